Background: an optimization exercise with open tools, aiming at small area. Do not read the settings as production practice.
The RTL was checked by simulation tests, not by an equivalence proof against the original design.
Runs are listed by start time; runs that overlapped did not see each other's results, and the first one shown may already differ from the original design.
The series may have gaps, and a smaller design here may also do less where the tests do not look.

## config.mk

```make
export PLATFORM = sky130hd
export DESIGN_NAME = SoC_Algorithm
export DESIGN_NICKNAME = SoC_Algorithm
export VERILOG_FILES = /design/flow/design.v
export SDC_FILE = /design/flow/constraint.sdc
export NUM_CORES = 4
export LEC_CHECK = 0
export CAP_MARGIN = 20
export CORE_MARGIN = 2
export CORE_UTILIZATION = 40
export SLEW_MARGIN = 20
```

## constraint.sdc

```tcl
create_clock -name core_clock -period 36.0 [get_ports {clk}]
set_input_delay 7.2000 -clock core_clock [delete_from_list [all_inputs] [get_ports {clk}]]
set_output_delay 7.2000 -clock core_clock [all_outputs]
set_load 0.01 [all_outputs]
```

## design.v

```verilog
module SoC_Algorithm (
    input clk,               
    input rst_n,           
    input [15:0] voltage,	
    input signed [15:0] current, 
    output reg [7:0] soc   
);
parameter SOC_SCALE    = 14000;      
parameter CLK_DIV 	= 50;             
parameter V_MAX        =  65535 ;	 
parameter V_MIN        =  0		;	 
parameter C_NOM       =  2000;	 
parameter ESR         =  1000;	 
parameter I_THRESH    =  5		; 
reg [15:0] clk_cnt;              
reg [15:0] v_comp;                
reg signed [31:0] q_accum;        
reg [7:0] soc_voltage;            
reg use_v_soc;                    
wire ms_tick;
reg signed [31:0] v_ocv;          
always @(posedge clk or negedge rst_n) begin
    if (!rst_n)begin
	clk_cnt <= 16'b0;
    end else if(clk_cnt == CLK_DIV -1)begin
	clk_cnt <= 16'b0;
    end else begin
	clk_cnt <= clk_cnt + 1;
    end
end
assign ms_tick = (clk_cnt == CLK_DIV-1);
always @(*) begin
    if (current > I_THRESH)begin        
        v_ocv = $signed({16'b0, voltage}) - ((current * ESR)/1000);
    end else if (current < -I_THRESH)begin  
        v_ocv = $signed({16'b0, voltage}) + (((-current) * ESR)/1000);
    end else begin                             
        v_ocv = $signed({16'b0, voltage});
    end
end
always @(posedge clk or negedge rst_n) begin
    if (!rst_n)begin 
	v_comp <= 16'b0;
    end else if (ms_tick) begin
        if (v_ocv < 0)begin
            v_comp <= 16'd0;
        end else if (v_ocv > 65535)begin
            v_comp <= 16'hFFFF;
        end else begin
            v_comp <= v_ocv[15:0];
        end
    end else begin
	v_comp <= v_comp;							 
     end
end
always @(posedge clk or negedge rst_n) begin
    if (!rst_n)begin
	soc_voltage <= 8'b0;
    end else if (ms_tick) begin
        if (v_comp >= V_MAX)begin 
		soc_voltage <= 100;
        end else if (v_comp <= V_MIN)begin 
		soc_voltage <= 0;
        end else begin
		soc_voltage <= ((v_comp - V_MIN) * 100) / (V_MAX - V_MIN);
	end
    end else begin
	soc_voltage <= soc_voltage;
    end
end
always @(posedge clk or negedge rst_n) begin
    if (!rst_n) begin
        q_accum <= 0;
        use_v_soc <= 1;
    end else if (ms_tick) begin
        if (current > -I_THRESH && current < I_THRESH) begin
            q_accum <= soc_voltage * SOC_SCALE;
            use_v_soc <= 1;
        end else begin
            q_accum <= q_accum + (current*100);
            use_v_soc <= 0;
        end
    end else begin
	use_v_soc <= use_v_soc;
    end
end
always @(posedge clk or negedge rst_n) begin
    if (!rst_n)begin
		soc <= 0;
    end else if (ms_tick) begin
        if (use_v_soc) begin
            soc <= soc_voltage;   
        end else begin
            if (q_accum >= 100 * SOC_SCALE)begin
				soc <= 100;
            end else if (q_accum <= 0)begin 
				soc <= 0;
            end else begin
				soc <= q_accum / SOC_SCALE;
	    end
        end
    end else begin
	 soc <= soc;
    end
end
endmodule
```

## run.sh

```bash
#!/bin/bash
# synth_recipe.tcl (not shown) runs the flow's synth.tcl, then flattens the netlist and writes it again
# the make line also repeats each setting of config.mk as NAME=value (left out here)
make -C /OpenROAD-flow-scripts/flow DESIGN_CONFIG=/design/flow/config.mk WORK_HOME=/design/flow/orfs CLKGATE_MAP_FILE= SYNTH_SCRIPT=/design/flow/synth_recipe.tcl finish
```

==> implementation parameters, run 1 <==
Parameter                              Value

Synthesis
  Area of the mapped netlist    ~42000 µm²
  Library cell with the highest instance count after synthesis    sky130_fd_sc_hd__nand2_1
  Top_reg_cell synth    sky130_fd_sc_hd__dfrtp_1
  Sequential cell area fraction in the yosys report    between 4 and 5%
  Count of unique library cells instantiated by Yosys    138
  Number of synthesized register bits    79
  Most area-consuming cells after synthesis    sky130_fd_sc_hd__ha_1 11%, sky130_fd_sc_hd__fa_1 8.8%, sky130_fd_sc_hd__xnor2_1 8.2%
  Library cell occupying the most area in the post-synthesis netlist    sky130_fd_sc_hd__ha_1
  Number of nets in the synthesized netlist    around 6300
  Mapped Cells    5715
  Synthesized area per cell    ~7.3 µm²
  Fraction of synthesized cell area taken by the top area cell type    11.0%
  Post-synth top cells    493 x sky130_fd_sc_hd__nand2_1, 476 x sky130_fd_sc_hd__inv_1, 460 x sky130_fd_sc_hd__nor2_1
  Share of synthesized registers carrying an async set or reset    100%
  Number of enable flip-flop cells after synthesis    0
  Number of warnings reported in the yosys synthesis log    1

STA
  Count of endpoints failing hold in the final timing report    0
  Worst slew margin relative to its limit    approximately 29%
  Final setup violation count    0
  Max Freq    between 0.02 and 0.03 GHz
  Number of slew-limit violations in the final report    0
  Clock Skews    ~0.017 ns
  Shortest period the worst path allows    34.63 ns
  Worst slew pin tran    about 1.0 ns
  Least setup slack across all paths after layout    between 1 and 1.5 ns
  Period utilisation layout    a little over nine tenths

Critical path
  Largest stage delay, worst path    around 0.57 ns
  CP startpoint kind    primary input
  Maximum fanout along the worst path    16
  Arrival time at the worst endpoint    between 30 and 40 ns
  Cell with the largest stage delay on the worst path    sky130_fd_sc_hd__or4b_1
  Crit path kind    primary input to register
  Crit end category    register
  Most numerous cell on the critical path    sky130_fd_sc_hd__a21o_1
  Worst Path Required    ~36 ns

Cells and area
  Total non-filler cell area in the finished layout    44600 µm²
  Layout area overhead    7.05%
  Share of the core filled with cells in the final layout    43.1%
  Final-layout fill cell count    10676
  Final Non-Filler Cells    7073
  Number of nets in the layout    around 6300
  Layout cells sized above 1    roughly 7.3%

Clock network
  Clock sink count    79
  Number of H-tree levels    3
  Clock latency at the later pin of the worst-skew pair    around 0.38 ns
  CTS tree    yes
  Clock transition time at the flip-flop clock pins of the worst setup and hold paths    ~0.08 ns
  CTS Hold Buffers Added    0
  Clock root buffer master    sky130_fd_sc_hd__clkbuf_16
  Number of CTS-inserted buffers    9
  Buffers from clock root to sink, at most    2

Floorplanning
  Top-level I/O count    42
  Initial core utilization    about two fifths
  Core area    103000 µm²
  Horizontal die dimension    about 330 µm
  Area enclosed by the die boundary    107000 µm²
  Std cell rows    about 120
  Die Ht    327 µm

Place
  Placed insts    between 7000 and 8000
  Final GP Congestion    0.939
  Port Buffers    41
  Standard cell area after detailed placement    ~44000 µm²
  HPWL Detailed    between 100000 and 150000 µm
  Worst slack, placed    slightly above 0.09 ns

Route
  Violation count after the first detailed-routing iteration    between 3000 and 4000
  Post-DR wirelength/cell    between 15 and 20 µm
  Number of detailed-routing iterations run before antenna repair    6
  Detailed-route vias per instance    roughly 6
  ANT nets after route    0
  Total DRC errors in the routed layout    0
  Drt total wl    between 100000 and 150000 µm
  Vias post-DR    approximately 42000

GRT
  Antenna violations before repair    5
  First-pass GRT wire length    around 210000 µm
  Vias in the first global route    slightly below 40000
  Total congestion overflow    0
  Largest net degree at the start of global routing    between 60 and 70
  Combined global-route utilization of all metal layers    around 22%

Worst hold path
  Worst min-delay path class    register to register

Run status
  Result of the run  no timing/DRC/antenna violations

Job
  Max-cap violation count    0
## area by class of cell
| type | instances | area [µm²] | share of cell area [%] |
|---|---|---|---|
| sequential | 79 | 1980 | 4.44 |
| clock inverter | 7 | 75.1 | 0.168 |
| inverter | 477 | 1790 | 4.03 |
| timing repair buffer | 145 | 1190 | 2.68 |
| antenna | 1 | 2.50 | 0.00561 |
| clock buffer | 9 | 225 | 0.505 |
| multi-input combinational | 4975 | 37600 | 84.3 |
| tap | 1380 | 1730 | 3.87 |
## logic make-up after synthesis
group | synth area share, %
flops | 4.75
fa+ha+maj | 20.4
compound gates | 31.9
simple gates | 22.0
xor+xnor | 11.5
buf+inv | 6.21
mux | 3.22
## worst max-delay path, delay by kind of cell
kind	cells	cell delay (ns)
AND/OR/NAND/NOR	20	5.63
adder cells (fa/ha/maj)	8	3.10
AO/OA/AOI/OAI	54	13.45
XOR/XNOR	7	1.38
buffers and inverters	11	1.86
multiplexers	6	2.20
## cells in the final DEF (no fill, tap or decap), types with 25 or more instances in the layout
master                            Yosys  final
sky130_fd_sc_hd__o31ai_1             58     56
sky130_fd_sc_hd__o21ai_1             45     45
sky130_fd_sc_hd__nand2_1            493    493
sky130_fd_sc_hd__fa_1               184    184
sky130_fd_sc_hd__nor3_1             166    161
sky130_fd_sc_hd__o211a_1             27     27
sky130_fd_sc_hd__o21a_1              57     56
sky130_fd_sc_hd__a21oi_1            338    333
sky130_fd_sc_hd__clkdlybuf4s50_1      0     39
sky130_fd_sc_hd__o2111ai_1           25     25
sky130_fd_sc_hd__or2_2               45     46
sky130_fd_sc_hd__a211oi_1           101     98
sky130_fd_sc_hd__ha_1               366    366
sky130_fd_sc_hd__xnor2_1            389    371
sky130_fd_sc_hd__a22oi_1             42     42
sky130_fd_sc_hd__or3_1               68     68
sky130_fd_sc_hd__o21ai_0            335    334
sky130_fd_sc_hd__nor2b_1             38     38
sky130_fd_sc_hd__and2_1              68     67
sky130_fd_sc_hd__xor2_1             147    146
sky130_fd_sc_hd__o22ai_1             41     41
sky130_fd_sc_hd__a31oi_1             96     91
sky130_fd_sc_hd__nand3_1            156    156
sky130_fd_sc_hd__a21o_1             102    102
sky130_fd_sc_hd__mux2_2              34     35
sky130_fd_sc_hd__and3_1              58     58
sky130_fd_sc_hd__inv_1              476    472
sky130_fd_sc_hd__o211ai_1            92     92
sky130_fd_sc_hd__a211o_1             38     38
sky130_fd_sc_hd__o21bai_1            41     41
sky130_fd_sc_hd__mux2i_1             79     74
sky130_fd_sc_hd__nor4_1              58     56
sky130_fd_sc_hd__buf_4                8    104
sky130_fd_sc_hd__nand2b_1            54     54
sky130_fd_sc_hd__nand4_1             59     59
sky130_fd_sc_hd__dfrtp_1             78     78
sky130_fd_sc_hd__nor2_1             460    456
## worst paths after layout
| kind | start | endpoint | slack (ns) | cells after the start |
|---|---|---|---|---|
| min in group asynchronous | rst_n | q_accum[19] | 6.81 | 1 |
| min | soc[4] | soc[4] | 0.49 | 2 |
| max in group asynchronous | rst_n | clk_cnt[13] | 28.16 | 2 |
| max reg2reg | q_accum[12] | soc[0] | 12.42 | 64 |
| min reg2reg | soc[4] | soc[4] | 0.49 | 2 |
| max | current[3] | v_comp[0] | 1.37 | 106 |
## registers in the layout, indices dropped and copies added, names as in the netlist
register / flops
q_accum: 30
clk_cnt: 16
v_comp: 16
soc: 8
soc_voltage: 8
use_v_soc: 1
## per-stage QoR
step                setup TNS [ns]  hold WS (ns)
floorplan                        0         0.469
global placement                 0         0.484
detailed placement               0         0.478
CTS                              0         0.494
global route               -0.0169         0.510
finish                           0         0.485
## metal layers
| layer | vias up | track usage, % | wire length, µm |
|---|---|---|---|
| met1 | 20115 | 31.7 | 59200 |
| met3 | 105 | 1.58 | 5150 |
| met2 | 994 | 37.8 | 57900 |
| li1 | 21072 | - | - |
| met4 | 8 | 3.77 | 1720 |
| met5 | - | 0 | 55 |
## what timing repair did
| item | in CTS | in global routing |
|---|---|---|
| endpoints found under the setup margin | 0 | 16 |
| buffers inserted | 0 | 8 |
| resized for setup | 0 | 79 |
Power of run 1 is not shown: default switching activity piles up to over one toggle a cycle in this logic, so the estimate is an artifact.
==> run 2: changes to the inputs <==
==> design.v (replaced) <==
module SoC_Algorithm (
    input clk,
    input rst_n,
    input [15:0] voltage,
    input signed [15:0] current,
    output [7:0] soc
);
function [32:0] radd;
    input [31:0] a;
    input [31:0] b;
    input ci;
    integer k;
    reg c;
    begin
        c = ci;
        for (k = 0; k < 32; k = k + 1) begin
            radd[k] = a[k] ^ b[k] ^ c;
            c = (a[k] & b[k]) | (c & (a[k] ^ b[k]));
        end
        radd[32] = c;
    end
endfunction
reg [5:0] clk_cnt;
reg [6:0] soc_vpend;      
reg [6:0] soc_voltage;
reg [29:0] q4;            
reg [15:0] cur_r;         
reg use_v_soc;
reg [6:0] soc_r;
reg [16:0] dv;            
wire ms_tick  = clk_cnt[5] & clk_cnt[4] & clk_cnt[0];                                             
wire add_last = ~clk_cnt[5] & clk_cnt[4] & clk_cnt[3] & ~clk_cnt[2] & ~clk_cnt[1] & ~clk_cnt[0];  
wire dv_load  = clk_cnt[5] & ~clk_cnt[4] & clk_cnt[3] & ~clk_cnt[2] & ~clk_cnt[1] & clk_cnt[0];   
always @(posedge clk or negedge rst_n) begin
    if (!rst_n) clk_cnt <= 6'd0;
    else if (ms_tick) clk_cnt <= 6'd0;
    else clk_cnt <= clk_cnt + 6'd1;
end
wire comp = (current > 16'sd5) || (current < -16'sd5);
wire rest = (current > -16'sd5) && (current < 16'sd5);
wire [15:0] cg = current & {16{comp}};
wire [32:0] xsum = radd({16'd0, voltage}, {16'd0, ~cg}, 1'b1);
wire [15:0] xs = xsum[15:0];
wire x_neg = ~cg[15] & ~xsum[16];    
wire x_ovf = cg[15] & xsum[16];      
wire [32:0] x3 = radd({16'd0, xs}, {15'd0, xs, 1'b0}, 1'b0);
wire [32:0] p = radd({16'd0, xs}, {x3[28:0], 3'd0}, 1'b0);
wire [6:0] q0 = p[20:14];
wire [32:0] lo = radd({25'd0, p[4:0], 2'b00}, {25'd0, q0}, 1'b1);
wire corr = lo[7] & (&p[13:5]);
wire [32:0] q0c = radd({25'd0, q0}, 32'd0, corr);
wire [6:0] f_x = x_neg ? 7'd0 : x_ovf ? 7'd100 : q0c[6:0];
wire [32:0] sv3 = radd({25'd0, soc_voltage}, {24'd0, soc_voltage, 1'b0}, 1'b0);
wire [32:0] sv35 = radd({20'd0, soc_voltage, 5'd0}, {23'd0, sv3[8:0]}, 1'b0);
wire [13:0] sv140 = {sv35[11:0], 2'b00};
wire [32:0] qs = radd({2'b0, q4}, {{16{cur_r[15]}}, cur_r}, 1'b0);
always @(posedge clk or negedge rst_n) begin
    if (!rst_n) begin
        q4 <= 30'd0;
        cur_r <= 16'd0;
    end else begin
        q4 <= (ms_tick & rest) ? 30'd0 : qs[29:0];
        if (ms_tick) cur_r <= rest ? {2'b0, sv140} : current;
        else if (add_last) cur_r <= 16'd0;
    end
end
wire [32:0] dd = radd({21'd0, dv[16:6]}, {21'd0, 11'd1173}, 1'b0);    
wire dge = dd[11];
always @(posedge clk) begin
    if (dv_load) dv <= q4[18:2];
    else dv <= {dge ? dd[9:0] : dv[15:6], dv[5:0], dge};
end
wire q_big = ~q4[29] & ((|q4[28:19]) | (q4[18:0] >= 19'd350000));
wire [6:0] q_soc = q4[29] ? 7'd0 : q_big ? 7'd100 : dv[6:0];
always @(posedge clk or negedge rst_n) begin
    if (!rst_n) begin
        soc_vpend <= 7'd0;
        soc_voltage <= 7'd0;
        use_v_soc <= 1'b1;
        soc_r <= 7'd0;
    end else if (ms_tick) begin
        soc_vpend <= f_x;
        soc_voltage <= soc_vpend;
        use_v_soc <= rest;
        soc_r <= use_v_soc ? soc_voltage : q_soc;
    end
end
assign soc = {1'b0, soc_r};
endmodule
==> implementation parameters, run 2 <==
Parameter                              Value

Run status
  Result of the run  no timing/DRC/antenna violations

Clock network
  Clock transition time at the flip-flop clock pins of the worst setup and hold paths    0.07 ns (about the same)
  Post-CTS Setup Repair Bufs    0 (unchanged)
  Number of CTS-inserted buffers    9 (unchanged)
  Number of H-tree levels    3 (unchanged)
  CTS Hold Buffers Added    0 (unchanged)
  Buffers from clock root to sink, at most    2 (unchanged)
  Clock latency at the later pin of the worst-skew pair    0.35 ns (-0.03 ns)
  Resized cells post-CTS    0 (unchanged)
  Clock sink count    91 (+15%)
  CTS tree    yes
  Clock root buffer master    sky130_fd_sc_hd__clkbuf_16

Critical path
  Largest stage delay, worst path    0.90 ns (+0.33 ns)
  Arrival time at the worst endpoint    19.62 ns (-15.24 ns)
  R2r startpoint    cur_r[0]
  Worst Path Required    36.21 ns (-0.03 ns)
  CP startpoint kind    primary input
  Crit end category    register
  Maximum fanout along the worst path    23 (+7)
  Register-to-register path setup slack    25.29 ns (+12.87 ns)
  Worst R2R Path Depth    32 (-50%)
  Count of buffer and inverter cells on the critical path    8 (-3)
  Crit path max-delay family    adder cells
  Worst reg2reg path endpoint    q4[28]
  Cell with the largest stage delay on the worst path    sky130_fd_sc_hd__or4_1
  Most numerous cell on the critical path    sky130_fd_sc_hd__fa_1
  Crit path kind    primary input to register

GRT
  Antenna violations before repair    0 (-5)
  Largest net degree at the start of global routing    75 (+23%)
  First-pass GRT wire length    25000 µm (-88%)
  Combined global-route utilization of all metal layers    17.9% (-4.5 points)
  Total congestion overflow    0 (unchanged)
  Vias in the first global route    4831 (-88%)

Cells and area
  Share of the core filled with cells in the final layout    46.6% (+3.5 points)
  Register containing the most flip-flops in the final layout    q4
  Layout area overhead    13.2%
  Combined area of the multi-input logic cells    3850 µm² (-90%)
  Leading cell types in the layout, fill and taps excluded    107 x sky130_fd_sc_hd__inv_1, 78 x sky130_fd_sc_hd__fa_1, 73 x sky130_fd_sc_hd__dfrtp_1, 43 x sky130_fd_sc_hd__nand2_1, 39 x sky130_fd_sc_hd__clkdlybuf4s50_1
  Sequential Area    2190 µm² (+11%)
  Regs by FF count    q4 (30), dv (17), cur_r (16)
  Max FFs per register    30 (unchanged)
  Number of nets in the layout    797 (-87%)
  Final-layout fill cell count    1551 (-85%)
  Antenna diode instance count    0 (-1)
  Leading cell type in the layout, fill and taps excluded    sky130_fd_sc_hd__inv_1
  Layout cells sized above 1    7.31% (+0.015 points)

Floorplanning
  Core area    16000 µm² (-85%)
  Horizontal die dimension    132 µm (-60%)
  Std cell rows    46 (-61%)
  Top-level I/O count    42 (unchanged)
  Area enclosed by the die boundary    17500 µm² (-84%)
  Die Ht    132 µm (-60%)
  Initial core utilization    41.1% (+0.86 points)

Route
  Post-DR wirelength/cell    16.3 µm (-7.2%)
  Detailed-route vias per instance    5.18 (-13%)
  Number of detailed-routing iterations run before antenna repair    4 (-2)
  Vias post-DR    4520 (-89%)
  Drt total wl    14200 µm (-89%)
  ANT nets after route    0 (unchanged)
  Violation count after the first detailed-routing iteration    207 (-94%)
  Total DRC errors in the routed layout    0 (unchanged)

STA
  Number of slew-limit violations in the final report    0 (unchanged)
  Sum of negative setup slack    0 ns (unchanged)
  Final setup violation count    0 (unchanged)
  Count of endpoints failing hold in the final timing report    0 (unchanged)
  Shortest period the worst path allows    19.41 ns (-15.22 ns)
  Worst slew pin tran    0.963 ns (-0.0821 ns)
  Max Freq    0.0515 GHz (+78%)
  RSZ-0062 raised after global routing    no
  Clock Skews    0.00796 ns (-0.00925 ns)
  Worst slew margin relative to its limit    35.8% (+6.6 points)
  Period utilisation layout    53.9% (-42 points)

Synthesis
  Area of the mapped netlist    6580 µm² (-84%)
  Library cell with the highest instance count after synthesis    sky130_fd_sc_hd__inv_1
  Fraction of synthesized cell area taken by the top area cell type    27.8% (+17 points)
  Number of synthesized register bits    91 (+15%)
  Most area-consuming cells after synthesis    sky130_fd_sc_hd__dfrtp_1 28%, sky130_fd_sc_hd__fa_1 24%, sky130_fd_sc_hd__ha_1 6.3%
  Number of enable flip-flop cells after synthesis    0 (unchanged)
  Top_reg_cell synth    sky130_fd_sc_hd__dfrtp_1
  Number of nets in the synthesized netlist    774 (-88%)
  Mapped Cells    629 (-89%)
  Post-synth top cells    107 x sky130_fd_sc_hd__inv_1, 78 x sky130_fd_sc_hd__fa_1, 73 x sky130_fd_sc_hd__dfrtp_1
  Count of unique library cells instantiated by Yosys    54 (-61%)
  Synthesized area per cell    10.5 µm² (+44%)
  Sequential cell area fraction in the yosys report    33.3% (+29 points)
  Share of synthesized registers carrying an async set or reset    81.3% (-19 points)
  Library cell occupying the most area in the post-synthesis netlist    sky130_fd_sc_hd__dfrtp_1
  Number of warnings reported in the yosys synthesis log    1 (unchanged)

Place
  HPWL Detailed    11000 µm (-89%)
  Port Buffers    40 (-2.4%)
  Final GP Congestion    0.894 (-4.8%)

Worst hold path
  Worst Hold Endpoint    dv[12]
  Launch instance of the worst min-delay path    q4[14]
  Count of cells along the worst hold path    2 (unchanged)
  Worst min-delay path class    register to register

Job
  Max-cap violation count    0 (unchanged)
run 2: cell count changes after synthesis, moves of 164 or more:
| cell | change |
|---|---|
| sky130_fd_sc_hd__a21oi_1 | -306 |
| sky130_fd_sc_hd__xnor2_1 | -384 |
| sky130_fd_sc_hd__nor2_1 | -450 |
| sky130_fd_sc_hd__nor3_1 | -164 |
| sky130_fd_sc_hd__ha_1 | -333 |
| sky130_fd_sc_hd__o21ai_0 | -302 |
| sky130_fd_sc_hd__nand2_1 | -450 |
| sky130_fd_sc_hd__inv_1 | -369 |
run 2: worst max-delay path by stage:
stage	cells past startpoint	end	slack (ns)	start
after floorplan	47	soc_vpend[6]	18.08	current[4]
after global placement	45	soc_vpend[6]	16.52	current[15]
after detailed placement	45	soc_vpend[6]	16.14	current[15]
after CTS	45	soc_vpend[6]	16.58	current[15]
after global routing	45	soc_vpend[6]	15.87	current[15]
final	45	soc_vpend[6]	16.59	current[15]
run 2: metrics by stage:
stage / setup slack (ns) / cell area (µm²) / std cells / hold slack [ns]
2_1_floorplan: 18.08 / 6580 / 629 / 0.439
3_3_place_gp: 16.52 / 7150 / 857 / 0.455
3_5_place_dp: 16.14 / 7150 / 857 / 0.469
4_1_cts: 16.58 / 7450 / 873 / 0.487
5_1_grt: 15.87 / 7450 / 873 / 0.512
6_report: 16.59 / 7450 / 873 / 0.490
run 2: area by class of cell:
cell class,instances,share of cell area (%)
inverters,108,5.44
multi-input cells,398,51.7
clock inverters,5,0.537
flip-flops and latches,91,29.4
repair buffers,44,5.74
well taps,216,3.63
clock buffers,11,3.54
run 2: logic make-up after synthesis:
logic type               count (synthesis)  share of synthesized area (%)
flip-flops                              91                           33.3
buffers and inverters                  140                           8.29
other                                    1                         0.0570
adder cells (fa/ha/maj)                111                           30.0
XOR/XNOR                                 7                          0.931
AO/OA/AOI/OAI                          151                           16.1
AND/OR/NAND/NOR                        115                           9.18
multiplexers                            13                           2.11
run 2: worst register-to-register path: cells and delay by family, from the launching register on:
family,cells,cell delay [ns]
DFF,1,0.36
AOI/OAI and AO/OA,1,0.13
adders and majority gates,29,9.97
buffers and inverters,2,0.12
run 2: layer usage:
metal	track usage [%]	part of all wire, %	vias up
li1	-	-	2155
met1	26.2	48	2302
met2	27.8	48	47
met3	2.88	2.1	16
met4	4.72	1.5	0
met5	0	0	-
Power of run 2 is not shown: the default activity estimate is doubtful for this run.
==> run 3: changes to the inputs <==
==> flow/run.sh (new file) <==
#!/bin/bash
set -euo pipefail
export BUFFER_PORTS_ARGS="-buffer_cell sky130_fd_sc_hd__buf_1"
bash standard.sh > flow_standard.log 2>&1
==> standard.sh (new file) <==
#!/bin/bash
# synth_recipe.tcl (not shown) runs the flow's synth.tcl, then flattens the netlist and writes it again
# the make line also repeats each setting of config.mk as NAME=value (left out here)
make -C /OpenROAD-flow-scripts/flow DESIGN_CONFIG=/design/flow/config.mk WORK_HOME=/design/flow/orfs CLKGATE_MAP_FILE= SYNTH_SCRIPT=/design/flow/synth_recipe.tcl "${@:-finish}"
--- a/config.mk
+++ b/config.mk
@@ -9,3 +9,5 @@
 export CORE_MARGIN = 2
 export CORE_UTILIZATION = 40
+export CTS_CLUSTER_DIAMETER = 200
+export CTS_CLUSTER_SIZE = 50
 export SLEW_MARGIN = 20
removed: run.sh
==> implementation parameters, run 3 <==
Parameter                              Value

STA
  Worst slew margin relative to its limit    35.8% (about the same)
  Worst slew pin tran    0.963 ns (-0.000126 ns)
  Number of slew-limit violations in the final report    0 (unchanged)
  Shortest period the worst path allows    19.21 ns (-0.197 ns)
  Max Freq    0.0521 GHz (+1.0%)
  RSZ-0062 raised after global routing    no
  Sum of negative setup slack    0 ns (unchanged)
  Period utilisation layout    53.4% (-0.55 points)
  Clock Skews    0.0102 ns (+0.00228 ns)
  Count of endpoints failing hold in the final timing report    0 (unchanged)
  Final setup violation count    0 (unchanged)

Route
  Post-DR wirelength/cell    16.3 µm (+0.42%)
  Violation count after the first detailed-routing iteration    262 (+27%)
  Number of detailed-routing iterations run before antenna repair    4 (unchanged)
  ANT nets after route    0 (unchanged)
  DR top layer    met4
  Met3 wire length    518 µm (+76%)
  Wire length the detailed router placed on met1    6550 µm (-4.7%)
  Detailed-route vias per instance    5.17 (about the same)
  Drt total wl    14300 µm (+0.42%)
  Total DRC errors in the routed layout    0 (unchanged)
  Routed wire length on met2    6950 µm (+1.8%)
  Vias post-DR    4516 (-0.088%)

Cells and area
  Antenna diode instance count    0 (unchanged)
  Layout cells sized above 1    7.31% (unchanged)
  Number of nets in the layout    797 (unchanged)
  Leading cell types in the layout, fill and taps excluded    107 x sky130_fd_sc_hd__inv_1, 78 x sky130_fd_sc_hd__fa_1, 73 x sky130_fd_sc_hd__dfrtp_1, 43 x sky130_fd_sc_hd__nand2_1, 39 x sky130_fd_sc_hd__buf_1
  Layout area overhead    9.20%
  Leading cell type in the layout, fill and taps excluded    sky130_fd_sc_hd__inv_1
  Max FFs per register    30 (unchanged)
  Final-layout fill cell count    1557 (+0.39%)
  Regs by FF count    q4 (30), dv (17), cur_r (16)
  Share of the core filled with cells in the final layout    44.9% (-1.7 points)
  Register containing the most flip-flops in the final layout    q4

Synthesis
  Synth Area in Compound Gates    16.1% (unchanged)
  Largest family of logic cells by synthesized area    adder cells
  Library cell with the highest instance count after synthesis    sky130_fd_sc_hd__inv_1
  Most area-consuming cells after synthesis    sky130_fd_sc_hd__dfrtp_1 28%, sky130_fd_sc_hd__fa_1 24%, sky130_fd_sc_hd__ha_1 6.3%
  Library cell occupying the most area in the post-synthesis netlist    sky130_fd_sc_hd__dfrtp_1
  Synthesized area per cell    10.5 µm² (unchanged)
  Area of the mapped netlist    6580 µm² (unchanged)
  Number of warnings reported in the yosys synthesis log    1 (unchanged)
  Number of enable flip-flop cells after synthesis    0 (unchanged)
  XOR/XNOR share of the synthesized area    0.931% (unchanged)
  Simple logic cell fraction of the synthesized area    9.18% (unchanged)
  Post-synth top cells    107 x sky130_fd_sc_hd__inv_1, 78 x sky130_fd_sc_hd__fa_1, 73 x sky130_fd_sc_hd__dfrtp_1
  Mux share of post-synthesis cell area    2.11% (unchanged)
  Number of synthesized register bits    91 (unchanged)
  Post-synthesis share of cell area spent on full adders, half adders and majority gates    30.0% (unchanged)
  Count of unique library cells instantiated by Yosys    54 (unchanged)
  Share of synthesized registers carrying an async set or reset    81.3% (unchanged)
  Top_reg_cell synth    sky130_fd_sc_hd__dfrtp_1
  Sequential cell area fraction in the yosys report    33.3% (unchanged)
  Number of nets in the synthesized netlist    774 (unchanged)
  Fraction of synthesized cell area taken by the top area cell type    27.8% (unchanged)
  Mapped Cells    629 (unchanged)

Critical path
  Arrival time at the worst endpoint    19.41 ns (-0.21 ns)
  Most numerous cell on the critical path    sky130_fd_sc_hd__fa_1
  Worst Path Required    36.20 ns (about the same)
  Cell with the largest stage delay on the worst path    sky130_fd_sc_hd__or4_1
  Crit path kind    primary input to register
  Maximum fanout along the worst path    23 (unchanged)
  Count of buffer and inverter cells on the critical path    8 (unchanged)
  Crit path max-delay family    adder cells
  Largest stage delay, worst path    0.90 ns (about the same)
  CP startpoint kind    primary input
  Crit end category    register

GRT
  Total congestion overflow    0 (unchanged)
  Antenna violations before repair    0 (unchanged)
  Largest net degree at the start of global routing    75 (unchanged)
  First-pass GRT wire length    24800 µm (-0.58%)
  Vias in the first global route    4909 (+1.6%)
  Combined global-route utilization of all metal layers    17.6% (-0.26 points)

Clock network
  Post-CTS Setup Repair Bufs    0 (unchanged)
  Clock root buffer master    sky130_fd_sc_hd__clkbuf_16
  Number of CTS-inserted buffers    9 (unchanged)
  Buffers from clock root to sink, at most    2 (unchanged)
  Number of H-tree levels    3 (unchanged)
  Clock transition time at the flip-flop clock pins of the worst setup and hold paths    0.06 ns (about the same)
  Clock latency at the later pin of the worst-skew pair    0.34 ns (about the same)
  Resized cells post-CTS    0 (unchanged)
  Clock sink count    91 (unchanged)
  CTS tree    yes
  CTS Hold Buffers Added    0 (unchanged)

Floorplanning
  Die Ht    132 µm (unchanged)
  Area enclosed by the die boundary    17500 µm² (unchanged)
  Horizontal die dimension    132 µm (unchanged)
  Std cell rows    46 (unchanged)
  Initial core utilization    41.1% (unchanged)
  Top-level I/O count    42 (unchanged)
  Core area    16000 µm² (unchanged)

Place
  Final GP Congestion    0.929 (+3.9%)
  Port Buffers    40 (unchanged)
  HPWL Detailed    11200 µm (+1.9%)

Worst hold path
  Worst min-delay path class    register to register

Job
  Max-cap violation count    0 (unchanged)

Run status
  Result of the run  no timing/DRC/antenna violations
-- run 3: cell counts after synthesis --
Identical to the previous run, type by type.
-- run 3: cell families after synthesis --
group,after synthesis
xor gates and xnor gates,7
muxes,13
buffers and inverters,140
adders and majority gates,111
other,1
DFF,91
and+or+nand+nor,115
AOI/OAI and AO/OA,151
-- run 3: metrics by stage --
| stage | hold WS [ns] | instance area [µm²] | std cells | setup WS, ns |
|---|---|---|---|---|
| 2_1_floorplan | 0.439 | 6580 | 629 | 18.08 |
| 3_3_place_gp | 0.459 | 6900 | 857 | 16.93 |
| 3_5_place_dp | 0.461 | 6900 | 857 | 16.44 |
| 4_1_cts | 0.479 | 7190 | 873 | 16.84 |
| 5_1_grt | 0.494 | 7190 | 873 | 16.05 |
| 6_report | 0.474 | 7190 | 873 | 16.79 |
-- run 3: worst paths after layout --
check / start / end / slack, ns / cells after the start
worst max-delay path: current[15] / soc_vpend[6] / 16.79 / 45
worst min-delay path: soc_vpend[0] / soc_voltage[0] / 0.47 / 2
worst min register to register: soc_vpend[0] / soc_voltage[0] / 0.47 / 2
min in group asynchronous: rst_n / q4[15] / 6.98 / 1
worst max register to register: cur_r[0] / q4[28] / 25.22 / 32
max in group asynchronous: rst_n / soc_voltage[1] / 28.36 / 1
-- run 3: layer usage --
layer	vias to the layer above	GRT usage, %
li1	2158	-
met1	2248	24.6
met2	86	28.8
met3	24	2.92
met4	0	4.72
met5	-	0
-- run 3: layout make-up --
type                            instances  area (µm²)  share of cell area (%)
Tap cell                              216         270                    3.76
Clock buffer                            9         225                    3.13
Sequential cell                        91        2190                    30.5
Multi-Input combinational cell        398        3850                    53.6
Clock inverter                          7        58.8                   0.818
Timing Repair Buffer                   44         184                    2.56
Inverter                              108         405                    5.64
-- run 3: worst min-delay path, stage by stage, from the launching register on --
cell and delay, ns:
sky130_fd_sc_hd__dfrtp_1 0.34, sky130_fd_sc_hd__nand2_1 0.05, sky130_fd_sc_hd__nand2_1 0.05
Power of run 3 is not shown: the default activity estimate is doubtful for this run.
==> run 4: changes to the inputs <==
--- a/config.mk
+++ b/config.mk
@@ -9,5 +9,4 @@
 export CORE_MARGIN = 2
 export CORE_UTILIZATION = 40
-export CTS_CLUSTER_DIAMETER = 200
-export CTS_CLUSTER_SIZE = 50
+export CTS_BUF_LIST = sky130_fd_sc_hd__clkbuf_8
 export SLEW_MARGIN = 20
==> implementation parameters, run 4 <==
Parameter                              Value

Critical path
  Crit path kind    primary input to register
  CP startpoint kind    primary input
  Arrival time at the worst endpoint    19.38 ns (-0.03 ns)
  Maximum fanout along the worst path    23 (unchanged)
  Launch point of the worst path    current[15]
  Register-to-register path setup slack    25.22 ns (about the same)
  Cell with the largest stage delay on the worst path    sky130_fd_sc_hd__or4_1
  Largest stage delay, worst path    0.90 ns (about the same)
  Worst R2R Path Depth    32 (unchanged)
  Crit end category    register
  Worst Path Required    36.23 ns (+0.03 ns)
  Most numerous cell on the critical path    sky130_fd_sc_hd__fa_1
  R2r startpoint    cur_r[0]

Cells and area
  Layout area overhead    7.66%
  Layout cells sized above 1    7.31% (unchanged)
  Register containing the most flip-flops in the final layout    q4
  Number of nets in the layout    797 (unchanged)
  Leading cell types in the layout, fill and taps excluded    107 x sky130_fd_sc_hd__inv_1, 78 x sky130_fd_sc_hd__fa_1, 73 x sky130_fd_sc_hd__dfrtp_1, 43 x sky130_fd_sc_hd__nand2_1, 39 x sky130_fd_sc_hd__buf_1
  Final Non-Filler Cells    873 (unchanged)
  Antenna diode instance count    0 (unchanged)
  Regs by FF count    q4 (30), dv (17), cur_r (16)
  Leading cell type in the layout, fill and taps excluded    sky130_fd_sc_hd__inv_1
  Max FFs per register    30 (unchanged)

Route
  Vias post-DR    4501 (-0.33%)
  ANT nets after route    0 (unchanged)
  Post-DR wirelength/cell    16.3 µm (-0.34%)
  Total DRC errors in the routed layout    0 (unchanged)
  Drt total wl    14200 µm (-0.34%)
  Violation count after the first detailed-routing iteration    223 (-15%)
  Number of detailed-routing iterations run before antenna repair    5 (+1)
  Detailed-route vias per instance    5.16 (-0.33%)

GRT
  Total congestion overflow    0 (unchanged)
  Vias in the first global route    4899 (-0.20%)
  Largest net degree at the start of global routing    75 (unchanged)
  Combined global-route utilization of all metal layers    17.6% (about the same)
  Antenna violations before repair    0 (unchanged)
  First-pass GRT wire length    24800 µm (-0.22%)

Synthesis
  Number of enable flip-flop cells after synthesis    0 (unchanged)
  Library cell with the highest instance count after synthesis    sky130_fd_sc_hd__inv_1
  Top_reg_cell synth    sky130_fd_sc_hd__dfrtp_1
  Area of the mapped netlist    6580 µm² (unchanged)
  Library cell occupying the most area in the post-synthesis netlist    sky130_fd_sc_hd__dfrtp_1
  Synthesized area per cell    10.5 µm² (unchanged)
  Share of synthesized registers carrying an async set or reset    81.3% (unchanged)
  Count of unique library cells instantiated by Yosys    54 (unchanged)
  Post-synth top cells    107 x sky130_fd_sc_hd__inv_1, 78 x sky130_fd_sc_hd__fa_1, 73 x sky130_fd_sc_hd__dfrtp_1
  Number of warnings reported in the yosys synthesis log    1 (unchanged)
  Fraction of synthesized cell area taken by the top area cell type    27.8% (unchanged)
  Mapped Cells    629 (unchanged)
  Number of synthesized register bits    91 (unchanged)
  Number of nets in the synthesized netlist    774 (unchanged)
  Most area-consuming cells after synthesis    sky130_fd_sc_hd__dfrtp_1 28%, sky130_fd_sc_hd__fa_1 24%, sky130_fd_sc_hd__ha_1 6.3%
  Sequential cell area fraction in the yosys report    33.3% (unchanged)

STA
  RSZ-0062 raised after global routing    no
  Shortest period the worst path allows    19.15 ns (-0.0582 ns)
  Sum of negative setup slack    0 ns (unchanged)
  Clock Skews    0.0160 ns (+0.00578 ns)
  Count of endpoints failing hold in the final timing report    0 (unchanged)
  Period utilisation layout    53.2% (-0.16 points)
  Least setup slack across all paths after layout    16.85 ns (+0.0582 ns)
  Max Freq    0.0522 GHz (+0.30%)
  Worst slew margin relative to its limit    36.9% (+1.1 points)
  Number of slew-limit violations in the final report    0 (unchanged)
  Worst slew pin tran    0.946 ns (-0.0167 ns)
  Final setup violation count    0 (unchanged)

Place
  Placed insts    857 (unchanged)
  Final GP Congestion    0.929 (unchanged)
  Port Buffers    40 (unchanged)
  Worst slack, placed    16.44 ns (unchanged)
  HPWL Detailed    11200 µm (unchanged)

Floorplanning
  Die Ht    132 µm (unchanged)
  Top-level I/O count    42 (unchanged)
  Core area    16000 µm² (unchanged)
  Initial core utilization    41.1% (unchanged)
  Horizontal die dimension    132 µm (unchanged)
  Std cell rows    46 (unchanged)
  Area enclosed by the die boundary    17500 µm² (unchanged)

Clock network
  Post-CTS Setup Repair Bufs    0 (unchanged)
  CTS tree    yes
  Clock root buffer master    sky130_fd_sc_hd__clkbuf_8
  Resized cells post-CTS    0 (unchanged)
  Number of H-tree levels    3 (unchanged)
  Clock transition time at the flip-flop clock pins of the worst setup and hold paths    0.08 ns (+0.02 ns)
  CTS Hold Buffers Added    0 (unchanged)
  Clock sink count    91 (unchanged)
  Buffers from clock root to sink, at most    2 (unchanged)
  Number of CTS-inserted buffers    9 (unchanged)
  Clock latency at the later pin of the worst-skew pair    0.37 ns (+0.03 ns)

Run status
  Result of the run  no timing/DRC/antenna violations

Worst hold path
  Launch instance of the worst min-delay path    soc_vpend[0]
  Worst min-delay path class    register to register
  Count of cells along the worst hold path    2 (unchanged)

Job
  Max-cap violation count    0 (unchanged)
## run 4: area by class of cell
cell class	instances	area (µm²)
fill	1575	8910
clock inverter	7	58.8
sequential	91	2190
tap	216	270
timing repair buffer	44	184
inverter	108	405
clock buffer	9	124
multi-input combinational	398	3850
## run 4: final timing paths
path / end
min in group asynchronous: q4[15]
worst max-delay path: soc_vpend[6]
worst min register to register: soc_voltage[0]
max in group asynchronous: soc_voltage[0]
worst min-delay path: soc_voltage[0]
worst max register to register: q4[28]
## run 4: cell families after synthesis
family / synth area share [%]
AOI/OAI and AO/OA: 16.1
buffers and inverters: 8.29
and+or+nand+nor: 9.18
adders and majority gates: 30.0
DFF: 33.3
muxes: 2.11
xor gates and xnor gates: 0.931
other: 0.0570
## run 4: metrics by stage
| step | instance area, µm² | hold slack, ns | util (%) |
|---|---|---|---|
| floorplan | 6580 | 0.439 | - |
| global placement | 6900 | 0.459 | 43.1 |
| detailed placement | 6900 | 0.461 | 43.1 |
| CTS | 7090 | 0.486 | 44.3 |
| global route | 7090 | 0.503 | 44.3 |
| finish | 7090 | 0.480 | 44.3 |
## run 4: critical path: cells and delay by family
kind | cells | cell delay, ns
adders and majority gates | 27 | 8.41
buffers and inverters | 8 | 1.05
xor gates and xnor gates | 1 | 0.13
AOI/OAI and AO/OA | 6 | 1.42
and+or+nand+nor | 3 | 1.17
## run 4: layer usage
metal / GRT usage (%) / part of all wire (%) / vias to the layer above
met3: 3.04 / 3.6 / 20
met1: 24.6 / 46 / 2250
met4: 4.72 / 1.5 / 0
met2: 28.6 / 49 / 78
met5: 0 / 0 / -
li1: - / - / 2153
Power of run 4 is not shown: the default activity estimate is doubtful for this run.
==> run 5: changes to the inputs <==
--- a/design.v
+++ b/design.v
@@ -25,11 +25,13 @@
 reg [6:0] soc_voltage;
 reg [29:0] q4;            
-reg [15:0] cur_r;         
 reg use_v_soc;
 reg [6:0] soc_r;
-reg [16:0] dv;            
+reg ticked;               
+reg [19:0] wk;            
+reg [1:0] scy;            
 wire ms_tick  = clk_cnt[5] & clk_cnt[4] & clk_cnt[0];                                             
-wire add_last = ~clk_cnt[5] & clk_cnt[4] & clk_cnt[3] & ~clk_cnt[2] & ~clk_cnt[1] & ~clk_cnt[0];  
 wire dv_load  = clk_cnt[5] & ~clk_cnt[4] & clk_cnt[3] & ~clk_cnt[2] & ~clk_cnt[1] & clk_cnt[0];   
+wire dv_en    = clk_cnt[5];                                                                       
+wire pass     = ticked & ~clk_cnt[5] & ~(&clk_cnt[4:1]);                                          
 always @(posedge clk or negedge rst_n) begin
     if (!rst_n) clk_cnt <= 6'd0;
@@ -53,24 +55,42 @@
 wire [32:0] sv3 = radd({25'd0, soc_voltage}, {24'd0, soc_voltage, 1'b0}, 1'b0);
 wire [32:0] sv35 = radd({20'd0, soc_voltage, 5'd0}, {23'd0, sv3[8:0]}, 1'b0);
-wire [13:0] sv140 = {sv35[11:0], 2'b00};
-wire [32:0] qs = radd({2'b0, q4}, {{16{cur_r[15]}}, cur_r}, 1'b0);
+wire [15:0] addend = rest ? {sv35[13:0], 2'b00} : current;
+wire qb = q4[0] & ~use_v_soc;            
+wire s1  = wk[15] ^ wk[18] ^ wk[19];
+wire k1  = (wk[15] & wk[18]) | (wk[19] & (wk[15] ^ wk[18]));
+wire sb  = qb ^ s1 ^ scy[0];
+wire k2  = (qb & s1) | (scy[0] & (qb ^ s1));
+wire c0n = k1 ^ k2 ^ scy[1];
+wire c1n = (k1 & k2) | (scy[1] & (k1 ^ k2));
 always @(posedge clk or negedge rst_n) begin
     if (!rst_n) begin
         q4 <= 30'd0;
-        cur_r <= 16'd0;
+        ticked <= 1'b0;
     end else begin
-        q4 <= (ms_tick & rest) ? 30'd0 : qs[29:0];
-        if (ms_tick) cur_r <= rest ? {2'b0, sv140} : current;
-        else if (add_last) cur_r <= 16'd0;
+        if (pass) q4 <= {sb, q4[29:1]};
+        if (ms_tick) ticked <= 1'b1;
     end
 end
-wire [32:0] dd = radd({21'd0, dv[16:6]}, {21'd0, 11'd1173}, 1'b0);    
-wire dge = dd[11];
 always @(posedge clk) begin
-    if (dv_load) dv <= q4[18:2];
-    else dv <= {dge ? dd[9:0] : dv[15:6], dv[5:0], dge};
+    if (ms_tick) scy <= 2'b00;
+    else scy <= {c1n, c0n};
+end
+wire [32:0] dd = radd({21'd0, wk[19:9]}, {21'd0, 11'd1173}, 1'b0);    
+wire dge = dv_en & dd[11];
+integer j;
+always @(posedge clk) begin
+    if (ms_tick) begin
+        wk[19:16] <= 4'd0;
+        for (j = 0; j < 16; j = j + 1) wk[15-j] <= addend[j];
+    end else if (dv_load) begin
+        wk[19:3] <= q4[18:2];
+    end else begin
+        wk[19:10] <= dge ? dd[9:0] : wk[18:9];
+        wk[9:1] <= wk[8:0];
+        wk[0] <= dv_en ? dge : wk[0];
+    end
 end
 wire q_big = ~q4[29] & ((|q4[28:19]) | (q4[18:0] >= 19'd350000));
-wire [6:0] q_soc = q4[29] ? 7'd0 : q_big ? 7'd100 : dv[6:0];
+wire [6:0] q_soc = q4[29] ? 7'd0 : q_big ? 7'd100 : wk[6:0];
 always @(posedge clk or negedge rst_n) begin
     if (!rst_n) begin
==> implementation parameters, run 5 <==
Parameter                              Value

Critical path
  Worst R2R Path Depth    20 (-38%)
  Register-to-register path setup slack    31.31 ns (+6.09 ns)
  Cell with the largest stage delay on the worst path    sky130_fd_sc_hd__fa_1
  R2r startpoint    soc_voltage[0]
  CP startpoint kind    primary input
  Crit path max-delay family    adder cells
  Largest stage delay, worst path    0.61 ns (-0.29 ns)
  Worst reg2reg path endpoint    wk[2]
  Crit end category    register
  Arrival time at the worst endpoint    19.05 ns (-0.33 ns)
  Most numerous cell on the critical path    sky130_fd_sc_hd__fa_1
  Maximum fanout along the worst path    13 (-43%)
  Worst Path Required    36.26 ns (+0.03 ns)
  Crit path kind    primary input to register
  Count of buffer and inverter cells on the critical path    8 (unchanged)

Synthesis
  Sequential cell area fraction in the yosys report    34.6% (+1.3 points)
  Synthesized area per cell    10.3 µm² (-1.7%)
  Mapped Cells    547 (-13%)
  Count of unique library cells instantiated by Yosys    57 (+5.6%)
  Area of the mapped netlist    5630 µm² (-15%)
  Fraction of synthesized cell area taken by the top area cell type    25.8% (-2.0 points)
  Number of warnings reported in the yosys synthesis log    1 (unchanged)
  Top_reg_cell synth    sky130_fd_sc_hd__dfrtp_1
  Number of enable flip-flop cells after synthesis    3 (+3)
  Library cell occupying the most area in the post-synthesis netlist    sky130_fd_sc_hd__dfrtp_1
  Share of synthesized registers carrying an async set or reset    72.8% (-8.5 points)
  Most area-consuming cells after synthesis    sky130_fd_sc_hd__dfrtp_1 26%, sky130_fd_sc_hd__fa_1 19%, sky130_fd_sc_hd__ha_1 7.3%
  Library cell with the highest instance count after synthesis    sky130_fd_sc_hd__inv_1
  Number of synthesized register bits    81 (-11%)
  Number of nets in the synthesized netlist    667 (-14%)
  Post-synth top cells    86 x sky130_fd_sc_hd__inv_1, 58 x sky130_fd_sc_hd__dfrtp_1, 53 x sky130_fd_sc_hd__fa_1

Worst hold path
  Worst Hold Endpoint    soc_r[3]
  Launch instance of the worst min-delay path    wk[3]
  Count of cells along the worst hold path    2 (unchanged)
  Worst min-delay path class    register to register

Route
  Detailed-route vias per instance    5.21 (+1.1%)
  Number of detailed-routing iterations run before antenna repair    5 (unchanged)
  Post-DR wirelength/cell    16.0 µm (-1.9%)
  Total DRC errors in the routed layout    0 (unchanged)
  ANT nets after route    0 (unchanged)
  Drt total wl    12300 µm (-14%)
  Vias post-DR    4004 (-11%)
  Violation count after the first detailed-routing iteration    364 (+63%)

Cells and area
  Max FFs per register    30 (unchanged)
  Leading cell types in the layout, fill and taps excluded    86 x sky130_fd_sc_hd__inv_1, 58 x sky130_fd_sc_hd__dfrtp_1, 53 x sky130_fd_sc_hd__fa_1, 47 x sky130_fd_sc_hd__nand2_1, 39 x sky130_fd_sc_hd__buf_1
  Number of nets in the layout    703 (-12%)
  Layout cells sized above 1    10.4% (+3.1 points)
  Layout area overhead    8.85%
  Final-layout fill cell count    1325 (-16%)
  Antenna diode instance count    0 (unchanged)
  Regs by FF count    q4 (30), wk (20)
  Leading cell type in the layout, fill and taps excluded    sky130_fd_sc_hd__inv_1
  Register containing the most flip-flops in the final layout    q4

Clock network
  Number of CTS-inserted buffers    9 (unchanged)
  Resized cells post-CTS    0 (unchanged)
  CTS Hold Buffers Added    0 (unchanged)
  Clock root buffer master    sky130_fd_sc_hd__clkbuf_8
  CTS tree    yes
  Number of H-tree levels    3 (unchanged)
  Clock sink count    81 (-11%)
  Clock latency at the later pin of the worst-skew pair    0.37 ns (about the same)
  Buffers from clock root to sink, at most    2 (unchanged)
  Clock transition time at the flip-flop clock pins of the worst setup and hold paths    0.09 ns (about the same)
  Post-CTS Setup Repair Bufs    0 (unchanged)

STA
  Sum of negative setup slack    0 ns (unchanged)
  RSZ-0062 raised after global routing    no
  Clock Skews    0.0122 ns (-0.00379 ns)
  Shortest period the worst path allows    18.79 ns (-0.362 ns)
  Number of slew-limit violations in the final report    0 (unchanged)
  Max Freq    0.0532 GHz (+1.9%)
  Period utilisation layout    52.2% (-1.0 points)
  Final setup violation count    0 (unchanged)
  Worst slew pin tran    1.07 ns (+0.120 ns)
  Worst slew margin relative to its limit    28.3% (-8.7 points)
  Count of endpoints failing hold in the final timing report    0 (unchanged)

Place
  Final GP Congestion    0.826 (-11%)
  HPWL Detailed    9530 µm (-15%)
  Port Buffers    40 (unchanged)

Floorplanning
  Area enclosed by the die boundary    15000 µm² (-14%)
  Horizontal die dimension    123 µm (-7.3%)
  Std cell rows    43 (-6.5%)
  Core area    13800 µm² (-14%)
  Top-level I/O count    42 (unchanged)
  Die Ht    123 µm (-7.3%)
  Initial core utilization    40.7% (-0.44 points)

GRT
  First-pass GRT wire length    20700 µm (-16%)
  Largest net degree at the start of global routing    60 (-20%)
  Total congestion overflow    0 (unchanged)
  Vias in the first global route    4097 (-16%)
  Combined global-route utilization of all metal layers    17.8% (+0.22 points)
  Antenna violations before repair    0 (unchanged)

Run status
  Result of the run  no timing/DRC/antenna violations

Job
  Max-cap violation count    0 (unchanged)
[run 5: changes by cell type after synthesis, moves of 9 or more]
cell                       before  now
sky130_fd_sc_hd__and3_1        12    2
sky130_fd_sc_hd__a21boi_0      19    1
sky130_fd_sc_hd__nor2_1        10   23
sky130_fd_sc_hd__dfrtp_1       73   58
sky130_fd_sc_hd__inv_1        107   86
sky130_fd_sc_hd__o211ai_1      12    3
sky130_fd_sc_hd__clkbuf_1      23    9
sky130_fd_sc_hd__mux2_2         7   29
sky130_fd_sc_hd__o221ai_1      12    0
sky130_fd_sc_hd__fa_1          78   53
[run 5: metrics by stage]
stage | worst slack (ns) | instance area, µm² | cells | hold slack (ns) | utilization [%]
detailed placement | 16.89 | 5930 | 752 | 0.463 | 42.9
global route | 16.48 | 6130 | 768 | 0.508 | 44.3
finish | 17.21 | 6130 | 768 | 0.476 | 44.3
global placement | 17.38 | 5930 | 752 | 0.458 | 42.9
CTS | 17.27 | 6130 | 768 | 0.485 | 44.3
floorplan | 18.15 | 5630 | 547 | 0.428 | -
[run 5: metal layers]
layer / global-route usage, % / share of wire (%) / vias to the layer above
met1: 25.5 / 46 / 1994
met2: 28.2 / 47 / 112
li1: - / - / 1889
met3: 2.97 / 6.2 / 9
met5: 0 / 0 / -
met4: 4.74 / 1.0 / 0
[run 5: final cells by class]
cell class	instances	area (µm²)	area share, %
multi-input cells	359	3230	52.8
flip-flops and latches	81	1950	31.8
inverters	86	323	5.27
well taps	180	225	3.68
repair buffers	46	196	3.21
clock buffers	9	124	2.02
clock inverters	7	76.3	1.25
[run 5: how the worst max path moves through the flow]
stage	depth (start not counted)	start	slack, ns	end
3_5_place_dp	48	current[9]	16.89	soc_vpend[6]
5_1_grt	48	current[8]	16.48	soc_vpend[6]
4_1_cts	48	current[9]	17.27	soc_vpend[6]
6_report	48	current[9]	17.21	soc_vpend[6]
3_3_place_gp	48	current[7]	17.38	soc_vpend[6]
2_1_floorplan	47	current[9]	18.15	soc_vpend[6]
[run 5: worst reg2reg max path: cells and delay by family, from the launching register on]
kind,cells,cell delay (ns)
adders and majority gates,12,3.45
DFF,1,0.49
buffers and inverters,7,0.43
AOI/OAI and AO/OA,1,0.07
[run 5: kinds of logic after synthesis]
family                   count (synthesis)  share of synthesized area, %
XOR/XNOR                                 5                         0.778
multiplexers                            43                          8.29
AND/OR/NAND/NOR                        130                          11.5
adder cells (fa/ha/maj)                 86                          26.2
flip-flops                              81                          34.6
other                                    1                        0.0666
buffers and inverters                  107                          7.94
AO/OA/AOI/OAI                           94                          10.6
Power of run 5 is not shown: the default activity estimate is doubtful for this run.
==> run 6: changes to the inputs <==
==> flow/run.sh (replaced) <==
#!/bin/bash
set -euo pipefail
export BUFFER_PORTS_ARGS="-buffer_cell sky130_fd_sc_hd__buf_1"
export CTS_ARGS="-sink_clustering_enable -repair_clock_nets -dont_use_dummy_load -buf_list sky130_fd_sc_hd__clkbuf_8"
bash standard.sh > flow_standard.log 2>&1
==> implementation parameters, run 6 <==
Parameter                              Value

Cells and area
  Max FFs per register    30 (unchanged)
  Register containing the most flip-flops in the final layout    q4
  Antenna diode instance count    0 (unchanged)
  Regs by FF count    q4 (30), wk (20)
  Final Non-Filler Cells    761 (-0.91%)
  Layout cells sized above 1    9.29% (-1.1 points)
  Leading cell types in the layout, fill and taps excluded    86 x sky130_fd_sc_hd__inv_1, 58 x sky130_fd_sc_hd__dfrtp_1, 53 x sky130_fd_sc_hd__fa_1, 47 x sky130_fd_sc_hd__nand2_1, 39 x sky130_fd_sc_hd__buf_1
  Number of nets in the layout    703 (unchanged)
  Leading cell type in the layout, fill and taps excluded    sky130_fd_sc_hd__inv_1
  Layout area overhead    7.49%

STA
  Count of endpoints failing hold in the final timing report    0 (unchanged)
  Worst slew margin relative to its limit    27.2% (-1.1 points)
  Shortest period the worst path allows    18.85 ns (+0.0549 ns)
  Period utilisation layout    52.4% (+0.15 points)
  RSZ-0062 raised after global routing    no
  Worst slew pin tran    1.08 ns (+0.0158 ns)
  Sum of negative setup slack    0 ns (unchanged)
  Final setup violation count    0 (unchanged)
  Clock Skews    0.0272 ns (+0.0150 ns)
  Number of slew-limit violations in the final report    0 (unchanged)
  Max Freq    0.0531 GHz (-0.29%)

Clock network
  Clock transition time at the flip-flop clock pins of the worst setup and hold paths    0.07 ns (-0.02 ns)
  Clock latency at the later pin of the worst-skew pair    0.36 ns (about the same)
  Clock root buffer master    sky130_fd_sc_hd__clkbuf_8
  CTS tree    yes
  Buffers from clock root to sink, at most    2 (unchanged)
  CTS Hold Buffers Added    0 (unchanged)
  Number of CTS-inserted buffers    9 (unchanged)
  Number of H-tree levels    3 (unchanged)
  Post-CTS Setup Repair Bufs    0 (unchanged)
  Clock sink count    81 (unchanged)
  Resized cells post-CTS    0 (unchanged)

Synthesis
  Top_reg_cell synth    sky130_fd_sc_hd__dfrtp_1
  Number of warnings reported in the yosys synthesis log    1 (unchanged)
  Number of nets in the synthesized netlist    667 (unchanged)
  Mapped Cells    547 (unchanged)
  Share of synthesized registers carrying an async set or reset    72.8% (unchanged)
  Post-synth top cells    86 x sky130_fd_sc_hd__inv_1, 58 x sky130_fd_sc_hd__dfrtp_1, 53 x sky130_fd_sc_hd__fa_1
  Library cell occupying the most area in the post-synthesis netlist    sky130_fd_sc_hd__dfrtp_1
  Sequential cell area fraction in the yosys report    34.6% (unchanged)
  Fraction of synthesized cell area taken by the top area cell type    25.8% (unchanged)
  Area of the mapped netlist    5630 µm² (unchanged)
  Count of unique library cells instantiated by Yosys    57 (unchanged)
  Synthesized area per cell    10.3 µm² (unchanged)
  Most area-consuming cells after synthesis    sky130_fd_sc_hd__dfrtp_1 26%, sky130_fd_sc_hd__fa_1 19%, sky130_fd_sc_hd__ha_1 7.3%
  Number of synthesized register bits    81 (unchanged)
  Number of enable flip-flop cells after synthesis    3 (unchanged)
  Library cell with the highest instance count after synthesis    sky130_fd_sc_hd__inv_1

GRT
  First-pass GRT wire length    20600 µm (-0.57%)
  Antenna violations before repair    0 (unchanged)
  Largest net degree at the start of global routing    60 (unchanged)
  Total congestion overflow    0 (unchanged)
  Vias in the first global route    4078 (-0.46%)
  Combined global-route utilization of all metal layers    17.7% (-0.14 points)

Place
  Final GP Congestion    0.826 (unchanged)
  Placed insts    752 (unchanged)
  HPWL Detailed    9530 µm (unchanged)
  Port Buffers    40 (unchanged)

Route
  Vias post-DR    4003 (-0.025%)
  ANT nets after route    0 (unchanged)
  Total DRC errors in the routed layout    0 (unchanged)
  Drt total wl    12200 µm (-0.26%)
  Post-DR wirelength/cell    16.1 µm (+0.66%)
  Violation count after the first detailed-routing iteration    362 (-0.55%)
  Detailed-route vias per instance    5.26 (+0.89%)
  Number of detailed-routing iterations run before antenna repair    5 (unchanged)

Critical path
  Worst Path Required    36.25 ns (about the same)
  Most numerous cell on the critical path    sky130_fd_sc_hd__fa_1
  Maximum fanout along the worst path    13 (unchanged)
  Cell with the largest stage delay on the worst path    sky130_fd_sc_hd__fa_1
  Largest stage delay, worst path    0.61 ns (about the same)
  Crit path kind    primary input to register
  CP startpoint kind    primary input
  Arrival time at the worst endpoint    19.09 ns (+0.04 ns)
  Crit end category    register
  Count of buffer and inverter cells on the critical path    8 (unchanged)
  Crit path max-delay family    adder cells

Floorplanning
  Initial core utilization    40.7% (unchanged)
  Horizontal die dimension    123 µm (unchanged)
  Area enclosed by the die boundary    15000 µm² (unchanged)
  Die Ht    123 µm (unchanged)
  Std cell rows    43 (unchanged)
  Core area    13800 µm² (unchanged)
  Top-level I/O count    42 (unchanged)

Worst hold path
  Worst min-delay path class    register to register

Run status
  Result of the run  no timing/DRC/antenna violations

Job
  Max-cap violation count    0 (unchanged)
[run 6: cell counts after synthesis]
No cell type changed its count.
[run 6: cell families (layout without fill, tap and decap cells)]
kind of cell | Yosys count | in the layout | share of synthesized area [%]
buffers and inverters | 107 | 141 | 7.94
other | 1 | 1 | 0.0666
muxes | 43 | 43 | 8.29
xor gates and xnor gates | 5 | 5 | 0.778
DFF | 81 | 81 | 34.6
adders and majority gates | 86 | 86 | 26.2
AOI/OAI and AO/OA | 94 | 94 | 10.6
and+or+nand+nor | 130 | 130 | 11.5
[run 6: path summary, 6_finish.rpt]
check / end / slack [ns] / cells after the start / start
setup / recovery: soc_vpend[6] / 17.15 / 48 / current[10]
hold / removal: soc_r[3] / 0.47 / 2 / wk[3]
setup reg to reg: wk[2] / 31.31 / 20 / soc_voltage[0]
hold reg to reg: soc_r[3] / 0.47 / 2 / wk[3]
max in group asynchronous: soc_voltage[1] / 28.49 / 2 / rst_n
min in group asynchronous: q4[18] / 6.98 / 2 / rst_n
[run 6: stage by stage]
stage | setup WS (ns) | hold WS (ns) | util (%) | cell area, µm²
final | 17.15 | 0.469 | 43.8 | 6050
after global routing | 16.47 | 0.496 | 43.8 | 6050
after CTS | 17.26 | 0.477 | 43.8 | 6050
after detailed placement | 16.89 | 0.463 | 42.9 | 5930
after global placement | 17.38 | 0.458 | 42.9 | 5930
after floorplan | 18.15 | 0.428 | - | 5630
[run 6: worst reg2reg max path, cell delays in order (launching register included)]
cell	delay, ns
sky130_fd_sc_hd__dfrtp_1	0.49
sky130_fd_sc_hd__ha_1	0.20
sky130_fd_sc_hd__inv_1	0.05
sky130_fd_sc_hd__fa_1	0.35
sky130_fd_sc_hd__inv_1	0.07
sky130_fd_sc_hd__fa_1	0.15
sky130_fd_sc_hd__inv_1	0.05
sky130_fd_sc_hd__fa_1	0.39
sky130_fd_sc_hd__fa_1	0.38
sky130_fd_sc_hd__inv_1	0.08
sky130_fd_sc_hd__fa_1	0.44
sky130_fd_sc_hd__fa_1	0.40
sky130_fd_sc_hd__inv_1	0.08
sky130_fd_sc_hd__fa_1	0.17
sky130_fd_sc_hd__inv_1	0.05
sky130_fd_sc_hd__fa_1	0.36
sky130_fd_sc_hd__ha_1	0.19
sky130_fd_sc_hd__ha_1	0.18
sky130_fd_sc_hd__ha_1	0.26
sky130_fd_sc_hd__inv_1	0.05
sky130_fd_sc_hd__o21ai_1	0.07
[run 6: layout make-up]
cell class                 instances  area (µm²)
clock buffer                       9         124
fill                            1333        7780
inverter                          86         323
multi-input combinational        359        3230
sequential                        81        1950
tap                              180         225
timing repair buffer              46         196
[run 6: layer usage]
layer	wire, µm	GRT usage (%)	up-vias
li1	-	-	1882
met1	5610	25.3	2001
met2	5720	27.8	108
met3	742	3.16	12
met4	153	4.74	0
met5	0	0	-
Power of run 6 is not shown: the default activity estimate is doubtful for this run.
==> run 7: changes to the inputs <==
--- a/design.v
+++ b/design.v
@@ -22,5 +22,4 @@
 endfunction
 reg [5:0] clk_cnt;
-reg [6:0] soc_vpend;      
 reg [6:0] soc_voltage;
 reg [29:0] q4;            
@@ -46,11 +45,46 @@
 wire x_neg = ~cg[15] & ~xsum[16];    
 wire x_ovf = cg[15] & xsum[16];      
-wire [32:0] x3 = radd({16'd0, xs}, {15'd0, xs, 1'b0}, 1'b0);
-wire [32:0] p = radd({16'd0, xs}, {x3[28:0], 3'd0}, 1'b0);
-wire [6:0] q0 = p[20:14];
-wire [32:0] lo = radd({25'd0, p[4:0], 2'b00}, {25'd0, q0}, 1'b1);
-wire corr = lo[7] & (&p[13:5]);
-wire [32:0] q0c = radd({25'd0, q0}, 32'd0, corr);
-wire [6:0] f_x = x_neg ? 7'd0 : x_ovf ? 7'd100 : q0c[6:0];
+reg [19:0] xw;
+reg [1:0] pca;           
+reg pcb;                 
+reg fneg, fovf;          
+wire lt16 = ~clk_cnt[5] & ~clk_cnt[4];
+wire lt19 = lt16 | (~clk_cnt[5] & ~clk_cnt[3] & ~clk_cnt[2] & ~(clk_cnt[1] & clk_cnt[0]));    
+wire lt20 = lt16 | (~clk_cnt[5] & ~clk_cnt[3] & ~clk_cnt[2]);                                
+wire lt24 = ~clk_cnt[5] & ~(clk_cnt[4] & clk_cnt[3]);
+wire kb   = lt16 & clk_cnt[3] & ~clk_cnt[2];                                                 
+wire ta = xw[15] & lt16;
+wire tb = xw[18] & lt19;
+wire tc = xw[19] & lt20;
+wire sa1 = ta ^ tb ^ tc;
+wire ka1 = (ta & tb) | (tc & (ta ^ tb));
+wire pb  = sa1 ^ pca[0] ^ pca[1];
+wire ka2 = (sa1 & pca[0]) | (pca[1] & (sa1 ^ pca[0]));
+wire zb2 = lt16 ? kb : xw[15];
+wire zb  = pb ^ zb2 ^ pcb;
+wire kz  = (pb & zb2) | (pcb & (pb ^ zb2));
+integer m;
+always @(posedge clk) begin
+    if (ms_tick) begin
+        xw[19:16] <= 4'd0;
+        for (m = 0; m < 16; m = m + 1) xw[15-m] <= xs[m];
+        pca <= 2'b00;
+        pcb <= 1'b0;
+    end else begin
+        xw <= {xw[18:0], lt24 ? pb : zb};
+        pca <= {ka1, ka2};
+        pcb <= kz;
+    end
+end
+always @(posedge clk or negedge rst_n) begin
+    if (!rst_n) begin
+        fneg <= 1'b1;
+        fovf <= 1'b0;
+    end else if (ms_tick) begin
+        fneg <= x_neg;
+        fovf <= x_ovf;
+    end
+end
+wire [6:0] f_x = fneg ? 7'd0 : fovf ? 7'd100 : {xw[12], xw[13], xw[14], xw[15], xw[16], xw[17], xw[18]};
 wire [32:0] sv3 = radd({25'd0, soc_voltage}, {24'd0, soc_voltage, 1'b0}, 1'b0);
 wire [32:0] sv35 = radd({20'd0, soc_voltage, 5'd0}, {23'd0, sv3[8:0]}, 1'b0);
@@ -95,11 +129,9 @@
 always @(posedge clk or negedge rst_n) begin
     if (!rst_n) begin
-        soc_vpend <= 7'd0;
         soc_voltage <= 7'd0;
         use_v_soc <= 1'b1;
         soc_r <= 7'd0;
     end else if (ms_tick) begin
-        soc_vpend <= f_x;
-        soc_voltage <= soc_vpend;
+        soc_voltage <= f_x;
         use_v_soc <= rest;
         soc_r <= use_v_soc ? soc_voltage : q_soc;
==> implementation parameters, run 7 <==
Parameter                              Value

Run status
  Result of the run  no timing/DRC/antenna violations

Synthesis
  Number of synthesized register bits    99 (+22%)
  Post-synth top cells    52 x sky130_fd_sc_hd__dfrtp_1, 51 x sky130_fd_sc_hd__inv_1, 42 x sky130_fd_sc_hd__dfxtp_1
  Library cell with the highest instance count after synthesis    sky130_fd_sc_hd__dfrtp_1
  Library cell occupying the most area in the post-synthesis netlist    sky130_fd_sc_hd__dfrtp_1
  Area of the mapped netlist    5250 µm² (-6.7%)
  Number of warnings reported in the yosys synthesis log    1 (unchanged)
  Top_reg_cell synth    sky130_fd_sc_hd__dfrtp_1
  Sequential cell area fraction in the yosys report    43.5% (+8.9 points)
  Number of enable flip-flop cells after synthesis    3 (unchanged)
  Synthesized area per cell    10.5 µm² (+1.6%)
  Mapped Cells    502 (-8.2%)
  Share of synthesized registers carrying an async set or reset    54.5% (-18 points)
  Number of nets in the synthesized netlist    582 (-13%)
  Most area-consuming cells after synthesis    sky130_fd_sc_hd__dfrtp_1 25%, sky130_fd_sc_hd__dfxtp_1 16%, sky130_fd_sc_hd__fa_1 11%
  Fraction of synthesized cell area taken by the top area cell type    24.8% (-1.0 points)
  Count of unique library cells instantiated by Yosys    54 (-5.3%)

Clock network
  Clock transition time at the flip-flop clock pins of the worst setup and hold paths    0.08 ns (about the same)
  Number of CTS-inserted buffers    9 (unchanged)
  CTS Hold Buffers Added    0 (unchanged)
  Resized cells post-CTS    0 (unchanged)
  Number of H-tree levels    3 (unchanged)
  Clock latency at the later pin of the worst-skew pair    0.37 ns (about the same)
  Clock root buffer master    sky130_fd_sc_hd__clkbuf_8
  Clock sink count    99 (+22%)
  CTS tree    yes
  Post-CTS Setup Repair Bufs    0 (unchanged)
  Buffers from clock root to sink, at most    2 (unchanged)

STA
  Shortest period the worst path allows    14.82 ns (-4.02 ns)
  RSZ-0062 raised after global routing    no
  Period utilisation layout    41.2% (-11 points)
  Number of slew-limit violations in the final report    0 (unchanged)
  Smallest hold slack    0.425 ns (-0.0444 ns)
  Sum of negative setup slack    0 ns (unchanged)
  Count of endpoints failing hold in the final timing report    0 (unchanged)
  Max Freq    0.0675 GHz (+27%)
  Worst slew pin tran    0.832 ns (-0.251 ns)
  Final setup violation count    0 (unchanged)
  Clock Skews    0.0258 ns (-0.00137 ns)
  Worst slew margin relative to its limit    44.2% (+17 points)

GRT
  Vias in the first global route    3775 (-7.4%)
  Combined global-route utilization of all metal layers    16.6% (-1.1 points)
  Antenna violations before repair    0 (unchanged)
  First-pass GRT wire length    18400 µm (-11%)
  Total congestion overflow    0 (unchanged)
  Largest net degree at the start of global routing    55 (-8.3%)

Route
  Routed wire length on met2    5210 µm (-8.8%)
  Detailed-route vias per instance    5.14 (-2.3%)
  Post-DR wirelength/cell    15.4 µm (-4.0%)
  Number of detailed-routing iterations run before antenna repair    4 (-1)
  ANT nets after route    0 (unchanged)
  Wire length the detailed router placed on met1    5020 µm (-10%)
  Met3 wire length    335 µm (-55%)
  DR top layer    met4
  Vias post-DR    3603 (-10%)
  Violation count after the first detailed-routing iteration    246 (-32%)
  Drt total wl    10800 µm (-12%)
  Total DRC errors in the routed layout    0 (unchanged)

Floorplanning
  Std cell rows    41 (-4.7%)
  Area enclosed by the die boundary    14100 µm² (-6.5%)
  Horizontal die dimension    119 µm (-3.3%)
  Top-level I/O count    42 (unchanged)
  Initial core utilization    41.3% (+0.55 points)
  Core area    12700 µm² (-8.0%)
  Die Ht    119 µm (-3.3%)

Place
  HPWL Detailed    7960 µm (-16%)
  Final GP Congestion    0.862 (+4.3%)
  Standard cell area after detailed placement    5520 µm² (-6.8%)
  Port Buffers    40 (unchanged)

Cells and area
  Max FFs per register    30 (unchanged)
  Layout area overhead    7.58% (about the same)
  Number of nets in the layout    611 (-13%)
  Regs by FF count    q4 (30), wk (20), xw (20)
  Antenna diode instance count    0 (unchanged)
  Total non-filler cell area in the finished layout    5650 µm² (-6.7%)
  Layout cells sized above 1    11.2% (+1.9 points)
  Leading cell type in the layout, fill and taps excluded    sky130_fd_sc_hd__dfrtp_1
  Register containing the most flip-flops in the final layout    q4
  Leading cell types in the layout, fill and taps excluded    52 x sky130_fd_sc_hd__dfrtp_1, 51 x sky130_fd_sc_hd__inv_1, 42 x sky130_fd_sc_hd__dfxtp_1, 39 x sky130_fd_sc_hd__buf_1, 37 x sky130_fd_sc_hd__nand2_1

Worst hold path
  Worst min-delay path class    register to register
  Launch instance of the worst min-delay path    xw[11]

Job
  Max-cap violation count    0 (unchanged)

Critical path
  Cell with the largest stage delay on the worst path    sky130_fd_sc_hd__buf_1
  Maximum fanout along the worst path    15 (+2)
  Crit end category    register
  Worst Path Required    36.29 ns (+0.04 ns)
  CP startpoint kind    primary input
  Largest stage delay, worst path    0.48 ns (-0.13 ns)
  Register-to-register path setup slack    30.98 ns (-0.33 ns)
  Launch point of the worst path    current[15]
  Arrival time at the worst endpoint    15.11 ns (-3.98 ns)
  Crit path kind    primary input to register
  Most numerous cell on the critical path    sky130_fd_sc_hd__fa_1
  R2r startpoint    soc_voltage[0]
run 7: per-layer routing:
layer	global-route usage [%]	up-vias
met4	7.81	0
met1	21.2	1766
met3	3.19	17
met5	0	-
li1	-	1759
met2	27.0	61
run 7: path summary, 6_finish.rpt:
check / to / cells after the start
hold / removal: xw[12] / 2
min in group asynchronous: q4[19] / 2
setup reg to reg: wk[2] / 20
max in group asynchronous: fovf / 2
setup / recovery: fovf / 26
hold reg to reg: xw[12] / 2
run 7: cell type report:
type                            count  area, µm²
Fill cell                        1273       7080
Timing Repair Buffer               46        196
Clock buffer                        9        124
Tap cell                          172        215
Sequential cell                    99       2280
Inverter                           51        191
Multi-Input combinational cell    324       2640
run 7: logic make-up after synthesis:
kind of cell               Yosys count  synth area share, %
adders and majority gates           46                 15.1
buffers and inverters               79                 6.36
and+or+nand+nor                    136                 13.5
DFF                                 99                 43.5
muxes                               46                 9.54
other                                1               0.0714
AOI/OAI and AO/OA                   91                 11.2
xor gates and xnor gates             4                0.668
run 7: metrics by stage:
step,setup WS [ns],utilization (%),std cells
after floorplan,21.71,-,502
after global placement,21.01,43.4,692
after detailed placement,20.82,43.4,692
after CTS,21.22,44.4,701
after global routing,20.83,44.4,701
final,21.18,44.4,701
run 7: worst max-delay path, delay by kind of cell:
kind	cells	cell delay, ns
AOI/OAI and AO/OA	3	0.61
adders and majority gates	16	5.78
buffers and inverters	3	0.60
and+or+nand+nor	4	0.89
Power of run 7 is not shown: the default activity estimate is doubtful for this run.
==> run 8: changes to the inputs <==
==> design.v (replaced) <==
module SoC_Algorithm (
    input clk,
    input rst_n,
    input [15:0] voltage,
    input signed [15:0] current,
    output [7:0] soc
);
function [32:0] radd;
    input [31:0] a;
    input [31:0] b;
    input ci;
    integer k;
    reg c;
    begin
        c = ci;
        for (k = 0; k < 32; k = k + 1) begin
            radd[k] = a[k] ^ b[k] ^ c;
            c = (a[k] & b[k]) | (c & (a[k] ^ b[k]));
        end
        radd[32] = c;
    end
endfunction
reg [5:0] clk_cnt;
reg [6:0] soc_voltage;
reg [24:0] qr;            
reg [4:0] qh;             
reg use_v_soc;
reg [6:0] soc_r;
reg ticked;               
reg [19:0] wk;            
reg [1:0] scy;            
wire ms_tick  = clk_cnt[5] & clk_cnt[4] & clk_cnt[0];                                             
wire dv_load  = clk_cnt[5] & ~clk_cnt[4] & clk_cnt[3] & ~clk_cnt[2] & ~clk_cnt[1] & clk_cnt[0];   
wire dv_en    = clk_cnt[5];                                                                       
wire lt25     = ~clk_cnt[5] & ~(clk_cnt[4] & clk_cnt[3] & (clk_cnt[2] | clk_cnt[1] | clk_cnt[0]));  
wire in2530   = ~clk_cnt[5] & clk_cnt[4] & clk_cnt[3] & ~(clk_cnt[2] & clk_cnt[1]) & (clk_cnt[2] | clk_cnt[1] | clk_cnt[0]);  
wire lt16     = ~clk_cnt[5] & ~clk_cnt[4];                                                        
wire lt24     = ~clk_cnt[5] & ~(clk_cnt[4] & clk_cnt[3]);                                         
wire at15     = lt16 & (&clk_cnt[3:0]);                                                           
wire kb       = lt16 & clk_cnt[3] & ~clk_cnt[2];                                                  
always @(posedge clk or negedge rst_n) begin
    if (!rst_n) clk_cnt <= 6'd0;
    else if (ms_tick) clk_cnt <= 6'd0;
    else clk_cnt <= clk_cnt + 6'd1;
end
wire comp = (current > 16'sd5) || (current < -16'sd5);
wire rest = (current > -16'sd5) && (current < 16'sd5);
wire [32:0] sv3 = radd({25'd0, soc_voltage}, {24'd0, soc_voltage, 1'b0}, 1'b0);
wire [32:0] sv35 = radd({20'd0, soc_voltage, 5'd0}, {23'd0, sv3[8:0]}, 1'b0);
wire [15:0] addend = rest ? {sv35[13:0], 2'b00} : current;
wire qb = (lt25 ? qr[0] : qh[0]) & ~use_v_soc;      
wire s1  = wk[15] ^ wk[18] ^ wk[19];
wire k1  = (wk[15] & wk[18]) | (wk[19] & (wk[15] ^ wk[18]));
wire sb  = qb ^ s1 ^ scy[0];
wire k2  = (qb & s1) | (scy[0] & (qb ^ s1));
wire c0n = k1 ^ k2 ^ scy[1];
wire c1n = (k1 & k2) | (scy[1] & (k1 ^ k2));
always @(posedge clk or negedge rst_n) begin
    if (!rst_n) begin
        qr <= 25'd0;
        qh <= 5'd0;
        ticked <= 1'b0;
    end else begin
        qr <= {(ticked & lt25) ? sb : qr[0], qr[24:1]};
        qh <= {(ticked & in2530) ? sb : qh[0], qh[4:1]};
        if (ms_tick) ticked <= 1'b1;
    end
end
always @(posedge clk) begin
    if (ms_tick) scy <= 2'b00;
    else scy <= {c1n, c0n};
end
reg [29:0] q41, q49;
integer b;
always @(*) begin
    for (b = 0; b < 25; b = b + 1) begin
        q41[b] = qr[(b + 9) % 25];
        q49[b] = qr[(b + 1) % 25];
    end
    for (b = 25; b < 30; b = b + 1) begin
        q41[b] = qh[(b + 4) % 5];
        q49[b] = qh[(b + 1) % 5];
    end
end
wire [32:0] dd = radd({21'd0, wk[19:9]}, {21'd0, 11'd1173}, 1'b0);    
wire dge = dv_en & dd[11];
integer j;
always @(posedge clk) begin
    if (ms_tick) begin
        wk[19:16] <= 4'd0;
        for (j = 0; j < 16; j = j + 1) wk[15-j] <= addend[j];
    end else if (dv_load) begin
        wk[19:3] <= q41[18:2];
    end else begin
        wk[19:10] <= dge ? dd[9:0] : wk[18:9];
        wk[9:1] <= wk[8:0];
        wk[0] <= dv_en ? dge : wk[0];
    end
end
reg [19:0] xw;
reg compf;               
reg xc;                  
reg [4:1] xd;            
reg [1:0] pca;           
reg pcb;                 
reg fneg, fovf;          
wire cgb = ~(wk[15] & compf);
wire xb  = (xw[19] ^ cgb ^ xc) & lt16;
wire xcn = (xw[19] & cgb) | (xc & (xw[19] ^ cgb));
wire ta = xb;
wire tb = xd[3];
wire tc = xd[4];
wire sa1 = ta ^ tb ^ tc;
wire ka1 = (ta & tb) | (tc & (ta ^ tb));
wire pb  = sa1 ^ pca[0] ^ pca[1];
wire ka2 = (sa1 & pca[0]) | (pca[1] & (sa1 ^ pca[0]));
wire zb2 = lt16 ? kb : xw[15];
wire zb  = pb ^ zb2 ^ pcb;
wire kz  = (pb & zb2) | (pcb & (pb ^ zb2));
integer m;
always @(posedge clk) begin
    if (ms_tick) begin
        for (m = 0; m < 16; m = m + 1) xw[19-m] <= voltage[m];
        xw[3:0] <= 4'd0;
        compf <= comp;
        xc <= 1'b1;
        xd <= 4'd0;
        pca <= 2'b00;
        pcb <= 1'b0;
    end else begin
        xw <= {xw[18:0], lt24 ? pb : zb};
        xc <= xcn;
        xd <= {xd[3:1], xb};
        pca <= {ka1, ka2};
        pcb <= kz;
    end
end
always @(posedge clk or negedge rst_n) begin
    if (!rst_n) begin
        fneg <= 1'b1;
        fovf <= 1'b0;
    end else if (at15 & ticked) begin
        fneg <= cgb & ~xcn;
        fovf <= ~cgb & xcn;
    end
end
wire [6:0] f_x = fneg ? 7'd0 : fovf ? 7'd100 : {xw[12], xw[13], xw[14], xw[15], xw[16], xw[17], xw[18]};
wire q_big = ~q49[29] & ((|q49[28:19]) | (q49[18:0] >= 19'd350000));
wire [6:0] q_soc = q49[29] ? 7'd0 : q_big ? 7'd100 : wk[6:0];
always @(posedge clk or negedge rst_n) begin
    if (!rst_n) begin
        soc_voltage <= 7'd0;
        use_v_soc <= 1'b1;
        soc_r <= 7'd0;
    end else if (ms_tick) begin
        soc_voltage <= f_x;
        use_v_soc <= rest;
        soc_r <= use_v_soc ? soc_voltage : q_soc;
    end
end
assign soc = {1'b0, soc_r};
endmodule
==> implementation parameters, run 8 <==
Parameter                              Value

Run status
  Result of the run  no timing/DRC/antenna violations

Cells and area
  Max FFs per register    25 (-17%)
  Leading cell types in the layout, fill and taps excluded    72 x sky130_fd_sc_hd__nand2_1, 52 x sky130_fd_sc_hd__dfrtp_1, 47 x sky130_fd_sc_hd__dfxtp_1, 39 x sky130_fd_sc_hd__buf_1, 35 x sky130_fd_sc_hd__inv_1
  Final Non-Filler Cells    629 (-10%)
  Share of the core filled with cells in the final layout    44.4% (about the same)
  Antenna diode instance count    0 (unchanged)
  Layout cells sized above 1    6.17% (-5.0 points)
  Leading cell type in the layout, fill and taps excluded    sky130_fd_sc_hd__nand2_1
  Layout area overhead    7.59% (about the same)
  Regs by FF count    qr (25), wk (20), xw (20)
  Number of nets in the layout    553 (-9.5%)
  Register containing the most flip-flops in the final layout    qr

Route
  Post-DR wirelength/cell    15.7 µm (+1.8%)
  ANT nets after route    0 (unchanged)
  Met3 wire length    326 µm (-2.7%)
  Routed wire length on met2    4860 µm (-6.8%)
  DR top layer    met4
  Total DRC errors in the routed layout    0 (unchanged)
  Vias post-DR    3275 (-9.1%)
  Wire length the detailed router placed on met1    4560 µm (-9.3%)
  Number of detailed-routing iterations run before antenna repair    15 (+11)
  Detailed-route vias per instance    5.21 (+1.3%)
  Violation count after the first detailed-routing iteration    174 (-29%)
  Drt total wl    9870 µm (-8.6%)

Clock network
  Resized cells post-CTS    0 (unchanged)
  Post-CTS Setup Repair Bufs    0 (unchanged)
  Number of CTS-inserted buffers    9 (unchanged)
  Clock latency at the later pin of the worst-skew pair    0.36 ns (about the same)
  Clock root buffer master    sky130_fd_sc_hd__clkbuf_8
  CTS tree    yes
  Number of H-tree levels    3 (unchanged)
  CTS Hold Buffers Added    0 (unchanged)
  Clock sink count    105 (+6.1%)
  Buffers from clock root to sink, at most    2 (unchanged)
  Clock transition time at the flip-flop clock pins of the worst setup and hold paths    0.07 ns (about the same)

Synthesis
  Most area-consuming cells after synthesis    sky130_fd_sc_hd__dfrtp_1 27%, sky130_fd_sc_hd__dfxtp_1 20%, sky130_fd_sc_hd__fa_1 6.3%
  Library cell occupying the most area in the post-synthesis netlist    sky130_fd_sc_hd__dfrtp_1
  Count of unique library cells instantiated by Yosys    55 (+1.9%)
  Area of the mapped netlist    4750 µm² (-9.5%)
  Top_reg_cell synth    sky130_fd_sc_hd__dfrtp_1
  Number of enable flip-flop cells after synthesis    4 (+1)
  Number of nets in the synthesized netlist    523 (-10%)
  Number of warnings reported in the yosys synthesis log    1 (unchanged)
  Share of synthesized registers carrying an async set or reset    51.4% (-3.1 points)
  Fraction of synthesized cell area taken by the top area cell type    27.4% (+2.6 points)
  Library cell with the highest instance count after synthesis    sky130_fd_sc_hd__nand2_1
  Mapped Cells    458 (-8.8%)
  Post-synth top cells    72 x sky130_fd_sc_hd__nand2_1, 52 x sky130_fd_sc_hd__dfrtp_1, 47 x sky130_fd_sc_hd__dfxtp_1
  Number of synthesized register bits    105 (+6.1%)
  Synthesized area per cell    10.4 µm² (-0.84%)
  Sequential cell area fraction in the yosys report    50.9% (+7.3 points)

STA
  Max Freq    0.113 GHz (+67%)
  Clock Skews    0.0230 ns (-0.00284 ns)
  Period utilisation layout    24.7% (-17 points)
  Worst slew pin tran    0.877 ns (+0.0454 ns)
  Count of endpoints failing hold in the final timing report    0 (unchanged)
  Final setup violation count    0 (unchanged)
  RSZ-0062 raised after global routing    no
  Worst slew margin relative to its limit    41.5% (-2.7 points)
  Sum of negative setup slack    0 ns (unchanged)
  Number of slew-limit violations in the final report    0 (unchanged)
  Shortest period the worst path allows    8.88 ns (-5.94 ns)

Critical path
  Cell-by-cell listing of the critical path    buf_1 -> nand4_1 -> nor4_2 -> nand3_1 -> a221oi_1 -> nor2_1
  Largest stage delay, worst path    0.46 ns (-0.02 ns)
  Maximum fanout along the worst path    8 (-7)
  Arrival time at the worst endpoint    8.97 ns (-6.14 ns)
  Crit path kind    primary input to register
  Worst Path Required    36.09 ns (-0.20 ns)
  Cell with the largest stage delay on the worst path    sky130_fd_sc_hd__buf_1
  Crit end category    register
  CP startpoint kind    primary input

Floorplanning
  Core area    11500 µm² (-9.5%)
  Std cell rows    39 (-4.9%)
  Top-level I/O count    42 (unchanged)
  Horizontal die dimension    113 µm (-4.7%)
  Area enclosed by the die boundary    12800 µm² (-9.2%)
  Die Ht    113 µm (-4.7%)
  Initial core utilization    41.2% (about the same)

GRT
  Combined global-route utilization of all metal layers    16.7% (+0.13 points)
  Largest net degree at the start of global routing    69 (+25%)
  Vias in the first global route    3327 (-12%)
  Antenna violations before repair    0 (unchanged)
  First-pass GRT wire length    16800 µm (-8.7%)
  Total congestion overflow    0 (unchanged)

Worst hold path
  Worst min-delay path class    register to register

Place
  Placed insts    620 (-10%)
  Port Buffers    40 (unchanged)
  HPWL Detailed    7020 µm (-12%)
  Final GP Congestion    0.790 (-8.3%)

Job
  Max-cap violation count    0 (unchanged)
[run 8: area by class of cell]
class,count,area [µm²]
multi-input cells,292,2070
inverters,36,136
well taps,143,179
fillers,1157,6410
clock buffers,9,124
flip-flops and latches,105,2410
repair buffers,44,181
[run 8: per-layer routing]
layer / vias to the layer above / track usage [%]
met5: - / 0
met4: 0 / 5.77
met3: 9 / 2.57
met2: 49 / 27.9
met1: 1612 / 22.4
li1: 1605 / -
[run 8: cell families after synthesis]
group | count (synthesis) | synth area share [%]
multiplexers | 18 | 3.85
AO/OA/AOI/OAI | 75 | 11.0
other | 1 | 0.0790
AND/OR/NAND/NOR | 164 | 17.5
buffers and inverters | 61 | 5.59
XOR/XNOR | 3 | 0.553
flip-flops | 105 | 50.9
adder cells (fa/ha/maj) | 31 | 10.5
[run 8: worst paths after layout]
kind / from / endpoint / slack (ns) / cells past startpoint
worst min-delay path: qr[4] / qr[3] / 0.35 / 0
worst max-delay path: current[15] / wk[1] / 27.12 / 6
max in group asynchronous: rst_n / soc_voltage[1] / 28.59 / 2
worst max register to register: soc_voltage[0] / wk[2] / 31.18 / 18
min in group asynchronous: rst_n / qr[16] / 6.94 / 2
worst min register to register: qr[4] / qr[3] / 0.35 / 0
[run 8: worst max-delay path: cells and delay by family]
| kind | cells | cell delay (ns) |
|---|---|---|
| AOI/OAI and AO/OA | 1 | 0.36 |
| buffers and inverters | 1 | 0.46 |
| and+or+nand+nor | 4 | 0.95 |
[run 8: metrics by stage]
| stage | worst slack, ns | area (µm²) | hold slack, ns |
|---|---|---|---|
| after floorplan | 27.40 | 4750 | 0.331 |
| after global placement | 26.89 | 4980 | 0.332 |
| after detailed placement | 26.80 | 4980 | 0.335 |
| after CTS | 27.18 | 5110 | 0.352 |
| after global routing | 26.95 | 5110 | 0.362 |
| final | 27.12 | 5110 | 0.350 |
Power of run 8 is not shown: the default activity estimate is doubtful for this run.
==> run 9: changes to the inputs <==
--- a/design.v
+++ b/design.v
@@ -28,4 +28,5 @@
 reg [6:0] soc_r;
 reg ticked;               
+reg zq;                   
 reg [19:0] wk;            
 reg [1:0] scy;            
@@ -49,5 +50,5 @@
 wire [32:0] sv35 = radd({20'd0, soc_voltage, 5'd0}, {23'd0, sv3[8:0]}, 1'b0);
 wire [15:0] addend = rest ? {sv35[13:0], 2'b00} : current;
-wire qb = (lt25 ? qr[0] : qh[0]) & ~use_v_soc;      
+wire qb = (lt25 ? qr[0] : qh[0]) & ~use_v_soc & ~zq;      
 wire s1  = wk[15] ^ wk[18] ^ wk[19];
 wire k1  = (wk[15] & wk[18]) | (wk[19] & (wk[15] ^ wk[18]));
@@ -56,13 +57,15 @@
 wire c0n = k1 ^ k2 ^ scy[1];
 wire c1n = (k1 & k2) | (scy[1] & (k1 ^ k2));
+always @(posedge clk) begin
+    qr <= {(ticked & lt25) ? sb : qr[0], qr[24:1]};
+    qh <= {(ticked & in2530) ? sb : qh[0], qh[4:1]};
+end
 always @(posedge clk or negedge rst_n) begin
     if (!rst_n) begin
-        qr <= 25'd0;
-        qh <= 5'd0;
         ticked <= 1'b0;
-    end else begin
-        qr <= {(ticked & lt25) ? sb : qr[0], qr[24:1]};
-        qh <= {(ticked & in2530) ? sb : qh[0], qh[4:1]};
-        if (ms_tick) ticked <= 1'b1;
+        zq <= 1'b1;
+    end else if (ms_tick) begin
+        ticked <= 1'b1;
+        zq <= ~ticked;
     end
 end
==> implementation parameters, run 9 <==
Parameter                              Value

Synthesis
  Area of the mapped netlist    4560 µm² (-4.0%)
  Synthesized area per cell    9.89 µm² (-4.6%)
  Mapped Cells    461 (+0.66%)
  Top_reg_cell synth    sky130_fd_sc_hd__dfxtp_1
  Number of warnings reported in the yosys synthesis log    1 (unchanged)
  Library cell occupying the most area in the post-synthesis netlist    sky130_fd_sc_hd__dfxtp_1
  Fraction of synthesized cell area taken by the top area cell type    33.8% (+6.4 points)
  Most area-consuming cells after synthesis    sky130_fd_sc_hd__dfxtp_1 34%, sky130_fd_sc_hd__dfrtp_1 12%, sky130_fd_sc_hd__fa_1 6.6%
  Share of synthesized registers carrying an async set or reset    23.6% (-28 points)
  Sequential cell area fraction in the yosys report    50.3% (-0.60 points)
  Library cell with the highest instance count after synthesis    sky130_fd_sc_hd__dfxtp_1
  Post-synth top cells    77 x sky130_fd_sc_hd__dfxtp_1, 73 x sky130_fd_sc_hd__nand2_1, 34 x sky130_fd_sc_hd__inv_1
  Number of nets in the synthesized netlist    526 (+0.57%)
  Number of enable flip-flop cells after synthesis    4 (unchanged)
  Count of unique library cells instantiated by Yosys    53 (-3.6%)
  Number of synthesized register bits    106 (+0.95%)

Floorplanning
  Horizontal die dimension    111 µm (-2.0%)
  Area enclosed by the die boundary    12300 µm² (-3.9%)
  Die Ht    111 µm (-2.0%)
  Initial core utilization    41.5% (+0.27 points)
  Top-level I/O count    42 (unchanged)
  Std cell rows    38 (-2.6%)
  Core area    11000 µm² (-4.6%)

Clock network
  Post-CTS Setup Repair Bufs    0 (unchanged)
  Clock transition time at the flip-flop clock pins of the worst setup and hold paths    0.08 ns (about the same)
  Clock root buffer master    sky130_fd_sc_hd__clkbuf_8
  Clock latency at the later pin of the worst-skew pair    0.36 ns (about the same)
  CTS tree    yes
  Number of H-tree levels    3 (unchanged)
  Buffers from clock root to sink, at most    2 (unchanged)
  CTS Hold Buffers Added    0 (unchanged)
  Resized cells post-CTS    0 (unchanged)
  Clock sink count    106 (+0.95%)
  Number of CTS-inserted buffers    9 (unchanged)

GRT
  Largest net degree at the start of global routing    64 (-7.2%)
  Total congestion overflow    0 (unchanged)
  Vias in the first global route    3258 (-2.1%)
  Antenna violations before repair    0 (unchanged)
  Combined global-route utilization of all metal layers    16.2% (-0.49 points)
  First-pass GRT wire length    16200 µm (-3.5%)

STA
  Number of slew-limit violations in the final report    0 (unchanged)
  Smallest hold slack    0.333 ns (-0.0165 ns)
  Shortest period the worst path allows    8.61 ns (-0.271 ns)
  Worst slew margin relative to its limit    49.5% (+8.0 points)
  Sum of negative setup slack    0 ns (unchanged)
  Worst slew pin tran    0.758 ns (-0.119 ns)
  Max Freq    0.116 GHz (+3.2%)
  RSZ-0062 raised after global routing    no
  Final setup violation count    0 (unchanged)
  Clock Skews    0.0361 ns (+0.0131 ns)
  Period utilisation layout    23.9% (-0.75 points)
  Count of endpoints failing hold in the final timing report    0 (unchanged)

Cells and area
  Final Non-Filler Cells    630 (+0.16%)
  Leading cell type in the layout, fill and taps excluded    sky130_fd_sc_hd__dfxtp_1
  Layout cells sized above 1    5.31% (-0.87 points)
  Register containing the most flip-flops in the final layout    qr
  Antenna diode instance count    0 (unchanged)
  Number of nets in the layout    557 (+0.72%)
  Regs by FF count    qr (25), wk (20), xw (20)
  Layout area overhead    8.02%
  Share of the core filled with cells in the final layout    44.8% (+0.47 points)
  Max FFs per register    25 (unchanged)
  Leading cell types in the layout, fill and taps excluded    77 x sky130_fd_sc_hd__dfxtp_1, 73 x sky130_fd_sc_hd__nand2_1, 40 x sky130_fd_sc_hd__buf_1, 34 x sky130_fd_sc_hd__inv_1, 32 x sky130_fd_sc_hd__nor2_1

Route
  ANT nets after route    0 (unchanged)
  Detailed-route vias per instance    5.17 (-0.74%)
  Number of detailed-routing iterations run before antenna repair    4 (-11)
  Violation count after the first detailed-routing iteration    151 (-13%)
  Vias post-DR    3256 (-0.58%)
  Post-DR wirelength/cell    14.8 µm (-5.9%)
  Drt total wl    9300 µm (-5.8%)
  Total DRC errors in the routed layout    0 (unchanged)

Critical path
  Maximum fanout along the worst path    15 (+7)
  CP startpoint kind    primary input
  Largest stage delay, worst path    0.55 ns (+0.09 ns)
  Crit path kind    primary input to register
  Register-to-register path setup slack    31.19 ns (about the same)
  Worst reg2reg path endpoint    wk[2]
  Crit end category    register
  Cell with the largest stage delay on the worst path    sky130_fd_sc_hd__a2bb2o_1
  R2r startpoint    soc_voltage[0]
  Worst Path Required    36.19 ns (+0.10 ns)
  Arrival time at the worst endpoint    8.80 ns (-0.17 ns)
  Cell-by-cell listing of the critical path    buf_1 -> nand4_1 -> nor4_2 -> a2bb2o_1 -> and2_1 -> o22ai_1
  Worst R2R Path Depth    18 (unchanged)

Worst hold path
  Worst min-delay path class    register to register
  Count of cells along the worst hold path    0 (unchanged)
  Launch instance of the worst min-delay path    qr[4]
  Worst Hold Endpoint    qr[3]

Place
  Final GP Congestion    0.804 (+1.7%)
  Port Buffers    40 (unchanged)
  Placed insts    620 (unchanged)
  HPWL Detailed    6730 µm (-4.2%)

Run status
  Result of the run  no timing/DRC/antenna violations

Job
  Max-cap violation count    0 (unchanged)
## run 9: worst max path at each step
stage / start / end / slack [ns]
after floorplan: current[13] / wk[1] / 27.49
after global placement: current[12] / wk[2] / 27.16
after detailed placement: current[15] / wk[9] / 27.05
after CTS: current[15] / wk[7] / 27.41
after global routing: current[15] / wk[2] / 27.27
final: current[15] / wk[7] / 27.39
## run 9: final cells by class
class | instances | area [µm²]
fill | 1074 | 6060
multi-input combinational | 297 | 2010
inverter | 35 | 131
clock buffer | 9 | 124
sequential | 106 | 2290
tap | 140 | 175
timing repair buffer | 43 | 193
## run 9: cells by family (layout without fill, tap and decap cells)
logic type | after synthesis | in the layout | synth area share (%)
simple gates | 164 | 164 | 16.9
flops | 106 | 106 | 50.3
compound gates | 80 | 80 | 11.4
buf+inv | 58 | 87 | 5.76
fa+ha+maj | 31 | 31 | 11.0
mux | 18 | 18 | 4.01
xor+xnor | 3 | 3 | 0.577
other cells | 1 | 1 | 0.0823
## run 9: layer usage
layer / global-route usage (%) / part of all wire (%)
met3: 4.48 / 5.1
met1: 23.1 / 50
met5: 0 / 0
met4: 4.25 / 1.2
met2: 24.4 / 44
## run 9: worst max-delay path, delay by kind of cell
family / cells / cell delay [ns]
AO/OA/AOI/OAI: 2 / 0.63
AND/OR/NAND/NOR: 3 / 0.77
buffers and inverters: 1 / 0.19
## run 9: through the flow
| stage | setup slack (ns) | cell area, µm² |
|---|---|---|
| 6_report | 27.39 | 4920 |
| 3_3_place_gp | 27.16 | 4770 |
| 5_1_grt | 27.27 | 4920 |
| 2_1_floorplan | 27.49 | 4560 |
| 3_5_place_dp | 27.05 | 4770 |
| 4_1_cts | 27.41 | 4900 |
Power of run 9 is not shown: the default activity estimate is doubtful for this run.
==> run 10: changes to the inputs <==
==> flow/run.sh (replaced) <==
#!/bin/bash
set -euo pipefail
export BUFFER_PORTS_ARGS="-buffer_cell sky130_fd_sc_hd__buf_1"
export CTS_ARGS="-repair_clock_nets -dont_use_dummy_load -buf_list sky130_fd_sc_hd__clkbuf_8"
bash standard.sh > flow_standard.log 2>&1
==> implementation parameters, run 10 <==
Parameter                              Value

Critical path
  Cell with the largest stage delay on the worst path    sky130_fd_sc_hd__a2bb2o_1
  Cell-by-cell listing of the critical path    buf_1 -> nand4_1 -> nor4_2 -> a2bb2o_1 -> and2_1 -> o22ai_1
  Crit end category    register
  Maximum fanout along the worst path    15 (unchanged)
  CP startpoint kind    primary input
  Crit path max-delay family    simple AND/OR/NAND/NOR gates
  Largest stage delay, worst path    0.55 ns (about the same)
  Count of buffer and inverter cells on the critical path    1 (unchanged)
  Worst Path Required    36.19 ns (about the same)
  Arrival time at the worst endpoint    8.80 ns (about the same)
  Crit path kind    primary input to register

STA
  Clock Skews    0.0361 ns (unchanged)
  Worst slew pin tran    0.758 ns (unchanged)
  Max Freq    0.116 GHz (unchanged)
  Number of slew-limit violations in the final report    0 (unchanged)
  Worst slew margin relative to its limit    49.5% (unchanged)
  Final setup violation count    0 (unchanged)
  Period utilisation layout    23.9% (unchanged)
  Count of endpoints failing hold in the final timing report    0 (unchanged)
  RSZ-0062 raised after global routing    no
  Shortest period the worst path allows    8.61 ns (unchanged)
  Sum of negative setup slack    0 ns (unchanged)

Cells and area
  Regs by FF count    qr (25), wk (20), xw (20)
  Share of the core filled with cells in the final layout    44.8% (unchanged)
  Layout area overhead    8.02% (unchanged)
  Register containing the most flip-flops in the final layout    qr
  Combined area of the multi-input logic cells    2010 µm² (unchanged)
  Number of nets in the layout    557 (unchanged)
  Final Non-Filler Cells    630 (unchanged)
  Leading cell types in the layout, fill and taps excluded    77 x sky130_fd_sc_hd__dfxtp_1, 73 x sky130_fd_sc_hd__nand2_1, 40 x sky130_fd_sc_hd__buf_1, 34 x sky130_fd_sc_hd__inv_1, 32 x sky130_fd_sc_hd__nor2_1
  Layout cells sized above 1    5.31% (unchanged)
  Leading cell type in the layout, fill and taps excluded    sky130_fd_sc_hd__dfxtp_1
  Antenna diode instance count    0 (unchanged)
  Final-layout fill cell count    1074 (unchanged)
  Sequential Area    2290 µm² (unchanged)
  Max FFs per register    25 (unchanged)

GRT
  Largest net degree at the start of global routing    64 (unchanged)
  Combined global-route utilization of all metal layers    16.2% (unchanged)
  First-pass GRT wire length    16200 µm (unchanged)
  Total congestion overflow    0 (unchanged)
  Vias in the first global route    3258 (unchanged)
  Antenna violations before repair    0 (unchanged)

Run status
  Result of the run  no timing/DRC/antenna violations

Place
  HPWL Detailed    6730 µm (unchanged)
  Final GP Congestion    0.804 (unchanged)
  Placed insts    620 (unchanged)
  Port Buffers    40 (unchanged)

Synthesis
  Count of unique library cells instantiated by Yosys    53 (unchanged)
  XOR/XNOR share of the synthesized area    0.576% (unchanged)
  Most area-consuming cells after synthesis    sky130_fd_sc_hd__dfxtp_1 34%, sky130_fd_sc_hd__dfrtp_1 12%, sky130_fd_sc_hd__fa_1 6.6%
  Simple logic cell fraction of the synthesized area    16.9% (unchanged)
  Library cell with the highest instance count after synthesis    sky130_fd_sc_hd__dfxtp_1
  Mux share of post-synthesis cell area    4.01% (unchanged)
  Top_reg_cell synth    sky130_fd_sc_hd__dfxtp_1
  Sequential cell area fraction in the yosys report    50.3% (unchanged)
  Number of synthesized register bits    106 (unchanged)
  Synth Area in Compound Gates    11.4% (unchanged)
  Number of enable flip-flop cells after synthesis    4 (unchanged)
  Largest family of logic cells by synthesized area    simple AND/OR/NAND/NOR gates
  Library cell occupying the most area in the post-synthesis netlist    sky130_fd_sc_hd__dfxtp_1
  Number of nets in the synthesized netlist    526 (unchanged)
  Mapped Cells    461 (unchanged)
  Fraction of synthesized cell area taken by the top area cell type    33.8% (unchanged)
  Number of warnings reported in the yosys synthesis log    1 (unchanged)
  Share of synthesized registers carrying an async set or reset    23.6% (unchanged)
  Area of the mapped netlist    4560 µm² (unchanged)
  Post-synthesis share of cell area spent on full adders, half adders and majority gates    11.0% (unchanged)
  Post-synth top cells    77 x sky130_fd_sc_hd__dfxtp_1, 73 x sky130_fd_sc_hd__nand2_1, 34 x sky130_fd_sc_hd__inv_1
  Synthesized area per cell    9.89 µm² (unchanged)

Route
  Detailed-route vias per instance    5.17 (unchanged)
  Drt total wl    9300 µm (unchanged)
  Violation count after the first detailed-routing iteration    151 (unchanged)
  Number of detailed-routing iterations run before antenna repair    4 (unchanged)
  ANT nets after route    0 (unchanged)
  Vias post-DR    3256 (unchanged)
  Post-DR wirelength/cell    14.8 µm (unchanged)
  Total DRC errors in the routed layout    0 (unchanged)

Clock network
  Clock sink count    106 (unchanged)
  Post-CTS Setup Repair Bufs    0 (unchanged)
  Buffers from clock root to sink, at most    2 (unchanged)
  Resized cells post-CTS    0 (unchanged)
  Clock root buffer master    sky130_fd_sc_hd__clkbuf_8
  CTS tree    yes
  Clock latency at the later pin of the worst-skew pair    0.36 ns (about the same)
  Clock transition time at the flip-flop clock pins of the worst setup and hold paths    0.08 ns (about the same)
  Number of H-tree levels    3 (unchanged)
  CTS Hold Buffers Added    0 (unchanged)
  Number of CTS-inserted buffers    9 (unchanged)

Floorplanning
  Area enclosed by the die boundary    12300 µm² (unchanged)
  Core area    11000 µm² (unchanged)
  Std cell rows    38 (unchanged)
  Initial core utilization    41.5% (unchanged)
  Top-level I/O count    42 (unchanged)
  Die Ht    111 µm (unchanged)
  Horizontal die dimension    111 µm (unchanged)

Job
  Max-cap violation count    0 (unchanged)

Worst hold path
  Worst min-delay path class    register to register
run 10: cell type report:
cell class	instances	share of cell area, %
Tap cell	140	3.56
Timing Repair Buffer	43	3.91
Multi-Input combinational cell	297	40.8
Sequential cell	106	46.5
Inverter	35	2.67
Clock buffer	9	2.52
run 10: worst paths after layout:
check / start / to / slack (ns) / cells past startpoint
min in group asynchronous: rst_n / soc_voltage[0] / 6.81 / 2
max reg2reg: soc_voltage[0] / wk[2] / 31.19 / 18
min reg2reg: qr[4] / qr[3] / 0.33 / 0
max: current[15] / wk[7] / 27.39 / 6
max in group asynchronous: rst_n / zq / 28.87 / 2
min: qr[4] / qr[3] / 0.33 / 0
run 10: cell families after synthesis:
family | Yosys count
AOI/OAI and AO/OA | 80
xor gates and xnor gates | 3
adders and majority gates | 31
buffers and inverters | 58
DFF | 106
muxes | 18
other | 1
and+or+nand+nor | 164
run 10: routing by layer:
metal	vias to the layer above	track usage (%)	routed length, µm
met2	69	24.4	4080
met1	1558	23.1	4640
met3	11	4.48	472
met4	0	4.25	116
li1	1618	-	-
met5	-	0	0
run 10: through the flow:
step | area [µm²] | hold slack, ns | worst slack (ns)
after floorplan | 4560 | 0.310 | 27.49
after global placement | 4770 | 0.316 | 27.16
after detailed placement | 4770 | 0.319 | 27.05
after CTS | 4900 | 0.338 | 27.41
after global routing | 4920 | 0.350 | 27.27
final | 4920 | 0.333 | 27.39
Power of run 10 is not shown: the default activity estimate is doubtful for this run.
==> run 11: changes to the inputs <==
==> flow/run.sh (replaced) <==
#!/bin/bash
set -euo pipefail
export BUFFER_PORTS_ARGS="-buffer_cell sky130_fd_sc_hd__buf_1"
export CTS_ARGS="-sink_clustering_enable -repair_clock_nets -dont_use_dummy_load -buf_list sky130_fd_sc_hd__clkbuf_8 -sink_clustering_size 40 -sink_clustering_max_diameter 150"
bash standard.sh > flow_standard.log 2>&1
==> implementation parameters, run 11 <==
Parameter                              Value

Run status
  Result of the run  no timing/DRC/antenna violations

Cells and area
  Leading cell types in the layout, fill and taps excluded    77 x sky130_fd_sc_hd__dfxtp_1, 73 x sky130_fd_sc_hd__nand2_1, 40 x sky130_fd_sc_hd__buf_1, 34 x sky130_fd_sc_hd__inv_1, 32 x sky130_fd_sc_hd__nor2_1
  Sequential Area    2290 µm² (unchanged)
  Combined area of the multi-input logic cells    2010 µm² (unchanged)
  Number of nets in the layout    557 (unchanged)
  Leading cell type in the layout, fill and taps excluded    sky130_fd_sc_hd__dfxtp_1
  Register containing the most flip-flops in the final layout    qr
  Regs by FF count    qr (25), wk (20), xw (20)
  Layout cells sized above 1    5.31% (unchanged)
  Max FFs per register    25 (unchanged)
  Layout area overhead    8.02% (unchanged)
  Share of the core filled with cells in the final layout    44.8% (unchanged)
  Final-layout fill cell count    1074 (unchanged)
  Antenna diode instance count    0 (unchanged)

Critical path
  Crit path kind    primary input to register
  Launch point of the worst path    current[15]
  Worst Path Required    36.19 ns (about the same)
  Worst R2R Path Depth    18 (unchanged)
  CP startpoint kind    primary input
  Largest stage delay, worst path    0.55 ns (about the same)
  Cell with the largest stage delay on the worst path    sky130_fd_sc_hd__a2bb2o_1
  Cell-by-cell listing of the critical path    buf_1 -> nand4_1 -> nor4_2 -> a2bb2o_1 -> and2_1 -> o22ai_1
  Worst reg2reg path endpoint    wk[2]
  Register-to-register path setup slack    31.19 ns (about the same)
  Arrival time at the worst endpoint    8.80 ns (about the same)
  Maximum fanout along the worst path    15 (unchanged)
  R2r startpoint    soc_voltage[0]
  Crit end category    register

Clock network
  Number of H-tree levels    3 (unchanged)
  Post-CTS Setup Repair Bufs    0 (unchanged)
  Clock root buffer master    sky130_fd_sc_hd__clkbuf_8
  Clock latency at the later pin of the worst-skew pair    0.36 ns (about the same)
  Number of CTS-inserted buffers    9 (unchanged)
  Resized cells post-CTS    0 (unchanged)
  Buffers from clock root to sink, at most    2 (unchanged)
  Clock sink count    106 (unchanged)
  Clock transition time at the flip-flop clock pins of the worst setup and hold paths    0.08 ns (about the same)
  CTS Hold Buffers Added    0 (unchanged)
  CTS tree    yes

GRT
  Combined global-route utilization of all metal layers    16.2% (unchanged)
  Total congestion overflow    0 (unchanged)
  Fraction of met2 tracks used by global routing    24.4% (unchanged)
  Antenna violations before repair    0 (unchanged)
  Layer with the highest usage after global routing    met2
  M1 GR Usage    23.1% (unchanged)
  Vias in the first global route    3258 (unchanged)
  Met3 usage in global routing    4.48% (unchanged)
  First-pass GRT wire length    16200 µm (unchanged)
  Largest net degree at the start of global routing    64 (unchanged)

STA
  Worst slew margin relative to its limit    49.5% (unchanged)
  Shortest period the worst path allows    8.61 ns (unchanged)
  Max Freq    0.116 GHz (unchanged)
  Worst slew pin tran    0.758 ns (unchanged)
  RSZ-0062 raised after global routing    no
  Count of endpoints failing hold in the final timing report    0 (unchanged)
  Clock Skews    0.0361 ns (unchanged)
  Period utilisation layout    23.9% (unchanged)
  Final setup violation count    0 (unchanged)
  Sum of negative setup slack    0 ns (unchanged)
  Number of slew-limit violations in the final report    0 (unchanged)

Place
  Final GP Congestion    0.804 (unchanged)
  HPWL Detailed    6730 µm (unchanged)
  Port Buffers    40 (unchanged)

Floorplanning
  Area enclosed by the die boundary    12300 µm² (unchanged)
  Top-level I/O count    42 (unchanged)
  Die Ht    111 µm (unchanged)
  Horizontal die dimension    111 µm (unchanged)
  Core area    11000 µm² (unchanged)
  Std cell rows    38 (unchanged)
  Initial core utilization    41.5% (unchanged)

Synthesis
  Library cell occupying the most area in the post-synthesis netlist    sky130_fd_sc_hd__dfxtp_1
  Area of the mapped netlist    4560 µm² (unchanged)
  Library cell with the highest instance count after synthesis    sky130_fd_sc_hd__dfxtp_1
  Synth Area in Compound Gates    11.4% (unchanged)
  Post-synth top cells    77 x sky130_fd_sc_hd__dfxtp_1, 73 x sky130_fd_sc_hd__nand2_1, 34 x sky130_fd_sc_hd__inv_1
  Largest family of logic cells by synthesized area    simple AND/OR/NAND/NOR gates
  Count of unique library cells instantiated by Yosys    53 (unchanged)
  XOR/XNOR share of the synthesized area    0.576% (unchanged)
  Mapped Cells    461 (unchanged)
  Number of warnings reported in the yosys synthesis log    1 (unchanged)
  Sequential cell area fraction in the yosys report    50.3% (unchanged)
  Number of nets in the synthesized netlist    526 (unchanged)
  Top_reg_cell synth    sky130_fd_sc_hd__dfxtp_1
  Number of enable flip-flop cells after synthesis    4 (unchanged)
  Most area-consuming cells after synthesis    sky130_fd_sc_hd__dfxtp_1 34%, sky130_fd_sc_hd__dfrtp_1 12%, sky130_fd_sc_hd__fa_1 6.6%
  Post-synthesis share of cell area spent on full adders, half adders and majority gates    11.0% (unchanged)
  Number of synthesized register bits    106 (unchanged)
  Share of synthesized registers carrying an async set or reset    23.6% (unchanged)
  Simple logic cell fraction of the synthesized area    16.9% (unchanged)
  Fraction of synthesized cell area taken by the top area cell type    33.8% (unchanged)
  Synthesized area per cell    9.89 µm² (unchanged)
  Mux share of post-synthesis cell area    4.01% (unchanged)

Route
  Drt total wl    9300 µm (unchanged)
  Vias post-DR    3256 (unchanged)
  Violation count after the first detailed-routing iteration    151 (unchanged)
  ANT nets after route    0 (unchanged)
  Total DRC errors in the routed layout    0 (unchanged)
  Post-DR wirelength/cell    14.8 µm (unchanged)
  Detailed-route vias per instance    5.17 (unchanged)
  Number of detailed-routing iterations run before antenna repair    4 (unchanged)

Worst hold path
  Worst Hold Endpoint    qr[3]
  Launch instance of the worst min-delay path    qr[4]
  Worst min-delay path class    register to register
  Count of cells along the worst hold path    0 (unchanged)

Job
  Max-cap violation count    0 (unchanged)
run 11: cell counts after synthesis:
No cell type changed its count.
run 11: how the worst max path moves through the flow:
| stage | end | slack [ns] | cells after the start |
|---|---|---|---|
| 6_report | wk[7] | 27.39 | 6 |
| 5_1_grt | wk[2] | 27.27 | 6 |
| 4_1_cts | wk[7] | 27.41 | 6 |
| 3_5_place_dp | wk[9] | 27.05 | 6 |
| 3_3_place_gp | wk[2] | 27.16 | 6 |
| 2_1_floorplan | wk[1] | 27.49 | 5 |
run 11: per-layer routing:
| metal | up-vias | wire (µm) |
|---|---|---|
| li1 | 1618 | - |
| met1 | 1558 | 4640 |
| met2 | 69 | 4080 |
| met3 | 11 | 472 |
| met4 | 0 | 116 |
| met5 | - | 0 |
run 11: through the flow:
stage | std cells | worst slack, ns | cell area, µm² | hold slack (ns)
CTS | 629 | 27.41 | 4900 | 0.338
global route | 630 | 27.27 | 4920 | 0.350
global placement | 620 | 27.16 | 4770 | 0.316
detailed placement | 620 | 27.05 | 4770 | 0.319
floorplan | 461 | 27.49 | 4560 | 0.310
finish | 630 | 27.39 | 4920 | 0.333
run 11: area by class of cell:
| cell class | instances | area share [%] |
|---|---|---|
| Clock buffer | 9 | 2.52 |
| Inverter | 35 | 2.67 |
| Multi-Input combinational cell | 297 | 40.8 |
| Sequential cell | 106 | 46.5 |
| Tap cell | 140 | 3.56 |
| Timing Repair Buffer | 43 | 3.91 |
run 11: critical path: cells and delay by family:
family	cells	cell delay, ns
AND/OR/NAND/NOR	3	0.77
AO/OA/AOI/OAI	2	0.63
buffers and inverters	1	0.19
run 11: kinds of logic (layout without fill, tap and decap cells):
| family | Yosys count | in the layout |
|---|---|---|
| muxes | 18 | 18 |
| AOI/OAI and AO/OA | 80 | 80 |
| buffers and inverters | 58 | 87 |
| other | 1 | 1 |
| and+or+nand+nor | 164 | 164 |
| adders and majority gates | 31 | 31 |
| xor gates and xnor gates | 3 | 3 |
| DFF | 106 | 106 |
Power of run 11 is not shown: the default activity estimate is doubtful for this run.
==> run 12: changes to the inputs <==
==> flow/run.sh (replaced) <==
#!/bin/bash
set -euo pipefail
export BUFFER_PORTS_ARGS="-buffer_cell sky130_fd_sc_hd__buf_1"
export CTS_ARGS="-sink_clustering_enable -repair_clock_nets -dont_use_dummy_load -buf_list sky130_fd_sc_hd__clkbuf_16 -sink_clustering_size 60 -sink_clustering_max_diameter 250"
bash standard.sh > flow_standard.log 2>&1
==> implementation parameters, run 12 <==
Parameter                              Value

Run status
  Result of the run  no timing/DRC/antenna violations

Floorplanning
  Die Ht    111 µm (unchanged)
  Initial core utilization    41.5% (unchanged)
  Top-level I/O count    42 (unchanged)
  Core area    11000 µm² (unchanged)
  Area enclosed by the die boundary    12300 µm² (unchanged)
  Horizontal die dimension    111 µm (unchanged)
  Std cell rows    38 (unchanged)

Synthesis
  Top_reg_cell synth    sky130_fd_sc_hd__dfxtp_1
  Library cell occupying the most area in the post-synthesis netlist    sky130_fd_sc_hd__dfxtp_1
  Sequential cell area fraction in the yosys report    50.3% (unchanged)
  Mapped Cells    461 (unchanged)
  Library cell with the highest instance count after synthesis    sky130_fd_sc_hd__dfxtp_1
  Number of enable flip-flop cells after synthesis    4 (unchanged)
  Post-synth top cells    77 x sky130_fd_sc_hd__dfxtp_1, 73 x sky130_fd_sc_hd__nand2_1, 34 x sky130_fd_sc_hd__inv_1
  Fraction of synthesized cell area taken by the top area cell type    33.8% (unchanged)
  Synthesized area per cell    9.89 µm² (unchanged)
  Number of nets in the synthesized netlist    526 (unchanged)
  Number of synthesized register bits    106 (unchanged)
  Area of the mapped netlist    4560 µm² (unchanged)
  Most area-consuming cells after synthesis    sky130_fd_sc_hd__dfxtp_1 34%, sky130_fd_sc_hd__dfrtp_1 12%, sky130_fd_sc_hd__fa_1 6.6%
  Count of unique library cells instantiated by Yosys    53 (unchanged)
  Number of warnings reported in the yosys synthesis log    1 (unchanged)
  Share of synthesized registers carrying an async set or reset    23.6% (unchanged)

Critical path
  CP startpoint kind    primary input
  Crit path kind    primary input to register
  Crit end category    register
  Worst reg2reg path endpoint    wk[2]
  Worst Path Required    36.17 ns (-0.02 ns)
  Launch point of the worst path    current[15]
  Worst R2R Path Depth    18 (unchanged)
  Arrival time at the worst endpoint    8.78 ns (-0.02 ns)
  Maximum fanout along the worst path    15 (unchanged)
  R2r startpoint    soc_voltage[0]
  Register-to-register path setup slack    31.19 ns (about the same)

Route
  Vias post-DR    3242 (-0.43%)
  Met3 wire length    470 µm (-0.42%)
  Wire length the detailed router placed on met1    4650 µm (+0.28%)
  Post-DR wirelength/cell    14.9 µm (+0.82%)
  ANT nets after route    0 (unchanged)
  Violation count after the first detailed-routing iteration    156 (+3.3%)
  Detailed-route vias per instance    5.15 (-0.43%)
  DR top layer    met4
  Total DRC errors in the routed layout    0 (unchanged)
  Drt total wl    9380 µm (+0.82%)
  Number of detailed-routing iterations run before antenna repair    4 (unchanged)
  Routed wire length on met2    4150 µm (+1.8%)

STA
  Least setup slack across all paths after layout    27.39 ns (+0.00260 ns)
  RSZ-0062 raised after global routing    no
  Worst slew pin tran    0.737 ns (-0.0204 ns)
  Worst slew margin relative to its limit    50.8% (+1.4 points)
  Sum of negative setup slack    0 ns (unchanged)
  Shortest period the worst path allows    8.61 ns (-0.00260 ns)
  Period utilisation layout    23.9% (about the same)
  Count of endpoints failing hold in the final timing report    0 (unchanged)
  Number of slew-limit violations in the final report    0 (unchanged)
  Max Freq    0.116 GHz (about the same)
  Final setup violation count    0 (unchanged)
  Clock Skews    0.0251 ns (-0.0110 ns)

Worst hold path
  Launch instance of the worst min-delay path    qr[4]
  Count of cells along the worst hold path    0 (unchanged)
  Worst min-delay path class    register to register
  Worst Hold Endpoint    qr[3]

Clock network
  Resized cells post-CTS    0 (unchanged)
  Clock sink count    106 (unchanged)
  Post-CTS Setup Repair Bufs    0 (unchanged)
  Clock root buffer master    sky130_fd_sc_hd__clkbuf_16
  Number of H-tree levels    3 (unchanged)
  Buffers from clock root to sink, at most    2 (unchanged)
  Number of CTS-inserted buffers    9 (unchanged)
  CTS Hold Buffers Added    0 (unchanged)
  Clock latency at the later pin of the worst-skew pair    0.34 ns (-0.02 ns)
  Clock transition time at the flip-flop clock pins of the worst setup and hold paths    0.06 ns (-0.02 ns)
  CTS tree    yes

Place
  Final GP Congestion    0.804 (unchanged)
  HPWL Detailed    6730 µm (unchanged)
  Port Buffers    40 (unchanged)
  Worst slack, placed    27.05 ns (unchanged)

GRT
  Largest net degree at the start of global routing    64 (unchanged)
  Vias in the first global route    3245 (-0.40%)
  Total congestion overflow    0 (unchanged)
  Combined global-route utilization of all metal layers    16.3% (+0.058 points)
  Antenna violations before repair    0 (unchanged)
  First-pass GRT wire length    16200 µm (about the same)

Cells and area
  Layout cells sized above 1    5.31% (unchanged)
  Leading cell type in the layout, fill and taps excluded    sky130_fd_sc_hd__dfxtp_1
  Leading cell types in the layout, fill and taps excluded    77 x sky130_fd_sc_hd__dfxtp_1, 73 x sky130_fd_sc_hd__nand2_1, 40 x sky130_fd_sc_hd__buf_1, 34 x sky130_fd_sc_hd__inv_1, 32 x sky130_fd_sc_hd__nor2_1
  Register containing the most flip-flops in the final layout    qr
  Antenna diode instance count    0 (unchanged)
  Number of nets in the layout    557 (unchanged)
  Layout area overhead    10.2%
  Regs by FF count    qr (25), wk (20), xw (20)
  Final-layout fill cell count    1057 (-1.6%)
  Max FFs per register    25 (unchanged)

Job
  Max-cap violation count    0 (unchanged)
==> run 12: cell types whose count changed in the layout (fill, tap and decap cells not counted) <==
cell / before / now
sky130_fd_sc_hd__clkbuf_16: 0 / 9
sky130_fd_sc_hd__clkbuf_8: 9 / 0
==> run 12: cells by family (layout without fill, tap and decap cells) <==
family	count (synthesis)	in the layout	share of synthesized area [%]
simple gates	164	164	16.9
compound gates	80	80	11.4
buf+inv	58	87	5.76
fa+ha+maj	31	31	11.0
xor+xnor	3	3	0.577
other cells	1	1	0.0823
flops	106	106	50.3
mux	18	18	4.01
==> run 12: layout make-up <==
| type | count | area (µm²) | area share (%) |
|---|---|---|---|
| Inverter | 35 | 131 | 2.61 |
| Clock buffer | 9 | 225 | 4.48 |
| Timing Repair Buffer | 43 | 193 | 3.83 |
| Multi-Input combinational cell | 297 | 2010 | 40.0 |
| Sequential cell | 106 | 2290 | 45.6 |
| Tap cell | 140 | 175 | 3.49 |
==> run 12: critical path, stage by stage <==
cell	delay, ns
sky130_fd_sc_hd__buf_1	0.19
sky130_fd_sc_hd__nand4_1	0.14
sky130_fd_sc_hd__nor4_2	0.40
sky130_fd_sc_hd__a2bb2o_1	0.55
sky130_fd_sc_hd__and2_1	0.22
sky130_fd_sc_hd__o22ai_1	0.08
==> run 12: worst max path at each step <==
stage / end / slack, ns
3_3_place_gp: wk[2] / 27.16
4_1_cts: wk[7] / 27.39
2_1_floorplan: wk[1] / 27.49
5_1_grt: wk[2] / 27.24
3_5_place_dp: wk[9] / 27.05
6_report: wk[7] / 27.39
==> run 12: per-layer routing <==
layer	vias to the layer above	global-route usage, %
met5	-	0
met4	0	4.25
met3	8	4.81
met2	73	24.6
met1	1549	22.9
li1	1612	-
==> run 12: through the flow <==
step / hold slack [ns] / cell area [µm²] / std cells / utilization [%]
2_1_floorplan: 0.310 / 4560 / 461 / -
3_3_place_gp: 0.316 / 4770 / 620 / 43.4
3_5_place_dp: 0.319 / 4770 / 620 / 43.4
4_1_cts: 0.333 / 5000 / 629 / 45.5
5_1_grt: 0.344 / 5020 / 630 / 45.8
6_report: 0.331 / 5020 / 630 / 45.8
Power of run 12 is not shown: the default activity estimate is doubtful for this run.
==> run 13: changes to the inputs <==
==> flow/run.sh (replaced) <==
#!/bin/bash
set -euo pipefail
export BUFFER_PORTS_ARGS="-buffer_cell sky130_fd_sc_hd__buf_1"
export CTS_ARGS="-sink_clustering_enable -repair_clock_nets -dont_use_dummy_load -buf_list {sky130_fd_sc_hd__clkbuf_4 sky130_fd_sc_hd__clkbuf_8}"
bash standard.sh > flow_standard.log 2>&1
==> implementation parameters, run 13 <==
Parameter                              Value

Floorplanning
  Top-level I/O count    42 (unchanged)
  Area enclosed by the die boundary    12300 µm² (unchanged)
  Initial core utilization    41.5% (unchanged)
  Die Ht    111 µm (unchanged)
  Core area    11000 µm² (unchanged)
  Horizontal die dimension    111 µm (unchanged)
  Std cell rows    38 (unchanged)

Synthesis
  Number of synthesized register bits    106 (unchanged)
  Top_reg_cell synth    sky130_fd_sc_hd__dfxtp_1
  Number of enable flip-flop cells after synthesis    4 (unchanged)
  Most area-consuming cells after synthesis    sky130_fd_sc_hd__dfxtp_1 34%, sky130_fd_sc_hd__dfrtp_1 12%, sky130_fd_sc_hd__fa_1 6.6%
  Mapped Cells    461 (unchanged)
  Area of the mapped netlist    4560 µm² (unchanged)
  Library cell with the highest instance count after synthesis    sky130_fd_sc_hd__dfxtp_1
  Count of unique library cells instantiated by Yosys    53 (unchanged)
  Fraction of synthesized cell area taken by the top area cell type    33.8% (unchanged)
  Number of warnings reported in the yosys synthesis log    1 (unchanged)
  Number of nets in the synthesized netlist    526 (unchanged)
  Sequential cell area fraction in the yosys report    50.3% (unchanged)
  Post-synth top cells    77 x sky130_fd_sc_hd__dfxtp_1, 73 x sky130_fd_sc_hd__nand2_1, 34 x sky130_fd_sc_hd__inv_1
  Library cell occupying the most area in the post-synthesis netlist    sky130_fd_sc_hd__dfxtp_1
  Synthesized area per cell    9.89 µm² (unchanged)
  Share of synthesized registers carrying an async set or reset    23.6% (unchanged)

Clock network
  Number of H-tree levels    3 (unchanged)
  Clock latency at the later pin of the worst-skew pair    0.36 ns (+0.02 ns)
  Buffers from clock root to sink, at most    2 (unchanged)
  Number of CTS-inserted buffers    9 (unchanged)
  Clock transition time at the flip-flop clock pins of the worst setup and hold paths    0.08 ns (+0.02 ns)
  Clock root buffer master    sky130_fd_sc_hd__clkbuf_8
  Post-CTS Setup Repair Bufs    0 (unchanged)
  CTS Hold Buffers Added    0 (unchanged)
  CTS tree    yes
  Resized cells post-CTS    0 (unchanged)
  Clock sink count    106 (unchanged)

Cells and area
  Leading cell type in the layout, fill and taps excluded    sky130_fd_sc_hd__dfxtp_1
  Layout cells sized above 1    5.31% (unchanged)
  Leading cell types in the layout, fill and taps excluded    77 x sky130_fd_sc_hd__dfxtp_1, 73 x sky130_fd_sc_hd__nand2_1, 40 x sky130_fd_sc_hd__buf_1, 34 x sky130_fd_sc_hd__inv_1, 32 x sky130_fd_sc_hd__nor2_1
  Layout area overhead    8.02%
  Register containing the most flip-flops in the final layout    qr
  Regs by FF count    qr (25), wk (20), xw (20)
  Antenna diode instance count    0 (unchanged)
  Max FFs per register    25 (unchanged)
  Number of nets in the layout    557 (unchanged)

Critical path
  Crit path kind    primary input to register
  Launch point of the worst path    current[15]
  Maximum fanout along the worst path    15 (unchanged)
  Capture point of the worst path    wk[7]
  Register-to-register path setup slack    31.19 ns (about the same)
  Arrival time at the worst endpoint    8.80 ns (+0.02 ns)
  Crit end category    register
  Worst Path Required    36.19 ns (+0.02 ns)
  CP startpoint kind    primary input
  Worst reg2reg path endpoint    wk[2]
  Worst R2R Path Depth    18 (unchanged)
  R2r startpoint    soc_voltage[0]

Route
  Detailed-route vias per instance    5.17 (+0.43%)
  Number of detailed-routing iterations run before antenna repair    4 (unchanged)
  Violation count after the first detailed-routing iteration    151 (-3.2%)
  Vias post-DR    3256 (+0.43%)
  Drt total wl    9300 µm (-0.81%)
  Post-DR wirelength/cell    14.8 µm (-0.81%)
  Total DRC errors in the routed layout    0 (unchanged)
  ANT nets after route    0 (unchanged)

Job
  Max-cap violation count    0 (unchanged)

GRT
  Combined global-route utilization of all metal layers    16.2% (-0.058 points)
  Largest net degree at the start of global routing    64 (unchanged)
  Total congestion overflow    0 (unchanged)
  Vias in the first global route    3258 (+0.40%)
  Antenna violations before repair    0 (unchanged)
  First-pass GRT wire length    16200 µm (about the same)

STA
  Clock Skews    0.0361 ns (+0.0110 ns)
  Sum of negative setup slack    0 ns (unchanged)
  Period utilisation layout    23.9% (about the same)
  RSZ-0062 raised after global routing    no
  Number of slew-limit violations in the final report    0 (unchanged)
  Worst slew pin tran    0.758 ns (+0.0204 ns)
  Max Freq    0.116 GHz (about the same)
  Count of endpoints failing hold in the final timing report    0 (unchanged)
  Final setup violation count    0 (unchanged)
  Shortest period the worst path allows    8.61 ns (+0.00260 ns)
  Worst slew margin relative to its limit    49.5% (-1.4 points)

Place
  Final GP Congestion    0.804 (unchanged)
  Port Buffers    40 (unchanged)
  HPWL Detailed    6730 µm (unchanged)

Worst hold path
  Worst min-delay path class    register to register

Run status
  Result of the run  no timing/DRC/antenna violations
==> run 13: cell counts after synthesis <==
Identical to the previous run, type by type.
==> run 13: per-stage QoR <==
step	util [%]	hold WS [ns]	setup WS (ns)	area, µm²	instances
2_1_floorplan	-	0.310	27.49	4560	461
3_3_place_gp	43.4	0.316	27.16	4770	620
3_5_place_dp	43.4	0.319	27.05	4770	620
4_1_cts	44.6	0.338	27.41	4900	629
5_1_grt	44.8	0.350	27.27	4920	630
6_report	44.8	0.333	27.39	4920	630
==> run 13: area by class of cell <==
type / count / area, µm²
Fill cell: 1074 / 6060
Sequential cell: 106 / 2290
Multi-Input combinational cell: 297 / 2010
Timing Repair Buffer: 43 / 193
Tap cell: 140 / 175
Inverter: 35 / 131
Clock buffer: 9 / 124
==> run 13: worst min-delay path by stage <==
stage	start	endpoint	slack [ns]	cells after the start
floorplan	qr[3]	qr[2]	0.31	0
global placement	qr[3]	qr[2]	0.32	0
detailed placement	qr[4]	qr[3]	0.32	0
CTS	qr[4]	qr[3]	0.34	0
global route	qr[4]	qr[3]	0.35	0
finish	qr[4]	qr[3]	0.33	0
==> run 13: kinds of logic after synthesis <==
logic type	count (synthesis)	synth area share, %
compound gates	80	11.4
flops	106	50.3
other cells	1	0.0823
fa+ha+maj	31	11.0
simple gates	164	16.9
buf+inv	58	5.76
mux	18	4.01
xor+xnor	3	0.577
==> run 13: metal layers <==
metal / GRT usage (%) / routed length (µm) / part of all wire [%]
met1: 23.1 / 4640 / 50
met2: 24.4 / 4080 / 44
met3: 4.48 / 472 / 5.1
met4: 4.25 / 116 / 1.2
met5: 0 / 0 / 0
==> run 13: critical path, cell delays in order <==
cell                       delay (ns)
sky130_fd_sc_hd__buf_1           0.19
sky130_fd_sc_hd__nand4_1         0.14
sky130_fd_sc_hd__nor4_2          0.41
sky130_fd_sc_hd__a2bb2o_1        0.55
sky130_fd_sc_hd__and2_1          0.22
sky130_fd_sc_hd__o22ai_1         0.08
Power of run 13 is not shown: the default activity estimate is doubtful for this run.
==> run 14: changes to the inputs <==
--- a/design.v
+++ b/design.v
@@ -101,5 +101,5 @@
     end
 end
-reg [19:0] xw;
+reg [18:0] xw;
 reg compf;               
 reg xc;                  
@@ -109,6 +109,6 @@
 reg fneg, fovf;          
 wire cgb = ~(wk[15] & compf);
-wire xb  = (xw[19] ^ cgb ^ xc) & lt16;
-wire xcn = (xw[19] & cgb) | (xc & (xw[19] ^ cgb));
+wire xb  = (xw[18] ^ cgb ^ xc) & lt16;
+wire xcn = (xw[18] & cgb) | (xc & (xw[18] ^ cgb));
 wire ta = xb;
 wire tb = xd[3];
@@ -124,18 +124,18 @@
 always @(posedge clk) begin
     if (ms_tick) begin
-        for (m = 0; m < 16; m = m + 1) xw[19-m] <= voltage[m];
-        xw[3:0] <= 4'd0;
+        for (m = 0; m < 16; m = m + 1) xw[18-m] <= voltage[m];
+        xw[2:0] <= {xw[1:0], lt24 ? pb : zb};    
         compf <= comp;
         xc <= 1'b1;
-        xd <= 4'd0;
-        pca <= 2'b00;
         pcb <= 1'b0;
     end else begin
-        xw <= {xw[18:0], lt24 ? pb : zb};
+        xw <= {xw[17:0], lt24 ? pb : zb};
         xc <= xcn;
-        xd <= {xd[3:1], xb};
-        pca <= {ka1, ka2};
         pcb <= kz;
     end
+end
+always @(posedge clk) begin
+    xd <= {xd[3:1], xb};
+    pca <= {ka1, ka2};
 end
 always @(posedge clk or negedge rst_n) begin
==> flow/run.sh (replaced) <==
#!/bin/bash
set -euo pipefail
export BUFFER_PORTS_ARGS="-buffer_cell sky130_fd_sc_hd__buf_1"
export CTS_ARGS="-sink_clustering_enable -repair_clock_nets -dont_use_dummy_load -buf_list sky130_fd_sc_hd__clkbuf_4 -root_buf sky130_fd_sc_hd__clkbuf_8 -sink_clustering_size 8 -sink_clustering_max_diameter 40"
bash standard.sh > flow_standard.log 2>&1
--- a/config.mk
+++ b/config.mk
@@ -6,7 +6,6 @@
 export NUM_CORES = 4
 export LEC_CHECK = 0
-export CAP_MARGIN = 20
+export CAP_MARGIN = 0
 export CORE_MARGIN = 2
-export CORE_UTILIZATION = 40
-export CTS_BUF_LIST = sky130_fd_sc_hd__clkbuf_8
-export SLEW_MARGIN = 20
+export CORE_UTILIZATION = 70
+export SLEW_MARGIN = 0
==> implementation parameters, run 14 <==
Parameter                              Value

Run status
  Result of the run  no timing/DRC/antenna violations

Clock network
  Number of H-tree levels    3 (unchanged)
  Post-CTS Setup Repair Bufs    0 (unchanged)
  Number of CTS-inserted buffers    9 (unchanged)
  Clock root buffer master    sky130_fd_sc_hd__clkbuf_8
  Buffers from clock root to sink, at most    2 (unchanged)
  Resized cells post-CTS    0 (unchanged)
  Clock sink count    105 (-0.94%)
  Clock transition time at the flip-flop clock pins of the worst setup and hold paths    0.09 ns (about the same)
  CTS Hold Buffers Added    0 (unchanged)
  CTS tree    yes
  Clock latency at the later pin of the worst-skew pair    0.37 ns (about the same)

Synthesis
  Number of enable flip-flop cells after synthesis    4 (unchanged)
  Synthesized area per cell    9.92 µm² (+0.33%)
  Post-synth top cells    76 x sky130_fd_sc_hd__dfxtp_1, 74 x sky130_fd_sc_hd__nand2_1, 36 x sky130_fd_sc_hd__inv_1
  Share of synthesized registers carrying an async set or reset    23.8% (+0.22 points)
  Area of the mapped netlist    4450 µm² (-2.3%)
  Fraction of synthesized cell area taken by the top area cell type    34.2% (+0.34 points)
  Number of nets in the synthesized netlist    514 (-2.3%)
  Mapped Cells    449 (-2.6%)
  Most area-consuming cells after synthesis    sky130_fd_sc_hd__dfxtp_1 34%, sky130_fd_sc_hd__dfrtp_1 12%, sky130_fd_sc_hd__fa_1 6.7%
  Count of unique library cells instantiated by Yosys    50 (-5.7%)
  Top_reg_cell synth    sky130_fd_sc_hd__dfxtp_1
  Sequential cell area fraction in the yosys report    51.0% (+0.72 points)
  Library cell with the highest instance count after synthesis    sky130_fd_sc_hd__dfxtp_1
  Number of synthesized register bits    105 (-0.94%)
  Library cell occupying the most area in the post-synthesis netlist    sky130_fd_sc_hd__dfxtp_1
  Number of warnings reported in the yosys synthesis log    1 (unchanged)

Critical path
  Crit end category    register
  CP startpoint kind    primary input
  Cell with the largest stage delay on the worst path    sky130_fd_sc_hd__nor4_2
  Maximum fanout along the worst path    10 (-5)
  Worst Path Required    36.11 ns (-0.08 ns)
  Arrival time at the worst endpoint    8.85 ns (+0.05 ns)
  Largest stage delay, worst path    0.46 ns (-0.09 ns)
  Worst R2R Path Depth    18 (unchanged)
  Cell-by-cell listing of the critical path    buf_1 -> nand4_1 -> nor4_2 -> nand2_1 -> a221oi_1 -> nor2_1
  Crit path kind    primary input to register
  Register-to-register path setup slack    31.12 ns (-0.07 ns)

Route
  Vias post-DR    3179 (-2.4%)
  Post-DR wirelength/cell    16.0 µm (+8.4%)
  Total DRC errors in the routed layout    0 (unchanged)
  Violation count after the first detailed-routing iteration    177 (+17%)
  Detailed-route vias per instance    5.70 (+10%)
  Number of detailed-routing iterations run before antenna repair    6 (+2)
  Drt total wl    8930 µm (-4.0%)
  ANT nets after route    0 (unchanged)

STA
  Least setup slack across all paths after layout    27.26 ns (-0.126 ns)
  Count of endpoints failing hold in the final timing report    0 (unchanged)
  Number of slew-limit violations in the final report    0 (unchanged)
  RSZ-0062 raised after global routing    no
  Max Freq    0.114 GHz (-1.4%)
  Shortest period the worst path allows    8.74 ns (+0.126 ns)
  Worst slew pin tran    1.18 ns (+0.417 ns)
  Period utilisation layout    24.3% (+0.35 points)
  Final setup violation count    0 (unchanged)
  Sum of negative setup slack    0 ns (unchanged)
  Worst slew margin relative to its limit    21.7% (-28 points)
  Clock Skews    0.0278 ns (-0.00828 ns)

Floorplanning
  Std cell rows    29 (-24%)
  Core area    6240 µm² (-43%)
  Area enclosed by the die boundary    7020 µm² (-43%)
  Top-level I/O count    42 (unchanged)
  Die Ht    83.8 µm (-24%)
  Horizontal die dimension    83.8 µm (-24%)
  Initial core utilization    71.4% (+30 points)

GRT
  Largest net degree at the start of global routing    51 (-20%)
  Vias in the first global route    3196 (-1.9%)
  Combined global-route utilization of all metal layers    27.6% (+11 points)
  Antenna violations before repair    0 (unchanged)
  First-pass GRT wire length    15100 µm (-6.8%)
  Total congestion overflow    0 (unchanged)

Place
  Port Buffers    40 (unchanged)
  Worst slack, placed    26.95 ns (-0.0992 ns)
  Final GP Congestion    0.813 (+1.1%)
  Placed insts    549 (-11%)
  HPWL Detailed    6450 µm (-4.1%)

Cells and area
  Antenna diode instance count    0 (unchanged)
  Layout area overhead    6.52%
  Share of the core filled with cells in the final layout    76.0% (+31 points)
  Regs by FF count    qr (25), wk (20), xw (19)
  Leading cell types in the layout, fill and taps excluded    76 x sky130_fd_sc_hd__dfxtp_1, 74 x sky130_fd_sc_hd__nand2_1, 40 x sky130_fd_sc_hd__buf_1, 36 x sky130_fd_sc_hd__inv_1, 29 x sky130_fd_sc_hd__nor2_1
  Final Non-Filler Cells    558 (-11%)
  Number of nets in the layout    548 (-1.6%)
  Final-layout fill cell count    456 (-58%)
  Layout cells sized above 1    4.99% (-0.32 points)
  Register containing the most flip-flops in the final layout    qr
  Leading cell type in the layout, fill and taps excluded    sky130_fd_sc_hd__dfxtp_1
  Max FFs per register    25 (unchanged)

Worst hold path
  Count of cells along the worst hold path    0 (unchanged)
  Worst min-delay path class    register to register

Job
  Max-cap violation count    0 (unchanged)
## run 14: cell types whose count changed after synthesis, moves of 2 or more
cell,change
sky130_fd_sc_hd__and2_1,-6
sky130_fd_sc_hd__inv_1,+2
sky130_fd_sc_hd__clkbuf_1,-2
sky130_fd_sc_hd__nor2_1,-3
## run 14: cell type report
class                           instances  area, µm²  area share (%)
Clock buffer                            9        124            2.61
Multi-Input combinational cell        287       1940            40.8
Timing Repair Buffer                   44        180            3.80
Inverter                               36        135            2.85
Sequential cell                       105       2270            47.9
Tap cell                               77       96.3            2.03
## run 14: final timing paths
path	from	end
worst max register to register	soc_voltage[0]	wk[2]
worst max-delay path	current[15]	wk[2]
max in group asynchronous	rst_n	use_v_soc
worst min register to register	qr[3]	qr[2]
min in group asynchronous	rst_n	soc_voltage[1]
worst min-delay path	qr[3]	qr[2]
## run 14: critical path, delay by kind of cell
kind	cells	cell delay [ns]
and+or+nand+nor	4	1.03
AOI/OAI and AO/OA	1	0.41
buffers and inverters	1	0.20
## run 14: kinds of logic after synthesis
family | count (synthesis) | synth area share, %
adder cells (fa/ha/maj) | 31 | 11.2
XOR/XNOR | 3 | 0.590
AND/OR/NAND/NOR | 155 | 16.0
other | 1 | 0.0842
buffers and inverters | 57 | 5.62
AO/OA/AOI/OAI | 78 | 11.1
flip-flops | 105 | 51.0
multiplexers | 19 | 4.33
## run 14: per-stage QoR
stage / hold slack, ns / area, µm²
6_report: 0.318 / 4740
3_5_place_dp: 0.315 / 4620
4_1_cts: 0.320 / 4740
5_1_grt: 0.326 / 4740
3_3_place_gp: 0.311 / 4620
2_1_floorplan: 0.310 / 4450
## run 14: per-layer routing
metal / wire, µm / up-vias / share of wire [%] / track usage [%]
li1: - / 1578 / - / -
met2: 4460 / 81 / 50 / 45.3
met4: 114 / 0 / 1.3 / 9.09
met3: 453 / 10 / 5.1 / 8.01
met5: 0 / - / 0 / 0
met1: 3900 / 1510 / 44 / 35.5
Power of run 14 is not shown: the default activity estimate is doubtful for this run.
==> run 15: changes to the inputs <==
==> flow/run.sh (replaced) <==
#!/bin/bash
set -euo pipefail
export BUFFER_PORTS_ARGS="-buffer_cell sky130_fd_sc_hd__buf_1"
export CTS_ARGS="-sink_clustering_enable -repair_clock_nets -dont_use_dummy_load -buf_list sky130_fd_sc_hd__clkbuf_8"
bash standard.sh > flow_standard.log 2>&1
==> implementation parameters, run 15 <==
Parameter                              Value

Cells and area
  Layout cells sized above 1    4.99% (unchanged)
  Antenna diode instance count    0 (unchanged)
  Regs by FF count    qr (25), wk (20), xw (19)
  Leading cell types in the layout, fill and taps excluded    76 x sky130_fd_sc_hd__dfxtp_1, 74 x sky130_fd_sc_hd__nand2_1, 40 x sky130_fd_sc_hd__buf_1, 36 x sky130_fd_sc_hd__inv_1, 29 x sky130_fd_sc_hd__nor2_1
  Register containing the most flip-flops in the final layout    qr
  Number of nets in the layout    548 (unchanged)
  Total non-filler cell area in the finished layout    4740 µm² (unchanged)
  Max FFs per register    25 (unchanged)
  Layout area overhead    6.52% (unchanged)
  Share of the core filled with cells in the final layout    76.0% (unchanged)
  Leading cell type in the layout, fill and taps excluded    sky130_fd_sc_hd__dfxtp_1
  Final Non-Filler Cells    558 (unchanged)

Worst hold path
  Worst min-delay path class    register to register
  Launch instance of the worst min-delay path    qr[3]
  Count of cells along the worst hold path    0 (unchanged)
  Worst Hold Endpoint    qr[2]

Synthesis
  Fraction of synthesized cell area taken by the top area cell type    34.2% (unchanged)
  Library cell with the highest instance count after synthesis    sky130_fd_sc_hd__dfxtp_1
  Area of the mapped netlist    4450 µm² (unchanged)
  Number of warnings reported in the yosys synthesis log    1 (unchanged)
  Count of unique library cells instantiated by Yosys    50 (unchanged)
  Synthesized area per cell    9.92 µm² (unchanged)
  Mapped Cells    449 (unchanged)
  Number of nets in the synthesized netlist    514 (unchanged)
  Top_reg_cell synth    sky130_fd_sc_hd__dfxtp_1
  Share of synthesized registers carrying an async set or reset    23.8% (unchanged)
  Sequential cell area fraction in the yosys report    51.0% (unchanged)
  Library cell occupying the most area in the post-synthesis netlist    sky130_fd_sc_hd__dfxtp_1
  Post-synth top cells    76 x sky130_fd_sc_hd__dfxtp_1, 74 x sky130_fd_sc_hd__nand2_1, 36 x sky130_fd_sc_hd__inv_1
  Number of synthesized register bits    105 (unchanged)
  Number of enable flip-flop cells after synthesis    4 (unchanged)
  Most area-consuming cells after synthesis    sky130_fd_sc_hd__dfxtp_1 34%, sky130_fd_sc_hd__dfrtp_1 12%, sky130_fd_sc_hd__fa_1 6.7%

Critical path
  Worst reg2reg path endpoint    wk[2]
  Cell with the largest stage delay on the worst path    sky130_fd_sc_hd__nor4_2
  Register-to-register path setup slack    31.12 ns (about the same)
  CP startpoint kind    primary input
  Crit path kind    primary input to register
  R2r startpoint    soc_voltage[0]
  Maximum fanout along the worst path    10 (unchanged)
  Arrival time at the worst endpoint    8.85 ns (about the same)
  Cell-by-cell listing of the critical path    buf_1 -> nand4_1 -> nor4_2 -> nand2_1 -> a221oi_1 -> nor2_1
  Worst R2R Path Depth    18 (unchanged)
  Worst Path Required    36.11 ns (about the same)
  Crit end category    register
  Largest stage delay, worst path    0.46 ns (about the same)

Route
  Detailed-route vias per instance    5.70 (unchanged)
  Number of detailed-routing iterations run before antenna repair    6 (unchanged)
  ANT nets after route    0 (unchanged)
  Drt total wl    8930 µm (unchanged)
  Vias post-DR    3179 (unchanged)
  Post-DR wirelength/cell    16.0 µm (unchanged)
  Total DRC errors in the routed layout    0 (unchanged)
  Violation count after the first detailed-routing iteration    177 (unchanged)

Place
  Placed insts    549 (unchanged)
  HPWL Detailed    6450 µm (unchanged)
  Final GP Congestion    0.813 (unchanged)
  Standard cell area after detailed placement    4620 µm² (unchanged)
  Port Buffers    40 (unchanged)

Floorplanning
  Core area    6240 µm² (unchanged)
  Top-level I/O count    42 (unchanged)
  Initial core utilization    71.4% (unchanged)
  Die Ht    83.8 µm (unchanged)
  Std cell rows    29 (unchanged)
  Horizontal die dimension    83.8 µm (unchanged)
  Area enclosed by the die boundary    7020 µm² (unchanged)

GRT
  Antenna violations before repair    0 (unchanged)
  Total congestion overflow    0 (unchanged)
  Vias in the first global route    3196 (unchanged)
  Combined global-route utilization of all metal layers    27.6% (unchanged)
  Largest net degree at the start of global routing    51 (unchanged)
  First-pass GRT wire length    15100 µm (unchanged)

STA
  Sum of negative setup slack    0 ns (unchanged)
  Clock Skews    0.0278 ns (unchanged)
  Count of endpoints failing hold in the final timing report    0 (unchanged)
  Shortest period the worst path allows    8.74 ns (unchanged)
  Max Freq    0.114 GHz (unchanged)
  Worst slew margin relative to its limit    21.7% (unchanged)
  Worst slew pin tran    1.18 ns (unchanged)
  Period utilisation layout    24.3% (unchanged)
  RSZ-0062 raised after global routing    no
  Final setup violation count    0 (unchanged)
  Number of slew-limit violations in the final report    0 (unchanged)

Clock network
  Clock root buffer master    sky130_fd_sc_hd__clkbuf_8
  CTS Hold Buffers Added    0 (unchanged)
  Number of CTS-inserted buffers    9 (unchanged)
  Clock sink count    105 (unchanged)
  Clock transition time at the flip-flop clock pins of the worst setup and hold paths    0.09 ns (about the same)
  CTS tree    yes
  Post-CTS Setup Repair Bufs    0 (unchanged)
  Resized cells post-CTS    0 (unchanged)
  Clock latency at the later pin of the worst-skew pair    0.37 ns (about the same)
  Buffers from clock root to sink, at most    2 (unchanged)
  Number of H-tree levels    3 (unchanged)

Job
  Max-cap violation count    0 (unchanged)

Run status
  Result of the run  no timing/DRC/antenna violations
run 15: cell counts after synthesis:
Identical to the previous run, type by type.
run 15: final cells by class:
type,count,area (µm²)
fillers,456,1500
clock buffers,9,124
well taps,77,96.3
multi-input cells,287,1940
inverters,36,135
repair buffers,44,180
flip-flops and latches,105,2270
run 15: kinds of logic after synthesis:
| family | Yosys count | share of synthesized area (%) |
|---|---|---|
| other | 1 | 0.0842 |
| buffers and inverters | 57 | 5.62 |
| multiplexers | 19 | 4.33 |
| AND/OR/NAND/NOR | 155 | 16.0 |
| flip-flops | 105 | 51.0 |
| adder cells (fa/ha/maj) | 31 | 11.2 |
| XOR/XNOR | 3 | 0.590 |
| AO/OA/AOI/OAI | 78 | 11.1 |
run 15: worst max-delay path by stage:
| stage | end | from | slack, ns | cells past startpoint |
|---|---|---|---|---|
| after detailed placement | wk[2] | current[15] | 26.95 | 6 |
| final | wk[2] | current[15] | 27.26 | 6 |
| after global placement | wk[2] | current[15] | 27.15 | 6 |
| after CTS | wk[2] | current[15] | 27.35 | 6 |
| after floorplan | wk[1] | current[13] | 27.49 | 5 |
| after global routing | wk[2] | current[15] | 27.16 | 6 |
run 15: routing by layer:
layer / vias up / routed length [µm] / track usage [%]
met3: 10 / 453 / 8.01
li1: 1578 / - / -
met5: - / 0 / 0
met1: 1510 / 3900 / 35.5
met2: 81 / 4460 / 45.3
met4: 0 / 114 / 9.09
run 15: per-stage QoR:
| step | setup WS, ns | hold slack (ns) |
|---|---|---|
| floorplan | 27.49 | 0.310 |
| global placement | 27.15 | 0.311 |
| detailed placement | 26.95 | 0.315 |
| CTS | 27.35 | 0.320 |
| global route | 27.16 | 0.326 |
| finish | 27.26 | 0.318 |
run 15: worst max-delay path: cells and delay by family:
| kind | cells | cell delay [ns] |
|---|---|---|
| buffers and inverters | 1 | 0.20 |
| AOI/OAI and AO/OA | 1 | 0.41 |
| and+or+nand+nor | 4 | 1.03 |
Power of run 15 is not shown: the default activity estimate is doubtful for this run.
==> run 16: changes to the inputs <==
--- a/design.v
+++ b/design.v
@@ -32,5 +32,5 @@
 reg [1:0] scy;            
 wire ms_tick  = clk_cnt[5] & clk_cnt[4] & clk_cnt[0];                                             
-wire dv_load  = clk_cnt[5] & ~clk_cnt[4] & clk_cnt[3] & ~clk_cnt[2] & ~clk_cnt[1] & clk_cnt[0];   
+wire dv_load  = clk_cnt[5] & ~clk_cnt[4] & clk_cnt[3] & ~clk_cnt[2] & ~clk_cnt[1] & ~clk_cnt[0];  
 wire dv_en    = clk_cnt[5];                                                                       
 wire lt25     = ~clk_cnt[5] & ~(clk_cnt[4] & clk_cnt[3] & (clk_cnt[2] | clk_cnt[1] | clk_cnt[0]));  
@@ -74,13 +74,13 @@
     else scy <= {c1n, c0n};
 end
-reg [29:0] q41, q49;
+reg [29:0] q40, q49;
 integer b;
 always @(*) begin
     for (b = 0; b < 25; b = b + 1) begin
-        q41[b] = qr[(b + 9) % 25];
+        q40[b] = qr[(b + 10) % 25];
         q49[b] = qr[(b + 1) % 25];
     end
     for (b = 25; b < 30; b = b + 1) begin
-        q41[b] = qh[(b + 4) % 5];
+        q40[b] = qh[b % 5];
         q49[b] = qh[(b + 1) % 5];
     end
@@ -94,5 +94,5 @@
         for (j = 0; j < 16; j = j + 1) wk[15-j] <= addend[j];
     end else if (dv_load) begin
-        wk[19:3] <= q41[18:2];
+        wk[19:2] <= {1'b0, q40[18:2]};
     end else begin
         wk[19:10] <= dge ? dd[9:0] : wk[18:9];
@@ -149,5 +149,5 @@
 end
 wire [6:0] f_x = fneg ? 7'd0 : fovf ? 7'd100 : {xw[12], xw[13], xw[14], xw[15], xw[16], xw[17], xw[18]};
-wire q_big = ~q49[29] & ((|q49[28:19]) | (q49[18:0] >= 19'd350000));
+wire q_big = (|q49[28:19]) | wk[7] | (wk[6] & wk[5] & (wk[4] | wk[3] | wk[2]));
 wire [6:0] q_soc = q49[29] ? 7'd0 : q_big ? 7'd100 : wk[6:0];
 always @(posedge clk or negedge rst_n) begin
--- a/config.mk
+++ b/config.mk
@@ -8,4 +8,5 @@
 export CAP_MARGIN = 0
 export CORE_MARGIN = 2
-export CORE_UTILIZATION = 70
+export CORE_UTILIZATION = 85
+export GPL_TIMING_DRIVEN = 0
 export SLEW_MARGIN = 0
==> implementation parameters, run 16 <==
Parameter                              Value

Route
  Violation count after the first detailed-routing iteration    832 (+370%)
  Number of detailed-routing iterations run before antenna repair    10 (+4)
  Total DRC errors in the routed layout    0 (unchanged)
  Post-DR wirelength/cell    25.0 µm (+56%)
  Vias post-DR    4057 (+28%)
  ANT nets after route    0 (unchanged)
  Drt total wl    13800 µm (+54%)
  Detailed-route vias per instance    7.34 (+29%)

Synthesis
  Area of the mapped netlist    4370 µm² (-1.9%)
  Synth Area in Compound Gates    10.8% (-0.28 points)
  Count of unique library cells instantiated by Yosys    46 (-8.0%)
  XOR/XNOR share of the synthesized area    0.601% (+0.011 points)
  Synthesized area per cell    10.1 µm² (+1.5%)
  Mapped Cells    434 (-3.3%)
  Share of synthesized registers carrying an async set or reset    23.8% (unchanged)
  Library cell with the highest instance count after synthesis    sky130_fd_sc_hd__dfxtp_1
  Library cell occupying the most area in the post-synthesis netlist    sky130_fd_sc_hd__dfxtp_1
  Number of nets in the synthesized netlist    499 (-2.9%)
  Sequential cell area fraction in the yosys report    51.7% (+0.73 points)
  Top_reg_cell synth    sky130_fd_sc_hd__dfxtp_1
  Fraction of synthesized cell area taken by the top area cell type    35.3% (+1.1 points)
  Number of enable flip-flop cells after synthesis    3 (-1)
  Mux share of post-synthesis cell area    4.87% (+0.54 points)
  Number of synthesized register bits    105 (unchanged)
  Post-synthesis share of cell area spent on full adders, half adders and majority gates    11.4% (+0.21 points)
  Simple logic cell fraction of the synthesized area    15.2% (-0.87 points)
  Most area-consuming cells after synthesis    sky130_fd_sc_hd__dfxtp_1 35%, sky130_fd_sc_hd__dfrtp_1 13%, sky130_fd_sc_hd__fa_1 6.9%
  Number of warnings reported in the yosys synthesis log    1 (unchanged)
  Post-synth top cells    77 x sky130_fd_sc_hd__dfxtp_1, 71 x sky130_fd_sc_hd__nand2_1, 37 x sky130_fd_sc_hd__inv_1
  Largest family of logic cells by synthesized area    simple AND/OR/NAND/NOR gates

Floorplanning
  Area enclosed by the die boundary    5730 µm² (-18%)
  Core area    5040 µm² (-19%)
  Std cell rows    26 (-10%)
  Horizontal die dimension    75.7 µm (-9.6%)
  Initial core utilization    86.7% (+15 points)
  Die Ht    75.7 µm (-9.6%)
  Top-level I/O count    42 (unchanged)

Clock network
  Clock sink count    105 (unchanged)
  CTS Hold Buffers Added    0 (unchanged)
  Resized cells post-CTS    0 (unchanged)
  Buffers from clock root to sink, at most    2 (unchanged)
  Post-CTS Setup Repair Bufs    0 (unchanged)
  Number of H-tree levels    3 (unchanged)
  Number of CTS-inserted buffers    9 (unchanged)
  Clock root buffer master    sky130_fd_sc_hd__clkbuf_8
  CTS tree    yes
  Clock transition time at the flip-flop clock pins of the worst setup and hold paths    0.09 ns (about the same)
  Clock latency at the later pin of the worst-skew pair    0.39 ns (+0.02 ns)

Place
  Port Buffers    40 (unchanged)
  HPWL Detailed    8050 µm (+25%)
  Final GP Congestion    1.04 (+28%)
  Worst slack, placed    27.11 ns (+0.152 ns)

GRT
  Vias in the first global route    4001 (+25%)
  Antenna violations before repair    1 (+1)
  Combined global-route utilization of all metal layers    54.2% (+27 points)
  First-pass GRT wire length    21400 µm (+42%)
  Total congestion overflow    0 (unchanged)
  Largest net degree at the start of global routing    26 (-49%)

STA
  Final setup violation count    0 (unchanged)
  Worst slew pin tran    0.697 ns (-0.478 ns)
  Clock Skews    0.0264 ns (-0.00137 ns)
  Shortest period the worst path allows    8.82 ns (+0.0884 ns)
  Sum of negative setup slack    0 ns (unchanged)
  Least setup slack across all paths after layout    27.18 ns (-0.0884 ns)
  Count of endpoints failing hold in the final timing report    0 (unchanged)
  Worst slew margin relative to its limit    53.2% (+32 points)
  Smallest hold slack    0.321 ns (+0.00299 ns)
  Period utilisation layout    24.5% (+0.25 points)
  RSZ-0062 raised after global routing    no
  Max Freq    0.113 GHz (-1.0%)
  Number of slew-limit violations in the final report    0 (unchanged)

Critical path
  CP startpoint kind    primary input
  Arrival time at the worst endpoint    9.05 ns (+0.20 ns)
  Cell-by-cell listing of the critical path    buf_1 -> nand4_1 -> nor4_4 -> nand2_2 -> a221oi_1 -> a21oi_1
  Crit end category    register
  Worst Path Required    36.23 ns (+0.12 ns)
  Maximum fanout along the worst path    10 (unchanged)
  Crit path kind    primary input to register
  Largest stage delay, worst path    0.55 ns (+0.09 ns)
  Cell with the largest stage delay on the worst path    sky130_fd_sc_hd__a221oi_1

Cells and area
  Leading cell type in the layout, fill and taps excluded    sky130_fd_sc_hd__dfxtp_1
  Layout area overhead    8.30%
  Antenna diode instance count    0 (unchanged)
  Register containing the most flip-flops in the final layout    qr
  Leading cell types in the layout, fill and taps excluded    77 x sky130_fd_sc_hd__dfxtp_1, 71 x sky130_fd_sc_hd__nand2_1, 41 x sky130_fd_sc_hd__buf_1, 37 x sky130_fd_sc_hd__inv_1, 31 x sky130_fd_sc_hd__nor2_1
  Regs by FF count    qr (25), wk (20), xw (19)
  Number of nets in the layout    550 (+0.36%)
  Share of the core filled with cells in the final layout    93.9% (+18 points)
  Final-layout fill cell count    158 (-65%)
  Max FFs per register    25 (unchanged)
  Layout cells sized above 1    7.45% (+2.5 points)

Run status
  Result of the run  no timing/DRC/antenna violations

Job
  Max-cap violation count    0 (unchanged)

Worst hold path
  Worst min-delay path class    register to register
## run 16: cell types whose count changed in the layout (fill, tap and decap cells not counted), sizes merged, moves of 3 or more
cell | previous run | this run
nand3 | 13 | 9
buf | 44 | 53
a221oi | 9 | 13
clkbuf | 9 | 14
a211oi | 5 | 2
nand2b | 4 | 1
o21ai | 22 | 25
and3 | 4 | 0
a211o | 4 | 0
a21oi | 22 | 18
## run 16: cell type report
type	instances	area, µm²	share of cell area, %
Inverter	37	139	2.93
Multi-Input combinational cell	274	1880	39.7
Clock buffer	9	124	2.62
Timing Repair Buffer	40	151	3.20
Tap cell	70	87.6	1.85
Sequential cell	105	2260	47.8
Buffer	18	91.3	1.93
## run 16: worst max-delay path: cells and delay by family
kind                   cells  cell delay [ns]
AOI/OAI and AO/OA          2             0.66
buffers and inverters      1             0.24
and+or+nand+nor            3             0.95
## run 16: kinds of logic after synthesis
kind of cell,after synthesis
muxes,21
DFF,105
buffers and inverters,55
adders and majority gates,31
other,1
xor gates and xnor gates,3
and+or+nand+nor,144
AOI/OAI and AO/OA,74
## run 16: through the flow
step,instances,area (µm²)
finish,553,4730
detailed placement,544,4610
global route,553,4730
CTS,553,4730
global placement,544,4610
floorplan,434,4370
## run 16: metal layers
metal	vias to the layer above	wire (µm)	GRT usage, %
li1	1558	-	-
met1	1858	4390	57.1
met2	460	6340	81.4
met3	179	1800	30.7
met4	2	1260	38.6
met5	-	18	1.85
## run 16: final timing paths
path	from	end	slack (ns)	depth (start not counted)
max	current[15]	wk[12]	27.18	6
min	qr[10]	qr[9]	0.32	0
max reg2reg	soc_voltage[1]	wk[2]	31.04	18
min reg2reg	qr[10]	qr[9]	0.32	0
max in group asynchronous	rst_n	soc_voltage[5]	28.73	1
min in group asynchronous	rst_n	soc_r[1]	6.83	1
Power of run 16 is not shown: the default activity estimate is doubtful for this run.
==> run 17: changes to the inputs <==
--- a/config.mk
+++ b/config.mk
@@ -8,5 +8,4 @@
 export CAP_MARGIN = 0
 export CORE_MARGIN = 2
-export CORE_UTILIZATION = 85
-export GPL_TIMING_DRIVEN = 0
+export CORE_UTILIZATION = 70
 export SLEW_MARGIN = 0
==> implementation parameters, run 17 <==
Parameter                              Value

Clock network
  Number of H-tree levels    3 (unchanged)
  Clock root buffer master    sky130_fd_sc_hd__clkbuf_8
  Resized cells post-CTS    0 (unchanged)
  CTS tree    yes
  Post-CTS Setup Repair Bufs    0 (unchanged)
  Clock sink count    105 (unchanged)
  Clock latency at the later pin of the worst-skew pair    0.36 ns (-0.03 ns)
  CTS Hold Buffers Added    0 (unchanged)
  Number of CTS-inserted buffers    9 (unchanged)
  Buffers from clock root to sink, at most    2 (unchanged)
  Clock transition time at the flip-flop clock pins of the worst setup and hold paths    0.09 ns (about the same)

GRT
  Vias in the first global route    3083 (-23%)
  Combined global-route utilization of all metal layers    26.5% (-28 points)
  Largest net degree at the start of global routing    50 (+92%)
  First-pass GRT wire length    14600 µm (-32%)
  Antenna violations before repair    0 (-1)
  Total congestion overflow    0 (unchanged)

STA
  Shortest period the worst path allows    8.44 ns (-0.387 ns)
  Final setup violation count    0 (unchanged)
  RSZ-0062 raised after global routing    no
  Worst slew pin tran    0.622 ns (-0.0750 ns)
  Clock Skews    0.0197 ns (-0.00677 ns)
  Sum of negative setup slack    0 ns (unchanged)
  Number of slew-limit violations in the final report    0 (unchanged)
  Max Freq    0.119 GHz (+4.6%)
  Period utilisation layout    23.4% (-1.1 points)
  Worst slew margin relative to its limit    58.4% (+5.2 points)
  Count of endpoints failing hold in the final timing report    0 (unchanged)

Place
  HPWL Detailed    6020 µm (-25%)
  Placed insts    535 (-1.7%)
  Port Buffers    40 (unchanged)
  Final GP Congestion    0.874 (-16%)

Synthesis
  Most area-consuming cells after synthesis    sky130_fd_sc_hd__dfxtp_1 35%, sky130_fd_sc_hd__dfrtp_1 13%, sky130_fd_sc_hd__fa_1 6.9%
  Library cell with the highest instance count after synthesis    sky130_fd_sc_hd__dfxtp_1
  Number of warnings reported in the yosys synthesis log    1 (unchanged)
  Count of unique library cells instantiated by Yosys    46 (unchanged)
  Mapped Cells    434 (unchanged)
  Share of synthesized registers carrying an async set or reset    23.8% (unchanged)
  Number of enable flip-flop cells after synthesis    3 (unchanged)
  Top_reg_cell synth    sky130_fd_sc_hd__dfxtp_1
  Library cell occupying the most area in the post-synthesis netlist    sky130_fd_sc_hd__dfxtp_1
  Fraction of synthesized cell area taken by the top area cell type    35.3% (unchanged)
  Area of the mapped netlist    4370 µm² (unchanged)
  Number of nets in the synthesized netlist    499 (unchanged)
  Synthesized area per cell    10.1 µm² (unchanged)
  Sequential cell area fraction in the yosys report    51.7% (unchanged)
  Post-synth top cells    77 x sky130_fd_sc_hd__dfxtp_1, 71 x sky130_fd_sc_hd__nand2_1, 37 x sky130_fd_sc_hd__inv_1
  Number of synthesized register bits    105 (unchanged)

Route
  Number of detailed-routing iterations run before antenna repair    5 (-5)
  Post-DR wirelength/cell    15.4 µm (-38%)
  Detailed-route vias per instance    5.73 (-22%)
  Total DRC errors in the routed layout    0 (unchanged)
  Violation count after the first detailed-routing iteration    271 (-67%)
  ANT nets after route    0 (unchanged)
  Vias post-DR    3116 (-23%)
  Drt total wl    8400 µm (-39%)

Critical path
  Launch point of the worst path    current[15]
  Worst Path Required    36.09 ns (-0.14 ns)
  R2r startpoint    soc_voltage[1]
  CP startpoint kind    primary input
  Crit path kind    primary input to register
  Crit end category    register
  Maximum fanout along the worst path    10 (unchanged)
  Arrival time at the worst endpoint    8.53 ns (-0.52 ns)

Floorplanning
  Top-level I/O count    42 (unchanged)
  Horizontal die dimension    83.0 µm (+9.7%)
  Core area    5990 µm² (+19%)
  Std cell rows    28 (+7.7%)
  Initial core utilization    73.0% (-14 points)
  Die Ht    83.0 µm (+9.7%)
  Area enclosed by the die boundary    6890 µm² (+20%)

Job
  Max-cap violation count    0 (unchanged)

Cells and area
  Share of the core filled with cells in the final layout    78.1% (-16 points)
  Layout cells sized above 1    5.76% (-1.7 points)
  Leading cell type in the layout, fill and taps excluded    sky130_fd_sc_hd__dfxtp_1
  Register containing the most flip-flops in the final layout    qr
  Final Non-Filler Cells    544 (-1.6%)
  Layout area overhead    7.01%
  Leading cell types in the layout, fill and taps excluded    77 x sky130_fd_sc_hd__dfxtp_1, 71 x sky130_fd_sc_hd__nand2_1, 40 x sky130_fd_sc_hd__buf_1, 37 x sky130_fd_sc_hd__inv_1, 31 x sky130_fd_sc_hd__nor2_1
  Regs by FF count    qr (25), wk (20), xw (19)
  Antenna diode instance count    0 (unchanged)
  Number of nets in the layout    536 (-2.5%)
  Max FFs per register    25 (unchanged)

Worst hold path
  Worst min-delay path class    register to register
  Launch instance of the worst min-delay path    qr[8]

Run status
  Result of the run  no timing/DRC/antenna violations
run 17: metal layers:
layer  wire (µm)  GRT usage, %  vias to the layer above
met4         110          7.00                        0
met3         473          6.06                       12
met2        4110          43.0                       83
met1        3700          36.2                     1494
li1            -             -                     1527
met5           0             0                        -
run 17: critical path: stages:
cell and delay, ns:
sky130_fd_sc_hd__buf_1 0.17, sky130_fd_sc_hd__nand4_1 0.17, sky130_fd_sc_hd__nor4_4 0.39, sky130_fd_sc_hd__nand2_2 0.19, sky130_fd_sc_hd__a221oi_1 0.33, sky130_fd_sc_hd__nor2_1 0.08
run 17: cell type report:
type	count	area, µm²
Clock buffer	9	124
Fill cell	410	1310
Inverter	37	139
Multi-Input combinational cell	274	1880
Sequential cell	105	2260
Tap cell	75	93.8
Timing Repair Buffer	44	180
run 17: path summary, 6_finish.rpt:
check                             to  slack [ns]  cells after the start
hold / removal                 qr[7]        0.31                      0
min in group asynchronous       fovf        6.81                      2
hold reg to reg                qr[7]        0.31                      0
setup / recovery               wk[1]       27.56                      6
max in group asynchronous  use_v_soc       28.88                      2
setup reg to reg               wk[2]       31.33                     18
run 17: stage by stage:
stage / hold slack [ns] / setup WS [ns] / cell area, µm²
global route: 0.336 / 27.45 / 4680
detailed placement: 0.315 / 27.22 / 4550
CTS: 0.314 / 27.59 / 4680
global placement: 0.310 / 27.23 / 4550
floorplan: 0.310 / 27.53 / 4370
finish: 0.314 / 27.56 / 4680
run 17: kinds of logic after synthesis:
kind of cell / share of synthesized area, %
adder cells (fa/ha/maj): 11.4
multiplexers: 4.87
other: 0.0858
AND/OR/NAND/NOR: 15.2
flip-flops: 51.7
AO/OA/AOI/OAI: 10.8
XOR/XNOR: 0.601
buffers and inverters: 5.27
Power of run 17 is not shown: the default activity estimate is doubtful for this run.
==> run 18: changes to the inputs <==
--- a/config.mk
+++ b/config.mk
@@ -8,4 +8,4 @@
 export CAP_MARGIN = 0
 export CORE_MARGIN = 2
-export CORE_UTILIZATION = 70
+export CORE_UTILIZATION = 60
 export SLEW_MARGIN = 0
==> implementation parameters, run 18 <==
Parameter                              Value

Run status
  Result of the run  no timing/DRC/antenna violations

Cells and area
  Layout area overhead    7.70%
  Register containing the most flip-flops in the final layout    qr
  Leading cell types in the layout, fill and taps excluded    77 x sky130_fd_sc_hd__dfxtp_1, 71 x sky130_fd_sc_hd__nand2_1, 40 x sky130_fd_sc_hd__buf_1, 37 x sky130_fd_sc_hd__inv_1, 31 x sky130_fd_sc_hd__nor2_1
  Final-layout fill cell count    641 (+56%)
  Number of nets in the layout    536 (unchanged)
  Max FFs per register    25 (unchanged)
  Regs by FF count    qr (25), wk (20), xw (19)
  Leading cell type in the layout, fill and taps excluded    sky130_fd_sc_hd__dfxtp_1
  Antenna diode instance count    0 (unchanged)
  Layout cells sized above 1    5.76% (unchanged)
  Final Non-Filler Cells    568 (+4.4%)

Synthesis
  Library cell occupying the most area in the post-synthesis netlist    sky130_fd_sc_hd__dfxtp_1
  Library cell with the highest instance count after synthesis    sky130_fd_sc_hd__dfxtp_1
  Share of synthesized registers carrying an async set or reset    23.8% (unchanged)
  Number of enable flip-flop cells after synthesis    3 (unchanged)
  Number of nets in the synthesized netlist    499 (unchanged)
  Post-synthesis share of cell area spent on full adders, half adders and majority gates    11.4% (unchanged)
  Post-synth top cells    77 x sky130_fd_sc_hd__dfxtp_1, 71 x sky130_fd_sc_hd__nand2_1, 37 x sky130_fd_sc_hd__inv_1
  Mux share of post-synthesis cell area    4.87% (unchanged)
  Top_reg_cell synth    sky130_fd_sc_hd__dfxtp_1
  Number of synthesized register bits    105 (unchanged)
  Count of unique library cells instantiated by Yosys    46 (unchanged)
  Fraction of synthesized cell area taken by the top area cell type    35.3% (unchanged)
  Most area-consuming cells after synthesis    sky130_fd_sc_hd__dfxtp_1 35%, sky130_fd_sc_hd__dfrtp_1 13%, sky130_fd_sc_hd__fa_1 6.9%
  Synth Area in Compound Gates    10.8% (unchanged)
  XOR/XNOR share of the synthesized area    0.601% (unchanged)
  Synthesized area per cell    10.1 µm² (unchanged)
  Sequential cell area fraction in the yosys report    51.7% (unchanged)
  Simple logic cell fraction of the synthesized area    15.2% (unchanged)
  Number of warnings reported in the yosys synthesis log    1 (unchanged)
  Mapped Cells    434 (unchanged)
  Largest family of logic cells by synthesized area    simple AND/OR/NAND/NOR gates
  Area of the mapped netlist    4370 µm² (unchanged)

Clock network
  Post-CTS Setup Repair Bufs    0 (unchanged)
  Resized cells post-CTS    0 (unchanged)
  Buffers from clock root to sink, at most    2 (unchanged)
  Clock root buffer master    sky130_fd_sc_hd__clkbuf_8
  Number of H-tree levels    3 (unchanged)
  CTS Hold Buffers Added    0 (unchanged)
  Clock sink count    105 (unchanged)
  CTS tree    yes
  Clock latency at the later pin of the worst-skew pair    0.37 ns (about the same)
  Number of CTS-inserted buffers    9 (unchanged)
  Clock transition time at the flip-flop clock pins of the worst setup and hold paths    0.10 ns (about the same)

Route
  Post-DR wirelength/cell    15.3 µm (-0.81%)
  ANT nets after route    0 (unchanged)
  Total DRC errors in the routed layout    0 (unchanged)
  Vias post-DR    3070 (-1.5%)
  Detailed-route vias per instance    5.40 (-5.6%)
  Violation count after the first detailed-routing iteration    139 (-49%)
  Drt total wl    8700 µm (+3.6%)
  Number of detailed-routing iterations run before antenna repair    4 (-1)

Floorplanning
  Core area    7140 µm² (+19%)
  Initial core utilization    61.3% (-12 points)
  Die Ht    89.4 µm (+7.6%)
  Horizontal die dimension    89.4 µm (+7.6%)
  Std cell rows    31 (+11%)
  Area enclosed by the die boundary    7990 µm² (+16%)
  Top-level I/O count    42 (unchanged)

Critical path
  Crit end category    register
  CP startpoint kind    primary input
  Maximum fanout along the worst path    10 (unchanged)
  Arrival time at the worst endpoint    8.60 ns (+0.07 ns)
  Crit path kind    primary input to register
  Worst Path Required    36.09 ns (about the same)

STA
  Period utilisation layout    23.6% (+0.18 points)
  Worst slew pin tran    0.606 ns (-0.0157 ns)
  Final setup violation count    0 (unchanged)
  Clock Skews    0.0270 ns (+0.00738 ns)
  Number of slew-limit violations in the final report    0 (unchanged)
  Sum of negative setup slack    0 ns (unchanged)
  Least setup slack across all paths after layout    27.50 ns (-0.0644 ns)
  Max Freq    0.118 GHz (-0.76%)
  Count of endpoints failing hold in the final timing report    0 (unchanged)
  Worst slew margin relative to its limit    59.3% (+0.88 points)
  RSZ-0062 raised after global routing    no
  Shortest period the worst path allows    8.50 ns (+0.0644 ns)

Place
  HPWL Detailed    6310 µm (+4.9%)
  Placed insts    559 (+4.5%)
  Worst slack, placed    27.13 ns (-0.0937 ns)
  Final GP Congestion    0.868 (-0.66%)
  Port Buffers    40 (unchanged)

GRT
  Vias in the first global route    2855 (-7.4%)
  Combined global-route utilization of all metal layers    23.8% (-2.7 points)
  First-pass GRT wire length    14100 µm (-3.5%)
  Largest net degree at the start of global routing    50 (unchanged)
  Total congestion overflow    0 (unchanged)
  Antenna violations before repair    0 (unchanged)

Job
  Max-cap violation count    0 (unchanged)

Worst hold path
  Worst min-delay path class    register to register
run 18: area by class of cell:
type                       count  area, µm²  area share [%]
sequential                   105       2260            48.0
multi-input combinational    274       1880            39.9
timing repair buffer          44        180            3.83
inverter                      37        139            2.95
clock buffer                   9        124            2.63
tap                           99        124            2.63
run 18: routing by layer:
layer	part of all wire [%]	up-vias	global-route usage [%]
met5	0	-	0
met4	0.85	0	6.24
met3	5.4	9	7.20
met2	47	75	37.8
met1	46	1459	31.9
li1	-	1527	-
run 18: worst paths after layout:
| check | from | endpoint | slack, ns | cells after the start |
|---|---|---|---|---|
| setup / recovery | current[15] | wk[1] | 27.50 | 6 |
| hold / removal | xw[0] | xw[1] | 0.31 | 0 |
| setup reg to reg | soc_voltage[0] | wk[1] | 31.41 | 18 |
| hold reg to reg | xw[0] | xw[1] | 0.31 | 0 |
| max in group asynchronous | rst_n | zq | 28.87 | 2 |
| min in group asynchronous | rst_n | soc_r[0] | 6.83 | 2 |
run 18: logic make-up (layout without fill, tap and decap cells):
family | after synthesis | in the layout
xor gates and xnor gates | 3 | 3
adders and majority gates | 31 | 31
other | 1 | 1
muxes | 21 | 21
DFF | 105 | 105
buffers and inverters | 55 | 90
AOI/OAI and AO/OA | 74 | 74
and+or+nand+nor | 144 | 144
run 18: metrics by stage:
step | cell area, µm² | utilization, % | hold WS [ns]
final | 4710 | 66.0 | 0.315
after detailed placement | 4580 | 64.2 | 0.312
after global placement | 4580 | 64.2 | 0.310
after floorplan | 4370 | - | 0.310
after CTS | 4710 | 66.0 | 0.320
after global routing | 4710 | 66.0 | 0.322
run 18: worst max-delay path, cell delays in order:
cell and delay, ns:
sky130_fd_sc_hd__buf_1 0.17, sky130_fd_sc_hd__nand4_1 0.17, sky130_fd_sc_hd__nor4_4 0.40, sky130_fd_sc_hd__nand2_2 0.23, sky130_fd_sc_hd__a221oi_1 0.34, sky130_fd_sc_hd__nor2_1 0.08
Power of run 18 is not shown: the default activity estimate is doubtful for this run.
==> run 19: changes to the inputs <==
--- a/config.mk
+++ b/config.mk
@@ -8,4 +8,4 @@
 export CAP_MARGIN = 0
 export CORE_MARGIN = 2
-export CORE_UTILIZATION = 60
+export CORE_UTILIZATION = 75
 export SLEW_MARGIN = 0
==> implementation parameters, run 19 <==
Parameter                              Value

STA
  Worst slew margin relative to its limit    59.8% (+0.50 points)
  Max Freq    0.118 GHz (about the same)
  RSZ-0062 raised after global routing    no
  Worst slew pin tran    0.599 ns (-0.00750 ns)
  Count of endpoints failing hold in the final timing report    0 (unchanged)
  Period utilisation layout    23.6% (about the same)
  Shortest period the worst path allows    8.50 ns (+0.00290 ns)
  Final setup violation count    0 (unchanged)
  Sum of negative setup slack    0 ns (unchanged)
  Clock Skews    0.0206 ns (-0.00646 ns)
  Number of slew-limit violations in the final report    0 (unchanged)

Synthesis
  Share of synthesized registers carrying an async set or reset    23.8% (unchanged)
  Top_reg_cell synth    sky130_fd_sc_hd__dfxtp_1
  Number of synthesized register bits    105 (unchanged)
  Number of nets in the synthesized netlist    499 (unchanged)
  Post-synth top cells    77 x sky130_fd_sc_hd__dfxtp_1, 71 x sky130_fd_sc_hd__nand2_1, 37 x sky130_fd_sc_hd__inv_1
  Number of enable flip-flop cells after synthesis    3 (unchanged)
  Synthesized area per cell    10.1 µm² (unchanged)
  Library cell with the highest instance count after synthesis    sky130_fd_sc_hd__dfxtp_1
  Number of warnings reported in the yosys synthesis log    1 (unchanged)
  Mapped Cells    434 (unchanged)
  Most area-consuming cells after synthesis    sky130_fd_sc_hd__dfxtp_1 35%, sky130_fd_sc_hd__dfrtp_1 13%, sky130_fd_sc_hd__fa_1 6.9%
  Count of unique library cells instantiated by Yosys    46 (unchanged)
  Area of the mapped netlist    4370 µm² (unchanged)
  Sequential cell area fraction in the yosys report    51.7% (unchanged)
  Fraction of synthesized cell area taken by the top area cell type    35.3% (unchanged)
  Library cell occupying the most area in the post-synthesis netlist    sky130_fd_sc_hd__dfxtp_1

Cells and area
  Leading cell types in the layout, fill and taps excluded    77 x sky130_fd_sc_hd__dfxtp_1, 71 x sky130_fd_sc_hd__nand2_1, 40 x sky130_fd_sc_hd__buf_1, 37 x sky130_fd_sc_hd__inv_1, 31 x sky130_fd_sc_hd__nor2_1
  Sequential Area    2260 µm² (unchanged)
  Layout cells sized above 1    5.76% (unchanged)
  Layout area overhead    6.93%
  Number of nets in the layout    536 (unchanged)
  Register containing the most flip-flops in the final layout    qr
  Final-layout fill cell count    328 (-49%)
  Regs by FF count    qr (25), wk (20), xw (19)
  Antenna diode instance count    0 (unchanged)
  Max FFs per register    25 (unchanged)
  Combined area of the multi-input logic cells    1880 µm² (unchanged)
  Leading cell type in the layout, fill and taps excluded    sky130_fd_sc_hd__dfxtp_1

Route
  Violation count after the first detailed-routing iteration    240 (+73%)
  Total DRC errors in the routed layout    0 (unchanged)
  Detailed-route vias per instance    5.89 (+8.9%)
  Post-DR wirelength/cell    16.3 µm (+6.5%)
  ANT nets after route    0 (unchanged)
  Number of detailed-routing iterations run before antenna repair    4 (unchanged)
  Drt total wl    8820 µm (+1.5%)
  Vias post-DR    3184 (+3.7%)

Place
  Port Buffers    40 (unchanged)
  Final GP Congestion    0.940 (+8.2%)
  HPWL Detailed    6560 µm (+3.9%)

Critical path
  Crit path kind    primary input to register
  Worst reg2reg path endpoint    wk[2]
  Crit path max-delay family    simple AND/OR/NAND/NOR gates
  Cell with the largest stage delay on the worst path    sky130_fd_sc_hd__nor4_4
  Cell-by-cell listing of the critical path    buf_1 -> nand4_1 -> nor4_4 -> nand2_2 -> a221oi_1 -> nor2_1
  Count of buffer and inverter cells on the critical path    1 (unchanged)
  Register-to-register path setup slack    31.26 ns (-0.15 ns)
  Largest stage delay, worst path    0.40 ns (about the same)
  Maximum fanout along the worst path    10 (unchanged)
  CP startpoint kind    primary input
  Worst R2R Path Depth    18 (unchanged)
  Worst Path Required    36.08 ns (about the same)
  Arrival time at the worst endpoint    8.58 ns (-0.02 ns)
  Crit end category    register
  R2r startpoint    soc_voltage[1]

Worst hold path
  Worst min-delay path class    register to register
  Worst Hold Endpoint    qr[8]
  Launch instance of the worst min-delay path    qr[9]
  Count of cells along the worst hold path    0 (unchanged)

Clock network
  Buffers from clock root to sink, at most    2 (unchanged)
  Clock root buffer master    sky130_fd_sc_hd__clkbuf_8
  CTS tree    yes
  CTS Hold Buffers Added    0 (unchanged)
  Clock sink count    105 (unchanged)
  Post-CTS Setup Repair Bufs    0 (unchanged)
  Clock latency at the later pin of the worst-skew pair    0.35 ns (-0.02 ns)
  Clock transition time at the flip-flop clock pins of the worst setup and hold paths    0.09 ns (about the same)
  Number of H-tree levels    3 (unchanged)
  Resized cells post-CTS    0 (unchanged)
  Number of CTS-inserted buffers    9 (unchanged)

GRT
  Total congestion overflow    0 (unchanged)
  Vias in the first global route    3093 (+8.3%)
  M1 GR Usage    38.3% (+6.3 points)
  Antenna violations before repair    0 (unchanged)
  First-pass GRT wire length    14400 µm (+1.8%)
  Layer with the highest usage after global routing    met2
  Largest net degree at the start of global routing    52 (+4.0%)
  Combined global-route utilization of all metal layers    29.8% (+6.0 points)
  Fraction of met2 tracks used by global routing    50.7% (+13 points)
  Met3 usage in global routing    6.52% (-0.69 points)

Floorplanning
  Horizontal die dimension    80.3 µm (-10%)
  Core area    5570 µm² (-22%)
  Area enclosed by the die boundary    6460 µm² (-19%)
  Std cell rows    27 (-13%)
  Initial core utilization    78.4% (+17 points)
  Die Ht    80.3 µm (-10%)
  Top-level I/O count    42 (unchanged)

Run status
  Result of the run  no timing/DRC/antenna violations

Job
  Max-cap violation count    0 (unchanged)
[run 19: metal layers]
layer  wire length, µm  part of all wire [%]
met2              4340                    49
met5                 0                     0
met1              3820                    43
met4               120                   1.4
met3               539                   6.1
[run 19: final cells by class]
| cell class | count | area share, % |
|---|---|---|
| Inverter | 37 | 2.97 |
| Sequential cell | 105 | 48.4 |
| Timing Repair Buffer | 44 | 3.85 |
| Tap cell | 72 | 1.93 |
| Multi-Input combinational cell | 274 | 40.2 |
| Clock buffer | 9 | 2.65 |
[run 19: how the worst max path moves through the flow]
stage	startpoint	end	slack (ns)	cells past startpoint
3_3_place_gp	current[15]	wk[1]	27.24	6
4_1_cts	current[15]	wk[1]	27.55	6
3_5_place_dp	current[15]	wk[1]	27.18	6
6_report	current[15]	wk[1]	27.50	6
5_1_grt	current[15]	wk[1]	27.41	6
2_1_floorplan	current[13]	wk[1]	27.53	5
[run 19: through the flow]
step	cells	utilization (%)	hold WS, ns	setup WS (ns)	instance area, µm²
after CTS	541	83.9	0.323	27.55	4670
final	541	83.9	0.321	27.50	4670
after detailed placement	532	81.6	0.313	27.18	4550
after floorplan	434	-	0.310	27.53	4370
after global placement	532	81.6	0.311	27.24	4550
after global routing	541	83.9	0.321	27.41	4670
[run 19: kinds of logic (layout without fill, tap and decap cells)]
group / count (synthesis) / after routing / synth area share [%]
buf+inv: 55 / 90 / 5.27
mux: 21 / 21 / 4.87
compound gates: 74 / 74 / 10.8
xor+xnor: 3 / 3 / 0.601
simple gates: 144 / 144 / 15.2
other cells: 1 / 1 / 0.0858
flops: 105 / 105 / 51.7
fa+ha+maj: 31 / 31 / 11.4
Power of run 19 is not shown: the default activity estimate is doubtful for this run.
==> run 20: changes to the inputs <==
==> flow/run.sh (replaced) <==
#!/bin/bash
# The standard layout (standard.sh), with three changes:
# - synthesis: synth_recipe.tcl unchanged, except that ABC maps with the
#   area-oriented script flow/abc_area.script instead of ORFS's speed script,
#   and full/half adders are left to ABC (ADDER_MAP_FILE empty);
# - the port buffers are made of the smallest buffer cell (buf_1);
# - the clock tree uses clkbuf_8 and no dummy loads.
# Each tool's output is kept in the logs under orfs/logs and in flow_own.log.
set -euo pipefail
HERE=$(pwd)
{
  echo "proc abc {args} {"
  echo "  set i [lsearch \$args -script]"
  echo "  if {\$i >= 0} { lset args [expr {\$i + 1}] $HERE/flow/abc_area.script }"
  echo "  yosys abc {*}\$args"
  echo "}"
  cat synth_recipe.tcl
} > own_synth.tcl
sed -e "s#SYNTH_SCRIPT=[^ ]*synth_recipe.tcl#SYNTH_SCRIPT=$HERE/own_synth.tcl ADDER_MAP_FILE=#" standard.sh > own.sh
grep -q "own_synth.tcl ADDER_MAP_FILE=" own.sh
export BUFFER_PORTS_ARGS="-buffer_cell sky130_fd_sc_hd__buf_1"
export CTS_ARGS="-sink_clustering_enable -repair_clock_nets -dont_use_dummy_load -buf_list sky130_fd_sc_hd__clkbuf_8"
bash own.sh > flow_own.log 2>&1
==> flow/abc_area.script (new file) <==
&get -n
&deepsyn -T 30
&put
dch -f
amap
topo
strash
dch
amap
topo
--- a/config.mk
+++ b/config.mk
@@ -8,4 +8,4 @@
 export CAP_MARGIN = 0
 export CORE_MARGIN = 2
-export CORE_UTILIZATION = 75
+export CORE_UTILIZATION = 70
 export SLEW_MARGIN = 0
==> implementation parameters, run 20 <==
Parameter                              Value

Clock network
  Post-CTS Setup Repair Bufs    0 (unchanged)
  Clock transition time at the flip-flop clock pins of the worst setup and hold paths    0.08 ns (about the same)
  Resized cells post-CTS    0 (unchanged)
  Clock sink count    105 (unchanged)
  Number of CTS-inserted buffers    9 (unchanged)
  CTS tree    yes
  Number of H-tree levels    3 (unchanged)
  Buffers from clock root to sink, at most    2 (unchanged)
  Clock root buffer master    sky130_fd_sc_hd__clkbuf_8
  Clock latency at the later pin of the worst-skew pair    0.37 ns (+0.02 ns)
  CTS Hold Buffers Added    0 (unchanged)

Floorplanning
  Area enclosed by the die boundary    6260 µm² (-3.1%)
  Die Ht    79.1 µm (-1.6%)
  Top-level I/O count    42 (unchanged)
  Core area    5470 µm² (-1.8%)
  Horizontal die dimension    79.1 µm (-1.6%)
  Initial core utilization    72.1% (-6.3 points)
  Std cell rows    27 (unchanged)

Route
  Routed wire length on met2    4780 µm (+10%)
  ANT nets after route    0 (unchanged)
  Post-DR wirelength/cell    17.3 µm (+6.1%)
  DR top layer    met4
  Vias post-DR    3486 (+9.5%)
  Met3 wire length    776 µm (+44%)
  Violation count after the first detailed-routing iteration    315 (+31%)
  Wire length the detailed router placed on met1    3870 µm (+1.1%)
  Number of detailed-routing iterations run before antenna repair    5 (+1)
  Total DRC errors in the routed layout    0 (unchanged)
  Detailed-route vias per instance    6.30 (+7.1%)
  Drt total wl    9570 µm (+8.5%)

Place
  HPWL Detailed    6830 µm (+4.1%)
  Port Buffers    40 (unchanged)
  Final GP Congestion    0.911 (-3.1%)
  Standard cell area after detailed placement    4220 µm² (-7.4%)
  Worst slack, placed    25.91 ns (-1.27 ns)

Cells and area
  Max FFs per register    25 (unchanged)
  Layout cells sized above 1    3.53% (-2.2 points)
  Leading cell types in the layout, fill and taps excluded    77 x sky130_fd_sc_hd__dfxtp_1, 74 x sky130_fd_sc_hd__nor2_1, 42 x sky130_fd_sc_hd__clkinv_1, 40 x sky130_fd_sc_hd__buf_1
  Number of nets in the layout    517 (-3.5%)
  Leading cell type in the layout, fill and taps excluded    sky130_fd_sc_hd__dfxtp_1
  Antenna diode instance count    0 (unchanged)
  Register containing the most flip-flops in the final layout    qr
  Total non-filler cell area in the finished layout    4340 µm² (-7.2%)
  Regs by FF count    qr (25), wk (20), xw (19)
  Layout area overhead    9.92%

STA
  Worst slew pin tran    0.846 ns (+0.248 ns)
  Max Freq    0.102 GHz (-13%)
  Shortest period the worst path allows    9.77 ns (+1.27 ns)
  Clock Skews    0.0297 ns (+0.00914 ns)
  RSZ-0062 raised after global routing    no
  Period utilisation layout    27.1% (+3.5 points)
  Smallest hold slack    0.330 ns (+0.00935 ns)
  Least setup slack across all paths after layout    26.23 ns (-1.27 ns)
  Sum of negative setup slack    0 ns (unchanged)
  Count of endpoints failing hold in the final timing report    0 (unchanged)
  Number of slew-limit violations in the final report    0 (unchanged)
  Worst slew margin relative to its limit    43.4% (-16 points)
  Final setup violation count    0 (unchanged)

Critical path
  Worst reg2reg path endpoint    wk[1]
  R2r startpoint    soc_voltage[0]
  Worst R2R Path Depth    19 (+1)
  Maximum fanout along the worst path    13 (+3)
  Capture point of the worst path    wk[5]
  Crit path kind    primary input to register
  Worst Path Required    36.24 ns (+0.16 ns)
  CP startpoint kind    primary input
  Arrival time at the worst endpoint    10.01 ns (+1.43 ns)
  Register-to-register path setup slack    32.17 ns (+0.91 ns)
  Crit end category    register
  Launch point of the worst path    current[2]

Synthesis
  Library cell with the highest instance count after synthesis    sky130_fd_sc_hd__dfxtp_1
  Number of enable flip-flop cells after synthesis    3 (unchanged)
  Fraction of synthesized cell area taken by the top area cell type    39.0% (+3.8 points)
  Sequential cell area fraction in the yosys report    57.3% (+5.6 points)
  Mapped Cells    429 (-1.2%)
  Synthesized area per cell    9.20 µm² (-8.6%)
  Area of the mapped netlist    3950 µm² (-9.7%)
  Number of warnings reported in the yosys synthesis log    1 (unchanged)
  Library cell occupying the most area in the post-synthesis netlist    sky130_fd_sc_hd__dfxtp_1
  Count of unique library cells instantiated by Yosys    39 (-15%)
  Top_reg_cell synth    sky130_fd_sc_hd__dfxtp_1
  Most area-consuming cells after synthesis    sky130_fd_sc_hd__dfxtp_1 39%, sky130_fd_sc_hd__dfrtp_1 14%, sky130_fd_sc_hd__nor2_1 7.0%
  Number of synthesized register bits    105 (unchanged)
  Number of nets in the synthesized netlist    463 (-7.2%)
  Share of synthesized registers carrying an async set or reset    23.8% (unchanged)
  Post-synth top cells    77 x sky130_fd_sc_hd__dfxtp_1, 74 x sky130_fd_sc_hd__nor2_1, 42 x sky130_fd_sc_hd__clkinv_1

Run status
  Result of the run  no timing/DRC/antenna violations

GRT
  Antenna violations before repair    0 (unchanged)
  Total congestion overflow    0 (unchanged)
  Vias in the first global route    3303 (+6.8%)
  Largest net degree at the start of global routing    39 (-25%)
  First-pass GRT wire length    15600 µm (+8.9%)
  Combined global-route utilization of all metal layers    32.9% (+3.1 points)

Worst hold path
  Worst min-delay path class    register to register

Job
  Max-cap violation count    0 (unchanged)
run 20: critical path: stages:
cell and delay [ns]:
sky130_fd_sc_hd__buf_1 0.16, sky130_fd_sc_hd__clkinv_1 0.14, sky130_fd_sc_hd__o21ai_0 0.13, sky130_fd_sc_hd__nand3_1 0.13, sky130_fd_sc_hd__o31a_1 0.33, sky130_fd_sc_hd__a21oi_1 0.17, sky130_fd_sc_hd__nand2_1 0.10, sky130_fd_sc_hd__nor3_1 0.64
sky130_fd_sc_hd__nor2_1 0.38, sky130_fd_sc_hd__clkinv_1 0.16, sky130_fd_sc_hd__o22ai_1 0.09, sky130_fd_sc_hd__a2111oi_0 0.37
run 20: area by class of cell:
class	instances	area, µm²
multi-input combinational	281	1530
timing repair buffer	44	180
clock buffer	9	124
inverter	42	158
fill	380	1130
tap	72	90.1
sequential	105	2260
run 20: how the worst min path moves through the flow:
stage | from | end | slack, ns | depth (start not counted)
2_1_floorplan | qr[11] | qr[10] | 0.31 | 0
3_3_place_gp | qr[11] | qr[10] | 0.31 | 0
3_5_place_dp | qr[6] | qr[5] | 0.31 | 0
4_1_cts | qr[10] | qr[9] | 0.33 | 0
5_1_grt | qr[10] | qr[9] | 0.33 | 0
6_report | qr[10] | qr[9] | 0.33 | 0
run 20: metrics by stage:
step                util, %  std cells
floorplan                 -        429
global placement       77.0        544
detailed placement     77.0        544
CTS                    79.3        553
global route           79.3        553
finish                 79.3        553
run 20: routing by layer:
layer  up-vias  GRT usage, %
li1       1637             -
met1      1630          43.6
met2       199          54.8
met3        20          7.50
met4         0          9.14
met5         -             0
run 20: cell families (layout without fill, tap and decap cells):
logic type      after synthesis  after routing  share of synthesized area [%]
other cells                   1              1                         0.0950
xor+xnor                      1              1                          0.222
simple gates                153            153                           16.8
flops                       105            105                           57.3
compound gates              126            126                           21.5
buf+inv                      43             95                           4.18
Power of run 20 is not shown: the default activity estimate is doubtful for this run.
==> run 21: changes to the inputs <==
--- a/config.mk
+++ b/config.mk
@@ -9,3 +9,4 @@
 export CORE_MARGIN = 2
 export CORE_UTILIZATION = 70
+export GPL_TIMING_DRIVEN = 0
 export SLEW_MARGIN = 0
==> implementation parameters, run 21 <==
Parameter                              Value

Floorplanning
  Area enclosed by the die boundary    6260 µm² (unchanged)
  Initial core utilization    72.1% (unchanged)
  Std cell rows    27 (unchanged)
  Horizontal die dimension    79.1 µm (unchanged)
  Top-level I/O count    42 (unchanged)
  Core area    5470 µm² (unchanged)
  Die Ht    79.1 µm (unchanged)

Route
  Detailed-route vias per instance    6.15 (-2.4%)
  Post-DR wirelength/cell    16.1 µm (-6.9%)
  Total DRC errors in the routed layout    0 (unchanged)
  Number of detailed-routing iterations run before antenna repair    7 (+2)
  Drt total wl    8890 µm (-7.1%)
  Vias post-DR    3395 (-2.6%)
  Violation count after the first detailed-routing iteration    288 (-8.6%)
  ANT nets after route    0 (unchanged)

Worst hold path
  Worst min-delay path class    register to register

Clock network
  Clock sink count    105 (unchanged)
  Number of H-tree levels    3 (unchanged)
  CTS Hold Buffers Added    0 (unchanged)
  Clock root buffer master    sky130_fd_sc_hd__clkbuf_8
  Clock latency at the later pin of the worst-skew pair    0.37 ns (about the same)
  CTS tree    yes
  Resized cells post-CTS    0 (unchanged)
  Buffers from clock root to sink, at most    2 (unchanged)
  Number of CTS-inserted buffers    9 (unchanged)
  Clock transition time at the flip-flop clock pins of the worst setup and hold paths    0.09 ns (about the same)
  Post-CTS Setup Repair Bufs    0 (unchanged)

Cells and area
  Leading cell types in the layout, fill and taps excluded    77 x sky130_fd_sc_hd__dfxtp_1, 74 x sky130_fd_sc_hd__nor2_1, 42 x sky130_fd_sc_hd__clkinv_1, 39 x sky130_fd_sc_hd__buf_1
  Layout area overhead    10.1%
  Number of nets in the layout    516 (-0.19%)
  Leading cell type in the layout, fill and taps excluded    sky130_fd_sc_hd__dfxtp_1
  Max FFs per register    25 (unchanged)
  Share of the core filled with cells in the final layout    79.4% (+0.11 points)
  Layout cells sized above 1    3.75% (+0.22 points)
  Register containing the most flip-flops in the final layout    qr
  Antenna diode instance count    0 (unchanged)
  Regs by FF count    qr (25), wk (20), xw (19)

STA
  Final setup violation count    0 (unchanged)
  Worst slew pin tran    1.07 ns (+0.223 ns)
  Period utilisation layout    28.1% (+0.98 points)
  Worst slew margin relative to its limit    28.3% (-15 points)
  Clock Skews    0.0317 ns (+0.00201 ns)
  Least setup slack across all paths after layout    25.87 ns (-0.352 ns)
  Shortest period the worst path allows    10.13 ns (+0.352 ns)
  Count of endpoints failing hold in the final timing report    0 (unchanged)
  Max Freq    0.0988 GHz (-3.5%)
  Number of slew-limit violations in the final report    0 (unchanged)
  Sum of negative setup slack    0 ns (unchanged)
  RSZ-0062 raised after global routing    no

GRT
  Combined global-route utilization of all metal layers    30.0% (-2.9 points)
  Total congestion overflow    0 (unchanged)
  Largest net degree at the start of global routing    34 (-13%)
  First-pass GRT wire length    14300 µm (-8.7%)
  Antenna violations before repair    0 (unchanged)
  Vias in the first global route    3053 (-7.6%)

Synthesis
  Number of enable flip-flop cells after synthesis    3 (unchanged)
  Library cell with the highest instance count after synthesis    sky130_fd_sc_hd__dfxtp_1
  Top_reg_cell synth    sky130_fd_sc_hd__dfxtp_1
  Number of synthesized register bits    105 (unchanged)
  Fraction of synthesized cell area taken by the top area cell type    39.0% (unchanged)
  Post-synth top cells    77 x sky130_fd_sc_hd__dfxtp_1, 74 x sky130_fd_sc_hd__nor2_1, 42 x sky130_fd_sc_hd__clkinv_1
  Count of unique library cells instantiated by Yosys    39 (unchanged)
  Sequential cell area fraction in the yosys report    57.3% (unchanged)
  Most area-consuming cells after synthesis    sky130_fd_sc_hd__dfxtp_1 39%, sky130_fd_sc_hd__dfrtp_1 14%, sky130_fd_sc_hd__nor2_1 7.0%
  Number of nets in the synthesized netlist    463 (unchanged)
  Number of warnings reported in the yosys synthesis log    1 (unchanged)
  Synthesized area per cell    9.20 µm² (unchanged)
  Mapped Cells    429 (unchanged)
  Area of the mapped netlist    3950 µm² (unchanged)
  Share of synthesized registers carrying an async set or reset    23.8% (unchanged)
  Library cell occupying the most area in the post-synthesis netlist    sky130_fd_sc_hd__dfxtp_1

Critical path
  Crit end category    register
  Crit path kind    primary input to register
  CP startpoint kind    primary input
  Arrival time at the worst endpoint    10.32 ns (+0.31 ns)
  Maximum fanout along the worst path    13 (unchanged)
  Worst Path Required    36.20 ns (-0.04 ns)

Place
  HPWL Detailed    6520 µm (-4.5%)
  Worst slack, placed    25.60 ns (-0.310 ns)
  Port Buffers    40 (unchanged)
  Final GP Congestion    0.939 (+3.1%)

Job
  Max-cap violation count    0 (unchanged)

Run status
  Result of the run  no timing/DRC/antenna violations
==> run 21: cell counts after synthesis <==
Identical to the previous run, type by type.
==> run 21: metrics by stage <==
stage                     hold slack (ns)  instance area [µm²]  std cells
after floorplan                     0.310                 3950        429
after global placement              0.312                 4190        541
after detailed placement            0.315                 4220        543
after CTS                           0.337                 4340        552
after global routing                0.334                 4350        552
final                               0.335                 4350        552
==> run 21: layout make-up <==
| cell class | count | area, µm² |
|---|---|---|
| Buffer | 1 | 7.51 |
| Clock buffer | 9 | 124 |
| Fill cell | 369 | 1130 |
| Inverter | 42 | 158 |
| Multi-Input combinational cell | 281 | 1530 |
| Sequential cell | 105 | 2260 |
| Tap cell | 72 | 90.1 |
| Timing Repair Buffer | 42 | 174 |
==> run 21: cell families (layout without fill, tap and decap cells) <==
logic type	after synthesis	count (layout)	share of synthesized area, %
DFF	105	105	57.3
and+or+nand+nor	153	153	16.8
other	1	1	0.0950
buffers and inverters	43	94	4.18
xor gates and xnor gates	1	1	0.222
AOI/OAI and AO/OA	126	126	21.5
==> run 21: routing by layer <==
layer  global-route usage [%]  vias to the layer above  wire (µm)
met5                        0                        -          0
met4                     9.66                        0        127
met3                     7.05                       16        668
met2                     48.9                      162       4260
met1                     39.8                     1583       3830
li1                         -                     1634          -
==> run 21: path summary, 6_finish.rpt <==
path | endpoint | slack (ns) | start | cells after the start
min in group asynchronous | fovf | 6.83 | rst_n | 1
hold / removal | xd[2] | 0.33 | xd[1] | 0
max in group asynchronous | clk_cnt[5] | 28.76 | rst_n | 1
setup / recovery | wk[5] | 25.87 | current[8] | 9
hold reg to reg | xd[2] | 0.33 | xd[1] | 0
setup reg to reg | wk[5] | 31.66 | clk_cnt[5] | 8
==> run 21: worst max-delay path, stage by stage <==
cell,delay (ns)
sky130_fd_sc_hd__buf_1,0.10
sky130_fd_sc_hd__or4_1,0.52
sky130_fd_sc_hd__a2111oi_0,0.36
sky130_fd_sc_hd__a41oi_1,0.24
sky130_fd_sc_hd__nor3_1,0.73
sky130_fd_sc_hd__nor2_1,0.43
sky130_fd_sc_hd__clkinv_1,0.20
sky130_fd_sc_hd__o22ai_1,0.09
sky130_fd_sc_hd__a2111oi_0,0.45
Power of run 21 is not shown: the default activity estimate is doubtful for this run.
==> run 22: changes to the inputs <==
--- a/design.v
+++ b/design.v
@@ -27,5 +27,4 @@
 reg use_v_soc;
 reg [6:0] soc_r;
-reg ticked;               
 reg zq;                   
 reg [19:0] wk;            
@@ -50,5 +49,5 @@
 wire [32:0] sv35 = radd({20'd0, soc_voltage, 5'd0}, {23'd0, sv3[8:0]}, 1'b0);
 wire [15:0] addend = rest ? {sv35[13:0], 2'b00} : current;
-wire qb = (lt25 ? qr[0] : qh[0]) & ~use_v_soc & ~zq;      
+wire qb = (lt25 ? qr[0] : qh[0]) & ~use_v_soc;      
 wire s1  = wk[15] ^ wk[18] ^ wk[19];
 wire k1  = (wk[15] & wk[18]) | (wk[19] & (wk[15] ^ wk[18]));
@@ -57,16 +56,12 @@
 wire c0n = k1 ^ k2 ^ scy[1];
 wire c1n = (k1 & k2) | (scy[1] & (k1 ^ k2));
+wire qin = sb & ~zq;
 always @(posedge clk) begin
-    qr <= {(ticked & lt25) ? sb : qr[0], qr[24:1]};
-    qh <= {(ticked & in2530) ? sb : qh[0], qh[4:1]};
+    qr <= {lt25 ? qin : qr[0], qr[24:1]};
+    qh <= {in2530 ? qin : qh[0], qh[4:1]};
 end
 always @(posedge clk or negedge rst_n) begin
-    if (!rst_n) begin
-        ticked <= 1'b0;
-        zq <= 1'b1;
-    end else if (ms_tick) begin
-        ticked <= 1'b1;
-        zq <= ~ticked;
-    end
+    if (!rst_n) zq <= 1'b1;
+    else if (dv_en) zq <= 1'b0;
 end
 always @(posedge clk) begin
@@ -143,5 +138,5 @@
         fneg <= 1'b1;
         fovf <= 1'b0;
-    end else if (at15 & ticked) begin
+    end else if (at15 & ~zq) begin
         fneg <= cgb & ~xcn;
         fovf <= ~cgb & xcn;
--- a/config.mk
+++ b/config.mk
@@ -9,4 +9,3 @@
 export CORE_MARGIN = 2
 export CORE_UTILIZATION = 70
-export GPL_TIMING_DRIVEN = 0
 export SLEW_MARGIN = 0
==> implementation parameters, run 22 <==
Parameter                              Value

Synthesis
  Number of synthesized register bits    104 (-0.95%)
  Mapped Cells    420 (-2.1%)
  Fraction of synthesized cell area taken by the top area cell type    39.6% (+0.57 points)
  Top_reg_cell synth    sky130_fd_sc_hd__dfxtp_1
  Share of synthesized registers carrying an async set or reset    23.1% (-0.73 points)
  Library cell occupying the most area in the post-synthesis netlist    sky130_fd_sc_hd__dfxtp_1
  Most area-consuming cells after synthesis    sky130_fd_sc_hd__dfxtp_1 40%, sky130_fd_sc_hd__dfrtp_1 14%, sky130_fd_sc_hd__nor2_1 6.3%
  Post-synth top cells    77 x sky130_fd_sc_hd__dfxtp_1, 65 x sky130_fd_sc_hd__nor2_1, 43 x sky130_fd_sc_hd__clkinv_1
  Number of nets in the synthesized netlist    454 (-1.9%)
  Count of unique library cells instantiated by Yosys    42 (+7.7%)
  Sequential cell area fraction in the yosys report    57.5% (+0.19 points)
  Area of the mapped netlist    3890 µm² (-1.4%)
  Number of warnings reported in the yosys synthesis log    1 (unchanged)
  Library cell with the highest instance count after synthesis    sky130_fd_sc_hd__dfxtp_1
  Synthesized area per cell    9.26 µm² (+0.69%)
  Number of enable flip-flop cells after synthesis    3 (unchanged)

Critical path
  Arrival time at the worst endpoint    9.62 ns (-0.70 ns)
  Crit end category    register
  Crit path kind    primary input to register
  Count of buffer and inverter cells on the critical path    1 (-1)
  CP startpoint kind    primary input
  Maximum fanout along the worst path    9 (-4)
  Cell with the largest stage delay on the worst path    sky130_fd_sc_hd__or4_1
  Crit path max-delay family    compound AO/OA/AOI/OAI gates
  Worst Path Required    36.22 ns (+0.02 ns)
  Largest stage delay, worst path    0.54 ns (-0.19 ns)
  Cell-by-cell listing of the critical path    buf_1 -> nand3_1 -> or4_1 -> o21ai_0 -> nand3b_1 -> a21oi_1 -> nor2_1 -> a222oi_1 -> o311ai_0

Cells and area
  Layout cells sized above 1    3.60% (-0.15 points)
  Max FFs per register    25 (unchanged)
  Sequential Area    2240 µm² (-1.1%)
  Combined area of the multi-input logic cells    1490 µm² (-2.5%)
  Layout area overhead    10.1% (about the same)
  Final Non-Filler Cells    544 (-1.4%)
  Number of nets in the layout    508 (-1.6%)
  Share of the core filled with cells in the final layout    78.8% (-0.63 points)
  Leading cell types in the layout, fill and taps excluded    77 x sky130_fd_sc_hd__dfxtp_1, 65 x sky130_fd_sc_hd__nor2_1, 43 x sky130_fd_sc_hd__clkinv_1, 40 x sky130_fd_sc_hd__buf_1
  Final-layout fill cell count    392 (+6.2%)
  Leading cell type in the layout, fill and taps excluded    sky130_fd_sc_hd__dfxtp_1
  Register containing the most flip-flops in the final layout    qr
  Regs by FF count    qr (25), wk (20), xw (19)
  Antenna diode instance count    0 (unchanged)

Clock network
  Clock sink count    104 (-0.95%)
  Resized cells post-CTS    0 (unchanged)
  CTS Hold Buffers Added    0 (unchanged)
  Post-CTS Setup Repair Bufs    0 (unchanged)
  Clock latency at the later pin of the worst-skew pair    0.36 ns (about the same)
  Number of H-tree levels    3 (unchanged)
  CTS tree    yes
  Clock transition time at the flip-flop clock pins of the worst setup and hold paths    0.09 ns (about the same)
  Buffers from clock root to sink, at most    2 (unchanged)
  Clock root buffer master    sky130_fd_sc_hd__clkbuf_8
  Number of CTS-inserted buffers    9 (unchanged)

Floorplanning
  Core area    5440 µm² (-0.62%)
  Area enclosed by the die boundary    6170 µm² (-1.3%)
  Initial core utilization    71.5% (-0.59 points)
  Die Ht    78.6 µm (-0.68%)
  Top-level I/O count    42 (unchanged)
  Std cell rows    27 (unchanged)
  Horizontal die dimension    78.6 µm (-0.68%)

STA
  RSZ-0062 raised after global routing    no
  Period utilisation layout    26.1% (-2.0 points)
  Clock Skews    0.0227 ns (-0.00904 ns)
  Sum of negative setup slack    0 ns (unchanged)
  Worst slew margin relative to its limit    39.1% (+11 points)
  Max Freq    0.106 GHz (+7.7%)
  Shortest period the worst path allows    9.40 ns (-0.721 ns)
  Count of endpoints failing hold in the final timing report    0 (unchanged)
  Worst slew pin tran    0.910 ns (-0.160 ns)
  Final setup violation count    0 (unchanged)
  Number of slew-limit violations in the final report    0 (unchanged)

Route
  ANT nets after route    0 (unchanged)
  Total DRC errors in the routed layout    0 (unchanged)
  Post-DR wirelength/cell    15.9 µm (-1.1%)
  Vias post-DR    3301 (-2.8%)
  Detailed-route vias per instance    6.07 (-1.3%)
  Number of detailed-routing iterations run before antenna repair    5 (-2)
  Drt total wl    8670 µm (-2.5%)
  Violation count after the first detailed-routing iteration    331 (+15%)

GRT
  Combined global-route utilization of all metal layers    30.0% (+0.059 points)
  Antenna violations before repair    0 (unchanged)
  First-pass GRT wire length    14200 µm (-0.43%)
  Total congestion overflow    0 (unchanged)
  Largest net degree at the start of global routing    33 (-2.9%)
  Vias in the first global route    3126 (+2.4%)

Place
  Final GP Congestion    0.956 (+1.9%)
  HPWL Detailed    6320 µm (-3.1%)
  Port Buffers    40 (unchanged)
  Placed insts    535 (-1.5%)

Run status
  Result of the run  no timing/DRC/antenna violations

Worst hold path
  Worst min-delay path class    register to register

Job
  Max-cap violation count    0 (unchanged)
## run 22: worst register-to-register path, stage by stage (launching register included)
cell                       delay (ns)
sky130_fd_sc_hd__dfrtp_1         0.47
sky130_fd_sc_hd__clkinv_1        0.17
sky130_fd_sc_hd__o21ai_0         0.20
sky130_fd_sc_hd__nor2b_1         0.21
sky130_fd_sc_hd__nor2_1          0.07
sky130_fd_sc_hd__nor2_1          0.13
sky130_fd_sc_hd__nor2_1          0.06
sky130_fd_sc_hd__a21oi_1         0.18
sky130_fd_sc_hd__nand2_1         0.11
sky130_fd_sc_hd__o21ai_0         0.23
sky130_fd_sc_hd__nor2_1          0.09
sky130_fd_sc_hd__clkinv_1        0.06
sky130_fd_sc_hd__and3_1          0.18
sky130_fd_sc_hd__nor2_1          0.07
sky130_fd_sc_hd__nand2_1         0.07
sky130_fd_sc_hd__o21ai_0         0.11
sky130_fd_sc_hd__nor2_1          0.14
sky130_fd_sc_hd__clkinv_1        0.14
sky130_fd_sc_hd__nor2_1          0.25
sky130_fd_sc_hd__a21oi_1         0.08
sky130_fd_sc_hd__nor2_1          0.13
sky130_fd_sc_hd__nor3_1          0.07
## run 22: stage by stage
| step | hold WS (ns) | setup slack, ns | area, µm² |
|---|---|---|---|
| finish | 0.334 | 26.60 | 4280 |
| global placement | 0.312 | 26.44 | 4160 |
| CTS | 0.335 | 26.65 | 4280 |
| global route | 0.338 | 26.48 | 4280 |
| detailed placement | 0.315 | 26.32 | 4160 |
| floorplan | 0.310 | 26.70 | 3890 |
## run 22: routing by layer
| metal | vias up | track usage, % | share of wire [%] |
|---|---|---|---|
| li1 | 1603 | - | - |
| met1 | 1531 | 38.4 | 44 |
| met2 | 145 | 49.4 | 47 |
| met3 | 22 | 7.47 | 6.8 |
| met4 | 0 | 11.2 | 2.3 |
| met5 | - | 0 | 0 |
## run 22: kinds of logic (layout without fill, tap and decap cells)
logic type,Yosys count,after routing,synth area share (%)
buf+inv,44,96,4.34
other cells,1,1,0.0964
flops,104,104,57.5
simple gates,139,139,15.6
compound gates,131,131,22.3
xor+xnor,1,1,0.225
## run 22: final cells by class
cell class | instances | share of cell area (%)
multi-input combinational | 272 | 34.8
clock buffer | 9 | 2.89
inverter | 43 | 3.77
timing repair buffer | 44 | 4.21
sequential | 104 | 52.2
tap | 72 | 2.10
## run 22: worst paths after layout
check	slack, ns	from	cells after the start	endpoint
worst min register to register	0.33	xw[1]	0	xw[2]
worst min-delay path	0.33	xw[1]	0	xw[2]
worst max-delay path	26.60	current[14]	9	wk[2]
max in group asynchronous	28.91	rst_n	2	zq
worst max register to register	32.65	soc_voltage[0]	21	wk[3]
min in group asynchronous	6.80	rst_n	2	soc_voltage[0]
Power of run 22 is not shown: the default activity estimate is doubtful for this run.
==> run 23: changes to the inputs <==
--- a/design.v
+++ b/design.v
@@ -46,10 +46,20 @@
 wire comp = (current > 16'sd5) || (current < -16'sd5);
 wire rest = (current > -16'sd5) && (current < 16'sd5);
-wire [32:0] sv3 = radd({25'd0, soc_voltage}, {24'd0, soc_voltage, 1'b0}, 1'b0);
-wire [32:0] sv35 = radd({20'd0, soc_voltage, 5'd0}, {23'd0, sv3[8:0]}, 1'b0);
-wire [15:0] addend = rest ? {sv35[13:0], 2'b00} : current;
-wire qb = (lt25 ? qr[0] : qh[0]) & ~use_v_soc;      
-wire s1  = wk[15] ^ wk[18] ^ wk[19];
-wire k1  = (wk[15] & wk[18]) | (wk[19] & (wk[15] ^ wk[18]));
+reg [15:0] wk_ld;
+integer n;
+always @(*) begin
+    for (n = 0; n < 16; n = n + 1)
+        wk_ld[n] = rest ? ((n >= 2 && n <= 8) ? soc_voltage[(8 - n) % 7] : 1'b0) : current[15 - n];
+end
+wire p2 = ~clk_cnt[5] ? (clk_cnt[4] & clk_cnt[3] & (clk_cnt[2] | clk_cnt[1] | clk_cnt[0]))      
+                      : ~clk_cnt[4] & ~(clk_cnt[3] & clk_cnt[2] & clk_cnt[1]);                    
+wire u    = use_v_soc;
+wire up2  = u & p2;
+wire qb = ((lt25 | u) ? qr[0] : qh[0]) & ~(u & lt25);
+wire qta = wk[15];
+wire qtb = u ? (wk[14] | (p2 & qr[1])) : wk[18];
+wire qtc = wk[19] | (up2 & qr[4]);
+wire s1  = qta ^ qtb ^ qtc;
+wire k1  = (qta & qtb) | (qtc & (qta ^ qtb));
 wire sb  = qb ^ s1 ^ scy[0];
 wire k2  = (qb & s1) | (scy[0] & (qb ^ s1));
@@ -58,10 +68,10 @@
 wire qin = sb & ~zq;
 always @(posedge clk) begin
-    qr <= {lt25 ? qin : qr[0], qr[24:1]};
-    qh <= {in2530 ? qin : qh[0], qh[4:1]};
+    qr <= {(lt25 | up2) ? qin : qr[0], qr[24:1]};
+    qh <= {in2530 ? (qin & ~u) : qh[0], qh[4:1]};
 end
 always @(posedge clk or negedge rst_n) begin
     if (!rst_n) zq <= 1'b1;
-    else if (dv_en) zq <= 1'b0;
+    else if (ms_tick) zq <= 1'b0;
 end
 always @(posedge clk) begin
@@ -86,7 +96,6 @@
 always @(posedge clk) begin
     if (ms_tick) begin
-        wk[19:16] <= 4'd0;
-        for (j = 0; j < 16; j = j + 1) wk[15-j] <= addend[j];
-    end else if (dv_load) begin
+        wk <= {4'd0, wk_ld};
+    end else if (dv_load & ~use_v_soc) begin
         wk[19:2] <= {1'b0, q40[18:2]};
     end else begin
==> implementation parameters, run 23 <==
Parameter                              Value

Synthesis
  Number of nets in the synthesized netlist    430 (-5.3%)
  Area of the mapped netlist    3740 µm² (-3.9%)
  Post-synth top cells    77 x sky130_fd_sc_hd__dfxtp_1, 53 x sky130_fd_sc_hd__clkinv_1, 53 x sky130_fd_sc_hd__nor2_1
  Most area-consuming cells after synthesis    sky130_fd_sc_hd__dfxtp_1 41%, sky130_fd_sc_hd__dfrtp_1 14%, sky130_fd_sc_hd__clkinv_1 5.3%
  Number of warnings reported in the yosys synthesis log    1 (unchanged)
  Library cell occupying the most area in the post-synthesis netlist    sky130_fd_sc_hd__dfxtp_1
  Sequential cell area fraction in the yosys report    59.8% (+2.3 points)
  Library cell with the highest instance count after synthesis    sky130_fd_sc_hd__dfxtp_1
  Mapped Cells    396 (-5.7%)
  Number of enable flip-flop cells after synthesis    3 (unchanged)
  Number of synthesized register bits    104 (unchanged)
  Fraction of synthesized cell area taken by the top area cell type    41.2% (+1.6 points)
  Synthesized area per cell    9.44 µm² (+1.9%)
  Count of unique library cells instantiated by Yosys    36 (-14%)
  Top_reg_cell synth    sky130_fd_sc_hd__dfxtp_1
  Share of synthesized registers carrying an async set or reset    23.1% (unchanged)

Route
  Detailed-route vias per instance    5.93 (-2.3%)
  Vias post-DR    3066 (-7.1%)
  Violation count after the first detailed-routing iteration    212 (-36%)
  Wire length the detailed router placed on met1    3460 µm (-9.6%)
  Routed wire length on met2    4000 µm (-1.4%)
  DR top layer    met4
  Total DRC errors in the routed layout    0 (unchanged)
  ANT nets after route    0 (unchanged)
  Drt total wl    8040 µm (-7.2%)
  Post-DR wirelength/cell    15.6 µm (-2.4%)
  Met3 wire length    482 µm (-19%)
  Number of detailed-routing iterations run before antenna repair    5 (unchanged)

Cells and area
  Regs by FF count    qr (25), wk (20), xw (19)
  Antenna diode instance count    0 (unchanged)
  Leading cell types in the layout, fill and taps excluded    77 x sky130_fd_sc_hd__dfxtp_1, 53 x sky130_fd_sc_hd__clkinv_1, 52 x sky130_fd_sc_hd__nor2_1, 40 x sky130_fd_sc_hd__buf_1, 32 x sky130_fd_sc_hd__nand2_1
  Leading cell type in the layout, fill and taps excluded    sky130_fd_sc_hd__dfxtp_1
  Number of nets in the layout    483 (-4.9%)
  Register containing the most flip-flops in the final layout    qr
  Layout cells sized above 1    3.58% (-0.022 points)
  Max FFs per register    25 (unchanged)
  Final-layout fill cell count    382 (-2.6%)
  Layout area overhead    10.1% (about the same)

Floorplanning
  Area enclosed by the die boundary    5940 µm² (-3.7%)
  Std cell rows    26 (-3.7%)
  Horizontal die dimension    77.1 µm (-1.9%)
  Top-level I/O count    42 (unchanged)
  Initial core utilization    72.8% (+1.2 points)
  Die Ht    77.1 µm (-1.9%)
  Core area    5140 µm² (-5.5%)

STA
  Smallest hold slack    0.336 ns (+0.00214 ns)
  Shortest period the worst path allows    9.32 ns (-0.0844 ns)
  Number of slew-limit violations in the final report    0 (unchanged)
  Clock Skews    0.0240 ns (+0.00129 ns)
  Max Freq    0.107 GHz (+0.91%)
  RSZ-0062 raised after global routing    no
  Count of endpoints failing hold in the final timing report    0 (unchanged)
  Sum of negative setup slack    0 ns (unchanged)
  Worst slew margin relative to its limit    45.9% (+6.8 points)
  Period utilisation layout    25.9% (-0.23 points)
  Worst slew pin tran    0.806 ns (-0.104 ns)
  Final setup violation count    0 (unchanged)

Run status
  Result of the run  no timing/DRC/antenna violations

Worst hold path
  Count of cells along the worst hold path    0 (unchanged)
  Worst min-delay path class    register to register

GRT
  First-pass GRT wire length    13700 µm (-3.4%)
  Total congestion overflow    0 (unchanged)
  Largest net degree at the start of global routing    37 (+12%)
  Combined global-route utilization of all metal layers    29.5% (-0.54 points)
  Vias in the first global route    3018 (-3.5%)
  Antenna violations before repair    0 (unchanged)

Place
  Port Buffers    40 (unchanged)
  HPWL Detailed    5830 µm (-7.7%)
  Final GP Congestion    0.893 (-6.6%)

Critical path
  Crit end category    register
  CP startpoint kind    primary input
  Register-to-register path setup slack    33.05 ns (+0.40 ns)
  Worst reg2reg path endpoint    wk[14]
  Launch point of the worst path    current[11]
  Worst Path Required    36.26 ns (+0.04 ns)
  Maximum fanout along the worst path    15 (+6)
  Arrival time at the worst endpoint    9.58 ns (-0.04 ns)
  Capture point of the worst path    wk[14]
  Worst R2R Path Depth    9 (-57%)
  Crit path kind    primary input to register
  R2r startpoint    clk_cnt[4]

Clock network
  Number of CTS-inserted buffers    9 (unchanged)
  CTS Hold Buffers Added    0 (unchanged)
  Clock latency at the later pin of the worst-skew pair    0.37 ns (about the same)
  Resized cells post-CTS    0 (unchanged)
  Post-CTS Setup Repair Bufs    0 (unchanged)
  Clock root buffer master    sky130_fd_sc_hd__clkbuf_8
  Clock sink count    104 (unchanged)
  Buffers from clock root to sink, at most    2 (unchanged)
  CTS tree    yes
  Clock transition time at the flip-flop clock pins of the worst setup and hold paths    0.10 ns (about the same)
  Number of H-tree levels    3 (unchanged)

Job
  Max-cap violation count    0 (unchanged)
==> run 23: worst min path at each step <==
stage,start,to,slack (ns)
2_1_floorplan,qr[11],qr[10],0.31
3_5_place_dp,xd[1],xd[2],0.32
5_1_grt,qr[2],qr[1],0.35
3_3_place_gp,qr[5],qr[4],0.31
6_report,xw[1],xw[2],0.34
4_1_cts,qr[2],qr[1],0.34
==> run 23: kinds of logic (layout without fill, tap and decap cells) <==
group | after synthesis | after routing | synth area share (%)
buf+inv | 54 | 105 | 5.52
other cells | 1 | 1 | 0.100
compound gates | 105 | 105 | 18.8
flops | 104 | 104 | 59.8
simple gates | 132 | 132 | 15.8
==> run 23: layout make-up <==
class                      count  area [µm²]  share of cell area (%)
multi-input combinational    238        1300                    31.6
inverter                      53         199                    4.83
tap                           70        87.6                    2.13
timing repair buffer          43         173                    4.19
sequential                   104        2240                    54.3
clock buffer                   9         124                    3.01
==> run 23: per-stage QoR <==
stage	worst slack [ns]	utilization, %	std cells	cell area (µm²)
3_5_place_dp	26.36	77.7	508	4000
4_1_cts	26.77	80.1	517	4120
3_3_place_gp	26.51	77.7	508	4000
5_1_grt	26.49	80.1	517	4120
6_report	26.68	80.1	517	4120
2_1_floorplan	26.91	-	396	3740
==> run 23: worst max-delay path, stage by stage <==
cell and delay, ns:
sky130_fd_sc_hd__buf_1 0.14, sky130_fd_sc_hd__nand4_1 0.11, sky130_fd_sc_hd__or2_0 0.24, sky130_fd_sc_hd__or4_1 0.50
sky130_fd_sc_hd__o21ai_0 0.28, sky130_fd_sc_hd__or2_0 0.64, sky130_fd_sc_hd__o21ai_0 0.20, sky130_fd_sc_hd__a31oi_1 0.18
sky130_fd_sc_hd__o21ai_0 0.09
==> run 23: routing by layer <==
layer  GRT usage (%)  vias to the layer above
met5               0                        -
met4            10.9                        0
met3            6.71                       13
met2            49.2                      109
met1            37.8                     1454
li1                -                     1490
Power of run 23 is not shown: the default activity estimate is doubtful for this run.

what the ideal ports hide:
No port has a modelled driver above. Below, the same layouts with a new extraction and two added sets of constraints. Step 1 assumes that a clkbuf_16 drives the clock port and a buf_2 every other input. Step 2 moves the port delays by t, midway between the first and last clock arrival at a register: inputs arrive t later, outputs are due t later. That takes back most of the time a late clock gives input paths. a / b / c = ideal ports / drivers / drivers and shift; a / b = the first two.
| run | shift t [ns] | slack for setup (ns) | hold slack, ns | latest minus earliest clock arrival (ns) | cell pins on the clock port's net |
|---|---|---|---|---|---|
| run 1 | 0.433 | 1.373 / 1.324 / 0.890 | 0.485 / 0.485 / 0.485 | 0.017 / 0.017 | 1 |
| run 2 | 0.380 | 16.592 / 16.580 / 16.200 | 0.490 / 0.490 / 0.490 | 0.008 / 0.008 | 1 |
| run 3 | 0.376 | 16.789 / 16.775 / 16.399 | 0.474 / 0.474 / 0.474 | 0.010 / 0.010 | 1 |
| run 4 | 0.390 | 16.847 / 16.831 / 16.441 | 0.480 / 0.480 / 0.480 | 0.016 / 0.016 | 1 |
| run 5 | 0.398 | 17.209 / 17.214 / 16.816 | 0.476 / 0.476 / 0.476 | 0.012 / 0.012 | 1 |
| run 6 | 0.385 | 17.154 / 17.161 / 16.776 | 0.469 / 0.469 / 0.469 | 0.027 / 0.028 | 1 |
| run 7 | 0.400 | 21.179 / 21.173 / 20.773 | 0.425 / 0.425 / 0.425 | 0.037 / 0.036 | 1 |
| run 8 | 0.387 | 27.119 / 27.097 / 26.710 | 0.350 / 0.350 / 0.350 | 0.023 / 0.023 | 1 |
| run 9 | 0.376 | 27.390 / 27.399 / 27.023 | 0.333 / 0.333 / 0.333 | 0.036 / 0.036 | 1 |
| run 10 | 0.376 | 27.390 / 27.399 / 27.023 | 0.333 / 0.333 / 0.333 | 0.036 / 0.036 | 1 |
| run 11 | 0.376 | 27.390 / 27.399 / 27.023 | 0.333 / 0.333 / 0.333 | 0.036 / 0.036 | 1 |
| run 12 | 0.365 | 27.393 / 27.409 / 27.043 | 0.331 / 0.331 / 0.331 | 0.025 / 0.025 | 1 |
| run 13 | 0.376 | 27.390 / 27.399 / 27.023 | 0.333 / 0.333 / 0.333 | 0.036 / 0.036 | 1 |
| run 14 | 0.389 | 27.265 / 27.273 / 26.884 | 0.318 / 0.318 / 0.318 | 0.028 / 0.027 | 1 |
| run 15 | 0.389 | 27.265 / 27.273 / 26.884 | 0.318 / 0.318 / 0.318 | 0.028 / 0.027 | 1 |
| run 16 | 0.403 | 27.176 / 27.184 / 26.781 | 0.321 / 0.321 / 0.321 | 0.026 / 0.026 | 1 |
| run 17 | 0.376 | 27.563 / 27.570 / 27.194 | 0.314 / 0.314 / 0.314 | 0.020 / 0.020 | 1 |
| run 18 | 0.386 | 27.499 / 27.508 / 27.122 | 0.315 / 0.315 / 0.315 | 0.027 / 0.027 | 1 |
| run 19 | 0.370 | 27.496 / 27.502 / 27.132 | 0.321 / 0.321 / 0.321 | 0.021 / 0.021 | 1 |
| run 20 | 0.387 | 26.227 / 26.239 / 25.853 | 0.330 / 0.330 / 0.330 | 0.030 / 0.029 | 1 |
| run 21 | 0.387 | 25.875 / 25.887 / 25.500 | 0.335 / 0.335 / 0.335 | 0.033 / 0.032 | 1 |
| run 22 | 0.381 | 26.595 / 26.604 / 26.223 | 0.334 / 0.334 / 0.334 | 0.024 / 0.024 | 1 |
| run 23 | 0.386 | 26.680 / 26.687 / 26.302 | 0.336 / 0.336 / 0.336 | 0.025 / 0.025 | 1 |
After both steps setup and hold are still met in every run listed. The setup slack of run 1, which loses most, moves by -0.049 ns with the drivers and by -0.483 ns with both steps.
